Source: an optimization exercise on an open RTL-to-GDS flow (aim: small area, a short achievable clock period and few clock cycles). Production flows keep margins and buffers that such runs may drop.
RTL that was checked went through simulation tests only; none was proved equivalent to the original.
Runs are listed by start time; runs that overlapped did not see each other's results, and the first one shown may already differ from the original design.
Not every run is shown, and edits may drop behaviour that the tests do not exercise.
No functional check of the RTL was part of runs 6 to 11, 14, 15, 17 and 18.
Power is estimated from default activity; no workload was simulated.

[config.mk]
export PLATFORM = sky130hd
export DESIGN_NAME = alu
export DESIGN_NICKNAME = alu
export VERILOG_FILES = /design/flow/design.v
export SDC_FILE = /design/flow/constraint.sdc
export NUM_CORES = 4
export LEC_CHECK = 0
export CAP_MARGIN = 20
export CORE_MARGIN = 2
export CORE_UTILIZATION = 40
export SLEW_MARGIN = 20
[constraint.sdc]
create_clock -name core_clock -period 9.0 [get_ports {clk}]
set_input_delay 1.8000 -clock core_clock [delete_from_list [all_inputs] [get_ports {clk}]]
set_output_delay 1.8000 -clock core_clock [all_outputs]
set_load 0.01 [all_outputs]
[design.v]
`default_nettype none
typedef enum logic [3:0] { 
    ALU_ADD, ALU_SUB, ALU_MUL, ALU_DIV,
    ALU_MOD, ALU_SHL, ALU_SHR, ALU_AND,
    ALU_OR , ALU_XOR, ALU_NOR, ALU_POPCNT, 
    ALU_CLZ, ALU_CTZ, ALU_XXX, ALU_CMP 
} alu_op_t;
module alu (
    input wire clk,
    input wire reset,
    input wire enable,
    input alu_op_t op,  
    input logic [15:0] ra,
    input logic [15:0] rb,
    output logic [15:0] out,
    output logic busy
);
    wire [16:0] diff = {1'b0, ra} - {1'b0, rb};  
    wire diff_borrow = diff[16];
    wire diff_zero = diff[15:0] == 0;
    logic div_start;
    logic div_busy;
    logic [15:0] q_out, r_out;
    divider u_divider (
        .clk      (clk),
        .reset    (reset),
        .start    (div_start),
        .dividend (ra),
        .divisor  (rb),
        .quotient (q_out),
        .remainder(r_out),
        .busy     (div_busy)
    );
    wire issue = enable && !div_busy;
    assign div_start = issue && (op == ALU_DIV || op == ALU_MOD);
    assign busy = div_busy;
    logic [15:0] alu_reg;
    logic [1:0] out_sel;
    assign out = (out_sel == 2'd1) ? q_out : ((out_sel == 2'd2) ? r_out : alu_reg);
    always_ff @(posedge clk) begin
        if (reset) out_sel <= 2'd0;
        else if (issue) out_sel <= (op == ALU_DIV) ? 2'd1 : ((op == ALU_MOD) ? 2'd2 : 2'd0);
    end
    integer i;
    always_ff @(posedge clk) begin
        if (reset) alu_reg <= 16'b0;
        else if (issue) begin
            case (op)
                ALU_ADD: alu_reg <= ra + rb;
                ALU_SUB: alu_reg <= diff[15:0];
                ALU_MUL: alu_reg <= ra * rb;
                ALU_DIV: alu_reg <= q_out;
                ALU_MOD: alu_reg <= r_out;
                ALU_SHL: alu_reg <= ra << rb;
                ALU_SHR: alu_reg <= ra >> rb;
                ALU_AND: alu_reg <= ra & rb;
                ALU_OR : alu_reg <= ra | rb;
                ALU_XOR: alu_reg <= ra ^ rb;
                ALU_NOR: alu_reg <= ~(ra | rb);
                ALU_POPCNT: begin : pop_logic
                    logic [4:0] count_temp;
                    count_temp = 5'b0;
                    for (i = 0; i < 16; i = i + 1)
                        count_temp = count_temp + ra[i];
                    alu_reg <= {11'b0, count_temp};
                end
                ALU_CLZ: begin : clz_logic
                    logic [15:0] val;
                    logic [3:0] count;
                    val = ra;
                    count = 0;
                    if (val[15:8] == 8'b0)  begin count += 8; val <<= 8; end
                    if (val[15:12] == 4'b0) begin count += 4; val <<= 4; end
                    if (val[15:14] == 2'b0) begin count += 2; val <<= 2; end
                    if (val[15] == 1'b0)    begin count += 1; end
                    alu_reg <= (ra == 0) ? 16 : {12'b0, count};
                end
                ALU_CTZ: begin : ctz_logic
                    logic [15:0] v;
                    logic [3:0] c;
                    v = ra;
                    c = 0;
                    if (v[7:0] == 8'b0) begin c += 8; v >>= 8; end
                    if (v[3:0] == 4'b0) begin c += 4; v >>= 4; end
                    if (v[1:0] == 2'b0) begin c += 2; v >>= 2; end
                    if (v[0] == 1'b0)   begin c += 1; end
                    alu_reg <= (ra == 16'b0) ? 16'd16 : {12'b0, c};
                end
                ALU_XXX: alu_reg <= out;  
                ALU_CMP: alu_reg <= {13'b0, (!diff_borrow & !diff_zero), diff_zero, diff_borrow};
            endcase
        end
    end
endmodule
module divider (
    input logic clk,
    input logic reset,
    input logic start,
    input logic [15:0] dividend,
    input logic [15:0] divisor,
    output logic [15:0] quotient,
    output logic [15:0] remainder,
    output logic busy
);
    logic [4:0] count;
    logic [31:0] temp;
    assign busy = (count != 0);
    assign quotient  = temp[15:0];
    assign remainder = temp[31:16];
    always_ff @(posedge clk) begin
        if (reset) begin
            count <= 0;
            temp  <= 0;
        end 
        else if (start && !busy) begin
            count <= 16;
            temp  <= {16'b0, dividend};
        end 
        else if (busy) begin
            logic [31:0] shifted_temp;
            shifted_temp = {temp[30:0], 1'b0};  
            if (shifted_temp[31:16] >= divisor) begin
                temp <= {shifted_temp[31:16] - divisor, shifted_temp[15:0] | 16'b1};
            end else begin
                temp <= shifted_temp;
            end
            count <= count - 1;
        end
    end
endmodule
[run.sh]
#!/bin/bash
# synth_recipe.tcl (not shown) runs the flow's synth.tcl, then flattens the netlist and writes it again
# the make line also repeats each setting of config.mk as NAME=value (left out here)
make -C /OpenROAD-flow-scripts/flow DESIGN_CONFIG=/design/flow/config.mk WORK_HOME=/design/flow/orfs CLKGATE_MAP_FILE= SYNTH_SCRIPT=/design/flow/synth_recipe.tcl finish
==> results of run 1 <==
==> synthesized netlist by cell type (all sizes together), types with 32 or more instances <==
library cell,instances
nor2,185
xnor2,51
clkbuf,84
inv,171
a211oi,32
ha,121
mux2i,34
dfxtp,55
nand2,164
nor3,32
fa,93
a21oi,125
nor2b,37
o21ai,71
==> cells by family after synthesis <==
kind of cell	Yosys count	share of synthesized area (%)
compound gates	432	23.5
mux	59	6.70
simple gates	547	20.3
fa+ha+maj	214	26.7
flops	55	8.71
buf+inv	290	8.93
xor+xnor	72	5.10
==> metrics by stage <==
stage          cells  area (um^2)  util [%]  total power (uW)
2_1_floorplan   1669        12600         -              2040
3_3_place_gp    2067        13700      43.6              2840
3_5_place_dp    2067        13700      43.6              2860
4_1_cts         2075        13800      44.1              3100
5_1_grt         2076        13800      44.1              3390
6_report        2078        13800      44.1              3140
==> per-layer routing <==
layer | part of all wire [%] | routed length, um | vias to the layer above | GRT usage [%]
met4 | 6.1 | 3720 | 4 | 19.3
met1 | 40 | 24800 | 6615 | 49.9
li1 | - | - | 5860 | -
met5 | 0.13 | 78 | - | 1.48
met2 | 42 | 26000 | 870 | 55.6
met3 | 11 | 6650 | 202 | 7.88
==> placed cells by master, fill, tap and decap left out, types with 11 or more instances in the layout <==
master,count
o21a_1,11
a221o_1,11
a211oi_1,30
xnor2_1,51
a22oi_1,18
nor2_1,184
clkdlybuf4s50_1,53
a311oi_1,14
dfxtp_1,54
or3_1,12
mux4_2,20
a221oi_1,16
o21ai_0,67
xor2_1,20
fa_1,93
nand2b_1,17
nor3_1,30
nand3_1,27
a21oi_1,125
nor2b_1,37
mux2i_1,34
a31oi_1,13
ha_1,121
nand2_1,164
buf_4,52
inv_1,170
==> power by group through the flow <==
stage | Clock [uW] | Combinational, uW | Sequential, uW
2_1_floorplan | 0 | 1690 | 350
5_1_grt | 237 | 2740 | 415
3_3_place_gp | 0 | 2430 | 413
4_1_cts | 232 | 2470 | 407
3_5_place_dp | 0 | 2450 | 413
6_report | 227 | 2490 | 415
==> worst max path at each step <==
stage	startpoint	to	slack, ns	cells after the start
finish	rb[5]	alu_reg[15]$_SDFFE_PP0P_	1.12	20
global route	rb[5]	alu_reg[15]$_SDFFE_PP0P_	0.82	20
CTS	rb[5]	alu_reg[15]$_SDFFE_PP0P_	1.17	20
detailed placement	rb[5]	alu_reg[15]$_SDFFE_PP0P_	0.84	20
global placement	rb[5]	alu_reg[15]$_SDFFE_PP0P_	0.97	20
floorplan	rb[1]	alu_reg[15]$_SDFFE_PP0P_	1.31	21
==> layout make-up <==
class	instances	area share, %
multi-input cells	1324	75.7
flip-flops and latches	55	7.98
repair buffers	107	6.74
inverters	179	4.87
well taps	402	3.64
clock buffers	5	0.906
clock inverters	3	0.136
diodes	3	0.0544
==> worst register-to-register path, cell delays in order (launching register included) <==
cell and delay [ns]:
dfxtp_1 0.63, ha_1 0.41, o21a_1 0.22, o2111a_1 0.22
o21a_1 0.13, o31ai_1 0.46, o211a_1 0.85, mux2i_1 0.27
a21oi_1 0.08
==> metrics.md, run 1 <==
| Metric | Value |
|---|---|
| Status | finished clean |
| Reg2reg end | u_divider.temp[31]$_SDFFE_PP0P_ |
| CTS buffer count | 5 |
| Fin crit period | slightly below 8 ns |
| Reg area | between 0.001 and 0.0015 mm^2 |
| RSZ-0062 raised after global routing | false |
| Die area | approximately 0.033 mm^2 |
| Seq pwr share | between 10% and 20% |
| Port Buffers | 55 |
| Fill cells | 3203 |
| Setup CP Type | in2reg |
| DRC Markers | 0 |
| Cells on worst reg2reg path | 8 |
| Total number of H-tree levels | 2 |
| Layout area overhead | 9.28% |
| NetSw | 1750 uW |
| Final setup margin | ~1.1 ns |
| Worst IR Drop VDD | about 0.19 mV |
| First-pass iteration count of the detailed router | 6 |
| Leak | about 0.0058 uW |
| Launch point of the worst reg-to-reg path | u_divider.temp[20]$_SDFFE_PP0P_ |
| WHS Endpoint | alu_reg[7]$_SDFFE_PP0P_ |
| Initial core utilization | around 40% |
| Clk slew on worst S/H paths | ~0.09 ns |
| Setup-failing EPs final | 0 |
| Setup TNS | 0 ns |
| Slew margin rel. | between 20 and 30% |
| Overflow after GRT | 0 |
| Hold Path Class | reg2reg |
| Layout cell share with drive strength beyond 1 | under 10% |
| Dominant synthesized flop cell | dfxtp_1 |
| Top-area cell type share of the netlist area | ~15% |
| Routed Antenna Nets | 0 |
| CTS tree | built |
| Arrival @ worst endpoint | a little over 8 ns |
| Pwr Density | between 200 and 250 mW/mm^2 |
| Worst reg-to-reg setup slack | approximately 5.6 ns |
| CTS Hold Buffers Added | 0 |
| Leading post-synthesis cells by cell area | fa_1, ha_1, dfxtp_1 |
| GP Congestion | 1.05 |
| Worst slack, placed | around 0.84 ns |
| Sequential fraction of the synthesis area | a little under 9% |
| Core region area | between 0.03 and 0.04 mm^2 |
| Max-Cap Viols | 0 |
| CTS root buf | clkbuf_16 |
| Routed length per placed instance | 29.4 um |
| Number of global-route vias before repair | 13102 |
| Hold path startpoint | alu_reg[7]$_SDFFE_PP0P_ |
| Fmax | about 130 MHz |
| Tightest Pin Transition | 1.09 ns |
| Crit path max fanout | 10 |
| Clk pwr share | under 10% |
| Worst Path Required | 9.23 ns |
| CP endpoint kind | flip-flop |
| Critical path's largest stage delay | 0.64 ns |
| Hold Path Stages | 2 |
| Cell row count | 65 |
| Final Max Tran Viols | 0 |
| Area leader, netlist | fa_1 |
| Max reg flops | 32 |
| Final HPWL DP | 47100 um |
| CP bufs+invs | 6 |
| Final hold slack | between 0.4 and 0.5 ns |
| Pint | between 1000 and 1500 uW |
| Synth async-reset ratio | 0% |
| Fin. Hold Viols | 0 |
| Crit-path cells | clkdlybuf4s50_1, clkinv_1, nor2_1, fa_1, inv_1, fa_1, fa_1, fa_1, inv_1, fa_1, inv_1, fa_1, inv_1, ha_1, a21oi_1, nor2b_1, o311ai_0, nand3_1, nor3b_1, o31a_1 |
| Comb pwr share | 79.5% |
| Routed vias/inst | around 6.5 |
| Most frequent cell on the critical path | fa_1 |
| Yosys cell types | a little under 90 |
| Nets | around 1900 |
| Multi-input logic area | approximately 0.010 mm^2 |
| Largest net degree at the start of global routing | around 50 |
| CP startpoint kind | input pin |
| Clock latency on the worst-skew pair | roughly 0.33 ns |
| Via Count | 13551 |
| Postcts setup bufs | 0 |
| DR iter-0 viols | approximately 1500 |
| Antenna violations before repair | 4 |
| Clock sink total | 55 |
| Post-synth EDFFs | 0 |
| Synth Instances | ~1700 |
| # IOs | between 50 and 60 |
| Sw Share | about 56% |
| First-pass GRT wire length | just under 90000 um |
| Period utilisation layout | between 80% and 90% |
| Gates resized, CTS repair | 0 |
| CTS Buffer Depth | 2 |
| Syn Area/Cell | 7.57 um^2 |
| Final WL | 61200 um |
| GRT Total Usage | 37.0% |
| Critical Path Slowest Stage Cell | clkdlybuf4s50_1 |
| Skew final | about 0.018 ns |
| Synth Cell Area | ~0.013 mm^2 |
| Synthesis Warnings | 2 |
| CP delay by family, top | adder cells |
| Die width | 182 um |
| Synthesized flop and latch total | 55 |
| Die height | about 180 um |
Testbench counts, summed over its fixed seeds: cycles 21,792.
==> run 2, diff against run 1 <==
==> design.v (replaced) <==
`default_nettype none
module alu (
    input wire clk,
    input wire reset,
    input wire enable,
    input wire [3:0] op,
    input wire [15:0] ra,
    input wire [15:0] rb,
    output logic [15:0] out,
    output logic busy
);
    localparam logic [3:0] ALU_ADD = 4'd0, ALU_SUB = 4'd1, ALU_MUL = 4'd2, ALU_DIV = 4'd3,
                           ALU_MOD = 4'd4, ALU_SHL = 4'd5, ALU_SHR = 4'd6, ALU_AND = 4'd7,
                           ALU_OR  = 4'd8, ALU_XOR = 4'd9, ALU_NOR = 4'd10, ALU_POPCNT = 4'd11,
                           ALU_CLZ = 4'd12, ALU_CTZ = 4'd13, ALU_XXX = 4'd14, ALU_CMP = 4'd15;
    logic [15:0] res;       
    logic [15:0] rem;       
    logic        out_rem;   
    logic [3:0]  cnt;       
    assign out = out_rem ? rem : res;
    wire is_div = (op == ALU_DIV) || (op == ALU_MOD);
    function automatic [4:0] clz16(input [15:0] v);
        logic [3:0] c;
        logic [15:0] t;
        begin
            t = v;
            c = 4'd0;
            if (t[15:8] == 8'b0) begin c[3] = 1'b1; t = t << 8; end
            if (t[15:12] == 4'b0) begin c[2] = 1'b1; t = t << 4; end
            if (t[15:14] == 2'b0) begin c[1] = 1'b1; t = t << 2; end
            if (t[15] == 1'b0) c[0] = 1'b1;
            clz16 = (v == 16'b0) ? 5'd16 : {1'b0, c};
        end
    endfunction
    wire [4:0] clz_a = clz16(ra);
    wire [4:0] clz_b = clz16(rb);
    wire [5:0] nm1 = {1'b0, clz_b} - {1'b0, clz_a};
    wire div_run = !nm1[5] && !clz_b[4];
    wire [4:0] n = nm1[4:0] + 5'd1;
    wire [4:0] shamt = is_div ? (div_run ? n : 5'd0) : {|rb[15:4], rb[3:0]};
    wire [15:0] shr = shamt[4] ? 16'b0 : (ra >> shamt[3:0]);
    wire [16:0] trial = {rem, ra[cnt]} - {1'b0, rb};
    wire        qbit = !trial[16];
    function automatic [4:0] popcnt16(input [15:0] v);
        logic [4:0] pc;
        begin
            pc = 5'b0;
            for (int k = 0; k < 16; k++)
                pc = pc + {4'b0, v[k]};
            popcnt16 = pc;
        end
    endfunction
    function automatic [15:0] rev16(input [15:0] v);
        for (int k = 0; k < 16; k++)
            rev16[k] = v[15 - k];
    endfunction
    logic [15:0] alu_val;
    always_comb begin
        alu_val = 16'b0;
        case (op)
            ALU_ADD: alu_val = ra + rb;
            ALU_SUB: alu_val = ra - rb;
            ALU_MUL: alu_val = ra * rb;
            ALU_SHL: alu_val = (|rb[15:4]) ? 16'b0 : (ra << rb[3:0]);
            ALU_SHR: alu_val = shr;
            ALU_AND: alu_val = ra & rb;
            ALU_OR : alu_val = ra | rb;
            ALU_XOR: alu_val = ra ^ rb;
            ALU_NOR: alu_val = ~(ra | rb);
            ALU_POPCNT: alu_val = {11'b0, popcnt16(ra)};
            ALU_CLZ: alu_val = {11'b0, clz_a};
            ALU_CTZ: alu_val = {11'b0, clz16(rev16(ra))};
            ALU_CMP: alu_val = {13'b0, ra > rb, ra == rb, ra < rb};
            default: alu_val = {16{rb == 16'b0}};   
        endcase
    end
    always_ff @(posedge clk) begin
        if (reset) begin
            res <= 16'b0;
            out_rem <= 1'b0;
            busy <= 1'b0;
        end else if (busy) begin
            res <= {res[14:0], qbit};
            if (cnt == 4'd0) busy <= 1'b0;
        end else if (enable && op != ALU_XXX) begin
            res <= alu_val;
            out_rem <= (op == ALU_MOD);
            busy <= is_div && div_run;
        end
    end
    always_ff @(posedge clk) begin
        if (busy) begin
            rem <= qbit ? trial[15:0] : {rem[14:0], ra[cnt]};
            cnt <= cnt - 4'd1;
        end else if (enable && is_div) begin
            rem <= shr;
            cnt <= nm1[3:0];
        end
    end
endmodule
==> metrics.md, run 2 <==
| Metric | Value |
|---|---|
| Area share of and/or/nand/nor cells after synthesis | 18.8% (was 20.3%) |
| First-pass iteration count of the detailed router | 5 (was 6) |
| Synthesis Warnings | 1 (was 2) |
| Hold Path Class | reg2reg (unchanged) |
| Sw Share | 53.4% (was 55.7%) |
| Port Buffers | 55 (unchanged) |
| Layout area overhead | 10.1% (was 9.28%) |
| Overflow after GRT | 0 (unchanged) |
| Skew final | 0.00328 ns (was 0.0185 ns) |
| Comb pwr share | 82.6% (was 79.5%) |
| DR iter-0 viols | 1281 (was 1492) |
| Multi-input logic area | 0.00974 mm^2 (was 0.0104 mm^2) |
| Cell row count | 62 (was 65) |
| Nets | 1815 (was 1925) |
| Clk slew on worst S/H paths | 0.06 ns (was 0.09 ns) |
| Setup-failing EPs final | 0 (unchanged) |
| Synth Cell Area | 0.0118 mm^2 (was 0.0126 mm^2) |
| Leak | 0.00568 uW (was 0.00578 uW) |
| Sequential fraction of the synthesis area | 8.17% (was 8.71%) |
| Slew margin rel. | 20.8% (was 27.2%) |
| Final WL | 48500 um (was 61200 um) |
| Most frequent cell on the critical path | fa_1 (unchanged) |
| Setup TNS | 0 ns (unchanged) |
| # IOs | 56 (unchanged) |
| Setup CP Type | in2reg (unchanged) |
| Mux share of post-synthesis cell area | 7.27% (was 6.70%) |
| Max-Cap Viols | 0 (unchanged) |
| Critical Path Slowest Stage Cell | clkdlybuf4s50_1 (unchanged) |
| Reg area | 962 um^2 (was 0.00110 mm^2) |
| Clk pwr share | 8.3% (was 7.2%) |
| Top-area cell type share of the netlist area | 15.8% (was 14.7%) |
| Fill cells | 2934 (was 3203) |
| Commonest cells after routing, fill and taps aside | inv_1, nand2_1, nor2_1 (was nor2_1, inv_1, nand2_1) |
| Crit path max fanout | 11 (was 10) |
| Post-synth EDFFs | 20 (was 0) |
| Routed Antenna Nets | 0 (unchanged) |
| Clock sink total | 38 (was 55) |
| Total number of H-tree levels | 2 (unchanged) |
| Seq pwr share | 9.1% (was 13.2%) |
| Area leader, netlist | fa_1 (unchanged) |
| Synth Instances | 1530 (was 1669) |
| Most frequent cell after synthesis | inv_1 (was nor2_1) |
| Synth async-reset ratio | 0% (unchanged) |
| Clock latency on the worst-skew pair | 0.30 ns (was 0.33 ns) |
| Die width | 176 um (was 182 um) |
| Period utilisation layout | 90.2% (was 87.6%) |
| Routed vias/inst | 6.15 (was 6.52) |
| Layout cell share with drive strength beyond 1 | 7.34% (was 6.93%) |
| Xor and xnor area share after synthesis | 5.51% (was 5.10%) |
| Critical path's largest stage delay | 0.97 ns (was 0.64 ns) |
| GP Congestion | 1.00 (was 1.05) |
| Via Count | 11920 (was 13551) |
| Leading post-synthesis cells by cell area | fa_1, ha_1, inv_1 (was fa_1, ha_1, dfxtp_1) |
| Syn Area/Cell | 7.69 um^2 (was 7.57 um^2) |
| Dominant synthesized flop cell | edfxtp_1 (was dfxtp_1) |
| CTS Buffer Depth | 2 (unchanged) |
| Compound-Gate Fraction of Synth Area | 21.5% (was 23.5%) |
| Largest net degree at the start of global routing | 61 (was 49) |
| Overall power | 2330 uW (was 3140 uW) |
| Worst IR Drop VDD | 0.190 mV (about the same) |
| Antenna violations before repair | 0 (was 4) |
| Pint | 1080 uW (was 1390 uW) |
| Fin. Hold Viols | 0 (unchanged) |
| Final Max Tran Viols | 0 (unchanged) |
| Crit-path cells | clkdlybuf4s50_1, inv_1, nor2_1, fa_1, inv_1, fa_1, fa_1, fa_1, inv_1, fa_1, inv_1, fa_1, inv_1, ha_1, nand3_1, nand2_1, a41oi_1, nor2b_1, xor2_1, nor2_1, a311oi_1, a211oi_1 (was clkdlybuf4s50_1, clkinv_1, nor2_1, fa_1, inv_1, fa_1, fa_1, fa_1, inv_1, fa_1, inv_1, fa_1, inv_1, ha_1, a21oi_1, nor2b_1, o311ai_0, nand3_1, nor3b_1, o31a_1) |
| Core region area | 0.0289 mm^2 (was 0.0313 mm^2) |
| CP endpoint kind | flip-flop (unchanged) |
| GRT Total Usage | 31.6% (was 37.0%) |
| Routed length per placed instance | 25.0 um (was 29.4 um) |
| Number of global-route vias before repair | 11816 (was 13102) |
| DRC Markers | 0 (unchanged) |
| Die height | 176 um (was 182 um) |
| CTS Hold Buffers Added | 0 (unchanged) |
| First-pass GRT wire length | 73300 um (was 89500 um) |
| Postcts setup bufs | 0 (unchanged) |
| CP startpoint kind | input pin (unchanged) |
| Worst Path Required | 9.14 ns (was 9.23 ns) |
| Gates resized, CTS repair | 0 (unchanged) |
| Synth Area in Adders | 29.6% (was 26.7%) |
| Status | finished clean (unchanged) |
| NetSw | 1240 uW (was 1750 uW) |
| Arrival @ worst endpoint | 8.26 ns (was 8.11 ns) |
| Yosys cell types | 87 (unchanged) |
| Die area | 0.0308 mm^2 (was 0.0330 mm^2) |
| Pwr Density | 179 mW/mm^2 (was 227 mW/mm^2) |
| RSZ-0062 raised after global routing | false (unchanged) |
| Final HPWL DP | 39100 um (was 47100 um) |
| CTS root buf | clkbuf_16 (unchanged) |
| Most common cell after layout, fill and taps aside | inv_1 (was nor2_1) |
| Tightest Pin Transition | 1.18 ns (was 1.09 ns) |
| Top post-synthesis cells by count | inv_1, nand2_1, nor2_1 (was nor2_1, inv_1, nand2_1) |
| Fin crit period | 8.12 ns (was 7.88 ns) |
| Largest family of logic cells by synthesized area | adder cells (unchanged) |
| Fmax | 123 MHz (was 127 MHz) |
| Diode count | 0 (was 3) |
| CTS tree | built (unchanged) |
| Initial core utilization | 40.8% (was 40.4%) |
| CTS buffer count | 5 (unchanged) |
| Synthesized flop and latch total | 38 (was 55) |
[run 2: changes by cell type in the layout (fill, tap and decap cells not counted), moves of 11 or more]
cell / previous run / this run
nor2_1: 184 / 159
inv_1: 170 / 182
nor2b_1: 37 / 20
mux2i_1: 34 / 47
edfxtp_1: 0 / 20
a21oi_1: 125 / 93
mux4_2: 20 / 9
o21ai_0: 67 / 54
dfxtp_1: 54 / 17
o211ai_1: 7 / 18
[run 2: metrics by stage]
step / instance area, um^2 / hold slack [ns] / util [%] / worst slack [ns] / std cells
after floorplan: 11800 / 0.456 / - / 1.69 / 1530
after global placement: 12800 / 0.517 / 44.4 / 0.659 / 1929
after detailed placement: 12800 / 0.523 / 44.4 / 0.617 / 1930
after CTS: 13000 / 0.531 / 44.9 / 0.923 / 1938
after global routing: 13000 / 0.540 / 44.9 / 0.653 / 1938
final: 13000 / 0.530 / 44.9 / 0.882 / 1938
[run 2: worst paths after layout]
| check | slack, ns | startpoint | depth (start not counted) | to |
|---|---|---|---|---|
| min reg2reg | 0.53 | res[1]$_SDFFE_PP0P_ | 2 | res[2]$_SDFFE_PP0P_ |
| max | 0.88 | ra[5] | 22 | res[13]$_SDFFE_PP0P_ |
| min | 0.53 | res[1]$_SDFFE_PP0P_ | 2 | res[2]$_SDFFE_PP0P_ |
| max reg2reg | 3.77 | cnt[0]$_DFFE_PP_ | 16 | rem[13]$_DFFE_PP_ |
[run 2: cell families (layout without fill, tap and decap cells)]
| group | Yosys count | after routing |
|---|---|---|
| compound gates | 363 | 363 |
| xor+xnor | 74 | 74 |
| fa+ha+maj | 223 | 223 |
| buf+inv | 276 | 300 |
| flops | 38 | 38 |
| mux | 71 | 71 |
| simple gates | 485 | 485 |
[run 2: final cells by class]
cell class                 instances  area share (%)
multi-input combinational       1216            75.2
timing repair buffer             105            7.12
clock inverter                     2          0.0869
inverter                         187            5.42
tap                              384            3.71
sequential                        38            7.42
clock buffer                       6            1.07
[run 2: metal layers]
metal  wire length (um)  track usage [%]  up-vias
li1                   -                -     5344
met1              20500             43.5     5802
met2              20400             47.6      638
met3               4840             6.82      136
met4               2690             14.4        0
met5                  0                0        -
[run 2: power by group through the flow]
stage / clock network (uW) / logic [uW] / registers (uW)
2_1_floorplan: 0 / 1340 / 207
3_3_place_gp: 0 / 1880 / 214
5_1_grt: 198 / 2120 / 212
3_5_place_dp: 0 / 1910 / 215
6_report: 194 / 1920 / 211
4_1_cts: 193 / 1920 / 211
[run 2: worst max-delay path, delay by kind of cell]
family | cells | cell delay (ns)
AOI/OAI and AO/OA | 3 | 0.62
xor gates and xnor gates | 1 | 0.33
adders and majority gates | 7 | 3.22
buffers and inverters | 6 | 1.63
and+or+nand+nor | 5 | 0.67
Testbench counts for the RTL of run 2, summed over its fixed seeds: cycles 14,726.
==> run 3, diff against run 2 <==
==> design.v (replaced) <==
`default_nettype none
module alu (
    input wire clk,
    input wire reset,
    input wire enable,
    input wire [3:0] op,
    input wire [15:0] ra,
    input wire [15:0] rb,
    output logic [15:0] out,
    output logic busy
);
    localparam logic [3:0] ALU_ADD = 4'd0, ALU_SUB = 4'd1, ALU_MUL = 4'd2, ALU_DIV = 4'd3,
                           ALU_MOD = 4'd4, ALU_SHL = 4'd5, ALU_SHR = 4'd6, ALU_AND = 4'd7,
                           ALU_OR  = 4'd8, ALU_XOR = 4'd9, ALU_NOR = 4'd10, ALU_POPCNT = 4'd11,
                           ALU_CLZ = 4'd12, ALU_CTZ = 4'd13, ALU_XXX = 4'd14, ALU_CMP = 4'd15;
    logic [15:0] x, y;      
    logic        cin;
    logic        mul;       
    logic        quo;       
    logic        first;     
    logic [3:0]  cnt;       
    logic        nbit;      
    assign out = x + y + {15'b0, cin};
    wire is_div = (op == ALU_DIV) || (op == ALU_MOD);
    function automatic [4:0] clz16(input [15:0] v);
        logic [3:0] c;
        logic [15:0] t;
        begin
            t = v;
            c = 4'd0;
            if (t[15:8] == 8'b0) begin c[3] = 1'b1; t = t << 8; end
            if (t[15:12] == 4'b0) begin c[2] = 1'b1; t = t << 4; end
            if (t[15:14] == 2'b0) begin c[1] = 1'b1; t = t << 2; end
            if (t[15] == 1'b0) c[0] = 1'b1;
            clz16 = (v == 16'b0) ? 5'd16 : {1'b0, c};
        end
    endfunction
    function automatic [3:0] clz8(input [7:0] v);
        logic [2:0] c;
        logic [7:0] t;
        begin
            t = v;
            c = 3'd0;
            if (t[7:4] == 4'b0) begin c[2] = 1'b1; t = t << 4; end
            if (t[7:6] == 2'b0) begin c[1] = 1'b1; t = t << 2; end
            if (t[7] == 1'b0) c[0] = 1'b1;
            clz8 = (v == 8'b0) ? 4'd8 : {1'b0, c};
        end
    endfunction
    function automatic [3:0] popcnt8(input [7:0] v);
        logic [1:0] p2 [4];
        logic [2:0] p4 [2];
        begin
            for (int k = 0; k < 4; k++) p2[k] = {1'b0, v[2*k]} + {1'b0, v[2*k+1]};
            for (int k = 0; k < 2; k++) p4[k] = {1'b0, p2[2*k]} + {1'b0, p2[2*k+1]};
            popcnt8 = {1'b0, p4[0]} + {1'b0, p4[1]};
        end
    endfunction
    function automatic [7:0] rev8(input [7:0] v);
        for (int k = 0; k < 8; k++)
            rev8[k] = v[7 - k];
    endfunction
    function automatic [15:0] rev16(input [15:0] v);
        for (int k = 0; k < 16; k++)
            rev16[k] = v[15 - k];
    endfunction
    wire       hi_zero = (ra[15:8] == 8'b0);
    wire       lo_zero = (ra[7:0] == 8'b0);
    wire [3:0] clz_hi = clz8(ra[15:8]);
    wire [3:0] clz_lo = clz8(ra[7:0]);
    wire [3:0] ctz_lo = clz8(rev8(ra[7:0]));
    wire [3:0] ctz_hi = clz8(rev8(ra[15:8]));
    wire [4:0] clz_a = clz16(ra);
    wire [4:0] clz_b = clz16(rb);
    wire [5:0] nm1 = {1'b0, clz_b} - {1'b0, clz_a};
    wire div_run = !nm1[5] && !clz_b[4];
    wire        shl = !busy && (op == ALU_SHL);
    wire [4:0]  shamt = busy ? {1'b0, cnt} + 5'd1 : {|rb[15:4], rb[3:0]};
    wire [15:0] sh_in = shl ? rev16(ra) : ra;
    wire [15:0] sh_r = shamt[4] ? 16'b0 : (sh_in >> shamt[3:0]);
    wire [15:0] sh_out = shl ? rev16(sh_r) : sh_r;
    wire [16:0] rem2 = {y, nbit};
    wire [16:0] trial = rem2 - {1'b0, rb};
    wire        qbit = !trial[16];
    wire [15:0] rem_next = qbit ? trial[15:0] : rem2[15:0];
    wire [1:0]  dsel = busy ? cnt[1:0] : 2'd0;
    wire [3:0]  digit = rb[4*dsel +: 4];
    wire [15:0] mcand = ra << {dsel, 2'b00};
    wire [15:0] pp0 = mcand & {16{digit[0]}};
    wire [15:0] pp1 = (mcand << 1) & {16{digit[1]}};
    wire [15:0] pp2 = (mcand << 2) & {16{digit[2]}};
    wire [15:0] pp3 = (mcand << 3) & {16{digit[3]}};
    wire [15:0] ax = busy ? x : 16'b0;
    wire [15:0] ay = busy ? y : 16'b0;
    wire [15:0] s1 = ax ^ ay ^ pp0;
    wire [15:0] c1 = ((ax & ay) | (ax & pp0) | (ay & pp0)) << 1;
    wire [15:0] s2 = pp1 ^ pp2 ^ pp3;
    wire [15:0] c2 = ((pp1 & pp2) | (pp1 & pp3) | (pp2 & pp3)) << 1;
    wire [15:0] s3 = s1 ^ c1 ^ s2;
    wire [15:0] c3 = ((s1 & c1) | (s1 & s2) | (c1 & s2)) << 1;
    wire [15:0] s4 = s3 ^ c3 ^ c2;
    wire [15:0] c4 = ((s3 & c3) | (s3 & c2) | (c3 & c2)) << 1;
    wire        mul_more = (dsel == 2'd0) ? |rb[15:4] : (dsel == 2'd1) ? |rb[15:8] :
                           (dsel == 2'd2) ? |rb[15:12] : 1'b0;
    wire lt = ra < rb;
    wire eq = ra == rb;
    logic [15:0] xv;
    always_comb begin
        case (op)
            ALU_ADD, ALU_SUB: xv = ra;
            ALU_MUL: xv = s4;
            ALU_SHL, ALU_SHR: xv = sh_out;
            ALU_AND: xv = ra & rb;
            ALU_OR : xv = ra | rb;
            ALU_XOR: xv = ra ^ rb;
            ALU_NOR: xv = ~(ra | rb);
            ALU_POPCNT: xv = {12'b0, popcnt8(ra[7:0])};
            ALU_CLZ: xv = {12'b0, clz_hi};
            ALU_CTZ: xv = {12'b0, ctz_lo};
            ALU_CMP: xv = {13'b0, !lt && !eq, eq, lt};
            ALU_DIV: xv = {16{rb == 16'b0}};   
            default: xv = 16'b0;               
        endcase
    end
    logic [15:0] yv;
    always_comb begin
        case (op)
            ALU_ADD: yv = rb;
            ALU_SUB: yv = ~rb;
            ALU_MUL: yv = c4;
            ALU_POPCNT: yv = {12'b0, popcnt8(ra[15:8])};
            ALU_CLZ: yv = {12'b0, hi_zero ? clz_lo : 4'd0};
            ALU_CTZ: yv = {12'b0, lo_zero ? ctz_hi : 4'd0};
            ALU_MOD: yv = ra;
            default: yv = 16'b0;
        endcase
    end
    always_ff @(posedge clk) begin
        if (reset) begin
            x <= 16'b0;
            y <= 16'b0;
            cin <= 1'b0;
            busy <= 1'b0;
        end else if (busy) begin
            if (mul) begin
                x <= s4;
                y <= c4;
                if (!mul_more) busy <= 1'b0;
            end else if (first) begin
                y <= sh_r;
            end else begin
                x <= {x[14:0], qbit & quo};
                y <= (cnt == 4'd0 && quo) ? 16'b0 : rem_next;
                if (cnt == 4'd0) busy <= 1'b0;
            end
        end else if (enable && op != ALU_XXX) begin
            x <= xv;
            y <= yv;
            cin <= (op == ALU_SUB);
            busy <= (is_div && div_run) || ((op == ALU_MUL) && mul_more);
        end
    end
    always_ff @(posedge clk) begin
        if (busy) begin
            if (mul) cnt <= cnt + 4'd1;
            else if (!first) cnt <= cnt - 4'd1;
            first <= 1'b0;
            nbit <= first ? ra[cnt] : ra[cnt - 4'd1];
        end else if (enable && is_div) begin
            cnt <= nm1[3:0];
            mul <= 1'b0;
            quo <= (op == ALU_DIV);
            first <= 1'b1;
        end else if (enable && op == ALU_MUL) begin
            cnt <= 4'd1;
            mul <= 1'b1;
        end
    end
endmodule
--- a/config.mk
+++ b/config.mk
@@ -5,7 +5,9 @@
 export SDC_FILE = /design/flow/constraint.sdc
 export NUM_CORES = 4
 export LEC_CHECK = 0
+export ABC_CLOCK_PERIOD_IN_PS = 4500
 export CAP_MARGIN = 20
 export CORE_MARGIN = 2
 export CORE_UTILIZATION = 40
+export SETUP_SLACK_MARGIN = 4.0
 export SLEW_MARGIN = 20
==> metrics.md, run 3 <==
| Metric | Value |
|---|---|
| Status | finished clean (unchanged) |
| Port Buffers | 55 (unchanged) |
| Die area | 0.0283 mm^2 (was 0.0308 mm^2) |
| Nets | 1731 (was 1815) |
| Area leader, netlist | fa_1 (unchanged) |
| Total number of H-tree levels | 2 (unchanged) |
| Synth async-reset ratio | 0% (unchanged) |
| Fill cells | 2468 (was 2934) |
| Clk slew on worst S/H paths | 0.08 ns (was 0.06 ns) |
| Yosys cell types | 85 (was 87) |
| Antenna violations before repair | 1 (was 0) |
| DRC Markers | 0 (unchanged) |
| Launch point of the worst reg-to-reg path | busy$_SDFF_PP0_ (was cnt[0]$_DFFE_PP_) |
| Skew final | 0.0112 ns (was 0.00328 ns) |
| Post-synth EDFFs | 7 (was 20) |
| Max-Cap Viols | 0 (unchanged) |
| Routed length per placed instance | 29.3 um (was 25.0 um) |
| Overflow after GRT | 0 (unchanged) |
| Fin crit period | 5.28 ns (was 8.12 ns) |
| Setup CP Type | in2reg (unchanged) |
| Reg area | 927 um^2 (was 962 um^2) |
| Top-area cell type share of the netlist area | 12.1% (was 15.8%) |
| Cells on worst reg2reg path | 15 (was 16) |
| Worst IR Drop VDD | 0.0694 mV (was 0.190 mV) |
| GRT Total Usage | 38.0% (was 31.6%) |
| Largest net degree at the start of global routing | 45 (was 61) |
| Synthesized flop and latch total | 42 (was 38) |
| Leak | 0.00593 uW (was 0.00568 uW) |
| Synth Cell Area | 0.0108 mm^2 (was 0.0118 mm^2) |
| Crit. path cell count | 10 (was 22) |
| CP bufs+invs | 2 (was 6) |
| Fmax | 189 MHz (was 123 MHz) |
| CTS Hold Buffers Added | 0 (unchanged) |
| Arrival @ worst endpoint | 5.53 ns (was 8.26 ns) |
| CTS root buf | clkbuf_16 (unchanged) |
| Top post-synthesis cells by count | inv_1, nand2_1, a21oi_1 (was inv_1, nand2_1, nor2_1) |
| Crit-path cells | dlygate4sd2_1, inv_1, a21o_1, a21oi_1, mux2i_1, mux2i_1, a221o_1, nor2_1, or4_1, a21oi_2 (was clkdlybuf4s50_1, inv_1, nor2_1, fa_1, inv_1, fa_1, fa_1, fa_1, inv_1, fa_1, inv_1, fa_1, inv_1, ha_1, nand3_1, nand2_1, a41oi_1, nor2b_1, xor2_1, nor2_1, a311oi_1, a211oi_1) |
| CP delay by family, top | compound AO/OA/AOI/OAI gates (was adder cells) |
| CP startpoint kind | input pin (unchanged) |
| Die height | 168 um (was 176 um) |
| Synthesis Warnings | 5 (was 1) |
| Most frequent cell after synthesis | inv_1 (unchanged) |
| Critical path's largest stage delay | 0.81 ns (was 0.97 ns) |
| Layout area overhead | 30.2% (was 10.1%) |
| CTS buffer count | 5 (unchanged) |
| Diode count | 0 (unchanged) |
| # IOs | 56 (unchanged) |
| Slew margin rel. | 30.4% (was 20.8%) |
| Clk pwr share | 15.4% (was 8.3%) |
| CP Launch Point | ra[15] (was ra[5]) |
| NetSw | 644 uW (was 1240 uW) |
| Comb pwr share | 68.4% (was 82.6%) |
| Layout cell share with drive strength beyond 1 | 28.9% (was 7.34%) |
| Period utilisation layout | 58.7% (was 90.2%) |
| DR iter-0 viols | 1907 (was 1281) |
| Worst Path Required | 9.25 ns (was 9.14 ns) |
| CTS Buffer Depth | 2 (unchanged) |
| Dominant synthesized flop cell | dfxtp_1 (was edfxtp_1) |
| Sequential fraction of the synthesis area | 8.45% (was 8.17%) |
| Pwr Density | 95.6 mW/mm^2 (was 179 mW/mm^2) |
| Number of global-route vias before repair | 12108 (was 11816) |
| Seq pwr share | 16.2% (was 9.1%) |
| Most common cell after layout, fill and taps aside | buf_4 (was inv_1) |
| Clock sink total | 42 (was 38) |
| Layout Cells excl Fill | 1873 (was 1938) |
| Post-Place Cells | 1738 (was 1930) |
| Setup crit end | x[1]$_SDFFE_PP0P_ (was res[13]$_SDFFE_PP0P_) |
| Final WL | 54900 um (was 48500 um) |
| Most frequent cell on the critical path | mux2i_1 (was fa_1) |
| Commonest cells after routing, fill and taps aside | buf_4, nand2_1, inv_1 (was inv_1, nand2_1, nor2_1) |
| Multi-input logic area | 0.00977 mm^2 (was 0.00974 mm^2) |
| Die width | 168 um (was 176 um) |
| GP Congestion | 1.01 (was 1.00) |
| Final Util | 52.5% (was 44.9%) |
| Crit path max fanout | 15 (was 11) |
| Critical Path Slowest Stage Cell | dlygate4sd2_1 (was clkdlybuf4s50_1) |
| Synth Instances | 1404 (was 1530) |
| Hold Path Stages | 2 (unchanged) |
| Final Max Tran Viols | 0 (unchanged) |
| Final HPWL DP | 37400 um (was 39100 um) |
| RSZ-0062 raised after global routing | true (was false) |
| First-pass iteration count of the detailed router | 11 (was 5) |
| Setup-failing EPs final | 0 (unchanged) |
| Via Count | 12810 (was 11920) |
| Pint | 698 uW (was 1080 uW) |
| Fin. Hold Viols | 0 (unchanged) |
| Routed Antenna Nets | 0 (unchanged) |
| Core region area | 0.0267 mm^2 (was 0.0289 mm^2) |
| CP endpoint kind | flip-flop (unchanged) |
| Overall power | 1340 uW (was 2330 uW) |
| CTS tree | built (unchanged) |
| Routed vias/inst | 6.84 (was 6.15) |
| Cell row count | 60 (was 62) |
| Worst reg-to-reg setup slack | 3.98 ns (was 3.77 ns) |
| Clock latency on the worst-skew pair | 0.31 ns (was 0.30 ns) |
| Sw Share | 48.0% (was 53.4%) |
| Tightest Pin Transition | 1.04 ns (was 1.18 ns) |
| First-pass GRT wire length | 80200 um (was 73300 um) |
| Syn Area/Cell | 7.68 um^2 (was 7.69 um^2) |
| Setup TNS | 0 ns (unchanged) |
| Reg2reg end | x[11]$_SDFFE_PP0P_ (was rem[13]$_DFFE_PP_) |
| Initial core utilization | 40.4% (was 40.8%) |
| Hold Path Class | reg2reg (unchanged) |
| Leading post-synthesis cells by cell area | fa_1, ha_1, dfxtp_1 (was fa_1, ha_1, inv_1) |
run 3: cells by family after synthesis:
logic type	after synthesis	share of synthesized area, %
compound gates	401	25.0
xor+xnor	59	5.06
fa+ha+maj	161	23.2
buf+inv	234	8.85
flops	42	8.45
mux	76	9.86
simple gates	431	19.6
run 3: per-layer routing:
layer  track usage, %  part of all wire [%]
met1             49.7                    37
met2             57.2                    42
met3             9.12                    14
met4             22.3                   8.0
met5                0                     0
run 3: power groups by stage:
stage | logic [uW] | clock network, uW | registers [uW]
finish | 918 | 207 | 217
global route | 968 | 210 | 217
CTS | 809 | 204 | 218
detailed placement | 703 | 0 | 221
global placement | 701 | 0 | 222
floorplan | 460 | 0 | 215
run 3: how the worst min path moves through the flow:
stage | slack, ns | from | endpoint
after floorplan | 0.47 | x[15]$_SDFFE_PP0P_ | x[15]$_SDFFE_PP0P_
after global placement | 0.52 | x[15]$_SDFFE_PP0P_ | x[15]$_SDFFE_PP0P_
after detailed placement | 0.53 | x[15]$_SDFFE_PP0P_ | x[15]$_SDFFE_PP0P_
after CTS | 0.55 | x[15]$_SDFFE_PP0P_ | x[15]$_SDFFE_PP0P_
after global routing | 0.55 | x[0]$_SDFFE_PP0P_ | x[0]$_SDFFE_PP0P_
final | 0.55 | x[0]$_SDFFE_PP0P_ | x[0]$_SDFFE_PP0P_
run 3: what timing repair did:
item | in CTS | in global routing
cloned | 6 | 0
endpoints found under the setup margin | 43 | 39
buffers inserted | 72 | 49
pin swaps | 99 | 113
gates resized for setup | 334 | 156
run 3: worst min-delay path: cells and delay by family, from the launching register on:
family,cells,cell delay [ns]
buffers and inverters,1,0.07
AOI/OAI and AO/OA,1,0.07
DFF,1,0.37
run 3: cell type report:
class                      count  share of cell area (%)
timing repair buffer         218                    15.8
clock buffer                   6                   0.918
multi-input combinational   1128                    69.6
sequential                    42                    6.60
tap                          341                    3.04
clock inverter                 2                  0.0980
inverter                     136                    3.92
run 3: metrics by stage:
step / setup slack (ns) / area [um^2] / hold WS (ns)
6_report: 3.72 / 14000 / 0.549
5_1_grt: 3.71 / 14000 / 0.549
4_1_cts: 3.91 / 13200 / 0.550
3_5_place_dp: 2.50 / 11700 / 0.528
3_3_place_gp: 2.54 / 11700 / 0.524
2_1_floorplan: 3.93 / 10900 / 0.467
Testbench counts for the RTL of run 3, summed over its fixed seeds: cycles 17,393.
==> run 4, diff against run 3 <==
==> config.mk (replaced) <==
export PLATFORM = sky130hd
export DESIGN_NAME = alu
export DESIGN_NICKNAME = alu
export VERILOG_FILES = /design/flow/design.v
export SDC_FILE = /design/flow/constraint.sdc
export NUM_CORES = 4
export LEC_CHECK = 0
export CAP_MARGIN = 20
export CORE_MARGIN = 2
export CORE_UTILIZATION = 40
export SLEW_MARGIN = 20
==> metrics.md, run 4 <==
| Metric | Value |
|---|---|
| Arrival @ worst endpoint | 6.50 ns (was 5.53 ns) |
| CP Launch Point | rb[0] (was ra[15]) |
| Fmax | 159 MHz (was 189 MHz) |
| Area leader, netlist | fa_1 (unchanged) |
| Period utilisation layout | 70.0% (was 58.7%) |
| # IOs | 56 (unchanged) |
| Setup CP Type | in2reg (unchanged) |
| Leak | 0.00491 uW (was 0.00593 uW) |
| CTS Hold Buffers Added | 0 (unchanged) |
| Routed Antenna Nets | 0 (unchanged) |
| Tightest Pin Transition | 1.14 ns (was 1.04 ns) |
| Synth Instances | 1404 (unchanged) |
| Worst slack, placed | 2.54 ns (was 2.50 ns) |
| Worst reg-to-reg setup slack | 3.47 ns (was 3.98 ns) |
| Layout area overhead | 9.77% (was 30.2%) |
| Nets | 1612 (was 1731) |
| DR iter-0 viols | 1594 (was 1907) |
| Synthesis Warnings | 5 (unchanged) |
| Sequential fraction of the synthesis area | 8.45% (unchanged) |
| Most frequent cell after synthesis | inv_1 (unchanged) |
| Overflow after GRT | 0 (unchanged) |
| Die area | 0.0283 mm^2 (unchanged) |
| Commonest cells after routing, fill and taps aside | inv_1, nand2_1, a21oi_1 (was buf_4, nand2_1, inv_1) |
| RSZ-0062 raised after global routing | false (was true) |
| Diode count | 0 (unchanged) |
| Final setup margin | 2.70 ns (was 3.72 ns) |
| Die width | 168 um (unchanged) |
| Clock latency on the worst-skew pair | 0.32 ns (was 0.31 ns) |
| Core region area | 0.0267 mm^2 (unchanged) |
| CP startpoint kind | input pin (unchanged) |
| Antenna violations before repair | 0 (was 1) |
| CTS Buffer Depth | 2 (unchanged) |
| Cell row count | 60 (unchanged) |
| Total number of H-tree levels | 2 (unchanged) |
| Routed length per placed instance | 27.8 um (was 29.3 um) |
| Final Util | 44.3% (was 52.5%) |
| Hold Path Class | reg2reg (unchanged) |
| Setup crit end | y[3]$_SDFFE_PP0P_ (was x[1]$_SDFFE_PP0P_) |
| First-pass GRT wire length | 72200 um (was 80200 um) |
| GRT Total Usage | 34.0% (was 38.0%) |
| CTS root buf | clkbuf_16 (unchanged) |
| First-pass iteration count of the detailed router | 8 (was 11) |
| DRC Markers | 0 (unchanged) |
| Postcts setup bufs | 0 (was 72) |
| Number of global-route vias before repair | 11192 (was 12108) |
| Crit path max fanout | 9 (was 15) |
| Top post-synthesis cells by count | inv_1, nand2_1, a21oi_1 (unchanged) |
| Status | finished clean (unchanged) |
| Leading post-synthesis cells by cell area | fa_1, ha_1, dfxtp_1 (unchanged) |
| Final WL | 48800 um (was 54900 um) |
| CTS tree | built (unchanged) |
| Synthesized flop and latch total | 42 (unchanged) |
| Initial core utilization | 40.4% (unchanged) |
| Port Buffers | 55 (unchanged) |
| Pwr Density | 96.9 mW/mm^2 (was 95.6 mW/mm^2) |
| Post-Place Cells | 1746 (was 1738) |
| Clock sink total | 42 (unchanged) |
| Final hold slack | 0.550 ns (was 0.549 ns) |
| Clk slew on worst S/H paths | 0.07 ns (was 0.08 ns) |
| Routed vias/inst | 6.67 (was 6.84) |
| Layout Cells excl Fill | 1754 (was 1873) |
| Reg2reg end | y[8]$_SDFFE_PP0P_ (was x[11]$_SDFFE_PP0P_) |
| Post-synth EDFFs | 7 (unchanged) |
| Gates resized, CTS repair | 0 (was 334) |
| Launch point of the worst reg-to-reg path | busy$_SDFF_PP0_ (unchanged) |
| Die height | 168 um (unchanged) |
| Syn Area/Cell | 7.68 um^2 (unchanged) |
| Worst Path Required | 9.20 ns (was 9.25 ns) |
| Setup TNS | 0 ns (unchanged) |
| Final HPWL DP | 36400 um (was 37400 um) |
| CTS buffer count | 5 (unchanged) |
| Synth async-reset ratio | 0% (unchanged) |
| Fin. Hold Viols | 0 (unchanged) |
| GP Congestion | 0.994 (was 1.01) |
| Top-area cell type share of the netlist area | 12.1% (unchanged) |
| Final Max Tran Viols | 0 (unchanged) |
| CP endpoint kind | flip-flop (unchanged) |
| Layout cell share with drive strength beyond 1 | 8.00% (was 28.9%) |
| Slew margin rel. | 23.8% (was 30.4%) |
| Skew final | 0.0160 ns (was 0.0112 ns) |
| Max-Cap Viols | 0 (unchanged) |
| Worst IR Drop VDD | 0.0608 mV (was 0.0694 mV) |
| Setup-failing EPs final | 0 (unchanged) |
| Largest net degree at the start of global routing | 45 (unchanged) |
| Synth Cell Area | 0.0108 mm^2 (unchanged) |
| Cells on worst reg2reg path | 13 (was 15) |
| Yosys cell types | 85 (unchanged) |
| Fin crit period | 6.30 ns (was 5.28 ns) |
| Most common cell after layout, fill and taps aside | inv_1 (was buf_4) |
| Via Count | 11692 (was 12810) |
| Dominant synthesized flop cell | dfxtp_1 (unchanged) |
[run 4: cell counts after synthesis]
Identical to the previous run, type by type.
[run 4: cell type report]
| class | count | area [um^2] |
|---|---|---|
| fill | 2731 | 14900 |
| multi-input combinational | 1128 | 8960 |
| sequential | 42 | 912 |
| timing repair buffer | 99 | 881 |
| inverter | 136 | 510 |
| tap | 341 | 427 |
| clock buffer | 5 | 125 |
| clock inverter | 3 | 25.0 |
[run 4: worst min path at each step]
stage,start,end,slack (ns),depth (start not counted)
after floorplan,x[15]$_SDFFE_PP0P_,x[15]$_SDFFE_PP0P_,0.47,2
after global placement,x[15]$_SDFFE_PP0P_,x[15]$_SDFFE_PP0P_,0.50,2
after detailed placement,x[15]$_SDFFE_PP0P_,x[15]$_SDFFE_PP0P_,0.52,2
after CTS,x[15]$_SDFFE_PP0P_,x[15]$_SDFFE_PP0P_,0.53,2
after global routing,x[15]$_SDFFE_PP0P_,x[15]$_SDFFE_PP0P_,0.58,2
final,x[15]$_SDFFE_PP0P_,x[15]$_SDFFE_PP0P_,0.55,2
[run 4: logic make-up after synthesis]
family	after synthesis	share of synthesized area [%]
AOI/OAI and AO/OA	401	25.0
xor gates and xnor gates	59	5.06
adders and majority gates	161	23.2
buffers and inverters	234	8.85
DFF	42	8.45
muxes	76	9.86
and+or+nand+nor	431	19.6
[run 4: power by group]
group	switching, uW	internal [uW]
logic	439	277
registers	20.2	202
clock network	104	105
total	563	584
[run 4: critical path: stages]
cell             delay [ns]
clkdlybuf4s50_1        0.67
nand2b_1               0.25
o21ai_0                0.12
a21oi_1                0.13
buf_4                  0.23
inv_1                  0.23
and3_1                 0.28
fa_1                   0.56
fa_1                   0.43
ha_1                   0.31
a222oi_1               0.31
o311ai_0               0.37
a222oi_1               0.44
o21ai_0                0.18
o2bb2ai_1              0.18
[run 4: stage by stage]
| step | power [uW] | instance area (um^2) |
|---|---|---|
| after floorplan | 668 | 10800 |
| after global placement | 912 | 11700 |
| after detailed placement | 918 | 11700 |
| after CTS | 1130 | 11800 |
| after global routing | 1200 | 11800 |
| final | 1150 | 11800 |
[run 4: per-layer routing]
layer / vias up / GRT usage, % / wire length, um / part of all wire, %
li1: 5105 / - / - / -
met1: 5565 / 45.0 / 19200 / 39
met2: 822 / 52.6 / 20900 / 43
met3: 200 / 6.79 / 5470 / 11
met4: 0 / 18.1 / 3240 / 6.6
met5: - / 0 / 0 / 0
==> run 5, diff against run 4 <==
==> flow/run.sh (new file) <==
#!/bin/bash
# The standard layout, with plain buffers (buf_4) on the ports instead of the
# delay cells buffer_ports picks by default.
set -euo pipefail
export BUFFER_PORTS_ARGS="-buffer_cell sky130_fd_sc_hd__buf_4"
bash standard.sh > standard_flow.log 2>&1
==> standard.sh (new file) <==
#!/bin/bash
# synth_recipe.tcl (not shown) runs the flow's synth.tcl, then flattens the netlist and writes it again
# the make line also repeats each setting of config.mk as NAME=value (left out here)
make -C /OpenROAD-flow-scripts/flow DESIGN_CONFIG=/design/flow/config.mk WORK_HOME=/design/flow/orfs CLKGATE_MAP_FILE= SYNTH_SCRIPT=/design/flow/synth_recipe.tcl "${@:-finish}"
removed: run.sh
==> metrics.md, run 5 <==
| Metric | Value |
|---|---|
| Status | finished clean (unchanged) |
| Fin. Hold Viols | 0 (unchanged) |
| Final Max Tran Viols | 0 (unchanged) |
| # IOs | 56 (unchanged) |
| Worst Path Required | 9.17 ns (was 9.20 ns) |
| CP Launch Point | rb[0] (unchanged) |
| Setup-failing EPs final | 0 (unchanged) |
| Port Buffers | 55 (unchanged) |
| Synth Instances | 1404 (unchanged) |
| First-pass GRT wire length | 73600 um (was 72200 um) |
| Launch point of the worst reg-to-reg path | busy$_SDFF_PP0_ (unchanged) |
| Largest net degree at the start of global routing | 58 (was 45) |
| Reg2reg end | y[10]$_SDFFE_PP0P_ (was y[8]$_SDFFE_PP0P_) |
| CP startpoint kind | input pin (unchanged) |
| WHS Endpoint | x[15]$_SDFFE_PP0P_ (unchanged) |
| Yosys cell types | 85 (unchanged) |
| Cells on worst reg2reg path | 13 (unchanged) |
| Worst IR Drop VDD | 0.0644 mV (was 0.0608 mV) |
| Hold path startpoint | x[15]$_SDFFE_PP0P_ (unchanged) |
| Layout area overhead | 7.22% (was 9.77%) |
| Slew margin rel. | 29.9% (was 23.8%) |
| Met1 GRT Util | 45.4% (was 45.0%) |
| Setup TNS | 0 ns (unchanged) |
| First-pass iteration count of the detailed router | 9 (was 8) |
| Worst reg-to-reg setup slack | 3.62 ns (was 3.47 ns) |
| Gates resized, CTS repair | 0 (unchanged) |
| Dominant synthesized flop cell | dfxtp_1 (unchanged) |
| Skew final | 0.0126 ns (was 0.0160 ns) |
| Via Count | 11689 (was 11692) |
| Antenna violations before repair | 0 (unchanged) |
| Routed vias/inst | 6.75 (was 6.67) |
| Top-area cell type share of the netlist area | 12.1% (unchanged) |
| Global route hottest layer | met2 (unchanged) |
| Area leader, netlist | fa_1 (unchanged) |
| Setup CP Type | in2reg (unchanged) |
| Diode count | 0 (unchanged) |
| Final Util | 43.3% (was 44.3%) |
| Synthesis Warnings | 5 (unchanged) |
| Max-Cap Viols | 0 (unchanged) |
| CTS Buffer Depth | 2 (unchanged) |
| Tightest Pin Transition | 1.05 ns (was 1.14 ns) |
| Overflow after GRT | 0 (unchanged) |
| Final HPWL DP | 36200 um (was 36400 um) |
| Fin crit period | 5.79 ns (was 6.30 ns) |
| Postcts setup bufs | 0 (unchanged) |
| GRT met2 Usage | 53.3% (was 52.6%) |
| Pwr Density | 99.5 mW/mm^2 (was 96.9 mW/mm^2) |
| Routed Antenna Nets | 0 (unchanged) |
| Cell row count | 60 (unchanged) |
| Clock sink total | 42 (unchanged) |
| Total number of H-tree levels | 2 (unchanged) |
| CTS root buf | clkbuf_16 (unchanged) |
| Top post-synthesis cells by count | inv_1, nand2_1, a21oi_1 (unchanged) |
| Placement Cell Area | 0.0114 mm^2 (was 0.0117 mm^2) |
| Hold Path Class | reg2reg (unchanged) |
| CP endpoint kind | flip-flop (unchanged) |
| Die height | 168 um (unchanged) |
| Synth async-reset ratio | 0% (unchanged) |
| Die area | 0.0283 mm^2 (unchanged) |
| DR iter-0 viols | 1716 (was 1594) |
| Sequential fraction of the synthesis area | 8.45% (unchanged) |
| Commonest cells after routing, fill and taps aside | inv_1, nand2_1, a21oi_1 (unchanged) |
| Met3 usage | 7.59% (was 6.79%) |
| Core region area | 0.0267 mm^2 (unchanged) |
| Synthesized flop and latch total | 42 (unchanged) |
| Hold Path Stages | 2 (unchanged) |
| Nets | 1590 (was 1612) |
| Clk slew on worst S/H paths | 0.07 ns (about the same) |
| GP Congestion | 0.966 (was 0.994) |
| Arrival @ worst endpoint | 5.96 ns (was 6.50 ns) |
| GRT Total Usage | 34.8% (was 34.0%) |
| Most common cell after layout, fill and taps aside | inv_1 (unchanged) |
| DRC Markers | 0 (unchanged) |
| Synth Cell Area | 0.0108 mm^2 (unchanged) |
| RSZ-0062 raised after global routing | false (unchanged) |
| Period utilisation layout | 64.3% (was 70.0%) |
| Die width | 168 um (unchanged) |
| Routed length per placed instance | 28.4 um (was 27.8 um) |
| CTS buffer count | 5 (unchanged) |
| Leak | 0.00488 uW (was 0.00491 uW) |
| Initial core utilization | 40.4% (unchanged) |
| Crit path max fanout | 9 (unchanged) |
| Syn Area/Cell | 7.68 um^2 (unchanged) |
| Fin area | 0.0116 mm^2 (was 0.0118 mm^2) |
| CTS tree | built (unchanged) |
| Number of global-route vias before repair | 11503 (was 11192) |
| Layout cell share with drive strength beyond 1 | 10.6% (was 8.00%) |
| Fmax | 173 MHz (was 159 MHz) |
| Most frequent cell after synthesis | inv_1 (unchanged) |
| Final WL | 49100 um (was 48800 um) |
| Clock latency on the worst-skew pair | 0.32 ns (about the same) |
| Leading post-synthesis cells by cell area | fa_1, ha_1, dfxtp_1 (unchanged) |
| Post-synth EDFFs | 7 (unchanged) |
| CTS Hold Buffers Added | 0 (unchanged) |
[run 5: cells by family (layout without fill, tap and decap cells)]
| group | after synthesis | after routing | share of synthesized area (%) |
|---|---|---|---|
| compound gates | 401 | 401 | 25.0 |
| xor+xnor | 59 | 59 | 5.06 |
| fa+ha+maj | 161 | 161 | 23.2 |
| buf+inv | 234 | 221 | 8.85 |
| flops | 42 | 42 | 8.45 |
| mux | 76 | 76 | 9.86 |
| simple gates | 431 | 431 | 19.6 |
[run 5: critical path: stages]
cell and delay (ns):
buf_4 0.16, a22o_1 0.25, a21oi_1 0.17, buf_4 0.23
inv_1 0.22, and2_1 0.25, fa_1 0.54, inv_1 0.05
fa_1 0.48, inv_1 0.05, fa_1 0.39, a221o_1 0.33
a222oi_1 0.44, o21ai_0 0.23, a311oi_1 0.28, a211oi_1 0.09
[run 5: worst max-delay path by stage]
| stage | endpoint |
|---|---|
| detailed placement | y[10]$_SDFFE_PP0P_ |
| floorplan | y[10]$_SDFFE_PP0P_ |
| CTS | y[10]$_SDFFE_PP0P_ |
| finish | y[10]$_SDFFE_PP0P_ |
| global placement | x[2]$_SDFFE_PP0P_ |
| global route | y[10]$_SDFFE_PP0P_ |
[run 5: stage by stage]
stage	std cells	total power [uW]	setup WS, ns	hold slack [ns]
finish	1732	1150	3.21	0.526
global route	1732	1210	2.98	0.603
CTS	1732	1130	3.31	0.524
detailed placement	1724	909	2.99	0.509
global placement	1724	904	3.07	0.500
floorplan	1404	668	3.59	0.467
[run 5: final cells by class]
type	count	area, um^2
clock buffers	6	150
clock inverters	2	13.8
fillers	2774	15200
inverters	136	510
multi-input cells	1128	8970
flip-flops and latches	42	912
well taps	341	427
repair buffers	77	578
[run 5: metal layers]
metal | share of wire, % | routed length (um) | up-vias
met5 | 0 | 0 | -
met4 | 6.4 | 3120 | 0
met3 | 11 | 5620 | 193
met2 | 43 | 21200 | 867
met1 | 39 | 19200 | 5571
li1 | - | - | 5058
[run 5: power breakdown]
group / switching, uW / leakage, uW / internal (uW) / total [uW]
clock: 97.4 / 0.0000824 / 121 / 218
combinational: 446 / 0.00445 / 266 / 711
sequential: 19.1 / 0.000351 / 202 / 221
==> run 6, diff against run 5 <==
--- a/design.v
+++ b/design.v
@@ -13,15 +13,37 @@
                            ALU_MOD = 4'd4, ALU_SHL = 4'd5, ALU_SHR = 4'd6, ALU_AND = 4'd7,
                            ALU_OR  = 4'd8, ALU_XOR = 4'd9, ALU_NOR = 4'd10, ALU_POPCNT = 4'd11,
                            ALU_CLZ = 4'd12, ALU_CTZ = 4'd13, ALU_XXX = 4'd14, ALU_CMP = 4'd15;
-    logic [15:0] x, y;      
+    localparam logic [2:0] O_SUM = 3'd0, O_LOGIC = 3'd1, O_CMP = 3'd2, O_SHL = 3'd3, O_SHR = 3'd4;
+    logic [15:0] x, y;
     logic        cin;
+    logic [2:0]  omode;
+    logic [3:0]  tt;        
     logic        mul;       
     logic        quo;       
     logic        first;     
     logic [3:0]  cnt;       
     logic        nbit;      
-    assign out = x + y + {15'b0, cin};
-    wire is_div = (op == ALU_DIV) || (op == ALU_MOD);
+    wire [16:0] sum = {1'b0, x} + {1'b0, y} + {16'b0, cin};
+    logic [15:0] lu;
+    always_comb
+        for (int i = 0; i < 16; i++)
+            lu[i] = tt[{x[i], y[i]}];
+    wire        dstart = busy && first;
+    wire [15:0] shin = dstart ? y : x;
+    wire [4:0]  shamt = dstart ? {1'b0, cnt} + 5'd1 : {|y[15:4], y[3:0]};
+    wire [15:0] shl_v = shamt[4] ? 16'b0 : (shin << shamt[3:0]);
+    wire [15:0] shr_v = shamt[4] ? 16'b0 : (shin >> shamt[3:0]);
+    wire        eq = &(x ^ y);
+    wire        ge = sum[16];
+    always_comb begin
+        case (omode)
+            O_LOGIC: out = lu;
+            O_CMP:   out = {13'b0, ge && !eq, eq, !ge};
+            O_SHL:   out = shl_v;
+            O_SHR:   out = shr_v;
+            default: out = sum[15:0];
+        endcase
+    end
     function automatic [4:0] clz16(input [15:0] v);
         logic [3:0] c;
         logic [15:0] t;
@@ -60,10 +82,6 @@
         for (int k = 0; k < 8; k++)
             rev8[k] = v[7 - k];
     endfunction
-    function automatic [15:0] rev16(input [15:0] v);
-        for (int k = 0; k < 16; k++)
-            rev16[k] = v[15 - k];
-    endfunction
     wire       hi_zero = (ra[15:8] == 8'b0);
     wire       lo_zero = (ra[7:0] == 8'b0);
     wire [3:0] clz_hi = clz8(ra[15:8]);
@@ -74,11 +92,6 @@
     wire [4:0] clz_b = clz16(rb);
     wire [5:0] nm1 = {1'b0, clz_b} - {1'b0, clz_a};
     wire div_run = !nm1[5] && !clz_b[4];
-    wire        shl = !busy && (op == ALU_SHL);
-    wire [4:0]  shamt = busy ? {1'b0, cnt} + 5'd1 : {|rb[15:4], rb[3:0]};
-    wire [15:0] sh_in = shl ? rev16(ra) : ra;
-    wire [15:0] sh_r = shamt[4] ? 16'b0 : (sh_in >> shamt[3:0]);
-    wire [15:0] sh_out = shl ? rev16(sh_r) : sh_r;
     wire [16:0] rem2 = {y, nbit};
     wire [16:0] trial = rem2 - {1'b0, rb};
     wire        qbit = !trial[16];
@@ -102,44 +115,35 @@
     wire [15:0] c4 = ((s3 & c3) | (s3 & c2) | (c3 & c2)) << 1;
     wire        mul_more = (dsel == 2'd0) ? |rb[15:4] : (dsel == 2'd1) ? |rb[15:8] :
                            (dsel == 2'd2) ? |rb[15:12] : 1'b0;
-    wire lt = ra < rb;
-    wire eq = ra == rb;
-    logic [15:0] xv;
+    logic [15:0] xv, yv;
+    logic [2:0]  mv;
+    logic [3:0]  tv;
     always_comb begin
+        xv = ra;
+        yv = rb;
+        mv = O_SUM;
+        tv = 4'b0000;
         case (op)
-            ALU_ADD, ALU_SUB: xv = ra;
-            ALU_MUL: xv = s4;
-            ALU_SHL, ALU_SHR: xv = sh_out;
-            ALU_AND: xv = ra & rb;
-            ALU_OR : xv = ra | rb;
-            ALU_XOR: xv = ra ^ rb;
-            ALU_NOR: xv = ~(ra | rb);
-            ALU_POPCNT: xv = {12'b0, popcnt8(ra[7:0])};
-            ALU_CLZ: xv = {12'b0, clz_hi};
-            ALU_CTZ: xv = {12'b0, ctz_lo};
-            ALU_CMP: xv = {13'b0, !lt && !eq, eq, lt};
-            ALU_DIV: xv = {16{rb == 16'b0}};   
-            default: xv = 16'b0;               
-        endcase
-    end
-    logic [15:0] yv;
-    always_comb begin
-        case (op)
-            ALU_ADD: yv = rb;
             ALU_SUB: yv = ~rb;
-            ALU_MUL: yv = c4;
-            ALU_POPCNT: yv = {12'b0, popcnt8(ra[15:8])};
-            ALU_CLZ: yv = {12'b0, hi_zero ? clz_lo : 4'd0};
-            ALU_CTZ: yv = {12'b0, lo_zero ? ctz_hi : 4'd0};
-            ALU_MOD: yv = ra;
-            default: yv = 16'b0;
+            ALU_MUL: begin xv = s4; yv = c4; end
+            ALU_DIV: begin xv = {16{rb == 16'b0}}; yv = ra; mv = O_LOGIC; tv = 4'b1100; end
+            ALU_MOD: begin xv = {16{rb == 16'b0}}; yv = ra; mv = O_LOGIC; tv = 4'b1010; end
+            ALU_SHL: mv = O_SHL;
+            ALU_SHR: mv = O_SHR;
+            ALU_AND: begin mv = O_LOGIC; tv = 4'b1000; end
+            ALU_OR:  begin mv = O_LOGIC; tv = 4'b1110; end
+            ALU_XOR: begin mv = O_LOGIC; tv = 4'b0110; end
+            ALU_NOR: begin mv = O_LOGIC; tv = 4'b0001; end
+            ALU_POPCNT: begin xv = {12'b0, popcnt8(ra[7:0])}; yv = {12'b0, popcnt8(ra[15:8])}; end
+            ALU_CLZ: begin xv = {12'b0, clz_hi}; yv = {12'b0, hi_zero ? clz_lo : 4'd0}; end
+            ALU_CTZ: begin xv = {12'b0, ctz_lo}; yv = {12'b0, lo_zero ? ctz_hi : 4'd0}; end
+            ALU_CMP: begin yv = ~rb; mv = O_CMP; end
+            default: ;
         endcase
     end
     always_ff @(posedge clk) begin
         if (reset) begin
-            x <= 16'b0;
-            y <= 16'b0;
-            cin <= 1'b0;
+            omode <= O_LOGIC;
             busy <= 1'b0;
         end else if (busy) begin
             if (mul) begin
@@ -147,17 +151,18 @@
                 y <= c4;
                 if (!mul_more) busy <= 1'b0;
             end else if (first) begin
-                y <= sh_r;
+                y <= shr_v;
             end else begin
-                x <= {x[14:0], qbit & quo};
-                y <= (cnt == 4'd0 && quo) ? 16'b0 : rem_next;
+                x <= {x[14:0], qbit};
+                y <= rem_next;
                 if (cnt == 4'd0) busy <= 1'b0;
             end
         end else if (enable && op != ALU_XXX) begin
             x <= xv;
             y <= yv;
-            cin <= (op == ALU_SUB);
-            busy <= (is_div && div_run) || ((op == ALU_MUL) && mul_more);
+            cin <= (op == ALU_SUB) || (op == ALU_CMP);
+            omode <= mv;
+            busy <= ((op == ALU_DIV || op == ALU_MOD) && div_run) || ((op == ALU_MUL) && mul_more);
         end
     end
     always_ff @(posedge clk) begin
@@ -166,14 +171,16 @@
             else if (!first) cnt <= cnt - 4'd1;
             first <= 1'b0;
             nbit <= first ? ra[cnt] : ra[cnt - 4'd1];
-        end else if (enable && is_div) begin
+        end else if (enable && (op == ALU_DIV || op == ALU_MOD)) begin
             cnt <= nm1[3:0];
             mul <= 1'b0;
             quo <= (op == ALU_DIV);
-            first <= 1'b1;
+            first <= div_run;
         end else if (enable && op == ALU_MUL) begin
             cnt <= 4'd1;
             mul <= 1'b1;
         end
+        if (reset) tt <= 4'b0000;
+        else if (!busy && enable && op != ALU_XXX) tt <= tv;
     end
 endmodule
==> metrics.md, run 6 <==
| Metric | Value |
|---|---|
| Status | finished clean (unchanged) |
| Commonest cells after routing, fill and taps aside | nor2_1, nand2_1, inv_1 (was inv_1, nand2_1, a21oi_1) |
| Die height | 170 um (was 168 um) |
| Routed length per placed instance | 25.8 um (was 28.4 um) |
| Routed vias/inst | 6.61 (was 6.75) |
| First-pass iteration count of the detailed router | 7 (was 9) |
| Setup-failing EPs final | 0 (unchanged) |
| CP endpoint kind | primary output (was flip-flop) |
| Crit path max fanout | 41 (was 9) |
| Fill cells | 2770 (was 2774) |
| Fmax | 163 MHz (was 173 MHz) |
| Initial core utilization | 40.7% (was 40.4%) |
| Setup CP Type | reg2out (was in2reg) |
| Core region area | 0.0270 mm^2 (was 0.0267 mm^2) |
| CTS buffer count | 5 (unchanged) |
| CTS Hold Buffers Added | 0 (unchanged) |
| Final WL | 45800 um (was 49100 um) |
| Clock latency on the worst-skew pair | 0.32 ns (about the same) |
| DRC Markers | 0 (unchanged) |
| Leak | 0.00483 uW (was 0.00488 uW) |
| Post-synth EDFFs | 39 (was 7) |
| Arrival @ worst endpoint | 4.34 ns (was 5.96 ns) |
| Critical path's largest stage delay | 0.63 ns (was 0.54 ns) |
| CTS root buf | clkbuf_16 (unchanged) |
| CP bufs+invs | 3 (was 5) |
| Crit-path cells | buf_4, inv_1, ha_1, and3_1, a21o_1, o311ai_1, a31oi_1, nand2_1, a21o_1, o211ai_1, buf_4 (was buf_4, a22o_1, a21oi_1, buf_4, inv_1, and2_1, fa_1, inv_1, fa_1, inv_1, fa_1, a221o_1, a222oi_1, o21ai_0, a311oi_1, a211oi_1) |
| CTS Buffer Depth | 2 (unchanged) |
| Cell row count | 60 (unchanged) |
| Tightest Pin Transition | 1.07 ns (was 1.05 ns) |
| DR iter-0 viols | 1597 (was 1716) |
| Most common cell after layout, fill and taps aside | nor2_1 (was inv_1) |
| Port Buffers | 55 (unchanged) |
| Crit. path cell count | 11 (was 16) |
| Top-area cell type share of the netlist area | 11.9% (was 12.1%) |
| Worst IR Drop VDD | 0.0776 mV (was 0.0644 mV) |
| Launch point of the worst reg-to-reg path | busy$_SDFF_PP0_ (unchanged) |
| Skew final | 0.00968 ns (was 0.0126 ns) |
| Sequential fraction of the synthesis area | 12.3% (was 8.45%) |
| Worst slack, placed | 3.20 ns (was 2.99 ns) |
| Worst reg-to-reg setup slack | 3.48 ns (was 3.62 ns) |
| Fin. Hold Viols | 0 (unchanged) |
| RSZ-0062 raised after global routing | false (unchanged) |
| Yosys cell types | 84 (was 85) |
| Via Count | 11754 (was 11689) |
| Slew margin rel. | 28.4% (was 29.9%) |
| Hold Path Class | reg2reg (unchanged) |
| Most frequent cell after synthesis | nor2_1 (was inv_1) |
| Reg2reg end | y[14]$_DFFE_PP_ (was y[10]$_SDFFE_PP0P_) |
| Worst Path Required | 7.20 ns (was 9.17 ns) |
| Total number of H-tree levels | 2 (unchanged) |
| Synthesis Warnings | 5 (unchanged) |
| Layout cell share with drive strength beyond 1 | 9.67% (was 10.6%) |
| Final Util | 43.7% (was 43.3%) |
| Hold Path Stages | 2 (unchanged) |
| Area leader, netlist | fa_1 (unchanged) |
| Overall power | 1360 uW (was 1150 uW) |
| Gates resized, CTS repair | 0 (unchanged) |
| Synthesized flop and latch total | 48 (was 42) |
| Postcts setup bufs | 0 (unchanged) |
| CTS tree | built (unchanged) |
| Max-Cap Viols | 0 (unchanged) |
| Synth Cell Area | 0.0110 mm^2 (was 0.0108 mm^2) |
| Synth async-reset ratio | 0% (unchanged) |
| Dominant synthesized flop cell | edfxtp_1 (was dfxtp_1) |
| Final Max Tran Viols | 0 (unchanged) |
| Final hold slack | 0.698 ns (was 0.526 ns) |
| CP delay by family, top | compound AO/OA/AOI/OAI gates (unchanged) |
| GP Congestion | 1.12 (was 0.966) |
| Period utilisation layout | 68.3% (was 64.3%) |
| Final setup margin | 2.86 ns (was 3.21 ns) |
| Pwr Density | 115 mW/mm^2 (was 99.5 mW/mm^2) |
| Clk slew on worst S/H paths | 0.07 ns (about the same) |
| Leading post-synthesis cells by cell area | fa_1, edfxtp_1, mux2i_1 (was fa_1, ha_1, dfxtp_1) |
| Diode count | 0 (unchanged) |
| Number of global-route vias before repair | 11140 (was 11503) |
| Largest net degree at the start of global routing | 65 (was 58) |
| Overflow after GRT | 0 (unchanged) |
| Antenna violations before repair | 4 (was 0) |
| Synth Instances | 1451 (was 1404) |
| Top post-synthesis cells by count | nor2_1, nand2_1, inv_1 (was inv_1, nand2_1, a21oi_1) |
| Fin crit period | 6.14 ns (was 5.79 ns) |
| Routed Antenna Nets | 0 (unchanged) |
| Hold path startpoint | nbit$_DFFE_PP_ (was x[15]$_SDFFE_PP0P_) |
| GRT Total Usage | 31.9% (was 34.8%) |
| # IOs | 56 (unchanged) |
| Critical Path Slowest Stage Cell | a21o_1 (was fa_1) |
| Die width | 170 um (was 168 um) |
| Layout area overhead | 7.41% (was 7.22%) |
| Clock sink total | 48 (was 42) |
| First-pass GRT wire length | 69200 um (was 73600 um) |
| Setup TNS | 0 ns (unchanged) |
| Die area | 0.0288 mm^2 (was 0.0283 mm^2) |
| CP startpoint kind | flip-flop (was input pin) |
| Cells on worst reg2reg path | 14 (was 13) |
| WHS Endpoint | y[0]$_DFFE_PP_ (was x[15]$_SDFFE_PP0P_) |
| Final HPWL DP | 34800 um (was 36200 um) |
| Nets | 1590 (unchanged) |
| Syn Area/Cell | 7.56 um^2 (was 7.68 um^2) |
## run 6: cell count changes after synthesis, sizes merged, moves of 13 or more
cell	previous run	this run
ha	96	50
a222oi	19	2
edfxtp	7	39
mux2i	41	64
nor2	98	153
o21ai	67	80
a221oi	12	25
dfxtp	35	9
## run 6: cells by family (layout without fill, tap and decap cells)
group,count (synthesis),after routing,synth area share [%]
and+or+nand+nor,483,483,20.8
AOI/OAI and AO/OA,432,432,26.3
buffers and inverters,232,218,8.14
adders and majority gates,115,115,17.6
muxes,95,95,11.1
DFF,48,48,12.3
xor gates and xnor gates,46,46,3.80
## run 6: worst max-delay path by stage
stage                startpoint              end  slack (ns)
6_report       cnt[0]$_DFFE_PP_           out[3]        2.86
3_3_place_gp             rb[15]  y[14]$_DFFE_PP_        3.18
3_5_place_dp             rb[15]  y[14]$_DFFE_PP_        3.20
5_1_grt        cnt[0]$_DFFE_PP_           out[3]        2.70
4_1_cts          y[0]$_DFFE_PP_           out[0]        3.03
2_1_floorplan             ra[0]  y[14]$_DFFE_PP_        3.97
## run 6: power by group
part / switching (uW) / leakage [uW] / internal (uW)
registers: 47.0 / 0.000440 / 262
clock network: 106 / 0.0000822 / 122
logic: 500 / 0.00431 / 319
total: 653 / 0.00483 / 702
## run 6: through the flow
| stage | instance area (um^2) | cells |
|---|---|---|
| floorplan | 11000 | 1451 |
| global placement | 11600 | 1770 |
| detailed placement | 11600 | 1770 |
| CTS | 11800 | 1778 |
| global route | 11800 | 1778 |
| finish | 11800 | 1778 |
## run 6: layout make-up
class,instances,area (um^2),share of cell area [%]
clock inverter,2,17.5,0.149
clock buffer,6,150,1.27
sequential,48,1360,11.5
multi-input combinational,1171,8740,74.2
timing repair buffer,82,616,5.22
inverter,128,480,4.08
tap,341,427,3.62
## run 6: worst reg2reg max path, cell delays in order (launching register included)
cell and delay (ns):
dfxtp_4 0.44, buf_4 0.58, buf_4 0.63, o21ai_1 0.19, buf_4 0.25, a22o_1 0.33
or2_2 0.31, fa_1 0.49, fa_1 0.55, inv_1 0.05, fa_1 0.46, a221oi_1 0.45
o32ai_1 0.16, a21oi_1 0.22, o21ai_0 0.12
## run 6: per-layer routing
| metal | routed length [um] | share of wire, % | vias to the layer above | global-route usage [%] |
|---|---|---|---|---|
| met5 | 47 | 0.10 | - | 0 |
| met4 | 2700 | 5.9 | 8 | 15.9 |
| li1 | - | - | 5219 | - |
| met1 | 18100 | 39 | 5557 | 41.9 |
| met3 | 5180 | 11 | 186 | 6.58 |
| met2 | 19800 | 43 | 784 | 49.7 |
==> run 7, diff against run 6 <==
--- a/config.mk
+++ b/config.mk
@@ -7,5 +7,5 @@
 export LEC_CHECK = 0
 export CAP_MARGIN = 20
 export CORE_MARGIN = 2
-export CORE_UTILIZATION = 40
+export CORE_UTILIZATION = 60
 export SLEW_MARGIN = 20
==> metrics.md, run 7 <==
| Metric | Value |
|---|---|
| Diode count | 0 (unchanged) |
| Crit path max fanout | 87 (was 41) |
| Most frequent cell after synthesis | nor2_1 (unchanged) |
| Postcts setup bufs | 0 (unchanged) |
| CTS buffer count | 5 (unchanged) |
| Sequential fraction of the synthesis area | 12.3% (unchanged) |
| Post-synth EDFFs | 39 (unchanged) |
| DRC Markers | 0 (unchanged) |
| Hold Path Class | reg2reg (unchanged) |
| CTS Buffer Depth | 2 (unchanged) |
| Overall power | 1360 uW (about the same) |
| Layout cell share with drive strength beyond 1 | 9.16% (was 9.67%) |
| Worst IR Drop VDD | 0.114 mV (was 0.0776 mV) |
| Top post-synthesis cells by count | nor2_1, nand2_1, inv_1 (unchanged) |
| Final setup margin | 3.04 ns (was 2.86 ns) |
| Skew final | 0.0142 ns (was 0.00968 ns) |
| Final WL | 44200 um (was 45800 um) |
| Yosys cell types | 84 (unchanged) |
| GRT Total Usage | 45.2% (was 31.9%) |
| Pwr Density | 117 mW/mm^2 (was 115 mW/mm^2) |
| Arrival @ worst endpoint | 4.16 ns (was 4.34 ns) |
| Leak | 0.00479 uW (was 0.00483 uW) |
| Clock sink total | 48 (unchanged) |
| Gates resized, CTS repair | 0 (unchanged) |
| GRT met2 Usage | 66.6% (was 49.7%) |
| Final HPWL DP | 33100 um (was 34800 um) |
| CP endpoint kind | primary output (unchanged) |
| Setup TNS | 0 ns (unchanged) |
| Synthesis Warnings | 5 (unchanged) |
| First-pass iteration count of the detailed router | 7 (unchanged) |
| Dominant synthesized flop cell | edfxtp_1 (unchanged) |
| Via Count | 12035 (was 11754) |
| Overflow after GRT | 0 (unchanged) |
| Layout area overhead | 5.72% (was 7.41%) |
| Met1 GRT Util | 59.8% (was 41.9%) |
| Worst slack, placed | 3.28 ns (was 3.20 ns) |
| Cell row count | 49 (was 60) |
| Number of global-route vias before repair | 11357 (was 11140) |
| Core region area | 0.0180 mm^2 (was 0.0270 mm^2) |
| CTS tree | built (unchanged) |
| Fin crit period | 5.96 ns (was 6.14 ns) |
| Top-area cell type share of the netlist area | 11.9% (unchanged) |
| Initial core utilization | 61.1% (was 40.7%) |
| Die area | 0.0194 mm^2 (was 0.0288 mm^2) |
| Setup CP Type | reg2out (unchanged) |
| RSZ-0062 raised after global routing | false (unchanged) |
| Global route hottest layer | met2 (unchanged) |
| Clk slew on worst S/H paths | 0.07 ns (about the same) |
| Routed length per placed instance | 26.6 um (was 25.8 um) |
| Most common cell after layout, fill and taps aside | nor2_1 (unchanged) |
| Synthesized flop and latch total | 48 (unchanged) |
| DR iter-0 viols | 1864 (was 1597) |
| Fill cells | 1682 (was 2770) |
| CP startpoint kind | flip-flop (unchanged) |
| Setup-failing EPs final | 0 (unchanged) |
| Fmax | 168 MHz (was 163 MHz) |
| Synth Cell Area | 0.0110 mm^2 (unchanged) |
| Status | finished clean (unchanged) |
| CTS root buf | clkbuf_16 (unchanged) |
| Clock latency on the worst-skew pair | 0.31 ns (was 0.32 ns) |
| First-pass GRT wire length | 67700 um (was 69200 um) |
| Synth async-reset ratio | 0% (unchanged) |
| Worst Path Required | 7.20 ns (about the same) |
| Routed vias/inst | 7.25 (was 6.61) |
| Slew margin rel. | 24.5% (was 28.4%) |
| Leading post-synthesis cells by cell area | fa_1, edfxtp_1, mux2i_1 (unchanged) |
| Final Max Tran Viols | 0 (unchanged) |
| Die height | 139 um (was 170 um) |
| Fin. Hold Viols | 0 (unchanged) |
| Routed Antenna Nets | 0 (unchanged) |
| Area leader, netlist | fa_1 (unchanged) |
| Die width | 139 um (was 170 um) |
| Syn Area/Cell | 7.56 um^2 (unchanged) |
| Commonest cells after routing, fill and taps aside | nor2_1, nand2_1, inv_1 (unchanged) |
| # IOs | 56 (unchanged) |
| Max-Cap Viols | 0 (unchanged) |
| CTS Hold Buffers Added | 0 (unchanged) |
| Port Buffers | 55 (unchanged) |
| Synth Instances | 1451 (unchanged) |
| Largest net degree at the start of global routing | 88 (was 65) |
| Antenna violations before repair | 1 (was 4) |
| Period utilisation layout | 66.2% (was 68.3%) |
| GP Congestion | 1.03 (was 1.12) |
| Tightest Pin Transition | 1.13 ns (was 1.07 ns) |
| Met3 usage | 13.2% (was 6.58%) |
| Nets | 1583 (was 1590) |
| Total number of H-tree levels | 2 (unchanged) |
[run 7: through the flow]
step                      instances  hold WS, ns  area, um^2  utilization (%)
after floorplan                1451        0.536       11000                -
after global placement         1651        0.585       11400             63.6
after detailed placement       1651        0.585       11400             63.6
after CTS                      1659        0.597       11600             64.5
after global routing           1659        0.657       11600             64.6
final                          1659        0.609       11600             64.6
[run 7: cells by family after synthesis]
family	count (synthesis)	synth area share, %
and+or+nand+nor	483	20.8
AOI/OAI and AO/OA	432	26.3
buffers and inverters	232	8.14
adders and majority gates	115	17.6
muxes	95	11.1
DFF	48	12.3
xor gates and xnor gates	46	3.80
[run 7: cell type report]
cell class              count  area, um^2  area share [%]
repair buffers             75         563            4.85
flip-flops and latches     48        1360            11.7
clock inverters             3        42.5           0.367
well taps                 229         287            2.47
clock buffers               5         125            1.08
inverters                 128         480            4.14
multi-input cells        1171        8750            75.4
[run 7: critical path: stages, from the launching register on]
cell and delay (ns):
dfxtp_4 0.70, buf_4 0.78, a21boi_1 0.23, nor2_1 0.55
mux2i_1 0.30, mux2i_1 0.13, mux2_2 0.34, nor3_1 0.32
a221oi_1 0.11, o21ai_0 0.16, buf_4 0.19
[run 7: power by group]
group	switching (uW)	leakage, uW	internal, uW	total, uW
sequential	53.3	0.000440	262	316
combinational	490	0.00427	316	806
clock	103	0.0000814	131	234
[run 7: path summary, 6_finish.rpt]
kind | to | startpoint | slack, ns | cells after the start
hold / removal | first$_SDFFE_PP0P_ | first$_SDFFE_PP0P_ | 0.61 | 2
setup / recovery | out[8] | busy$_SDFF_PP0_ | 3.04 | 10
setup reg to reg | y[9]$_DFFE_PP_ | busy$_SDFF_PP0_ | 3.72 | 13
hold reg to reg | first$_SDFFE_PP0P_ | first$_SDFFE_PP0P_ | 0.61 | 2
[run 7: per-layer routing]
metal	vias up	routed length [um]
li1	5217	-
met1	5509	16300
met2	1046	18200
met3	263	6410
met4	0	3180
met5	-	0
==> run 8, diff against run 7 <==
--- a/design.v
+++ b/design.v
@@ -13,10 +13,10 @@
                            ALU_MOD = 4'd4, ALU_SHL = 4'd5, ALU_SHR = 4'd6, ALU_AND = 4'd7,
                            ALU_OR  = 4'd8, ALU_XOR = 4'd9, ALU_NOR = 4'd10, ALU_POPCNT = 4'd11,
                            ALU_CLZ = 4'd12, ALU_CTZ = 4'd13, ALU_XXX = 4'd14, ALU_CMP = 4'd15;
-    localparam logic [2:0] O_SUM = 3'd0, O_LOGIC = 3'd1, O_CMP = 3'd2, O_SHL = 3'd3, O_SHR = 3'd4;
+    localparam logic [1:0] O_SUM = 2'd0, O_LOGIC = 2'd1, O_CMP = 2'd2;
     logic [15:0] x, y;
     logic        cin;
-    logic [2:0]  omode;
+    logic [1:0]  omode;
     logic [3:0]  tt;        
     logic        mul;       
     logic        quo;       
@@ -28,19 +28,12 @@
     always_comb
         for (int i = 0; i < 16; i++)
             lu[i] = tt[{x[i], y[i]}];
-    wire        dstart = busy && first;
-    wire [15:0] shin = dstart ? y : x;
-    wire [4:0]  shamt = dstart ? {1'b0, cnt} + 5'd1 : {|y[15:4], y[3:0]};
-    wire [15:0] shl_v = shamt[4] ? 16'b0 : (shin << shamt[3:0]);
-    wire [15:0] shr_v = shamt[4] ? 16'b0 : (shin >> shamt[3:0]);
     wire        eq = &(x ^ y);
     wire        ge = sum[16];
     always_comb begin
         case (omode)
             O_LOGIC: out = lu;
             O_CMP:   out = {13'b0, ge && !eq, eq, !ge};
-            O_SHL:   out = shl_v;
-            O_SHR:   out = shr_v;
             default: out = sum[15:0];
         endcase
     end
@@ -88,6 +81,15 @@
     wire [3:0] clz_lo = clz8(ra[7:0]);
     wire [3:0] ctz_lo = clz8(rev8(ra[7:0]));
     wire [3:0] ctz_hi = clz8(rev8(ra[15:8]));
+    function automatic [15:0] rev16(input [15:0] v);
+        for (int k = 0; k < 16; k++)
+            rev16[k] = v[15 - k];
+    endfunction
+    wire        shl = !busy && (op == ALU_SHL);
+    wire [4:0]  shamt = busy ? {1'b0, cnt} + 5'd1 : {|rb[15:4], rb[3:0]};
+    wire [15:0] sh_in = shl ? rev16(ra) : ra;
+    wire [15:0] sh_r = shamt[4] ? 16'b0 : (sh_in >> shamt[3:0]);
+    wire [15:0] sh_out = shl ? rev16(sh_r) : sh_r;
     wire [4:0] clz_a = clz16(ra);
     wire [4:0] clz_b = clz16(rb);
     wire [5:0] nm1 = {1'b0, clz_b} - {1'b0, clz_a};
@@ -116,7 +118,7 @@
     wire        mul_more = (dsel == 2'd0) ? |rb[15:4] : (dsel == 2'd1) ? |rb[15:8] :
                            (dsel == 2'd2) ? |rb[15:12] : 1'b0;
     logic [15:0] xv, yv;
-    logic [2:0]  mv;
+    logic [1:0]  mv;
     logic [3:0]  tv;
     always_comb begin
         xv = ra;
@@ -128,8 +130,7 @@
             ALU_MUL: begin xv = s4; yv = c4; end
             ALU_DIV: begin xv = {16{rb == 16'b0}}; yv = ra; mv = O_LOGIC; tv = 4'b1100; end
             ALU_MOD: begin xv = {16{rb == 16'b0}}; yv = ra; mv = O_LOGIC; tv = 4'b1010; end
-            ALU_SHL: mv = O_SHL;
-            ALU_SHR: mv = O_SHR;
+            ALU_SHL, ALU_SHR: begin xv = sh_out; mv = O_LOGIC; tv = 4'b1100; end
             ALU_AND: begin mv = O_LOGIC; tv = 4'b1000; end
             ALU_OR:  begin mv = O_LOGIC; tv = 4'b1110; end
             ALU_XOR: begin mv = O_LOGIC; tv = 4'b0110; end
@@ -151,7 +152,7 @@
                 y <= c4;
                 if (!mul_more) busy <= 1'b0;
             end else if (first) begin
-                y <= shr_v;
+                y <= sh_r;
             end else begin
                 x <= {x[14:0], qbit};
                 y <= rem_next;
--- a/config.mk
+++ b/config.mk
@@ -7,5 +7,5 @@
 export LEC_CHECK = 0
 export CAP_MARGIN = 20
 export CORE_MARGIN = 2
-export CORE_UTILIZATION = 60
+export CORE_UTILIZATION = 40
 export SLEW_MARGIN = 20
==> metrics.md, run 8 <==
| Metric | Value |
|---|---|
| Clk slew on worst S/H paths | 0.07 ns (about the same) |
| CTS buffer count | 5 (unchanged) |
| Layout Cells excl Fill | 1631 (was 1659) |
| Initial core utilization | 40.9% (was 61.1%) |
| Clock sink total | 47 (was 48) |
| GRT met2 Usage | 45.6% (was 66.6%) |
| GP Congestion | 1.03 (about the same) |
| CTS Hold Buffers Added | 0 (unchanged) |
| Fin. Hold Viols | 0 (unchanged) |
| Syn Area/Cell | 8.19 um^2 (was 7.56 um^2) |
| Setup-failing EPs final | 0 (unchanged) |
| Routed vias/inst | 6.49 (was 7.25) |
| Crit-path cells | buf_4, mux2i_1, a22oi_1, o22ai_1, inv_1, and2_1, fa_1, inv_1, fa_1, inv_1, fa_1, a22o_1, a2111oi_0, o32ai_1, a31o_2 (was buf_4, a21boi_1, nor2_1, mux2i_1, mux2i_1, mux2_2, nor3_1, a221oi_1, o21ai_0, buf_4) |
| Antenna violations before repair | 1 (unchanged) |
| Routed Antenna Nets | 0 (unchanged) |
| Yosys cell types | 102 (was 84) |
| Fill cells | 2661 (was 1682) |
| Total number of H-tree levels | 2 (unchanged) |
| Final HPWL DP | 31100 um (was 33100 um) |
| Dominant synthesized flop cell | edfxtp_1 (unchanged) |
| Die area | 0.0281 mm^2 (was 0.0194 mm^2) |
| GRT Total Usage | 29.3% (was 45.2%) |
| Worst reg-to-reg setup slack | 3.72 ns (about the same) |
| Post-synth EDFFs | 39 (unchanged) |
| Crit path max fanout | 10 (was 87) |
| Hold Path Class | reg2reg (unchanged) |
| Postcts setup bufs | 0 (unchanged) |
| Hold Path Stages | 2 (unchanged) |
| Fin crit period | 5.85 ns (was 5.96 ns) |
| Synth Instances | 1309 (was 1451) |
| DRC Markers | 0 (unchanged) |
| Post-Place Cells | 1622 (was 1651) |
| Most common cell after layout, fill and taps aside | inv_1 (was nor2_1) |
| Cells on worst reg2reg path | 15 (was 13) |
| Core region area | 0.0262 mm^2 (was 0.0180 mm^2) |
| Hold path startpoint | omode[1]$_SDFFE_PP0P_ (was first$_SDFFE_PP0P_) |
| Gates resized, CTS repair | 0 (unchanged) |
| Period utilisation layout | 65.0% (was 66.2%) |
| Die height | 168 um (was 139 um) |
| WHS Endpoint | omode[1]$_SDFFE_PP0P_ (was first$_SDFFE_PP0P_) |
| Overflow after GRT | 0 (unchanged) |
| Synthesized flop and latch total | 47 (was 48) |
| CTS tree | built (unchanged) |
| Leading post-synthesis cells by cell area | fa_1, edfxtp_1, ha_1 (was fa_1, edfxtp_1, mux2i_1) |
| Port Buffers | 55 (unchanged) |
| Slew margin rel. | 33.0% (was 24.5%) |
| # IOs | 56 (unchanged) |
| Final Max Tran Viols | 0 (unchanged) |
| Commonest cells after routing, fill and taps aside | inv_1, nand2_1, nor2_1 (was nor2_1, nand2_1, inv_1) |
| Global route hottest layer | met2 (unchanged) |
| Fmax | 171 MHz (was 168 MHz) |
| CP endpoint kind | flip-flop (was primary output) |
| Arrival @ worst endpoint | 5.93 ns (was 4.16 ns) |
| First-pass iteration count of the detailed router | 5 (was 7) |
| Critical path's largest stage delay | 0.57 ns (was 0.78 ns) |
| Cell row count | 59 (was 49) |
| Synth Cell Area | 0.0107 mm^2 (was 0.0110 mm^2) |
| Skew final | 0.0120 ns (was 0.0142 ns) |
| Worst IR Drop VDD | 0.0611 mV (was 0.114 mV) |
| CTS root buf | clkbuf_16 (unchanged) |
| Largest net degree at the start of global routing | 66 (was 88) |
| Most frequent cell after synthesis | inv_1 (was nor2_1) |
| Met1 GRT Util | 39.5% (was 59.8%) |
| Area leader, netlist | fa_1 (unchanged) |
| Layout cell share with drive strength beyond 1 | 13.4% (was 9.16%) |
| Tightest Pin Transition | 1.00 ns (was 1.13 ns) |
| CP delay by family, top | compound AO/OA/AOI/OAI gates (was buffers and inverters) |
| Leak | 0.00466 uW (was 0.00479 uW) |
| Launch point of the worst reg-to-reg path | cnt[0]$_DFFE_PP_ (was busy$_SDFF_PP0_) |
| Nets | 1450 (was 1583) |
| CTS Buffer Depth | 2 (unchanged) |
| Setup TNS | 0 ns (unchanged) |
| Sequential fraction of the synthesis area | 12.4% (was 12.3%) |
| Number of global-route vias before repair | 10227 (was 11357) |
| DR iter-0 viols | 1347 (was 1864) |
| Via Count | 10591 (was 12035) |
| Pwr Density | 113 mW/mm^2 (was 117 mW/mm^2) |
| Met3 usage | 5.08% (was 13.2%) |
| Top-area cell type share of the netlist area | 12.1% (was 11.9%) |
| Die width | 168 um (was 139 um) |
| CP startpoint kind | input pin (was flip-flop) |
| Routed length per placed instance | 25.0 um (was 26.6 um) |
| Synth async-reset ratio | 0% (unchanged) |
| First-pass GRT wire length | 63100 um (was 67700 um) |
| Critical Path Slowest Stage Cell | o22ai_1 (was buf_4) |
| Clock latency on the worst-skew pair | 0.32 ns (was 0.31 ns) |
| Status | finished clean (unchanged) |
| Reg2reg end | y[12]$_DFFE_PP_ (was y[9]$_DFFE_PP_) |
| CP bufs+invs | 4 (was 2) |
| Worst Path Required | 9.08 ns (was 7.20 ns) |
| Layout area overhead | 6.33% (was 5.72%) |
| Synthesis Warnings | 5 (unchanged) |
| Max-Cap Viols | 0 (unchanged) |
| RSZ-0062 raised after global routing | false (unchanged) |
| Top post-synthesis cells by count | inv_1, nand2_1, nor2_1 (was nor2_1, nand2_1, inv_1) |
| Final WL | 40800 um (was 44200 um) |
| Setup CP Type | in2reg (was reg2out) |
==> run 8: cell count changes after synthesis, sizes merged, moves of 10 or more <==
cell | previous run | this run
a21oi | 115 | 73
and3 | 7 | 17
clkbuf | 71 | 57
nand2 | 130 | 112
nor2 | 153 | 84
==> run 8: worst min-delay path: stages, from the launching register on <==
cell and delay [ns]:
dfxtp_1 0.36, nand2_1 0.07, a21oi_1 0.05
==> run 8: metal layers <==
| layer | routed length (um) | vias to the layer above |
|---|---|---|
| met5 | 0 | - |
| met4 | 2260 | 0 |
| met3 | 3630 | 133 |
| met2 | 18000 | 561 |
| met1 | 16900 | 5153 |
| li1 | - | 4744 |
==> run 8: kinds of logic after synthesis <==
family	synth area share (%)
flip-flops	12.4
adder cells (fa/ha/maj)	18.2
buffers and inverters	8.83
AND/OR/NAND/NOR	19.6
multiplexers	12.7
AO/OA/AOI/OAI	24.8
XOR/XNOR	3.55
==> run 8: worst max-delay path by stage <==
| stage | from | to | slack (ns) | cells past startpoint |
|---|---|---|---|---|
| after floorplan | ra[2] | y[12]$_DFFE_PP_ | 3.65 | 15 |
| after global placement | rb[12] | y[12]$_DFFE_PP_ | 3.05 | 15 |
| after detailed placement | rb[12] | y[12]$_DFFE_PP_ | 2.87 | 15 |
| after CTS | rb[12] | y[12]$_DFFE_PP_ | 3.18 | 15 |
| after global routing | rb[12] | y[12]$_DFFE_PP_ | 2.92 | 15 |
| final | rb[12] | y[12]$_DFFE_PP_ | 3.15 | 15 |
==> run 8: final cells by class <==
cell class	count	area (um^2)	share of cell area (%)
inverter	132	498	4.37
sequential	47	1340	11.7
timing repair buffer	71	533	4.68
clock inverter	1	6.26	0.0549
tap	335	419	3.68
multi-input combinational	1037	8450	74.1
clock buffer	7	153	1.34
antenna	1	2.50	0.0220
==> run 8: power by group <==
group / internal, uW / switching, uW
clock network: 119 / 97.9
logic: 313 / 457
registers: 259 / 35.9
total: 691 / 591
==> run 8: stage by stage <==
step / hold slack (ns) / cell area (um^2) / total power (uW) / util, % / setup slack [ns]
global placement: 0.512 / 11200 / 1050 / 42.8 / 3.05
CTS: 0.537 / 11400 / 1270 / 43.5 / 3.18
finish: 0.535 / 11400 / 1280 / 43.5 / 3.15
floorplan: 0.449 / 10700 / 823 / - / 3.65
global route: 0.591 / 11400 / 1370 / 43.5 / 2.92
detailed placement: 0.526 / 11200 / 1050 / 42.8 / 2.87
==> run 9, diff against run 8 <==
--- a/design.v
+++ b/design.v
@@ -23,6 +23,7 @@
     logic        first;     
     logic [3:0]  cnt;       
     logic        nbit;      
+    logic [3:0]  mdig;      
     wire [16:0] sum = {1'b0, x} + {1'b0, y} + {16'b0, cin};
     logic [15:0] lu;
     always_comb
@@ -99,7 +100,7 @@
     wire        qbit = !trial[16];
     wire [15:0] rem_next = qbit ? trial[15:0] : rem2[15:0];
     wire [1:0]  dsel = busy ? cnt[1:0] : 2'd0;
-    wire [3:0]  digit = rb[4*dsel +: 4];
+    wire [3:0]  digit = busy ? mdig : rb[3:0];
     wire [15:0] mcand = ra << {dsel, 2'b00};
     wire [15:0] pp0 = mcand & {16{digit[0]}};
     wire [15:0] pp1 = (mcand << 1) & {16{digit[1]}};
@@ -170,6 +171,7 @@
         if (busy) begin
             if (mul) cnt <= cnt + 4'd1;
             else if (!first) cnt <= cnt - 4'd1;
+            mdig <= rb[4*(cnt[1:0] + 2'd1) +: 4];
             first <= 1'b0;
             nbit <= first ? ra[cnt] : ra[cnt - 4'd1];
         end else if (enable && (op == ALU_DIV || op == ALU_MOD)) begin
@@ -179,6 +181,7 @@
             first <= div_run;
         end else if (enable && op == ALU_MUL) begin
             cnt <= 4'd1;
+            mdig <= rb[7:4];
             mul <= 1'b1;
         end
         if (reset) tt <= 4'b0000;
--- a/config.mk
+++ b/config.mk
@@ -7,5 +7,5 @@
 export LEC_CHECK = 0
 export CAP_MARGIN = 20
 export CORE_MARGIN = 2
-export CORE_UTILIZATION = 40
+export CORE_UTILIZATION = 60
 export SLEW_MARGIN = 20
==> metrics.md, run 9 <==
| Metric | Value |
|---|---|
| Status | finished clean (unchanged) |
| Hold Path Stages | 2 (unchanged) |
| Pwr Density | 116 mW/mm^2 (was 113 mW/mm^2) |
| Setup-failing EPs final | 0 (unchanged) |
| Final Util | 64.8% (was 43.5%) |
| GRT Total Usage | 43.8% (was 29.3%) |
| Period utilisation layout | 62.5% (was 65.0%) |
| Layout cell share with drive strength beyond 1 | 13.1% (was 13.4%) |
| Initial core utilization | 61.6% (was 40.9%) |
| Sequential fraction of the synthesis area | 13.6% (was 12.4%) |
| Synthesized flop and latch total | 51 (was 47) |
| Postcts setup bufs | 0 (unchanged) |
| Layout area overhead | 5.10% (was 6.33%) |
| Port Buffers | 55 (unchanged) |
| Setup CP Type | reg2out (was in2reg) |
| CTS Buffer Depth | 2 (unchanged) |
| Final Max Tran Viols | 0 (unchanged) |
| Met1 GRT Util | 57.4% (was 39.5%) |
| Reg2reg end | y[9]$_DFFE_PP_ (was y[12]$_DFFE_PP_) |
| Nets | 1456 (was 1450) |
| Worst Path Required | 7.20 ns (was 9.08 ns) |
| Most frequent cell on the critical path | a21o_1 |
| Setup TNS | 0 ns (unchanged) |
| Worst reg-to-reg setup slack | 3.60 ns (was 3.72 ns) |
| Critical path's largest stage delay | 0.63 ns (was 0.57 ns) |
| Gates resized, CTS repair | 0 (unchanged) |
| Routed length per placed instance | 26.7 um (was 25.0 um) |
| Largest net degree at the start of global routing | 60 (was 66) |
| Clk slew on worst S/H paths | 0.07 ns (about the same) |
| # IOs | 56 (unchanged) |
| Compound-Gate Fraction of Synth Area | 25.6% (was 24.8%) |
| Cell row count | 48 (was 59) |
| Tightest Pin Transition | 1.02 ns (was 1.00 ns) |
| CTS Hold Buffers Added | 0 (unchanged) |
| CP bufs+invs | 3 (was 4) |
| Most common cell after layout, fill and taps aside | inv_1 (unchanged) |
| Core region area | 0.0174 mm^2 (was 0.0262 mm^2) |
| Fin area | 0.0112 mm^2 (was 0.0114 mm^2) |
| Hold Path Class | reg2reg (unchanged) |
| WHS Endpoint | omode[1]$_SDFFE_PP0P_ (unchanged) |
| Routed Antenna Nets | 0 (unchanged) |
| Mux share of post-synthesis cell area | 11.9% (was 12.7%) |
| Top-area cell type share of the netlist area | 12.2% (was 12.1%) |
| Area leader, netlist | fa_1 (unchanged) |
| Fill cells | 1555 (was 2661) |
| Syn Area/Cell | 8.10 um^2 (was 8.19 um^2) |
| Worst IR Drop VDD | 0.0913 mV (was 0.0611 mV) |
| Fin. Hold Viols | 0 (unchanged) |
| First-pass GRT wire length | 61100 um (was 63100 um) |
| Global route hottest layer | met2 (unchanged) |
| Fmax | 178 MHz (was 171 MHz) |
| Cells on worst reg2reg path | 15 (unchanged) |
| Die height | 138 um (was 168 um) |
| Layout Cells excl Fill | 1526 (was 1631) |
| RSZ-0062 raised after global routing | false (unchanged) |
| Synth Area in Adders | 18.2% (about the same) |
| CTS buffer count | 5 (unchanged) |
| Synthesis Warnings | 5 (unchanged) |
| Top post-synthesis cells by count | inv_1, nand2_1, nor2_1 (unchanged) |
| Synth async-reset ratio | 0% (unchanged) |
| Max-Cap Viols | 0 (unchanged) |
| CP endpoint kind | primary output (was flip-flop) |
| Leak | 0.00452 uW (was 0.00466 uW) |
| Leading post-synthesis cells by cell area | fa_1, edfxtp_1, mux4_2 (was fa_1, edfxtp_1, ha_1) |
| DR iter-0 viols | 1578 (was 1347) |
| Via Count | 11058 (was 10591) |
| Fin crit period | 5.63 ns (was 5.85 ns) |
| Number of global-route vias before repair | 10327 (was 10227) |
| Dominant synthesized flop cell | edfxtp_1 (unchanged) |
| Routed vias/inst | 7.25 (was 6.49) |
| Total number of H-tree levels | 2 (unchanged) |
| CP startpoint kind | flip-flop (was input pin) |
| Antenna violations before repair | 2 (was 1) |
| Multi-input logic area | 0.00836 mm^2 (was 0.00845 mm^2) |
| Largest family of logic cells by synthesized area | compound AO/OA/AOI/OAI gates (unchanged) |
| GRT met2 Usage | 68.6% (was 45.6%) |
| Xor and xnor area share after synthesis | 3.73% (was 3.55%) |
| Crit-path cells | inv_1, fa_1, inv_1, fa_1, a21o_1, a21o_1, a21oi_1, o21ai_0, a21o_1, nor4b_1, o21ai_0, a22oi_1, buf_4 (was buf_4, mux2i_1, a22oi_1, o22ai_1, inv_1, and2_1, fa_1, inv_1, fa_1, inv_1, fa_1, a22o_1, a2111oi_0, o32ai_1, a31o_2) |
| Yosys cell types | 88 (was 102) |
| Critical Path Slowest Stage Cell | edfxtp_1 (was o22ai_1) |
| Clock sink total | 51 (was 47) |
| Die width | 138 um (was 168 um) |
| Arrival @ worst endpoint | 3.83 ns (was 5.93 ns) |
| Crit path max fanout | 7 (was 10) |
| Reg area | 0.00146 mm^2 (was 0.00134 mm^2) |
| CTS tree | built (unchanged) |
| First-pass iteration count of the detailed router | 7 (was 5) |
| CP delay by family, top | compound AO/OA/AOI/OAI gates (unchanged) |
| Post-Place Cells | 1518 (was 1622) |
| Slew margin rel. | 31.4% (was 33.0%) |
| Hold path startpoint | omode[1]$_SDFFE_PP0P_ (unchanged) |
| Diode count | 0 (was 1) |
| Area share of and/or/nand/nor cells after synthesis | 18.7% (was 19.6%) |
| Final hold slack | 0.556 ns (was 0.535 ns) |
| Most frequent cell after synthesis | inv_1 (unchanged) |
| Met3 usage | 12.1% (was 5.08%) |
| Placement Cell Area | 0.0111 mm^2 (was 0.0112 mm^2) |
| Skew final | 0.0125 ns (was 0.0120 ns) |
| Synth Cell Area | 0.0107 mm^2 (about the same) |
| Clock latency on the worst-skew pair | 0.31 ns (was 0.32 ns) |
| Launch point of the worst reg-to-reg path | cnt[0]$_DFFE_PP_ (unchanged) |
| DRC Markers | 0 (unchanged) |
| Overflow after GRT | 0 (unchanged) |
| GP Congestion | 1.10 (was 1.03) |
| Commonest cells after routing, fill and taps aside | inv_1, nand2_1, nor2_1 (unchanged) |
| CTS root buf | clkbuf_16 (unchanged) |
| Die area | 0.0189 mm^2 (was 0.0281 mm^2) |
| Final WL | 40800 um (about the same) |
| Synth Instances | 1320 (was 1309) |
| Final HPWL DP | 30700 um (was 31100 um) |
| Post-synth EDFFs | 43 (was 39) |
==> run 9: cell types whose count changed in the layout (fill, tap and decap cells not counted), sizes merged, moves of 10 or more <==
cell	change
and3	-10
a221oi	-12
nor2b	-11
nor2	+31
mux4	+13
mux2i	-42
nand2	+12
o221a	+10
a21oi	+25
==> run 9: kinds of logic (layout without fill, tap and decap cells) <==
family          Yosys count  in the layout
fa+ha+maj               117            117
mux                      75             75
xor+xnor                 44             44
simple gates            413            413
compound gates          394            394
flops                    51             51
buf+inv                 226            207
==> run 9: area by class of cell <==
| class | instances | share of cell area (%) |
|---|---|---|
| clock inverters | 1 | 0.0445 |
| clock buffers | 7 | 1.18 |
| repair buffers | 68 | 4.54 |
| flip-flops and latches | 51 | 12.9 |
| well taps | 225 | 2.50 |
| multi-input cells | 1043 | 74.4 |
| inverters | 131 | 4.37 |
==> run 9: layer usage <==
metal | vias to the layer above | part of all wire [%] | routed length, um
met5 | - | 0 | 0
met4 | 0 | 5.0 | 2020
met3 | 151 | 14 | 5840
met2 | 832 | 43 | 17700
met1 | 5300 | 37 | 15200
li1 | 4775 | - | -
==> run 9: power breakdown <==
group          total [uW]  switching [uW]  internal [uW]
Combinational         785             460            325
Clock                 199            95.3            103
Sequential            319            38.1            280
Total                1300             594            709
==> run 9: worst max path at each step <==
stage	from	to	slack, ns	cells after the start
finish	y[0]$_DFFE_PP_	out[0]	3.37	13
CTS	y[0]$_DFFE_PP_	out[0]	3.44	13
floorplan	ra[3]	y[9]$_DFFE_PP_	3.91	15
global placement	rb[0]	y[5]$_DFFE_PP_	3.54	12
global route	y[0]$_DFFE_PP_	out[0]	3.23	13
detailed placement	rb[0]	x[3]$_DFFE_PP_	3.48	12
==> run 9: through the flow <==
step	total power (uW)	setup WS, ns
2_1_floorplan	853	3.91
3_3_place_gp	1060	3.54
3_5_place_dp	1080	3.48
4_1_cts	1280	3.44
5_1_grt	1370	3.23
6_report	1300	3.37
==> run 9: worst register-to-register path: stages, from the launching register on <==
cell and delay, ns:
edfxtp_1 0.75, clkinv_1 0.53, nor2_1 0.74, a22oi_1 0.15
nor2_1 0.25, a21oi_1 0.14, or2_2 0.34, fa_1 0.48
fa_1 0.55, inv_1 0.05, fa_1 0.41, a21oi_1 0.15
o21ai_0 0.10, a221o_1 0.29, o21ai_0 0.07, a31oi_1 0.07
==> run 10, diff against run 9 <==
--- a/config.mk
+++ b/config.mk
@@ -8,4 +8,5 @@
 export CAP_MARGIN = 20
 export CORE_MARGIN = 2
 export CORE_UTILIZATION = 60
+export SETUP_SLACK_MARGIN = 3.6
 export SLEW_MARGIN = 20
==> metrics.md, run 10 <==
| Metric | Value |
|---|---|
| Core region area | 0.0174 mm^2 (unchanged) |
| Final HPWL DP | 30700 um (unchanged) |
| Final WL | 40900 um (was 40800 um) |
| Worst reg-to-reg setup slack | 3.76 ns (was 3.60 ns) |
| Routed Antenna Nets | 0 (unchanged) |
| DRC Markers | 0 (unchanged) |
| Cells on worst reg2reg path | 9 (was 15) |
| Launch point of the worst reg-to-reg path | cnt[1]$_DFFE_PP_ (was cnt[0]$_DFFE_PP_) |
| Fin crit period | 5.24 ns (was 5.63 ns) |
| Clock sink total | 51 (unchanged) |
| Commonest cells after routing, fill and taps aside | inv_1, nand2_1, nor2_1 (unchanged) |
| Fill cells | 1551 (was 1555) |
| Diode count | 0 (unchanged) |
| Setup-failing EPs final | 0 (unchanged) |
| Post-synth EDFFs | 43 (unchanged) |
| # IOs | 56 (unchanged) |
| Setup TNS | 0 ns (unchanged) |
| Tightest Pin Transition | 1.04 ns (was 1.02 ns) |
| Synthesized flop and latch total | 51 (unchanged) |
| Total number of H-tree levels | 2 (unchanged) |
| Synth Cell Area | 0.0107 mm^2 (unchanged) |
| Final hold slack | 0.555 ns (was 0.556 ns) |
| Die width | 138 um (unchanged) |
| GP Congestion | 1.10 (unchanged) |
| Nets | 1458 (was 1456) |
| Fin. Hold Viols | 0 (unchanged) |
| CP Launch Point | cnt[1]$_DFFE_PP_ (was y[0]$_DFFE_PP_) |
| Fmax | 191 MHz (was 178 MHz) |
| Arrival @ worst endpoint | 5.29 ns (was 3.83 ns) |
| GRT Total Usage | 43.8% (unchanged) |
| Worst IR Drop VDD | 0.0916 mV (was 0.0913 mV) |
| Routed vias/inst | 7.24 (was 7.25) |
| Port Buffers | 55 (unchanged) |
| Leak | 0.00453 uW (was 0.00452 uW) |
| First-pass GRT wire length | 61100 um (about the same) |
| Antenna violations before repair | 2 (unchanged) |
| Final Max Tran Viols | 0 (unchanged) |
| CP startpoint kind | flip-flop (unchanged) |
| DR iter-0 viols | 1678 (was 1578) |
| CTS root buf | clkbuf_16 (unchanged) |
| Largest net degree at the start of global routing | 60 (unchanged) |
| Yosys cell types | 88 (unchanged) |
| Skew final | 0.0129 ns (was 0.0125 ns) |
| First-pass iteration count of the detailed router | 12 (was 7) |
| Layout area overhead | 5.37% (was 5.10%) |
| Leading post-synthesis cells by cell area | fa_1, edfxtp_1, mux4_2 (unchanged) |
| Area leader, netlist | fa_1 (unchanged) |
| Most frequent cell after synthesis | inv_1 (unchanged) |
| Die area | 0.0189 mm^2 (unchanged) |
| Critical path's largest stage delay | 0.86 ns (was 0.63 ns) |
| Slew margin rel. | 30.3% (was 31.4%) |
| CP endpoint kind | flip-flop (was primary output) |
| Critical Path Slowest Stage Cell | edfxtp_1 (unchanged) |
| Number of global-route vias before repair | 10326 (was 10327) |
| Synth Instances | 1320 (unchanged) |
| Crit-path cells | clkinv_1, ha_1, a21oi_4, mux4_2, mux2i_1, nor2_1, a31oi_1, o221a_2, o22ai_1 (was inv_1, fa_1, inv_1, fa_1, a21o_1, a21o_1, a21oi_1, o21ai_0, a21o_1, nor4b_1, o21ai_0, a22oi_1, buf_4) |
| Top-area cell type share of the netlist area | 12.2% (unchanged) |
| Cell row count | 48 (unchanged) |
| Clk slew on worst S/H paths | 0.08 ns (was 0.07 ns) |
| Synth async-reset ratio | 0% (unchanged) |
| CTS tree | built (unchanged) |
| Period utilisation layout | 58.2% (was 62.5%) |
| Syn Area/Cell | 8.10 um^2 (unchanged) |
| Reg2reg end | y[4]$_DFFE_PP_ (was y[9]$_DFFE_PP_) |
| Synthesis Warnings | 5 (unchanged) |
| Clock latency on the worst-skew pair | 0.32 ns (was 0.31 ns) |
| Overall power | 1310 uW (was 1300 uW) |
| Hold Path Class | reg2reg (unchanged) |
| Via Count | 11065 (was 11058) |
| Top post-synthesis cells by count | inv_1, nand2_1, nor2_1 (unchanged) |
| Setup crit end | y[4]$_DFFE_PP_ (was out[0]) |
| Most common cell after layout, fill and taps aside | inv_1 (unchanged) |
| CTS buffer count | 5 (unchanged) |
| Initial core utilization | 61.6% (unchanged) |
| Max-Cap Viols | 0 (unchanged) |
| Sequential fraction of the synthesis area | 13.6% (unchanged) |
| Layout cell share with drive strength beyond 1 | 13.5% (was 13.1%) |
| Setup CP Type | reg2reg (was reg2out) |
| Overflow after GRT | 0 (unchanged) |
| CTS Buffer Depth | 2 (unchanged) |
| Worst Path Required | 9.05 ns (was 7.20 ns) |
| Dominant synthesized flop cell | edfxtp_1 (unchanged) |
| Status | finished clean (unchanged) |
| Routed length per placed instance | 26.8 um (was 26.7 um) |
| Die height | 138 um (unchanged) |
| Crit path max fanout | 21 (was 7) |
| RSZ-0062 raised after global routing | false (unchanged) |
| Pwr Density | 116 mW/mm^2 (about the same) |
run 10: repair_timing:
action                                  CTS  global route
endpoints found under the setup margin    2             8
setup buffers                             0             2
hold buffers                              0             0
resized for setup                         1             5
cloned                                    0             0
pin swaps                                 0             0
run 10: worst min-delay path by stage:
stage,startpoint,to,slack [ns],depth (start not counted)
2_1_floorplan,omode[1]$_SDFFE_PP0P_,omode[1]$_SDFFE_PP0P_,0.51,2
3_3_place_gp,omode[1]$_SDFFE_PP0P_,omode[1]$_SDFFE_PP0P_,0.54,2
3_5_place_dp,omode[1]$_SDFFE_PP0P_,omode[1]$_SDFFE_PP0P_,0.54,2
4_1_cts,omode[1]$_SDFFE_PP0P_,omode[1]$_SDFFE_PP0P_,0.55,2
5_1_grt,omode[1]$_SDFFE_PP0P_,omode[1]$_SDFFE_PP0P_,0.58,2
6_report,omode[1]$_SDFFE_PP0P_,omode[1]$_SDFFE_PP0P_,0.55,2
run 10: critical path, delay by kind of cell (launching register included):
family	cells	cell delay, ns
AOI/OAI and AO/OA	4	1.70
adders and majority gates	1	0.54
buffers and inverters	1	0.49
DFF	1	0.86
muxes	2	1.24
and+or+nand+nor	1	0.11
run 10: stage by stage:
| stage | cell area [um^2] | std cells | setup WS [ns] | utilization (%) |
|---|---|---|---|---|
| after detailed placement | 11100 | 1518 | 3.48 | 64.0 |
| after global routing | 11300 | 1528 | 3.60 | 64.9 |
| after global placement | 11100 | 1518 | 3.54 | 64.0 |
| final | 11300 | 1528 | 3.76 | 64.9 |
| after CTS | 11200 | 1526 | 3.62 | 64.8 |
| after floorplan | 10700 | 1320 | 3.91 | - |
run 10: layout make-up:
class,instances,area [um^2],area share [%]
Tap cell,225,282,2.50
Clock inverter,1,5.00,0.0444
Inverter,131,492,4.36
Timing Repair Buffer,70,526,4.66
Multi-Input combinational cell,1043,8380,74.3
Clock buffer,7,133,1.18
Sequential cell,51,1460,12.9
run 10: routing by layer:
metal | GRT usage (%) | vias up | wire length [um]
li1 | - | 4781 | -
met1 | 57.4 | 5270 | 15200
met2 | 68.6 | 847 | 17800
met3 | 12.1 | 167 | 5830
met4 | 17.8 | 0 | 2050
met5 | 0 | - | 0
run 10: logic make-up (layout without fill, tap and decap cells):
group,Yosys count,in the layout,synth area share [%]
AND/OR/NAND/NOR,413,413,18.7
AO/OA/AOI/OAI,394,394,25.6
buffers and inverters,226,209,8.32
adder cells (fa/ha/maj),117,117,18.2
multiplexers,75,75,11.9
flip-flops,51,51,13.6
XOR/XNOR,44,44,3.73
run 10: where the power goes:
group	internal, uW	leakage, uW	switching, uW
clock network	103	0.0000679	96.4
registers	280	0.000473	37.7
logic	326	0.00399	463
==> run 11, diff against run 10 <==
--- a/config.mk
+++ b/config.mk
@@ -8,5 +8,5 @@
 export CAP_MARGIN = 20
 export CORE_MARGIN = 2
 export CORE_UTILIZATION = 60
-export SETUP_SLACK_MARGIN = 3.6
+export SETUP_SLACK_MARGIN = 4.0
 export SLEW_MARGIN = 20
==> metrics.md, run 11 <==
| Metric | Value |
|---|---|
| Yosys cell types | 88 (unchanged) |
| Clock latency on the worst-skew pair | 0.31 ns (was 0.32 ns) |
| Slew margin rel. | 27.9% (was 30.3%) |
| GP Congestion | 1.09 (was 1.10) |
| Synth Cell Area | 0.0107 mm^2 (unchanged) |
| Most frequent cell after synthesis | inv_1 (unchanged) |
| Nets | 1462 (was 1458) |
| Worst IR Drop VDD | 0.0967 mV (was 0.0916 mV) |
| Number of global-route vias before repair | 10179 (was 10326) |
| Most frequent cell on the critical path | mux2i_1 |
| Critical Path Slowest Stage Cell | mux2i_1 (was edfxtp_1) |
| First-pass iteration count of the detailed router | 8 (was 12) |
| Skew final | 0.00242 ns (was 0.0129 ns) |
| Status | finished clean (unchanged) |
| CTS buffer count | 5 (unchanged) |
| Met2 WL post-DR | 17300 um (was 17800 um) |
| CTS Buffer Depth | 2 (unchanged) |
| Post-Place Cells | 1518 (unchanged) |
| Crit-path cells | buf_4, and2b_1, a21oi_4, mux4_2, mux2i_1, mux2i_1, a21oi_1, o221ai_1, a22o_1 (was clkinv_1, ha_1, a21oi_4, mux4_2, mux2i_1, nor2_1, a31oi_1, o221a_2, o22ai_1) |
| Largest net degree at the start of global routing | 66 (was 60) |
| CP endpoint kind | flip-flop (unchanged) |
| Layout cell share with drive strength beyond 1 | 16.4% (was 13.5%) |
| Critical path's largest stage delay | 0.62 ns (was 0.86 ns) |
| Diode count | 0 (unchanged) |
| Synth Instances | 1320 (unchanged) |
| Sequential fraction of the synthesis area | 13.6% (unchanged) |
| Seq pwr share | 23.9% (was 24.3%) |
| Clock sink total | 51 (unchanged) |
| Die height | 138 um (unchanged) |
| Pwr Density | 115 mW/mm^2 (was 116 mW/mm^2) |
| Crit path max fanout | 18 (was 21) |
| Antenna violations before repair | 1 (was 2) |
| Period utilisation layout | 56.1% (was 58.2%) |
| Final WL | 39800 um (was 40900 um) |
| DRC Markers | 0 (unchanged) |
| Syn Area/Cell | 8.10 um^2 (unchanged) |
| Synth async-reset ratio | 0% (unchanged) |
| Max-Cap Viols | 0 (unchanged) |
| Top-area cell type share of the netlist area | 12.2% (unchanged) |
| RSZ-0062 raised after global routing | true (was false) |
| DR iter-0 viols | 1572 (was 1678) |
| Fill cells | 1518 (was 1551) |
| Dominant synthesized flop cell | edfxtp_1 (unchanged) |
| Fin. Hold Viols | 0 (unchanged) |
| Final HPWL DP | 29800 um (was 30700 um) |
| Routed Antenna Nets | 0 (unchanged) |
| Die area | 0.0189 mm^2 (unchanged) |
| Layout area overhead | 7.60% (was 5.37%) |
| Reg area | 0.00146 mm^2 (unchanged) |
| Routed vias/inst | 7.14 (was 7.24) |
| DRT met1 WL | 15400 um (was 15200 um) |
| Area leader, netlist | fa_1 (unchanged) |
| Synthesized flop and latch total | 51 (unchanged) |
| CP startpoint kind | input pin (was flip-flop) |
| Fin crit period | 5.04 ns (was 5.24 ns) |
| CTS root buf | clkbuf_16 (unchanged) |
| Setup-failing EPs final | 0 (unchanged) |
| Total number of H-tree levels | 2 (unchanged) |
| Most common cell after layout, fill and taps aside | inv_1 (unchanged) |
| Post-synth EDFFs | 43 (unchanged) |
| Final Max Tran Viols | 0 (unchanged) |
| Comb pwr share | 61.0% (was 60.4%) |
| First-pass GRT wire length | 59900 um (was 61100 um) |
| Worst Path Required | 9.08 ns (was 9.05 ns) |
| Initial core utilization | 61.6% (unchanged) |
| Multi-input logic area | 0.00854 mm^2 (was 0.00838 mm^2) |
| Die width | 138 um (unchanged) |
| Routed wl met3 | 5580 um (was 5830 um) |
| GRT Total Usage | 42.7% (was 43.8%) |
| Commonest cells after routing, fill and taps aside | inv_1, nand2_1, nor2_1 (unchanged) |
| Synthesis Warnings | 5 (unchanged) |
| Clk pwr share | 15.2% (was 15.3%) |
| Top routing layer in use | met4 (unchanged) |
| Fmax | 198 MHz (was 191 MHz) |
| Setup CP Type | in2reg (was reg2reg) |
| Leading post-synthesis cells by cell area | fa_1, edfxtp_1, mux4_2 (unchanged) |
| # IOs | 56 (unchanged) |
| Leak | 0.00457 uW (was 0.00453 uW) |
| Top post-synthesis cells by count | inv_1, nand2_1, nor2_1 (unchanged) |
| CTS Hold Buffers Added | 0 (unchanged) |
| Setup TNS | 0 ns (unchanged) |
| Routed length per placed instance | 26.0 um (was 26.8 um) |
| Via Count | 10941 (was 11065) |
| Layout Cells excl Fill | 1532 (was 1528) |
| Overflow after GRT | 0 (unchanged) |
| CTS tree | built (unchanged) |
| Core region area | 0.0174 mm^2 (unchanged) |
| Tightest Pin Transition | 1.08 ns (was 1.04 ns) |
| NetSw | 600 uW (was 597 uW) |
| Arrival @ worst endpoint | 5.12 ns (was 5.29 ns) |
| Cell row count | 48 (unchanged) |
| Hold Path Class | reg2reg (unchanged) |
| Port Buffers | 55 (unchanged) |
| Sw Share | 45.5% (was 45.7%) |
| Final Util | 66.3% (was 64.9%) |
| Clk slew on worst S/H paths | 0.07 ns (was 0.08 ns) |
| Overall power | 1320 uW (was 1310 uW) |
| Pint | 720 uW (was 710 uW) |
-- run 11: cell types whose count changed in the layout (fill, tap and decap cells not counted), moves of 4 or more --
| cell | previous run | this run |
|---|---|---|
| a21oi_1 | 96 | 91 |
| buf_6 | 0 | 8 |
| inv_1 | 128 | 124 |
| a21oi_2 | 1 | 6 |
| fa_2 | 0 | 4 |
| fa_1 | 65 | 61 |
| o21ai_0 | 63 | 58 |
| buf_4 | 70 | 65 |
-- run 11: kinds of logic (layout without fill, tap and decap cells) --
group	count (synthesis)	after routing	share of synthesized area [%]
muxes	75	75	11.9
xor gates and xnor gates	44	44	3.73
AOI/OAI and AO/OA	394	394	25.6
and+or+nand+nor	413	413	18.7
buffers and inverters	226	213	8.32
adders and majority gates	117	117	18.2
DFF	51	51	13.6
-- run 11: routing by layer --
| layer | vias to the layer above | global-route usage, % |
|---|---|---|
| met5 | - | 0 |
| met3 | 127 | 14.8 |
| li1 | 4799 | - |
| met2 | 759 | 65.3 |
| met4 | 0 | 16.0 |
| met1 | 5256 | 56.0 |
-- run 11: final timing paths --
path,cells past startpoint,slack (ns),to,from
worst min register to register,2,0.56,omode[1]$_SDFFE_PP0P_,omode[1]$_SDFFE_PP0P_
worst min-delay path,2,0.56,omode[1]$_SDFFE_PP0P_,omode[1]$_SDFFE_PP0P_
worst max-delay path,9,3.96,x[15]$_DFFE_PP_,rb[1]
worst max register to register,16,4.12,y[9]$_DFFE_PP_,cnt[0]$_DFFE_PP_
-- run 11: cell type report --
class / instances / area share, %
multi-input combinational: 1043 / 74.2
sequential: 51 / 12.6
clock inverter: 1 / 0.0435
tap: 225 / 2.45
clock buffer: 7 / 1.15
inverter: 131 / 4.37
timing repair buffer: 74 / 5.15
-- run 11: power by group through the flow --
stage	Clock [uW]	Sequential, uW	Combinational, uW
finish	200	315	804
floorplan	0	299	555
CTS	198	313	767
detailed placement	0	319	756
global placement	0	318	746
global route	205	317	872
-- run 11: worst max-delay path, delay by kind of cell --
kind	cells	cell delay, ns
AO/OA/AOI/OAI	4	1.55
buffers and inverters	1	0.14
multiplexers	3	1.41
AND/OR/NAND/NOR	1	0.20
-- run 11: timing repair --
item | in CTS | in global routing
gates resized for setup | 17 | 47
setup buffers | 2 | 4
pin swaps | 0 | 15
endpoints found under the setup margin | 14 | 26
-- run 11: per-stage QoR --
| step | instance area (um^2) | hold WS [ns] | worst slack, ns |
|---|---|---|---|
| after floorplan | 10700 | 0.505 | 4.01 |
| after global placement | 11100 | 0.533 | 3.48 |
| after detailed placement | 11100 | 0.559 | 3.52 |
| after CTS | 11300 | 0.567 | 4.00 |
| after global routing | 11500 | 0.593 | 3.95 |
| final | 11500 | 0.564 | 3.96 |
==> run 12, diff against run 11 <==
--- a/design.v
+++ b/design.v
@@ -24,11 +24,13 @@
     logic [3:0]  cnt;       
     logic        nbit;      
     logic [3:0]  mdig;      
-    wire [16:0] sum = {1'b0, x} + {1'b0, y} + {16'b0, cin};
+    wire [17:0] sum2 = {1'b0, x, 1'b1} + {1'b0, y, cin};
+    wire [16:0] sum = sum2[17:1];
     logic [15:0] lu;
     always_comb
         for (int i = 0; i < 16; i++)
-            lu[i] = tt[{x[i], y[i]}];
+            lu[i] = (tt[3] & x[i] & y[i]) | (tt[2] & x[i] & ~y[i]) |
+                    (tt[1] & ~x[i] & y[i]) | (tt[0] & ~x[i] & ~y[i]);
     wire        eq = &(x ^ y);
     wire        ge = sum[16];
     always_comb begin
--- a/config.mk
+++ b/config.mk
@@ -8,5 +8,5 @@
 export CAP_MARGIN = 20
 export CORE_MARGIN = 2
 export CORE_UTILIZATION = 60
-export SETUP_SLACK_MARGIN = 4.0
+export SETUP_SLACK_MARGIN = 4.2
 export SLEW_MARGIN = 20
==> metrics.md, run 12 <==
| Metric | Value |
|---|---|
| Largest net degree at the start of global routing | 68 (was 66) |
| Synth Cell Area | 0.0103 mm^2 (was 0.0107 mm^2) |
| Synthesized flop and latch total | 51 (unchanged) |
| Status | finished clean (unchanged) |
| Area leader, netlist | edfxtp_1 (was fa_1) |
| DRC Markers | 0 (unchanged) |
| Pwr Density | 116 mW/mm^2 (was 115 mW/mm^2) |
| Worst IR Drop VDD | 0.0847 mV (was 0.0967 mV) |
| CTS Hold Buffers Added | 0 (unchanged) |
| Routed vias/inst | 7.07 (was 7.14) |
| Setup-failing EPs final | 0 (unchanged) |
| Most common cell after layout, fill and taps aside | nand2_1 (was inv_1) |
| Leading post-synthesis cells by cell area | edfxtp_1, fa_1, ha_1 (was fa_1, edfxtp_1, mux4_2) |
| Clock latency on the worst-skew pair | 0.32 ns (was 0.31 ns) |
| Worst reg-to-reg setup slack | 4.29 ns (was 4.12 ns) |
| Crit. path cell count | 18 (was 9) |
| Syn Area/Cell | 7.64 um^2 (was 8.10 um^2) |
| Initial core utilization | 61.6% (about the same) |
| Commonest cells after routing, fill and taps aside | nand2_1, nor2_1, inv_1 (was inv_1, nand2_1, nor2_1) |
| CP endpoint kind | flip-flop (unchanged) |
| Core region area | 0.0166 mm^2 (was 0.0174 mm^2) |
| Clock sink total | 51 (unchanged) |
| GRT Total Usage | 44.2% (was 42.7%) |
| Die height | 135 um (was 138 um) |
| CP Launch Point | ra[8] (was rb[1]) |
| Max-Cap Viols | 0 (unchanged) |
| Dominant synthesized flop cell | edfxtp_1 (unchanged) |
| Tightest Pin Transition | 1.09 ns (was 1.08 ns) |
| Clk slew on worst S/H paths | 0.08 ns (was 0.07 ns) |
| GP Congestion | 1.10 (was 1.09) |
| Cells on worst reg2reg path | 14 (was 16) |
| Overflow after GRT | 0 (unchanged) |
| Via Count | 11298 (was 10941) |
| RSZ-0062 raised after global routing | true (unchanged) |
| DR iter-0 viols | 1585 (was 1572) |
| Synth Instances | 1341 (was 1320) |
| Die area | 0.0181 mm^2 (was 0.0189 mm^2) |
| Reg2reg end | y[15]$_DFFE_PP_ (was y[9]$_DFFE_PP_) |
| Post-Place Cells | 1543 (was 1518) |
| Leak | 0.00479 uW (was 0.00457 uW) |
| Routed wl met3 | 6320 um (was 5580 um) |
| Setup TNS | 0 ns (unchanged) |
| Hold Path Class | reg2reg (unchanged) |
| Routed length per placed instance | 25.4 um (was 26.0 um) |
| Diode count | 0 (unchanged) |
| Final HPWL DP | 30200 um (was 29800 um) |
| Cell row count | 47 (was 48) |
| Setup CP Type | in2reg (unchanged) |
| CTS buffer count | 5 (unchanged) |
| Die width | 135 um (was 138 um) |
| Port Buffers | 55 (unchanged) |
| Hold Path Stages | 2 (unchanged) |
| CP bufs+invs | 4 (was 1) |
| Setup crit end | y[13]$_DFFE_PP_ (was x[15]$_DFFE_PP_) |
| Crit path max fanout | 4 (was 18) |
| Most frequent cell after synthesis | nand2_1 (was inv_1) |
| Fin crit period | 5.04 ns (about the same) |
| CTS tree | built (unchanged) |
| First-pass iteration count of the detailed router | 9 (was 8) |
| CTS root buf | clkbuf_16 (unchanged) |
| First-pass GRT wire length | 60500 um (was 59900 um) |
| Routed Antenna Nets | 0 (unchanged) |
| Most frequent cell on the critical path | inv_1 (was mux2i_1) |
| Final Max Tran Viols | 0 (unchanged) |
| Synthesis Warnings | 5 (unchanged) |
| Layout Cells excl Fill | 1597 (was 1532) |
| Worst Path Required | 9.05 ns (was 9.08 ns) |
| Top routing layer in use | met4 (unchanged) |
| Fin. Hold Viols | 0 (unchanged) |
| CP startpoint kind | input pin (unchanged) |
| Layout cell share with drive strength beyond 1 | 18.7% (was 16.4%) |
| Overall power | 1360 uW (was 1320 uW) |
| Fill cells | 1427 (was 1518) |
| Total number of H-tree levels | 2 (unchanged) |
| Critical path's largest stage delay | 0.54 ns (was 0.62 ns) |
| Number of global-route vias before repair | 10535 (was 10179) |
| Launch point of the worst reg-to-reg path | cnt[1]$_DFFE_PP_ (was cnt[0]$_DFFE_PP_) |
| Top-area cell type share of the netlist area | 12.6% (was 12.2%) |
| Met2 WL post-DR | 17100 um (was 17300 um) |
| Skew final | 0.0133 ns (was 0.00242 ns) |
| Slew margin rel. | 26.7% (was 27.9%) |
| Post-synth EDFFs | 43 (unchanged) |
| Layout area overhead | 14.7% (was 7.60%) |
| Final Util | 70.7% (was 66.3%) |
| CTS Buffer Depth | 2 (unchanged) |
| Yosys cell types | 76 (was 88) |
| CP delay by family, top | adder cells (was compound AO/OA/AOI/OAI gates) |
| # IOs | 56 (unchanged) |
| Fmax | 198 MHz (about the same) |
| Arrival @ worst endpoint | 5.09 ns (was 5.12 ns) |
| Critical Path Slowest Stage Cell | fa_1 (was mux2i_1) |
| Crit-path cells | buf_12, inv_1, o211ai_1, o21ai_2, a22oi_2, and2_4, fa_1, inv_1, fa_1, inv_1, fa_2, nor2_1, o21ai_0, o211ai_1, o21ai_1, a22o_1, a21oi_2, o311ai_1 (was buf_4, and2b_1, a21oi_4, mux4_2, mux2i_1, mux2i_1, a21oi_1, o221ai_1, a22o_1) |
| Top post-synthesis cells by count | nand2_1, nor2_1, inv_1 (was inv_1, nand2_1, nor2_1) |
| Nets | 1531 (was 1462) |
| DRT met1 WL | 14600 um (was 15400 um) |
| Period utilisation layout | 56.0% (was 56.1%) |
| Sequential fraction of the synthesis area | 14.2% (was 13.6%) |
| Final hold slack | 0.561 ns (was 0.564 ns) |
| Synth async-reset ratio | 0% (unchanged) |
| Final WL | 40500 um (was 39800 um) |
| Antenna violations before repair | 0 (was 1) |
run 12: cell types whose count changed after synthesis, moves of 12 or more:
cell and change:
a21oi_1 +16, a221oi_1 +17, mux2_2 -12, mux4_2 -18
nand2_1 +13, nor2_1 +19, o21ai_0 +13, o31ai_1 +12
run 12: area by class of cell:
type                       instances  area, um^2  area share [%]
clock buffer                       6         129            1.10
clock inverter                     2        12.5           0.106
inverter                         131         514            4.37
multi-input combinational       1073        8410            71.5
sequential                        51        1460            12.4
tap                              220         275            2.34
timing repair buffer             114         963            8.19
run 12: power by group:
group	total [uW]	switching, uW	internal (uW)
combinational	834	485	349
clock	204	101	103
sequential	323	42.2	281
total	1360	628	733
run 12: kinds of logic after synthesis:
logic type	count (synthesis)	share of synthesized area (%)
AOI/OAI and AO/OA	417	26.9
xor gates and xnor gates	50	4.41
DFF	51	14.2
buffers and inverters	218	8.38
muxes	54	7.81
adders and majority gates	116	18.8
and+or+nand+nor	435	19.5
run 12: per-layer routing:
layer  vias to the layer above  track usage, %
met1                      5230            57.6
met5                         -               0
li1                       4898               -
met2                       961            65.8
met4                         0            22.2
met3                       209            14.4
run 12: worst min-delay path by stage:
stage                                     start                     to  slack [ns]
after global placement    omode[1]$_SDFFE_PP0P_  omode[1]$_SDFFE_PP0P_        0.53
after CTS                 omode[1]$_SDFFE_PP0P_  omode[1]$_SDFFE_PP0P_        0.56
after detailed placement  omode[1]$_SDFFE_PP0P_  omode[1]$_SDFFE_PP0P_        0.54
after global routing      omode[1]$_SDFFE_PP0P_  omode[1]$_SDFFE_PP0P_        0.60
after floorplan           omode[1]$_SDFFE_PP0P_  omode[1]$_SDFFE_PP0P_        0.51
final                     omode[1]$_SDFFE_PP0P_  omode[1]$_SDFFE_PP0P_        0.56
run 12: timing repair:
item                                    4_1_cts  5_1_grt
gates resized for setup                      61       69
cloned                                        0        1
pin swaps                                    11       33
setup buffers                                11       34
endpoints found under the setup margin       40       38
run 12: tightest hold or removal path, stage by stage (launching register included):
cell and delay [ns]:
dfxtp_1 0.34, a21oi_1 0.12, nor3_1 0.06
run 12: metrics by stage:
| step | setup slack [ns] | area (um^2) |
|---|---|---|
| 6_report | 3.96 | 11800 |
| 5_1_grt | 3.90 | 11800 |
| 4_1_cts | 3.95 | 11200 |
| 3_5_place_dp | 3.36 | 10800 |
| 3_3_place_gp | 3.33 | 10800 |
| 2_1_floorplan | 4.05 | 10300 |
Testbench counts for the RTL of run 12, summed over its fixed seeds: cycles 17,393.
==> run 13, diff against run 12 <==
--- a/config.mk
+++ b/config.mk
@@ -8,5 +8,5 @@
 export CAP_MARGIN = 20
 export CORE_MARGIN = 2
 export CORE_UTILIZATION = 60
-export SETUP_SLACK_MARGIN = 4.2
+export SETUP_SLACK_MARGIN = 4.6
 export SLEW_MARGIN = 20
==> metrics.md, run 13 <==
| Metric | Value |
|---|---|
| Setup TNS | 0 ns (unchanged) |
| Setup CP Type | in2reg (unchanged) |
| Port Buffers | 55 (unchanged) |
| Final Util | 79.8% (was 70.7%) |
| Top post-synthesis cells by count | nand2_1, nor2_1, inv_1 (unchanged) |
| Critical Path Slowest Stage Cell | fa_1 (unchanged) |
| Xor and xnor area share after synthesis | 4.41% (unchanged) |
| Synthesized flop and latch total | 51 (unchanged) |
| Nets | 1612 (was 1531) |
| Clock latency on the worst-skew pair | 0.32 ns (about the same) |
| Core region area | 0.0166 mm^2 (unchanged) |
| Synthesis Warnings | 5 (unchanged) |
| Sequential fraction of the synthesis area | 14.2% (unchanged) |
| Top routing layer in use | met4 (unchanged) |
| CTS root buf | clkbuf_16 (unchanged) |
| Largest family of logic cells by synthesized area | compound AO/OA/AOI/OAI gates (unchanged) |
| Via Count | 12076 (was 11298) |
| Final HPWL DP | 30500 um (was 30200 um) |
| CTS Buffer Depth | 2 (unchanged) |
| Leading post-synthesis cells by cell area | edfxtp_1, fa_1, ha_1 (unchanged) |
| Clk slew on worst S/H paths | 0.08 ns (about the same) |
| Yosys cell types | 76 (unchanged) |
| Top-area cell type share of the netlist area | 12.6% (unchanged) |
| Hold Path Class | reg2reg (unchanged) |
| Synth Instances | 1341 (unchanged) |
| Leak | 0.00544 uW (was 0.00479 uW) |
| Syn Area/Cell | 7.64 um^2 (unchanged) |
| NetSw | 707 uW (was 628 uW) |
| Fmax | 199 MHz (was 198 MHz) |
| Met2 WL post-DR | 19200 um (was 17100 um) |
| Crit-path cells | buf_12, buf_12, buf_4, buf_6, buf_6, buf_6, a22oi_2, buf_6, nor2_4, fa_1, inv_1, fa_1, inv_1, fa_2, a22oi_2, a21oi_1, a221oi_1, o211ai_1 (was buf_12, inv_1, o211ai_1, o21ai_2, a22oi_2, and2_4, fa_1, inv_1, fa_1, inv_1, fa_2, nor2_1, o21ai_0, o211ai_1, o21ai_1, a22o_1, a21oi_2, o311ai_1) |
| Post-synth EDFFs | 43 (unchanged) |
| Largest net degree at the start of global routing | 92 (was 68) |
| First-pass GRT wire length | 67000 um (was 60500 um) |
| Status | finished clean (unchanged) |
| Clock sink total | 51 (unchanged) |
| GP Congestion | 1.08 (was 1.10) |
| Arrival @ worst endpoint | 5.07 ns (was 5.09 ns) |
| DRC Markers | 0 (unchanged) |
| Max-Cap Viols | 0 (unchanged) |
| Clk pwr share | 15.1% (was 15.0%) |
| Number of global-route vias before repair | 11509 (was 10535) |
| Layout cell share with drive strength beyond 1 | 31.8% (was 18.7%) |
| Final WL | 45400 um (was 40500 um) |
| Total number of H-tree levels | 2 (unchanged) |
| CP bufs+invs | 9 (was 4) |
| Fin crit period | 5.03 ns (was 5.04 ns) |
| Fin. Hold Viols | 0 (unchanged) |
| Comb pwr share | 64.7% (was 61.3%) |
| Period utilisation layout | 55.8% (was 56.0%) |
| Commonest cells after routing, fill and taps aside | buf_4, nand2_1, nor2_1 (was nand2_1, nor2_1, inv_1) |
| Fill cells | 1165 (was 1427) |
| Routed Antenna Nets | 0 (unchanged) |
| Worst IR Drop VDD | 0.0818 mV (was 0.0847 mV) |
| Routed wl met3 | 7190 um (was 6320 um) |
| CP startpoint kind | input pin (unchanged) |
| Tightest Pin Transition | 1.10 ns (was 1.09 ns) |
| Critical path's largest stage delay | 0.51 ns (was 0.54 ns) |
| Antenna violations before repair | 0 (unchanged) |
| Routed vias/inst | 7.19 (was 7.07) |
| GRT Total Usage | 49.1% (was 44.2%) |
| CP delay by family, top | adder cells (unchanged) |
| Seq pwr share | 20.2% (was 23.8%) |
| Synth Cell Area | 0.0103 mm^2 (unchanged) |
| RSZ-0062 raised after global routing | true (unchanged) |
| Skew final | 0.0103 ns (was 0.0133 ns) |
| Cell row count | 47 (unchanged) |
| Sw Share | 44.9% (was 46.1%) |
| DRT met1 WL | 15800 um (was 14600 um) |
| Final Max Tran Viols | 0 (unchanged) |
| CTS buffer count | 5 (unchanged) |
| Die width | 135 um (unchanged) |
| # IOs | 56 (unchanged) |
| Routed length per placed instance | 27.0 um (was 25.4 um) |
| Area share of and/or/nand/nor cells after synthesis | 19.5% (unchanged) |
| Mux share of post-synthesis cell area | 7.81% (unchanged) |
| Slew margin rel. | 26.2% (was 26.7%) |
| CP endpoint kind | flip-flop (unchanged) |
| DR iter-0 viols | 1722 (was 1585) |
| Initial core utilization | 61.6% (unchanged) |
| Pint | 867 uW (was 733 uW) |
| Dominant synthesized flop cell | edfxtp_1 (unchanged) |
| Layout area overhead | 29.5% (was 14.7%) |
| Most common cell after layout, fill and taps aside | buf_4 (was nand2_1) |
| Compound-Gate Fraction of Synth Area | 26.9% (unchanged) |
| Synth Area in Adders | 18.8% (unchanged) |
| First-pass iteration count of the detailed router | 8 (was 9) |
| Die area | 0.0181 mm^2 (unchanged) |
| Pwr Density | 119 mW/mm^2 (was 116 mW/mm^2) |
| CTS tree | built (unchanged) |
| Overflow after GRT | 0 (unchanged) |
| Synth async-reset ratio | 0% (unchanged) |
| Most frequent cell after synthesis | nand2_1 (unchanged) |
| Die height | 135 um (unchanged) |
| Most frequent cell on the critical path | buf_6 (was inv_1) |
| Crit path max fanout | 4 (unchanged) |
| Worst Path Required | 9.04 ns (was 9.05 ns) |
| Setup-failing EPs final | 0 (unchanged) |
| Area leader, netlist | edfxtp_1 (unchanged) |
## run 13: cell counts after synthesis
Identical to the previous run, type by type.
## run 13: repair_timing
| action | CTS | global route |
|---|---|---|
| hold buffers | 0 | 0 |
| setup buffers | 99 | 23 |
| gates resized for setup | 173 | 92 |
| endpoints found under the setup margin | 47 | 46 |
| endpoints found under the hold margin | 0 | 0 |
| gates cloned | 2 | 0 |
| pin swaps | 111 | 92 |
## run 13: layout make-up
| cell class | count | area [um^2] | share of cell area, % |
|---|---|---|---|
| antenna | 1 | 2.50 | 0.0188 |
| clock buffer | 8 | 179 | 1.35 |
| inverter | 131 | 536 | 4.03 |
| multi-input combinational | 1072 | 9020 | 67.9 |
| sequential | 51 | 1460 | 11.0 |
| tap | 220 | 275 | 2.07 |
| timing repair buffer | 196 | 1810 | 13.6 |
## run 13: cell families after synthesis
family	Yosys count
AND/OR/NAND/NOR	435
AO/OA/AOI/OAI	417
buffers and inverters	218
adder cells (fa/ha/maj)	116
multiplexers	54
flip-flops	51
XOR/XNOR	50
## run 13: path summary, 6_finish.rpt
check / start / to / slack [ns] / cells past startpoint
worst max register to register: cnt[0]$_DFFE_PP_ / y[13]$_DFFE_PP_ / 4.11 / 17
worst min register to register: omode[1]$_SDFFE_PP0P_ / omode[1]$_SDFFE_PP0P_ / 0.56 / 2
worst min-delay path: omode[1]$_SDFFE_PP0P_ / omode[1]$_SDFFE_PP0P_ / 0.56 / 2
worst max-delay path: ra[8] / y[11]$_DFFE_PP_ / 3.97 / 18
## run 13: metrics by stage
step,instances,total power [uW],instance area (um^2),hold slack (ns),setup slack (ns)
after floorplan,1341,869,10800,0.505,4.05
after global placement,1546,1080,11100,0.526,3.63
after detailed placement,1546,1090,11100,0.547,3.58
after CTS,1655,1450,12800,0.556,4.11
after global routing,1678,1630,13300,0.598,3.92
final,1679,1570,13300,0.560,3.97
## run 13: worst register-to-register path, stage by stage (launching register included)
cell	delay, ns
edfxtp_1	0.36
clkinv_1	0.38
nor2_1	0.94
nand2_1	0.18
o21ai_2	0.11
a22oi_2	0.11
nand2b_4	0.19
fa_1	0.46
fa_1	0.57
inv_2	0.05
fa_2	0.38
nor2_2	0.11
o21ai_2	0.06
o211ai_1	0.14
o21ai_1	0.09
a22o_1	0.21
a21oi_2	0.16
o311ai_1	0.12
## run 13: metal layers
layer	track usage (%)	vias up
met5	0	-
met4	27.1	0
met3	20.0	277
met2	73.9	1029
met1	59.9	5691
li1	-	5079
## run 13: power groups by stage
| stage | Sequential (uW) | Clock (uW) | Combinational, uW |
|---|---|---|---|
| floorplan | 300 | 0 | 570 |
| CTS | 314 | 233 | 907 |
| detailed placement | 323 | 0 | 767 |
| global route | 319 | 239 | 1080 |
| finish | 319 | 238 | 1020 |
| global placement | 323 | 0 | 754 |
==> run 14, diff against run 13 <==
--- a/design.v
+++ b/design.v
@@ -84,15 +84,10 @@
     wire [3:0] clz_lo = clz8(ra[7:0]);
     wire [3:0] ctz_lo = clz8(rev8(ra[7:0]));
     wire [3:0] ctz_hi = clz8(rev8(ra[15:8]));
-    function automatic [15:0] rev16(input [15:0] v);
-        for (int k = 0; k < 16; k++)
-            rev16[k] = v[15 - k];
-    endfunction
-    wire        shl = !busy && (op == ALU_SHL);
-    wire [4:0]  shamt = busy ? {1'b0, cnt} + 5'd1 : {|rb[15:4], rb[3:0]};
-    wire [15:0] sh_in = shl ? rev16(ra) : ra;
-    wire [15:0] sh_r = shamt[4] ? 16'b0 : (sh_in >> shamt[3:0]);
-    wire [15:0] sh_out = shl ? rev16(sh_r) : sh_r;
+    wire        sh_big = |rb[15:4];
+    wire [15:0] shl_v = sh_big ? 16'b0 : (ra << rb[3:0]);
+    wire [4:0]  shamt = busy ? {1'b0, cnt} + 5'd1 : {sh_big, rb[3:0]};
+    wire [15:0] sh_r = shamt[4] ? 16'b0 : (ra >> shamt[3:0]);
     wire [4:0] clz_a = clz16(ra);
     wire [4:0] clz_b = clz16(rb);
     wire [5:0] nm1 = {1'b0, clz_b} - {1'b0, clz_a};
@@ -133,7 +128,8 @@
             ALU_MUL: begin xv = s4; yv = c4; end
             ALU_DIV: begin xv = {16{rb == 16'b0}}; yv = ra; mv = O_LOGIC; tv = 4'b1100; end
             ALU_MOD: begin xv = {16{rb == 16'b0}}; yv = ra; mv = O_LOGIC; tv = 4'b1010; end
-            ALU_SHL, ALU_SHR: begin xv = sh_out; mv = O_LOGIC; tv = 4'b1100; end
+            ALU_SHL: begin xv = shl_v; mv = O_LOGIC; tv = 4'b1100; end
+            ALU_SHR: begin xv = sh_r; mv = O_LOGIC; tv = 4'b1100; end
             ALU_AND: begin mv = O_LOGIC; tv = 4'b1000; end
             ALU_OR:  begin mv = O_LOGIC; tv = 4'b1110; end
             ALU_XOR: begin mv = O_LOGIC; tv = 4'b0110; end
--- a/config.mk
+++ b/config.mk
@@ -8,5 +8,5 @@
 export CAP_MARGIN = 20
 export CORE_MARGIN = 2
 export CORE_UTILIZATION = 60
-export SETUP_SLACK_MARGIN = 4.6
+export SETUP_SLACK_MARGIN = 4.0
 export SLEW_MARGIN = 20
==> metrics.md, run 14 <==
| Metric | Value |
|---|---|
| Status | finished clean (unchanged) |
| Worst Path Required | 9.05 ns (was 9.04 ns) |
| Synthesis Warnings | 5 (unchanged) |
| Max-Cap Viols | 0 (unchanged) |
| Top post-synthesis cells by count | inv_1, nand2_1, a21oi_1 (was nand2_1, nor2_1, inv_1) |
| Largest net degree at the start of global routing | 48 (was 92) |
| RSZ-0062 raised after global routing | true (unchanged) |
| Layout cell share with drive strength beyond 1 | 16.4% (was 31.8%) |
| First-pass GRT wire length | 62600 um (was 67000 um) |
| Fin area | 0.0119 mm^2 (was 0.0133 mm^2) |
| Fin crit period | 5.02 ns (was 5.03 ns) |
| Port Buffers | 55 (unchanged) |
| Arrival @ worst endpoint | 5.07 ns (about the same) |
| Tightest Pin Transition | 1.18 ns (was 1.10 ns) |
| Fin. Hold Viols | 0 (unchanged) |
| Clock latency on the worst-skew pair | 0.32 ns (about the same) |
| Layout Cells excl Fill | 1602 (was 1679) |
| Skew final | 0.0145 ns (was 0.0103 ns) |
| Yosys cell types | 79 (was 76) |
| Met1 GRT Util | 59.1% (was 59.9%) |
| Global route hottest layer | met2 (unchanged) |
| CTS root buf | clkbuf_16 (unchanged) |
| Setup CP Type | in2reg (unchanged) |
| Via Count | 11383 (was 12076) |
| Die height | 137 um (was 135 um) |
| CTS Buffer Depth | 2 (unchanged) |
| Critical path's largest stage delay | 0.57 ns (was 0.51 ns) |
| Pwr Density | 118 mW/mm^2 (was 119 mW/mm^2) |
| Crit-path cells | buf_6, fa_1, inv_2, fa_1, fa_1, inv_2, ha_4, inv_4, fa_2, nor3_2, a221oi_2, o211ai_1, a221oi_1, o22ai_1 (was buf_12, buf_12, buf_4, buf_6, buf_6, buf_6, a22oi_2, buf_6, nor2_4, fa_1, inv_1, fa_1, inv_1, fa_2, a22oi_2, a21oi_1, a221oi_1, o211ai_1) |
| Crit path max fanout | 18 (was 4) |
| CTS buffer count | 5 (unchanged) |
| CP endpoint kind | flip-flop (unchanged) |
| Fill cells | 1495 (was 1165) |
| GRT Total Usage | 45.1% (was 49.1%) |
| Overflow after GRT | 0 (unchanged) |
| Dominant synthesized flop cell | edfxtp_1 (unchanged) |
| Synth Instances | 1365 (was 1341) |
| Initial core utilization | 61.4% (was 61.6%) |
| Synthesized flop and latch total | 51 (unchanged) |
| Hold Path Class | reg2reg (unchanged) |
| Worst slack, placed | 3.27 ns (was 3.58 ns) |
| Syn Area/Cell | 7.81 um^2 (was 7.64 um^2) |
| First-pass iteration count of the detailed router | 8 (unchanged) |
| Area leader, netlist | edfxtp_1 (unchanged) |
| Nets | 1530 (was 1612) |
| Top-area cell type share of the netlist area | 12.1% (was 12.6%) |
| Layout area overhead | 11.5% (was 29.5%) |
| Fmax | 199 MHz (about the same) |
| Met3 usage | 10.9% (was 20.0%) |
| Final setup margin | 3.98 ns (was 3.97 ns) |
| Critical Path Slowest Stage Cell | fa_2 (was fa_1) |
| Setup TNS | 0 ns (unchanged) |
| Worst IR Drop VDD | 0.100 mV (was 0.0818 mV) |
| GP Congestion | 1.07 (was 1.08) |
| Setup-failing EPs final | 0 (unchanged) |
| Most common cell after layout, fill and taps aside | nand2_1 (was buf_4) |
| GRT met2 Usage | 67.0% (was 73.9%) |
| Final hold slack | 0.559 ns (was 0.560 ns) |
| Slew margin rel. | 21.1% (was 26.2%) |
| # IOs | 56 (unchanged) |
| Die area | 0.0188 mm^2 (was 0.0181 mm^2) |
| DRC Markers | 0 (unchanged) |
| Post-synth EDFFs | 43 (unchanged) |
| Routed Antenna Nets | 0 (unchanged) |
| Core region area | 0.0174 mm^2 (was 0.0166 mm^2) |
| Clk slew on worst S/H paths | 0.09 ns (was 0.08 ns) |
| Die width | 137 um (was 135 um) |
| Final Max Tran Viols | 0 (unchanged) |
| Final WL | 42500 um (was 45400 um) |
| Clock sink total | 51 (unchanged) |
| Period utilisation layout | 55.8% (about the same) |
| Routed vias/inst | 7.11 (was 7.19) |
| Leak | 0.00490 uW (was 0.00544 uW) |
| Antenna violations before repair | 1 (was 0) |
| Number of global-route vias before repair | 10448 (was 11509) |
| Sequential fraction of the synthesis area | 13.6% (was 14.2%) |
| Cell row count | 48 (was 47) |
| DR iter-0 viols | 1629 (was 1722) |
| Synth async-reset ratio | 0% (unchanged) |
| Commonest cells after routing, fill and taps aside | nand2_1, inv_1, nor2_1 (was buf_4, nand2_1, nor2_1) |
| Final HPWL DP | 31600 um (was 30500 um) |
| Leading post-synthesis cells by cell area | edfxtp_1, fa_1, ha_1 (unchanged) |
| Most frequent cell on the critical path | fa_1 (was buf_6) |
| CP startpoint kind | input pin (unchanged) |
| CTS tree | built (unchanged) |
| Routed length per placed instance | 26.5 um (was 27.0 um) |
| Placement Cell Area | 0.0111 mm^2 (about the same) |
| Post-Place Cells | 1563 (was 1546) |
| Synth Cell Area | 0.0107 mm^2 (was 0.0103 mm^2) |
| Total number of H-tree levels | 2 (unchanged) |
[run 14: power by group]
group          total [uW]  internal, uW  switching, uW
Clock                 218           106            112
Combinational         862           356            506
Sequential            321           281           40.1
[run 14: cell type report]
type | count | area [um^2] | area share [%]
antenna | 1 | 2.50 | 0.0211
inverter | 128 | 498 | 4.19
clock buffer | 5 | 125 | 1.05
timing repair buffer | 98 | 815 | 6.86
clock inverter | 3 | 26.3 | 0.221
tap | 225 | 282 | 2.37
sequential | 51 | 1460 | 12.2
timing repair inverter | 1 | 5.00 | 0.0421
multi-input combinational | 1090 | 8670 | 73.0
[run 14: worst max-delay path: cells and delay by family]
kind | cells | cell delay [ns]
buffers and inverters | 4 | 0.31
adder cells (fa/ha/maj) | 5 | 2.21
AND/OR/NAND/NOR | 1 | 0.05
AO/OA/AOI/OAI | 4 | 0.67
[run 14: path summary, 6_finish.rpt]
check                        start                    end  slack [ns]  cells after the start
max                          ra[3]         x[1]$_DFFE_PP_        3.98                     14
min reg2reg  omode[1]$_SDFFE_PP0P_  omode[1]$_SDFFE_PP0P_        0.56                      2
max reg2reg        busy$_SDFF_PP0_         x[8]$_DFFE_PP_        4.13                     14
min          omode[1]$_SDFFE_PP0P_  omode[1]$_SDFFE_PP0P_        0.56                      2
[run 14: logic make-up after synthesis]
| group | Yosys count | synth area share [%] |
|---|---|---|
| and+or+nand+nor | 425 | 19.1 |
| AOI/OAI and AO/OA | 408 | 24.5 |
| buffers and inverters | 224 | 8.15 |
| adders and majority gates | 116 | 18.1 |
| muxes | 101 | 13.1 |
| DFF | 51 | 13.6 |
| xor gates and xnor gates | 40 | 3.42 |
[run 14: metal layers]
metal / vias up / routed length, um / share of wire [%]
met5: - / 0 / 0
met4: 0 / 3250 / 7.6
met3: 238 / 5890 / 14
met2: 954 / 17900 / 42
met1: 5231 / 15400 / 36
li1: 4960 / - / -
[run 14: stage by stage]
stage / total power (uW) / utilization, %
final: 1400 / 68.4
after floorplan: 858 / -
after CTS: 1330 / 65.7
after global placement: 1100 / 64.0
after detailed placement: 1110 / 64.0
after global routing: 1470 / 68.4
[run 14: timing repair]
action | CTS | global route
gates cloned | 0 | 1
setup buffers | 7 | 22
gates resized for setup | 23 | 80
endpoints found under the setup margin | 26 | 34
pin swaps | 2 | 16
hold buffers | 0 | 0
==> run 15, diff against run 14 <==
--- a/design.v
+++ b/design.v
@@ -1,4 +1,24 @@
 `default_nettype none
+module alu_csa62 (
+    input wire [15:0] a, b, p0, p1, p2, p3,
+    output wire [15:0] s, c
+);
+    wire [15:0] s1 = a ^ b ^ p0;
+    wire [15:0] c1 = ((a & b) | (a & p0) | (b & p0)) << 1;
+    wire [15:0] s2 = p1 ^ p2 ^ p3;
+    wire [15:0] c2 = ((p1 & p2) | (p1 & p3) | (p2 & p3)) << 1;
+    wire [15:0] s3 = s1 ^ c1 ^ s2;
+    wire [15:0] c3 = ((s1 & c1) | (s1 & s2) | (c1 & s2)) << 1;
+    assign s = s3 ^ c3 ^ c2;
+    assign c = ((s3 & c3) | (s3 & c2) | (c3 & c2)) << 1;
+endmodule
+module alu_mux2 (
+    input wire sel,
+    input wire [15:0] a, b,
+    output wire [15:0] o
+);
+    assign o = sel ? a : b;
+endmodule
 module alu (
     input wire clk,
     input wire reset,
@@ -13,7 +33,7 @@
                            ALU_MOD = 4'd4, ALU_SHL = 4'd5, ALU_SHR = 4'd6, ALU_AND = 4'd7,
                            ALU_OR  = 4'd8, ALU_XOR = 4'd9, ALU_NOR = 4'd10, ALU_POPCNT = 4'd11,
                            ALU_CLZ = 4'd12, ALU_CTZ = 4'd13, ALU_XXX = 4'd14, ALU_CMP = 4'd15;
-    localparam logic [1:0] O_SUM = 2'd0, O_LOGIC = 2'd1, O_CMP = 2'd2;
+    localparam logic [1:0] O_SUM = 2'd0, O_LOGIC = 2'd1, O_CMP = 2'd2, O_POP = 2'd3;
     logic [15:0] x, y;
     logic        cin;
     logic [1:0]  omode;
@@ -33,10 +53,12 @@
                     (tt[1] & ~x[i] & y[i]) | (tt[0] & ~x[i] & ~y[i]);
     wire        eq = &(x ^ y);
     wire        ge = sum[16];
+    wire [4:0]  pop = {2'b0, x[2:0]} + {2'b0, x[5:3]} + {2'b0, y[2:0]} + {2'b0, y[5:3]};
     always_comb begin
         case (omode)
             O_LOGIC: out = lu;
             O_CMP:   out = {13'b0, ge && !eq, eq, !ge};
+            O_POP:   out = {11'b0, pop};
             default: out = sum[15:0];
         endcase
     end
@@ -65,14 +87,14 @@
             clz8 = (v == 8'b0) ? 4'd8 : {1'b0, c};
         end
     endfunction
-    function automatic [3:0] popcnt8(input [7:0] v);
-        logic [1:0] p2 [4];
-        logic [2:0] p4 [2];
-        begin
-            for (int k = 0; k < 4; k++) p2[k] = {1'b0, v[2*k]} + {1'b0, v[2*k+1]};
-            for (int k = 0; k < 2; k++) p4[k] = {1'b0, p2[2*k]} + {1'b0, p2[2*k+1]};
-            popcnt8 = {1'b0, p4[0]} + {1'b0, p4[1]};
-        end
+    function automatic [2:0] popcnt4(input [3:0] v);
+        case (v)
+            4'h0: popcnt4 = 3'd0;
+            4'h1, 4'h2, 4'h4, 4'h8: popcnt4 = 3'd1;
+            4'h7, 4'hB, 4'hD, 4'hE: popcnt4 = 3'd3;
+            4'hF: popcnt4 = 3'd4;
+            default: popcnt4 = 3'd2;
+        endcase
     endfunction
     function automatic [7:0] rev8(input [7:0] v);
         for (int k = 0; k < 8; k++)
@@ -84,14 +106,24 @@
     wire [3:0] clz_lo = clz8(ra[7:0]);
     wire [3:0] ctz_lo = clz8(rev8(ra[7:0]));
     wire [3:0] ctz_hi = clz8(rev8(ra[15:8]));
-    wire        sh_big = |rb[15:4];
-    wire [15:0] shl_v = sh_big ? 16'b0 : (ra << rb[3:0]);
-    wire [4:0]  shamt = busy ? {1'b0, cnt} + 5'd1 : {sh_big, rb[3:0]};
-    wire [15:0] sh_r = shamt[4] ? 16'b0 : (ra >> shamt[3:0]);
+    function automatic [15:0] rev16(input [15:0] v);
+        for (int k = 0; k < 16; k++)
+            rev16[k] = v[15 - k];
+    endfunction
+    wire        shl = !busy && (op == ALU_SHL);
+    wire [4:0]  shamt = busy ? {1'b0, cnt} + 5'd1 : {|rb[15:4], rb[3:0]};
+    wire [15:0] sh_in = shl ? rev16(ra) : ra;
+    wire [15:0] sh_r = shamt[4] ? 16'b0 : (sh_in >> shamt[3:0]);
+    wire [15:0] sh_out = shl ? rev16(sh_r) : sh_r;
     wire [4:0] clz_a = clz16(ra);
     wire [4:0] clz_b = clz16(rb);
     wire [5:0] nm1 = {1'b0, clz_b} - {1'b0, clz_a};
-    wire div_run = !nm1[5] && !clz_b[4];
+    logic [15:0] rb_above;   
+    always_comb begin
+        rb_above[15] = 1'b0;
+        for (int i = 14; i >= 0; i--) rb_above[i] = rb_above[i + 1] | rb[i + 1];
+    end
+    wire div_run = (rb != 16'b0) && |(ra & ~rb_above);
     wire [16:0] rem2 = {y, nbit};
     wire [16:0] trial = rem2 - {1'b0, rb};
     wire        qbit = !trial[16];
@@ -105,14 +137,8 @@
     wire [15:0] pp3 = (mcand << 3) & {16{digit[3]}};
     wire [15:0] ax = busy ? x : 16'b0;
     wire [15:0] ay = busy ? y : 16'b0;
-    wire [15:0] s1 = ax ^ ay ^ pp0;
-    wire [15:0] c1 = ((ax & ay) | (ax & pp0) | (ay & pp0)) << 1;
-    wire [15:0] s2 = pp1 ^ pp2 ^ pp3;
-    wire [15:0] c2 = ((pp1 & pp2) | (pp1 & pp3) | (pp2 & pp3)) << 1;
-    wire [15:0] s3 = s1 ^ c1 ^ s2;
-    wire [15:0] c3 = ((s1 & c1) | (s1 & s2) | (c1 & s2)) << 1;
-    wire [15:0] s4 = s3 ^ c3 ^ c2;
-    wire [15:0] c4 = ((s3 & c3) | (s3 & c2) | (c3 & c2)) << 1;
+    wire [15:0] s4, c4;
+    alu_csa62 u_csa (.a(ax), .b(ay), .p0(pp0), .p1(pp1), .p2(pp2), .p3(pp3), .s(s4), .c(c4));
     wire        mul_more = (dsel == 2'd0) ? |rb[15:4] : (dsel == 2'd1) ? |rb[15:8] :
                            (dsel == 2'd2) ? |rb[15:12] : 1'b0;
     logic [15:0] xv, yv;
@@ -125,21 +151,36 @@
         tv = 4'b0000;
         case (op)
             ALU_SUB: yv = ~rb;
-            ALU_MUL: begin xv = s4; yv = c4; end
             ALU_DIV: begin xv = {16{rb == 16'b0}}; yv = ra; mv = O_LOGIC; tv = 4'b1100; end
             ALU_MOD: begin xv = {16{rb == 16'b0}}; yv = ra; mv = O_LOGIC; tv = 4'b1010; end
-            ALU_SHL: begin xv = shl_v; mv = O_LOGIC; tv = 4'b1100; end
-            ALU_SHR: begin xv = sh_r; mv = O_LOGIC; tv = 4'b1100; end
+            ALU_SHL, ALU_SHR: begin xv = sh_out; mv = O_LOGIC; tv = 4'b1100; end
             ALU_AND: begin mv = O_LOGIC; tv = 4'b1000; end
             ALU_OR:  begin mv = O_LOGIC; tv = 4'b1110; end
             ALU_XOR: begin mv = O_LOGIC; tv = 4'b0110; end
             ALU_NOR: begin mv = O_LOGIC; tv = 4'b0001; end
-            ALU_POPCNT: begin xv = {12'b0, popcnt8(ra[7:0])}; yv = {12'b0, popcnt8(ra[15:8])}; end
+            ALU_POPCNT: begin
+                xv = {10'b0, popcnt4(ra[7:4]), popcnt4(ra[3:0])};
+                yv = {10'b0, popcnt4(ra[15:12]), popcnt4(ra[11:8])};
+                mv = O_POP;
+            end
             ALU_CLZ: begin xv = {12'b0, clz_hi}; yv = {12'b0, hi_zero ? clz_lo : 4'd0}; end
             ALU_CTZ: begin xv = {12'b0, ctz_lo}; yv = {12'b0, lo_zero ? ctz_hi : 4'd0}; end
             ALU_CMP: begin yv = ~rb; mv = O_CMP; end
             default: ;
         endcase
+    end
+    wire        issue = !busy && enable && op != ALU_XXX;
+    wire        sel_mul = busy ? mul : (op == ALU_MUL);
+    wire [15:0] x_other = !busy ? xv : {x[14:0], qbit};
+    wire [15:0] y_other = !busy ? yv : first ? sh_r : rem_next;
+    wire        x_load = issue || (busy && (mul || !first));
+    wire        y_load = issue || busy;
+    wire [15:0] x_next, y_next;
+    alu_mux2 u_xmux (.sel(sel_mul), .a(s4), .b(x_other), .o(x_next));
+    alu_mux2 u_ymux (.sel(sel_mul), .a(c4), .b(y_other), .o(y_next));
+    always_ff @(posedge clk) begin
+        if (x_load) x <= x_next;
+        if (y_load) y <= y_next;
     end
     always_ff @(posedge clk) begin
         if (reset) begin
@@ -147,19 +188,11 @@
             busy <= 1'b0;
         end else if (busy) begin
             if (mul) begin
-                x <= s4;
-                y <= c4;
                 if (!mul_more) busy <= 1'b0;
-            end else if (first) begin
-                y <= sh_r;
-            end else begin
-                x <= {x[14:0], qbit};
-                y <= rem_next;
+            end else if (!first) begin
                 if (cnt == 4'd0) busy <= 1'b0;
             end
         end else if (enable && op != ALU_XXX) begin
-            x <= xv;
-            y <= yv;
             cin <= (op == ALU_SUB) || (op == ALU_CMP);
             omode <= mv;
             busy <= ((op == ALU_DIV || op == ALU_MOD) && div_run) || ((op == ALU_MUL) && mul_more);
--- a/config.mk
+++ b/config.mk
@@ -10,3 +10,4 @@
 export CORE_UTILIZATION = 60
 export SETUP_SLACK_MARGIN = 4.0
 export SLEW_MARGIN = 20
+export SYNTH_HIERARCHICAL = 1
==> metrics.md, run 15 <==
| Metric | Value |
|---|---|
| DRC Markers | 0 (unchanged) |
| Antenna violations before repair | 1 (unchanged) |
| Synthesized flop and latch total | 51 (unchanged) |
| Most common cell after layout, fill and taps aside | nor2_1 (was nand2_1) |
| Largest net degree at the start of global routing | 67 (was 48) |
| Arrival @ worst endpoint | 3.11 ns (was 5.07 ns) |
| Worst IR Drop VDD | 0.153 mV (was 0.100 mV) |
| Fill cells | 1578 (was 1495) |
| Top-area cell type share of the netlist area | 12.3% (was 12.1%) |
| CTS Buffer Depth | 2 (unchanged) |
| Final Max Tran Viols | 0 (unchanged) |
| Dominant synthesized flop cell | edfxtp_1 (unchanged) |
| Sequential fraction of the synthesis area | 13.3% (was 13.6%) |
| Top post-synthesis cells by count | nor2_1, a21oi_1, nand2_1 (was inv_1, nand2_1, a21oi_1) |
| Nets | 1481 (was 1530) |
| # IOs | 56 (unchanged) |
| Leading post-synthesis cells by cell area | fa_1, edfxtp_1, mux4_2 (was edfxtp_1, fa_1, ha_1) |
| Total number of H-tree levels | 2 (unchanged) |
| Final HPWL DP | 29800 um (was 31600 um) |
| Tightest Pin Transition | 1.18 ns (about the same) |
| Clock sink total | 51 (unchanged) |
| Overflow after GRT | 0 (unchanged) |
| Die height | 139 um (was 137 um) |
| Port Buffers | 55 (unchanged) |
| Fmax | 204 MHz (was 199 MHz) |
| Synthesis Warnings | 7 (was 5) |
| Final WL | 40000 um (was 42500 um) |
| Layout Cells excl Fill | 1550 (was 1602) |
| Area leader, netlist | fa_1 (was edfxtp_1) |
| Reg area | 0.00146 mm^2 (unchanged) |
| GRT Total Usage | 40.6% (was 45.1%) |
| RSZ-0062 raised after global routing | true (unchanged) |
| Slew margin rel. | 20.8% (was 21.1%) |
| CP startpoint kind | flip-flop (was input pin) |
| Diode count | 0 (was 1) |
| Clk slew on worst S/H paths | 0.08 ns (was 0.09 ns) |
| Most frequent cell on the critical path | a21oi_1 (was fa_1) |
| Critical path's largest stage delay | 0.56 ns (was 0.57 ns) |
| Status | finished clean (unchanged) |
| Layout cell share with drive strength beyond 1 | 15.5% (was 16.4%) |
| Routed length per placed instance | 25.8 um (was 26.5 um) |
| Setup-failing EPs final | 0 (unchanged) |
| Die width | 139 um (was 137 um) |
| Die area | 0.0192 mm^2 (was 0.0188 mm^2) |
| CTS buffer count | 5 (unchanged) |
| Final Util | 65.5% (was 68.4%) |
| Yosys cell types | 80 (was 79) |
| Synth Cell Area | 0.0109 mm^2 (was 0.0107 mm^2) |
| Core region area | 0.0179 mm^2 (was 0.0174 mm^2) |
| CTS root buf | clkbuf_16 (unchanged) |
| CP endpoint kind | primary output (was flip-flop) |
| Post-Place Cells | 1520 (was 1563) |
| GRT met2 Usage | 61.3% (was 67.0%) |
| Multi-input logic area | 0.00887 mm^2 (was 0.00867 mm^2) |
| Met1 GRT Util | 55.0% (was 59.1%) |
| Number of global-route vias before repair | 10214 (was 10448) |
| CP bufs+invs | 1 (was 4) |
| Pwr Density | 169 mW/mm^2 (was 118 mW/mm^2) |
| Initial core utilization | 60.8% (was 61.4%) |
| CTS tree | built (unchanged) |
| Post-synth EDFFs | 43 (unchanged) |
| Leak | 0.00478 uW (was 0.00490 uW) |
| Crit path max fanout | 6 (was 18) |
| Setup TNS | 0 ns (unchanged) |
| Routed vias/inst | 7.03 (was 7.11) |
| Most frequent cell after synthesis | nor2_1 |
| Critical Path Slowest Stage Cell | edfxtp_1 (was fa_2) |
| Commonest cells after routing, fill and taps aside | nor2_1, a21oi_1, nand2_1 (was nand2_1, inv_1, nor2_1) |
| Layout area overhead | 7.67% (was 11.5%) |
| Synth async-reset ratio | 0% (unchanged) |
| Global route hottest layer | met2 (unchanged) |
| Hold Path Class | reg2reg (unchanged) |
| Max-Cap Viols | 0 (unchanged) |
| Syn Area/Cell | 8.26 um^2 (was 7.81 um^2) |
| Via Count | 10893 (was 11383) |
| Met3 usage | 11.5% (was 10.9%) |
| DR iter-0 viols | 1249 (was 1629) |
| Cell row count | 49 (was 48) |
| Setup CP Type | reg2out (was in2reg) |
| First-pass GRT wire length | 60700 um (was 62600 um) |
| GP Congestion | 1.04 (was 1.07) |
| Skew final | 0.0164 ns (was 0.0145 ns) |
| Crit-path cells | ha_2, nand2_1, or3_1, o221ai_1, a21o_1, a21oi_1, o21ai_0, a211oi_1, a21oi_1, a21oi_1, buf_4 (was buf_6, fa_1, inv_2, fa_1, fa_1, inv_2, ha_4, inv_4, fa_2, nor3_2, a221oi_2, o211ai_1, a221oi_1, o22ai_1) |
| Period utilisation layout | 54.5% (was 55.8%) |
| Worst Path Required | 7.20 ns (was 9.05 ns) |
| Clock latency on the worst-skew pair | 0.32 ns (about the same) |
| First-pass iteration count of the detailed router | 6 (was 8) |
| Routed Antenna Nets | 0 (unchanged) |
| CP delay by family, top | compound AO/OA/AOI/OAI gates (was adder cells) |
| Synth Instances | 1318 (was 1365) |
| Fin crit period | 4.91 ns (was 5.02 ns) |
| Fin. Hold Viols | 0 (unchanged) |
run 15: cell types whose count changed in the layout (fill, tap and decap cells not counted), moves of 15 or more:
cell      delta
a211oi_1    +15
inv_1       -61
mux2_4      +19
mux2i_1     -25
nand2_1     -25
nor2_1      +78
o21ai_0     -17
o22ai_1     -21
xnor2_1     +15
run 15: per-module statistics from Yosys (local to each module, per instance):
module / times used / area [um^2] / cells / flip-flops and latches
alu_csa62: 1 / 1300 / 78 / 0
alu_mux2: 2 / 249 / 18 / 0
alu: 1 / 9090 / 1204 / 51
run 15: worst paths after layout:
path / from / to / depth (start not counted) / slack (ns)
hold / removal: first$_SDFFE_PP0P_ / first$_SDFFE_PP0P_ / 2 / 0.64
setup reg to reg: cnt[0]$_DFFE_PP_ / x[13]$_DFFE_PP_ / 10 / 4.56
hold reg to reg: first$_SDFFE_PP0P_ / first$_SDFFE_PP0P_ / 2 / 0.64
setup / recovery: y[7]$_DFFE_PP_ / out[0] / 11 / 4.09
run 15: through the flow:
step	worst slack, ns	hold WS [ns]	power (uW)	area, um^2
finish	4.09	0.644	1980	11700
global route	3.96	0.679	2110	11700
CTS	4.04	0.638	1900	11500
detailed placement	3.55	0.629	1620	11300
global placement	3.67	0.623	1600	11300
floorplan	4.14	0.511	1290	10900
run 15: worst register-to-register path, stage by stage, from the launching register on:
cell and delay [ns]:
edfxtp_1 0.80, inv_1 0.21, nor2_1 0.15, buf_4 0.26
a22oi_1 0.13, o21ai_0 0.68, nor2_1 0.17, fa_1 0.54
fa_1 0.58, fa_1 0.42, mux2_2 0.27
run 15: layout make-up:
class | instances | area share [%]
Inverter | 60 | 1.95
Timing Repair Buffer | 90 | 5.87
Tap cell | 229 | 2.44
Multi-Input combinational cell | 1112 | 75.7
Clock buffer | 5 | 1.07
Clock inverter | 3 | 0.576
Sequential cell | 51 | 12.4
run 15: what timing repair did:
item | 4_1_cts | 5_1_grt
setup endpoints to repair | 7 | 13
resized for setup | 3 | 14
hold buffers | 0 | 0
buffers inserted | 5 | 16
pin swaps | 0 | 5
run 15: where the power goes:
group / switching, uW / total (uW) / internal [uW]
registers: 81.9 / 394 / 312
clock network: 100 / 260 / 160
logic: 740 / 1330 / 588
total: 922 / 1980 / 1060
run 15: logic make-up (layout without fill, tap and decap cells):
family	count (synthesis)	in the layout	share of synthesized area, %
and+or+nand+nor	442	442	18.6
DFF	51	51	13.3
AOI/OAI and AO/OA	376	376	23.1
adders and majority gates	122	122	18.6
muxes	110	110	15.5
buffers and inverters	161	158	6.36
xor gates and xnor gates	54	54	4.47
other	2	8	0.0690
run 15: per-layer routing:
| metal | share of wire (%) | up-vias |
|---|---|---|
| li1 | - | 4813 |
| met1 | 40 | 5231 |
| met2 | 43 | 720 |
| met3 | 12 | 129 |
| met4 | 5.3 | 0 |
| met5 | 0 | - |
==> run 16, diff against run 15 <==
==> design.v: back to that of run 12 <==
--- a/config.mk
+++ b/config.mk
@@ -10,4 +10,3 @@
 export CORE_UTILIZATION = 60
 export SETUP_SLACK_MARGIN = 4.0
 export SLEW_MARGIN = 20
-export SYNTH_HIERARCHICAL = 1
==> metrics.md, run 16 <==
| Metric | Value |
|---|---|
| Status | finished clean (unchanged) |
| Routed vias/inst | 7.19 (was 7.03) |
| Fin area | 0.0112 mm^2 (was 0.0117 mm^2) |
| Critical Path Slowest Stage Cell | a221o_1 (was edfxtp_1) |
| Diode count | 0 (unchanged) |
| Top routing layer in use | met4 (unchanged) |
| Sequential fraction of the synthesis area | 14.2% (was 13.3%) |
| Clock latency on the worst-skew pair | 0.32 ns (about the same) |
| Post-Place Cells | 1542 (was 1520) |
| Worst IR Drop VDD | 0.0807 mV (was 0.153 mV) |
| Top post-synthesis cells by count | nand2_1, nor2_1, inv_1 (was nor2_1, a21oi_1, nand2_1) |
| Pwr Density | 119 mW/mm^2 (was 169 mW/mm^2) |
| Commonest cells after routing, fill and taps aside | nand2_1, nor2_1, inv_1 (was nor2_1, a21oi_1, nand2_1) |
| Setup-failing EPs final | 0 (unchanged) |
| Total number of H-tree levels | 2 (unchanged) |
| Routed length per placed instance | 26.3 um (was 25.8 um) |
| Layout Cells excl Fill | 1567 (was 1550) |
| Fmax | 200 MHz (was 204 MHz) |
| Synthesis Warnings | 5 (was 7) |
| Arrival @ worst endpoint | 5.22 ns (was 3.11 ns) |
| Die area | 0.0181 mm^2 (was 0.0192 mm^2) |
| First-pass iteration count of the detailed router | 8 (was 6) |
| Cells on worst reg2reg path | 15 (was 10) |
| Placement Cell Area | 0.0107 mm^2 (was 0.0113 mm^2) |
| Fin. Hold Viols | 0 (unchanged) |
| Crit. path cell count | 17 (was 11) |
| Period utilisation layout | 55.7% (was 54.5%) |
| Top-area cell type share of the netlist area | 12.6% (was 12.3%) |
| Max-Cap Viols | 0 (unchanged) |
| Final Max Tran Viols | 0 (unchanged) |
| Skew final | 0.0174 ns (was 0.0164 ns) |
| Port Buffers | 55 (unchanged) |
| CTS Buffer Depth | 2 (unchanged) |
| Slew margin rel. | 19.6% (was 20.8%) |
| GRT Total Usage | 45.5% (was 40.6%) |
| Critical path's largest stage delay | 0.37 ns (was 0.56 ns) |
| Final HPWL DP | 30700 um (was 29800 um) |
| CP endpoint kind | flip-flop (was primary output) |
| Synthesized flop and latch total | 51 (unchanged) |
| Syn Area/Cell | 7.64 um^2 (was 8.26 um^2) |
| DRC Markers | 0 (unchanged) |
| CTS tree | built (unchanged) |
| Clock sink total | 51 (unchanged) |
| Antenna violations before repair | 0 (was 1) |
| Layout cell share with drive strength beyond 1 | 14.0% (was 15.5%) |
| CTS buffer count | 5 (unchanged) |
| Hold Path Stages | 2 (unchanged) |
| Clk slew on worst S/H paths | 0.08 ns (about the same) |
| Routed wl met3 | 5880 um (was 4730 um) |
| DR iter-0 viols | 1587 (was 1249) |
| Leading post-synthesis cells by cell area | edfxtp_1, fa_1, ha_1 (was fa_1, edfxtp_1, mux4_2) |
| Crit path max fanout | 13 (was 6) |
| Overflow after GRT | 0 (unchanged) |
| Tightest Pin Transition | 1.19 ns (was 1.18 ns) |
| Yosys cell types | 76 (was 80) |
| Routed Antenna Nets | 0 (unchanged) |
| CTS Hold Buffers Added | 0 (unchanged) |
| Die width | 135 um (was 139 um) |
| Nets | 1501 (was 1481) |
| Initial core utilization | 61.6% (was 60.8%) |
| GP Congestion | 1.08 (was 1.04) |
| Crit-path cells | buf_6, inv_1, ha_1, and2_1, nand2_1, nand3_1, a221o_1, or2_2, ha_1, nor2b_1, o21ai_0, nand2b_1, a21o_1, a21oi_1, nor2_1, a22o_1, a32o_1 (was ha_2, nand2_1, or3_1, o221ai_1, a21o_1, a21oi_1, o21ai_0, a211oi_1, a21oi_1, a21oi_1, buf_4) |
| CTS root buf | clkbuf_16 (unchanged) |
| Setup CP Type | in2reg (was reg2out) |
| # IOs | 56 (unchanged) |
| Dominant synthesized flop cell | edfxtp_1 (unchanged) |
| Synth async-reset ratio | 0% (unchanged) |
| CP delay by family, top | compound AO/OA/AOI/OAI gates (unchanged) |
| Fin crit period | 5.01 ns (was 4.91 ns) |
| Via Count | 11264 (was 10893) |
| Largest net degree at the start of global routing | 67 (unchanged) |
| Setup TNS | 0 ns (unchanged) |
| Leak | 0.00464 uW (was 0.00478 uW) |
| First-pass GRT wire length | 61900 um (was 60700 um) |
| RSZ-0062 raised after global routing | true (unchanged) |
| Synth Instances | 1341 (was 1318) |
| Most frequent cell after synthesis | nand2_1 (was nor2_1) |
| CP bufs+invs | 2 (was 1) |
| Die height | 135 um (was 139 um) |
| Worst Path Required | 9.21 ns (was 7.20 ns) |
| Core region area | 0.0166 mm^2 (was 0.0179 mm^2) |
| CP startpoint kind | input pin (was flip-flop) |
| Met2 WL post-DR | 17400 um (was 17300 um) |
| Layout area overhead | 9.69% (was 7.67%) |
| Cell row count | 47 (was 49) |
| Most common cell after layout, fill and taps aside | nand2_1 (was nor2_1) |
| Area leader, netlist | edfxtp_1 (was fa_1) |
| Number of global-route vias before repair | 10490 (was 10214) |
| Synth Cell Area | 0.0103 mm^2 (was 0.0109 mm^2) |
| Hold Path Class | reg2reg (unchanged) |
| Final WL | 41200 um (was 40000 um) |
| Most frequent cell on the critical path | ha_1 (was a21oi_1) |
| Post-synth EDFFs | 43 (unchanged) |
| DRT met1 WL | 14500 um (was 15900 um) |
run 16: power by group:
| group | internal, uW | total, uW | switching [uW] |
|---|---|---|---|
| Combinational | 322 | 803 | 481 |
| Sequential | 281 | 319 | 37.6 |
| Clock | 106 | 215 | 110 |
| Total | 708 | 1340 | 628 |
run 16: path summary, 6_finish.rpt:
path | startpoint | endpoint | slack, ns
worst max-delay path | ra[1] | busy$_SDFF_PP0_ | 3.99
worst max register to register | busy$_SDFF_PP0_ | y[9]$_DFFE_PP_ | 4.12
worst min register to register | omode[1]$_SDFFE_PP0P_ | omode[1]$_SDFFE_PP0P_ | 0.55
worst min-delay path | omode[1]$_SDFFE_PP0P_ | omode[1]$_SDFFE_PP0P_ | 0.55
run 16: final cells by class:
type,count,area (um^2)
clock buffer,5,125
clock inverter,3,22.5
fill,1482,5400
inverter,131,497
multi-input combinational,1072,8200
sequential,51,1460
tap,220,275
timing repair buffer,85,672
run 16: worst min-delay path, delay by kind of cell (launching register included):
family             cells  cell delay [ns]
DFF                    1             0.34
AOI/OAI and AO/OA      1             0.12
and+or+nand+nor        1             0.06
run 16: layer usage:
layer  vias up  GRT usage [%]
li1       4832              -
met1      5251           58.2
met2       946           67.5
met3       235           13.1
met4         0           28.7
met5         -              0
run 16: logic make-up (layout without fill, tap and decap cells):
kind of cell             after synthesis  count (layout)  share of synthesized area, %
AND/OR/NAND/NOR                      435             435                          19.5
adder cells (fa/ha/maj)              116             116                          18.8
XOR/XNOR                              50              50                          4.41
flip-flops                            51              51                          14.2
AO/OA/AOI/OAI                        417             417                          26.9
multiplexers                          54              54                          7.81
buffers and inverters                218             224                          8.38
run 16: metrics by stage:
| step | hold slack (ns) | setup slack (ns) | power (uW) | util (%) |
|---|---|---|---|---|
| after floorplan | 0.505 | 4.00 | 831 | - |
| after global placement | 0.530 | 3.42 | 1050 | 64.4 |
| after detailed placement | 0.546 | 3.39 | 1060 | 64.4 |
| after CTS | 0.561 | 3.98 | 1280 | 66.0 |
| after global routing | 0.624 | 3.85 | 1410 | 67.6 |
| final | 0.553 | 3.99 | 1340 | 67.6 |
run 16: repair_timing:
action	in CTS	in global routing
setup endpoints to repair	21	27
resized for setup	32	45
endpoints found under the hold margin	0	0
cloned	0	0
buffers inserted	4	12
pin swaps	4	9
Testbench counts for the RTL of run 16, summed over its fixed seeds: cycles 17,393.
==> run 17, diff against run 16 <==
==> design.v: back to that of run 15 <==
--- a/config.mk
+++ b/config.mk
@@ -8,5 +8,6 @@
 export CAP_MARGIN = 20
 export CORE_MARGIN = 2
 export CORE_UTILIZATION = 60
-export SETUP_SLACK_MARGIN = 4.0
+export SETUP_SLACK_MARGIN = 4.3
 export SLEW_MARGIN = 20
+export SYNTH_HIERARCHICAL = 1
==> metrics.md, run 17 <==
| Metric | Value |
|---|---|
| Diode count | 0 (unchanged) |
| CP startpoint kind | flip-flop (was input pin) |
| Cell row count | 49 (was 47) |
| Area leader, netlist | fa_1 (was edfxtp_1) |
| Hold Path Class | reg2reg (unchanged) |
| Placement Cell Area | 0.0113 mm^2 (was 0.0107 mm^2) |
| DRC Markers | 0 (unchanged) |
| Leak | 0.00492 uW (was 0.00464 uW) |
| Dominant synthesized flop cell | edfxtp_1 (unchanged) |
| Comb pwr share | 71.0% (was 60.0%) |
| Met2 WL post-DR | 17700 um (was 17400 um) |
| DRT met1 WL | 15700 um (was 14500 um) |
| GP Congestion | 1.04 (was 1.08) |
| CP delay by family, top | compound AO/OA/AOI/OAI gates (unchanged) |
| Fill cells | 1572 (was 1482) |
| Final WL | 41000 um (was 41200 um) |
| Pint | 1050 uW (was 708 uW) |
| NetSw | 979 uW (was 628 uW) |
| Seq pwr share | 18.7% (was 23.8%) |
| Worst Path Required | 7.20 ns (was 9.21 ns) |
| Routed length per placed instance | 26.0 um (was 26.3 um) |
| Antenna violations before repair | 0 (unchanged) |
| Worst IR Drop VDD | 0.143 mV (was 0.0807 mV) |
| Top post-synthesis cells by count | nor2_1, a21oi_1, nand2_1 (was nand2_1, nor2_1, inv_1) |
| # IOs | 56 (unchanged) |
| Total number of H-tree levels | 2 (unchanged) |
| Routed wl met3 | 5350 um (was 5880 um) |
| Nets | 1505 (was 1501) |
| Crit-path cells | buf_4, ha_4, nor2b_1, o31a_1, o2111ai_2, nand2_2, a311oi_4, nor3_2, o31a_1, a22o_1, buf_4 (was buf_6, inv_1, ha_1, and2_1, nand2_1, nand3_1, a221o_1, or2_2, ha_1, nor2b_1, o21ai_0, nand2b_1, a21o_1, a21oi_1, nor2_1, a22o_1, a32o_1) |
| Synthesis Warnings | 7 (was 5) |
| Setup TNS | 0 ns (unchanged) |
| Critical path's largest stage delay | 0.43 ns (was 0.37 ns) |
| Largest net degree at the start of global routing | 59 (was 67) |
| Die width | 139 um (was 135 um) |
| Routed Antenna Nets | 0 (unchanged) |
| Most common cell after layout, fill and taps aside | nor2_1 (was nand2_1) |
| Arrival @ worst endpoint | 3.03 ns (was 5.22 ns) |
| Final Max Tran Viols | 0 (unchanged) |
| Fin area | 0.0122 mm^2 (was 0.0112 mm^2) |
| Post-synth EDFFs | 43 (unchanged) |
| First-pass GRT wire length | 62500 um (was 61900 um) |
| Skew final | 0.0218 ns (was 0.0174 ns) |
| Reg2reg end | x[7]$_DFFE_PP_ (was y[9]$_DFFE_PP_) |
| DR iter-0 viols | 1490 (was 1587) |
| Setup crit end | out[13] (was busy$_SDFF_PP0_) |
| RSZ-0062 raised after global routing | true (unchanged) |
| Top routing layer in use | met4 (unchanged) |
| Die area | 0.0192 mm^2 (was 0.0181 mm^2) |
| Status | finished clean (unchanged) |
| Synth Cell Area | 0.0109 mm^2 (was 0.0103 mm^2) |
| Layout Cells excl Fill | 1574 (was 1567) |
| Overall power | 2030 uW (was 1340 uW) |
| Max-Cap Viols | 0 (unchanged) |
| Commonest cells after routing, fill and taps aside | nor2_1, buf_4, nand2_1 (was nand2_1, nor2_1, inv_1) |
| Fmax | 207 MHz (was 200 MHz) |
| Sequential fraction of the synthesis area | 13.3% (was 14.2%) |
| Port Buffers | 55 (unchanged) |
| Fin. Hold Viols | 0 (unchanged) |
| Critical Path Slowest Stage Cell | edfxtp_1 (was a221o_1) |
| GRT Total Usage | 41.8% (was 45.5%) |
| Worst reg-to-reg setup slack | 4.41 ns (was 4.12 ns) |
| Die height | 139 um (was 135 um) |
| Leading post-synthesis cells by cell area | fa_1, edfxtp_1, mux4_2 (was edfxtp_1, fa_1, ha_1) |
| Layout area overhead | 12.0% (was 9.69%) |
| Via Count | 11142 (was 11264) |
| CTS Buffer Depth | 2 (unchanged) |
| Crit path max fanout | 5 (was 13) |
| Syn Area/Cell | 8.26 um^2 (was 7.64 um^2) |
| CTS buffer count | 5 (unchanged) |
| Final HPWL DP | 29500 um (was 30700 um) |
| Setup-failing EPs final | 0 (unchanged) |
| Fin crit period | 4.83 ns (was 5.01 ns) |
| Most frequent cell after synthesis | nor2_1 (was nand2_1) |
| Pwr Density | 167 mW/mm^2 (was 119 mW/mm^2) |
| Tightest Pin Transition | 1.14 ns (was 1.19 ns) |
| Synthesized flop and latch total | 51 (unchanged) |
| Post-Place Cells | 1519 (was 1542) |
| Number of global-route vias before repair | 10774 (was 10490) |
| Core region area | 0.0179 mm^2 (was 0.0166 mm^2) |
| Synth async-reset ratio | 0% (unchanged) |
| CTS Hold Buffers Added | 0 (unchanged) |
| Clock latency on the worst-skew pair | 0.32 ns (about the same) |
| Layout cell share with drive strength beyond 1 | 20.7% (was 14.0%) |
| CTS tree | built (unchanged) |
| Initial core utilization | 60.8% (was 61.6%) |
| CTS root buf | clkbuf_16 (unchanged) |
| Clock sink total | 51 (unchanged) |
| Launch point of the worst reg-to-reg path | busy$_SDFF_PP0_ (unchanged) |
| Period utilisation layout | 53.6% (was 55.7%) |
| Cells on worst reg2reg path | 8 (was 15) |
| Overflow after GRT | 0 (unchanged) |
| First-pass iteration count of the detailed router | 6 (was 8) |
| Routed vias/inst | 7.08 (was 7.19) |
| CP Launch Point | y[1]$_DFFE_PP_ (was ra[1]) |
| Top-area cell type share of the netlist area | 12.3% (was 12.6%) |
| Setup CP Type | reg2out (was in2reg) |
| Clk slew on worst S/H paths | 0.09 ns (was 0.08 ns) |
| Synth Instances | 1318 (was 1341) |
| Clk pwr share | 10.3% (was 16.1%) |
| Sw Share | 48.2% (was 47.0%) |
| CP bufs+invs | 2 (unchanged) |
| Slew margin rel. | 24.0% (was 19.6%) |
| CP endpoint kind | primary output (was flip-flop) |
| Yosys cell types | 80 (was 76) |
| Crit. path cell count | 11 (was 17) |
[run 17: cell types whose count changed in the layout (fill, tap and decap cells not counted), sizes merged, moves of 15 or more]
cell | before | now
nand3 | 38 | 22
mux4 | 20 | 37
mux2 | 5 | 35
xnor2 | 26 | 41
nor2 | 135 | 187
a22oi | 30 | 15
nand2 | 135 | 103
buf | 83 | 113
inv | 131 | 60
a211oi | 8 | 23
a221oi | 31 | 15
[run 17: metal layers]
metal / vias up / GRT usage (%)
met5: - / 0
met2: 822 / 64.1
met4: 0 / 19.0
met3: 169 / 10.9
li1: 4852 / -
met1: 5299 / 56.0
[run 17: how the worst min path moves through the flow]
stage / start / end / slack (ns) / depth (start not counted)
after CTS: first$_SDFFE_PP0P_ / first$_SDFFE_PP0P_ / 0.63 / 2
after global routing: first$_SDFFE_PP0P_ / first$_SDFFE_PP0P_ / 0.66 / 2
after floorplan: busy$_SDFF_PP0_ / nbit$_DFFE_PP_ / 0.51 / 0
after global placement: first$_SDFFE_PP0P_ / first$_SDFFE_PP0P_ / 0.61 / 2
after detailed placement: first$_SDFFE_PP0P_ / first$_SDFFE_PP0P_ / 0.62 / 2
final: first$_SDFFE_PP0P_ / first$_SDFFE_PP0P_ / 0.63 / 2
[run 17: worst register-to-register path: stages (launching register included)]
cell and delay, ns:
dfxtp_4 0.71, buf_4 0.63, o21ai_2 0.47, a32oi_1 0.58
nor2_1 0.14, fa_1 0.55, fa_1 0.58, fa_1 0.41
mux2_4 0.26
[run 17: per-module statistics from Yosys (local to each module, per instance)]
| module | cell area [um^2] | cells | copies in the design |
|---|---|---|---|
| alu_csa62 | 1300 | 78 | 1 |
| alu_mux2 | 249 | 18 | 2 |
| alu | 9090 | 1204 | 1 |
[run 17: cell type report]
type                    instances  area [um^2]  share of cell area [%]
multi-input cells            1113         9200                    75.4
inverters                      60          229                    1.88
repair buffers                113          876                    7.18
well taps                     229          287                    2.35
clock inverters                 3         23.8                   0.195
flip-flops and latches         51         1460                    11.9
clock buffers                   5          125                    1.03
[run 17: through the flow]
step	worst slack (ns)	util [%]	hold WS, ns
3_3_place_gp	3.43	62.9	0.610
3_5_place_dp	3.46	63.0	0.616
2_1_floorplan	4.27	-	0.511
5_1_grt	4.08	68.1	0.661
4_1_cts	4.21	65.9	0.625
6_report	4.17	68.1	0.628
[run 17: what timing repair did]
item                                   CTS  global route
pin swaps                               15            18
setup endpoints to repair               35            46
endpoints found under the hold margin    0             0
setup buffers                           29            17
gates cloned                             1             0
resized for setup                       37            46
[run 17: cells by family (layout without fill, tap and decap cells)]
logic type | count (synthesis) | after routing | synth area share, %
other | 2 | 8 | 0.0690
AO/OA/AOI/OAI | 376 | 377 | 23.1
buffers and inverters | 161 | 181 | 6.36
AND/OR/NAND/NOR | 442 | 442 | 18.6
adder cells (fa/ha/maj) | 122 | 122 | 18.6
flip-flops | 51 | 51 | 13.3
XOR/XNOR | 54 | 54 | 4.47
multiplexers | 110 | 110 | 15.5
[run 17: power groups by stage]
stage          combinational (uW)  clock (uW)  sequential [uW]
3_5_place_dp                 1210           0              408
3_3_place_gp                 1190           0              405
4_1_cts                      1320         211              382
6_report                     1440         210              379
2_1_floorplan                 941           0              352
5_1_grt                      1560         215              383
==> run 18, diff against run 17 <==
--- a/design.v
+++ b/design.v
@@ -1,24 +1,4 @@
 `default_nettype none
-module alu_csa62 (
-    input wire [15:0] a, b, p0, p1, p2, p3,
-    output wire [15:0] s, c
-);
-    wire [15:0] s1 = a ^ b ^ p0;
-    wire [15:0] c1 = ((a & b) | (a & p0) | (b & p0)) << 1;
-    wire [15:0] s2 = p1 ^ p2 ^ p3;
-    wire [15:0] c2 = ((p1 & p2) | (p1 & p3) | (p2 & p3)) << 1;
-    wire [15:0] s3 = s1 ^ c1 ^ s2;
-    wire [15:0] c3 = ((s1 & c1) | (s1 & s2) | (c1 & s2)) << 1;
-    assign s = s3 ^ c3 ^ c2;
-    assign c = ((s3 & c3) | (s3 & c2) | (c3 & c2)) << 1;
-endmodule
-module alu_mux2 (
-    input wire sel,
-    input wire [15:0] a, b,
-    output wire [15:0] o
-);
-    assign o = sel ? a : b;
-endmodule
 module alu (
     input wire clk,
     input wire reset,
@@ -33,7 +13,7 @@
                            ALU_MOD = 4'd4, ALU_SHL = 4'd5, ALU_SHR = 4'd6, ALU_AND = 4'd7,
                            ALU_OR  = 4'd8, ALU_XOR = 4'd9, ALU_NOR = 4'd10, ALU_POPCNT = 4'd11,
                            ALU_CLZ = 4'd12, ALU_CTZ = 4'd13, ALU_XXX = 4'd14, ALU_CMP = 4'd15;
-    localparam logic [1:0] O_SUM = 2'd0, O_LOGIC = 2'd1, O_CMP = 2'd2, O_POP = 2'd3;
+    localparam logic [1:0] O_SUM = 2'd0, O_LOGIC = 2'd1, O_CMP = 2'd2;
     logic [15:0] x, y;
     logic        cin;
     logic [1:0]  omode;
@@ -53,12 +33,10 @@
                     (tt[1] & ~x[i] & y[i]) | (tt[0] & ~x[i] & ~y[i]);
     wire        eq = &(x ^ y);
     wire        ge = sum[16];
-    wire [4:0]  pop = {2'b0, x[2:0]} + {2'b0, x[5:3]} + {2'b0, y[2:0]} + {2'b0, y[5:3]};
     always_comb begin
         case (omode)
             O_LOGIC: out = lu;
             O_CMP:   out = {13'b0, ge && !eq, eq, !ge};
-            O_POP:   out = {11'b0, pop};
             default: out = sum[15:0];
         endcase
     end
@@ -87,14 +65,14 @@
             clz8 = (v == 8'b0) ? 4'd8 : {1'b0, c};
         end
     endfunction
-    function automatic [2:0] popcnt4(input [3:0] v);
-        case (v)
-            4'h0: popcnt4 = 3'd0;
-            4'h1, 4'h2, 4'h4, 4'h8: popcnt4 = 3'd1;
-            4'h7, 4'hB, 4'hD, 4'hE: popcnt4 = 3'd3;
-            4'hF: popcnt4 = 3'd4;
-            default: popcnt4 = 3'd2;
-        endcase
+    function automatic [3:0] popcnt8(input [7:0] v);
+        logic [1:0] p2 [4];
+        logic [2:0] p4 [2];
+        begin
+            for (int k = 0; k < 4; k++) p2[k] = {1'b0, v[2*k]} + {1'b0, v[2*k+1]};
+            for (int k = 0; k < 2; k++) p4[k] = {1'b0, p2[2*k]} + {1'b0, p2[2*k+1]};
+            popcnt8 = {1'b0, p4[0]} + {1'b0, p4[1]};
+        end
     endfunction
     function automatic [7:0] rev8(input [7:0] v);
         for (int k = 0; k < 8; k++)
@@ -137,8 +115,14 @@
     wire [15:0] pp3 = (mcand << 3) & {16{digit[3]}};
     wire [15:0] ax = busy ? x : 16'b0;
     wire [15:0] ay = busy ? y : 16'b0;
-    wire [15:0] s4, c4;
-    alu_csa62 u_csa (.a(ax), .b(ay), .p0(pp0), .p1(pp1), .p2(pp2), .p3(pp3), .s(s4), .c(c4));
+    wire [15:0] s1 = ax ^ ay ^ pp0;
+    wire [15:0] c1 = ((ax & ay) | (ax & pp0) | (ay & pp0)) << 1;
+    wire [15:0] s2 = pp1 ^ pp2 ^ pp3;
+    wire [15:0] c2 = ((pp1 & pp2) | (pp1 & pp3) | (pp2 & pp3)) << 1;
+    wire [15:0] s3 = s1 ^ c1 ^ s2;
+    wire [15:0] c3 = ((s1 & c1) | (s1 & s2) | (c1 & s2)) << 1;
+    wire [15:0] s4 = s3 ^ c3 ^ c2;
+    wire [15:0] c4 = ((s3 & c3) | (s3 & c2) | (c3 & c2)) << 1;
     wire        mul_more = (dsel == 2'd0) ? |rb[15:4] : (dsel == 2'd1) ? |rb[15:8] :
                            (dsel == 2'd2) ? |rb[15:12] : 1'b0;
     logic [15:0] xv, yv;
@@ -151,6 +135,7 @@
         tv = 4'b0000;
         case (op)
             ALU_SUB: yv = ~rb;
+            ALU_MUL: begin xv = s4; yv = c4; end
             ALU_DIV: begin xv = {16{rb == 16'b0}}; yv = ra; mv = O_LOGIC; tv = 4'b1100; end
             ALU_MOD: begin xv = {16{rb == 16'b0}}; yv = ra; mv = O_LOGIC; tv = 4'b1010; end
             ALU_SHL, ALU_SHR: begin xv = sh_out; mv = O_LOGIC; tv = 4'b1100; end
@@ -158,29 +143,12 @@
             ALU_OR:  begin mv = O_LOGIC; tv = 4'b1110; end
             ALU_XOR: begin mv = O_LOGIC; tv = 4'b0110; end
             ALU_NOR: begin mv = O_LOGIC; tv = 4'b0001; end
-            ALU_POPCNT: begin
-                xv = {10'b0, popcnt4(ra[7:4]), popcnt4(ra[3:0])};
-                yv = {10'b0, popcnt4(ra[15:12]), popcnt4(ra[11:8])};
-                mv = O_POP;
-            end
+            ALU_POPCNT: begin xv = {12'b0, popcnt8(ra[7:0])}; yv = {12'b0, popcnt8(ra[15:8])}; end
             ALU_CLZ: begin xv = {12'b0, clz_hi}; yv = {12'b0, hi_zero ? clz_lo : 4'd0}; end
             ALU_CTZ: begin xv = {12'b0, ctz_lo}; yv = {12'b0, lo_zero ? ctz_hi : 4'd0}; end
             ALU_CMP: begin yv = ~rb; mv = O_CMP; end
             default: ;
         endcase
-    end
-    wire        issue = !busy && enable && op != ALU_XXX;
-    wire        sel_mul = busy ? mul : (op == ALU_MUL);
-    wire [15:0] x_other = !busy ? xv : {x[14:0], qbit};
-    wire [15:0] y_other = !busy ? yv : first ? sh_r : rem_next;
-    wire        x_load = issue || (busy && (mul || !first));
-    wire        y_load = issue || busy;
-    wire [15:0] x_next, y_next;
-    alu_mux2 u_xmux (.sel(sel_mul), .a(s4), .b(x_other), .o(x_next));
-    alu_mux2 u_ymux (.sel(sel_mul), .a(c4), .b(y_other), .o(y_next));
-    always_ff @(posedge clk) begin
-        if (x_load) x <= x_next;
-        if (y_load) y <= y_next;
     end
     always_ff @(posedge clk) begin
         if (reset) begin
@@ -188,11 +156,19 @@
             busy <= 1'b0;
         end else if (busy) begin
             if (mul) begin
+                x <= s4;
+                y <= c4;
                 if (!mul_more) busy <= 1'b0;
-            end else if (!first) begin
+            end else if (first) begin
+                y <= sh_r;
+            end else begin
+                x <= {x[14:0], qbit};
+                y <= rem_next;
                 if (cnt == 4'd0) busy <= 1'b0;
             end
         end else if (enable && op != ALU_XXX) begin
+            x <= xv;
+            y <= yv;
             cin <= (op == ALU_SUB) || (op == ALU_CMP);
             omode <= mv;
             busy <= ((op == ALU_DIV || op == ALU_MOD) && div_run) || ((op == ALU_MUL) && mul_more);
--- a/config.mk
+++ b/config.mk
@@ -8,6 +8,5 @@
 export CAP_MARGIN = 20
 export CORE_MARGIN = 2
 export CORE_UTILIZATION = 60
-export SETUP_SLACK_MARGIN = 4.3
+export SETUP_SLACK_MARGIN = 4.0
 export SLEW_MARGIN = 20
-export SYNTH_HIERARCHICAL = 1
==> metrics.md, run 18 <==
| Metric | Value |
|---|---|
| Number of global-route vias before repair | 10811 (was 10774) |
| Layout area overhead | 8.48% (was 12.0%) |
| First-pass GRT wire length | 63900 um (was 62500 um) |
| Worst Path Required | 9.07 ns (was 7.20 ns) |
| Syn Area/Cell | 8.03 um^2 (was 8.26 um^2) |
| Layout cell share with drive strength beyond 1 | 15.2% (was 20.7%) |
| Post-synth EDFFs | 43 (unchanged) |
| Leak | 0.00481 uW (was 0.00492 uW) |
| Pwr Density | 117 mW/mm^2 (was 167 mW/mm^2) |
| DRT met1 WL | 15800 um (was 15700 um) |
| Cell row count | 49 (unchanged) |
| Initial core utilization | 61.1% (was 60.8%) |
| Fin. Hold Viols | 0 (unchanged) |
| Synth Cell Area | 0.0109 mm^2 (about the same) |
| CP startpoint kind | input pin (was flip-flop) |
| Port Buffers | 55 (unchanged) |
| Max-Cap Viols | 0 (unchanged) |
| Met2 WL post-DR | 18100 um (was 17700 um) |
| # IOs | 56 (unchanged) |
| Clock latency on the worst-skew pair | 0.31 ns (was 0.32 ns) |
| Core region area | 0.0179 mm^2 (unchanged) |
| Crit path max fanout | 9 (was 5) |
| Most frequent cell after synthesis | nor2_1 (unchanged) |
| Top-area cell type share of the netlist area | 11.8% (was 12.3%) |
| Tightest Pin Transition | 1.17 ns (was 1.14 ns) |
| Arrival @ worst endpoint | 5.03 ns (was 3.03 ns) |
| Leading post-synthesis cells by cell area | edfxtp_1, fa_1, ha_1 (was fa_1, edfxtp_1, mux4_2) |
| Status | finished clean (unchanged) |
| Slew margin rel. | 21.8% (was 24.0%) |
| Routed Antenna Nets | 0 (unchanged) |
| Antenna violations before repair | 2 (was 0) |
| GRT Total Usage | 43.0% (was 41.8%) |
| RSZ-0062 raised after global routing | true (unchanged) |
| Die area | 0.0193 mm^2 (was 0.0192 mm^2) |
| Setup CP Type | in2reg (was reg2out) |
| Fin crit period | 4.96 ns (was 4.83 ns) |
| Commonest cells after routing, fill and taps aside | nor2_1, inv_1, nand2_1 (was nor2_1, buf_4, nand2_1) |
| CP endpoint kind | flip-flop (was primary output) |
| Nets | 1510 (was 1505) |
| Setup-failing EPs final | 0 (unchanged) |
| Clk slew on worst S/H paths | 0.07 ns (was 0.09 ns) |
| Period utilisation layout | 55.2% (was 53.6%) |
| Clock sink total | 51 (unchanged) |
| Top routing layer in use | met5 (was met4) |
| Via Count | 11455 (was 11142) |
| Die width | 139 um (about the same) |
| First-pass iteration count of the detailed router | 8 (was 6) |
| Routed wl met3 | 5820 um (was 5350 um) |
| Setup TNS | 0 ns (unchanged) |
| Diode count | 0 (unchanged) |
| CTS root buf | clkbuf_16 (unchanged) |
| GP Congestion | 1.02 (was 1.04) |
| Synthesis Warnings | 5 (was 7) |
| Synth Instances | 1362 (was 1318) |
| Final WL | 42400 um (was 41000 um) |
| Top post-synthesis cells by count | nor2_1, inv_1, nand2_1 (was nor2_1, a21oi_1, nand2_1) |
| DR iter-0 viols | 1758 (was 1490) |
| Dominant synthesized flop cell | edfxtp_1 (unchanged) |
| Most frequent cell on the critical path | fa_1 |
| Die height | 139 um (about the same) |
| Synth async-reset ratio | 0% (unchanged) |
| Critical path's largest stage delay | 0.50 ns (was 0.43 ns) |
| Critical Path Slowest Stage Cell | fa_1 (was edfxtp_1) |
| Overflow after GRT | 0 (unchanged) |
| Post-Place Cells | 1561 (was 1519) |
| Most common cell after layout, fill and taps aside | nor2_1 (unchanged) |
| CTS Hold Buffers Added | 0 (unchanged) |
| Crit-path cells | buf_4, nor2b_4, a21oi_2, or2_2, fa_1, fa_1, inv_1, fa_2, a22o_1, a2111oi_4, o32ai_2, a41o_1 (was buf_4, ha_4, nor2b_1, o31a_1, o2111ai_2, nand2_2, a311oi_4, nor3_2, o31a_1, a22o_1, buf_4) |
| Routed length per placed instance | 26.7 um (was 26.0 um) |
| Sequential fraction of the synthesis area | 13.3% (about the same) |
| Largest net degree at the start of global routing | 83 (was 59) |
| Final HPWL DP | 31400 um (was 29500 um) |
| Hold Path Class | reg2reg (unchanged) |
| Total number of H-tree levels | 2 (unchanged) |
| CTS tree | built (unchanged) |
| Fmax | 201 MHz (was 207 MHz) |
| CTS Buffer Depth | 2 (unchanged) |
| Yosys cell types | 93 (was 80) |
| Final Util | 66.3% (was 68.1%) |
| Final Max Tran Viols | 0 (unchanged) |
| Worst IR Drop VDD | 0.0809 mV (was 0.143 mV) |
| Layout Cells excl Fill | 1587 (was 1574) |
| Synthesized flop and latch total | 51 (unchanged) |
| CTS buffer count | 5 (unchanged) |
| Routed vias/inst | 7.22 (was 7.08) |
| Area leader, netlist | edfxtp_1 (was fa_1) |
| DRC Markers | 0 (unchanged) |
| Skew final | 0.00799 ns (was 0.0218 ns) |
| Overall power | 1390 uW (was 2030 uW) |
-- run 18: changes by cell type in the layout (fill, tap and decap cells not counted), sizes merged, moves of 23 or more --
cell | previous run | this run
mux2i | 38 | 61
mux2 | 35 | 7
nor2 | 187 | 147
inv | 60 | 119
buf | 113 | 87
-- run 18: per-stage QoR --
| stage | cell area [um^2] | setup slack (ns) | hold slack [ns] |
|---|---|---|---|
| floorplan | 11000 | 4.02 | 0.477 |
| global placement | 11300 | 3.56 | 0.529 |
| detailed placement | 11300 | 3.45 | 0.546 |
| CTS | 11500 | 3.97 | 0.563 |
| global route | 11900 | 3.96 | 0.602 |
| finish | 11900 | 4.04 | 0.548 |
-- run 18: layout make-up --
cell class	instances	area (um^2)
clock buffer	7	164
clock inverter	1	5.00
fill	1613	6030
inverter	122	469
multi-input combinational	1089	8780
sequential	51	1460
tap	229	287
timing repair buffer	88	709
-- run 18: timing repair --
| action | 4_1_cts | 5_1_grt |
|---|---|---|
| pin swaps | 2 | 6 |
| cloned | 0 | 1 |
| gates resized for setup | 14 | 43 |
| setup buffers | 1 | 15 |
| endpoints found under the setup margin | 27 | 30 |
-- run 18: metal layers --
metal  track usage (%)  up-vias
met2              64.0      809
met3              13.5      197
met1              57.2     5460
met5                 0        -
met4              20.0        4
li1                  -     4985
-- run 18: worst paths after layout --
check | from | end | slack (ns) | cells after the start
hold / removal | omode[1]$_SDFFE_PP0P_ | omode[1]$_SDFFE_PP0P_ | 0.55 | 2
setup reg to reg | cnt[0]$_DFFE_PP_ | x[9]$_DFFE_PP_ | 4.20 | 14
setup / recovery | rb[0] | y[14]$_DFFE_PP_ | 4.04 | 12
hold reg to reg | omode[1]$_SDFFE_PP0P_ | omode[1]$_SDFFE_PP0P_ | 0.55 | 2
-- run 18: power breakdown --
group / switching, uW / internal [uW] / leakage [uW] / total [uW]
clock: 97.9 / 128 / 0.0000850 / 226
combinational: 504 / 343 / 0.00425 / 848
sequential: 37.3 / 281 / 0.000473 / 318
total: 640 / 751 / 0.00481 / 1390
-- run 18: worst max-delay path, delay by kind of cell --
family,cells,cell delay [ns]
AND/OR/NAND/NOR,2,0.72
adder cells (fa/ha/maj),3,1.33
AO/OA/AOI/OAI,5,0.96
buffers and inverters,2,0.22
-- run 18: cells by family (layout without fill, tap and decap cells) --
| family | Yosys count | in the layout | synth area share (%) |
|---|---|---|---|
| mux | 94 | 94 | 11.9 |
| compound gates | 405 | 406 | 25.7 |
| xor+xnor | 42 | 42 | 3.66 |
| simple gates | 433 | 433 | 19.6 |
| fa+ha+maj | 114 | 114 | 17.4 |
| flops | 51 | 51 | 13.3 |
| buf+inv | 223 | 218 | 8.53 |

## port drivers added, routing unchanged
In the flow no input, the clock included, has a driving cell. The finished layouts below were timed again as built, in two steps.
Step 1 assumes that a clkbuf_16 drives the clock port and a buf_2 every other input.
Step 2 adds t to the input delays and takes it off the output delays; t is the mean of the earliest and latest rising clock arrival at the registers after step 1. Input paths then give back, and output paths get back, about the clock's delay inside the block.
Slacks: no drivers / after step 1 / after step 2; pairs: no drivers / after step 1.
run	t (ns)	slack for setup (ns)	clock arrival spread, ns
run 1	0.370	1.120 / 1.143 / 0.773	0.018 / 0.018
run 2	0.339	0.882 / 0.901 / 0.562	0.003 / 0.003
run 3	0.357	3.716 / 3.749 / 3.392	0.012 / 0.012
run 4	0.365	2.696 / 2.723 / 2.358	0.016 / 0.016
run 5	0.359	3.211 / 3.240 / 2.881	0.013 / 0.014
run 6	0.360	2.857 / 2.810 / 2.994	0.010 / 0.009
run 7	0.354	3.040 / 2.991 / 3.120	0.015 / 0.014
run 8	0.361	3.151 / 3.180 / 2.819	0.012 / 0.012
run 9	0.357	3.373 / 3.324 / 3.367	0.013 / 0.013
run 10	0.357	3.760 / 3.742 / 3.443	0.013 / 0.013
run 11	0.361	3.955 / 3.981 / 3.619	0.003 / 0.003
run 12	0.361	3.959 / 3.961 / 3.600	0.013 / 0.014
run 13	0.358	3.975 / 3.971 / 3.613	0.010 / 0.010
run 14	0.359	3.981 / 3.975 / 3.615	0.015 / 0.015
run 15	0.354	4.094 / 4.050 / 3.815	0.017 / 0.016
run 16	0.353	3.991 / 3.992 / 3.638	0.017 / 0.017
run 17	0.357	4.173 / 4.126 / 3.981	0.022 / 0.022
run 18	0.354	4.036 / 4.017 / 3.698	0.008 / 0.008
After both steps setup and hold are still met in every run listed. For run 14, which loses most, drivers alone change the setup slack by -0.006 ns; drivers and shift together by -0.366 ns.
